This is an optimization exercise on Yosys and OpenROAD, whose aim is small area and a short achievable clock period, not a production implementation. The RTL was checked by simulation tests, not by an equivalence proof against the original design. The runs stand in the order in which they began. Some may have run side by side, so a run need not build on the results above it, and the first need not be the original design. The series may have gaps, and a smaller design here may also do less where the tests do not look. Power figures rest on the tool's default switching activity, not on a simulated workload.

`flow/config.mk`:
```
export PLATFORM = sky130hd
export DESIGN_NAME = cpu
export DESIGN_NICKNAME = cpu
export VERILOG_FILES = /design/flow/design.v
export SDC_FILE = /design/flow/constraint.sdc
export NUM_CORES = 4
export LEC_CHECK = 0
export ABC_CLOCK_PERIOD_IN_PS = 10000
export CAP_MARGIN = 20
export CORE_MARGIN = 2
export CORE_UTILIZATION = 40
export SETUP_SLACK_MARGIN = 1.0
export SLEW_MARGIN = 20
```
`flow/constraint.sdc`:
```
create_clock -name core_clock -period 15.0 [get_ports {clk}]
set_input_delay 3.0000 -clock core_clock [delete_from_list [all_inputs] [get_ports {clk}]]
set_output_delay 3.0000 -clock core_clock [all_outputs]
set_load 0.01 [all_outputs]
```
`flow/design.v`:
```
module alu(
    input [31:0] input1,
    input [31:0] input2,
    input [3:0] alucon,
    output reg zero_,
    output reg [31:0] out
    );
    always @ (*) begin
        case (alucon)
            4'b0000 : out <= input1 + input2;  
            4'b1000 : out <= input1 - input2;  
            4'b0001 : out <= input1 << input2[4:0];  
            4'b0101 : out <= input1 >> input2[4:0];  
            4'b0010 : out <= $signed(input1) < $signed(input2);  
            4'b0011 : out <= input1 < input2;  
            4'b0100 : out <= input1 ^ input2;  
            4'b0110 : out <= input1 | input2;  
            4'b0111 : out <= input1 & input2;  
            4'b1101 : out <= $signed(input1) >>> input2[4:0];  
            default : out <= 32'b0;
        endcase
        if(out == 0) begin
            zero_ <= 1'b1;                
        end else begin
            zero_ <= 1'b0;
        end
    end 
endmodule
module alucontrol(
    input [1:0] aluop,
    input [6:0] funct7,
    input [2:0] funct3,
    input [31:0] idata,
    output reg [3:0] alucon
    );
    always @ (*) begin
        alucon <= 4'b1010;  
        if (aluop == 2'b00) begin  
            alucon <= 4'b0000;  
        end
        if (aluop == 2'b01) begin  
            case (funct3)
            3'b000: alucon<=4'b1000;  
            3'b001: alucon<=4'b1000;
            3'b100: alucon<=4'b0010;  
            3'b101: alucon<=4'b0010;
            3'b110: alucon<=4'b0011;  
            3'b111: alucon<=4'b0011;
            endcase   
        end
        if (aluop == 2'b10) begin  
            if (idata[6:0] == 7'b0010011 && (funct3 != 3'b001) && (funct3 != 3'b101) ) begin
                alucon[2:0] <= funct3[2:0];
                alucon[3] <= idata[5];
            end
            else begin
                alucon[2:0] <= funct3[2:0];
                alucon[3] <= funct7[5];
            end
        end
    end
endmodule
module control(
    input [31:0] idata,  
    output reg [1:0] aluop,  
    output reg regwrite,  
    output reg [1:0] alusrc,  
    output reg memtoreg, 
    output reg branch, 
    output reg jump 
    );
    always @ (*) begin
        memtoreg <= (idata[6:0] == 7'b0000011);  
        case(idata[6:0])
            7'b1100011: aluop <= 2'b01;  
            7'b0010011: aluop <= 2'b10;  
            7'b0110011: aluop <= 2'b10;  
            default: aluop <= 2'b00;
        endcase
        case(idata[6:0])
            7'b0010111: alusrc <= 2'b11;  
            7'b0100011: alusrc <= 2'b01;  
            7'b0000011: alusrc <= 2'b01;
            7'b0010011: alusrc <= 2'b01;
            7'b0110111: alusrc <= 2'b01;  
            default: alusrc <= 2'b00;
        endcase
        case(idata[6:0])
            7'b0110011: regwrite<= 1'b1;
            7'b0000011: regwrite<= 1'b1;
            7'b0010011: regwrite<= 1'b1;
            7'b1101111: regwrite<= 1'b1;
            7'b1100111: regwrite<= 1'b1;
            7'b0010111: regwrite<= 1'b1;
            7'b0110111: regwrite<= 1'b1;
            default: regwrite<= 1'b0;
        endcase
        case(idata[6:0])
            7'b1100011: branch<= 1'b1;
            default: branch<= 1'b0;
        endcase
        case(idata[6:0])
            7'b1100111: jump<= 1'b1;
            7'b1101111: jump<= 1'b1;
            default: jump<= 1'b0;
        endcase
    end
endmodule
module immgen(
    input [31:0] idata,
    output reg [31:0] imm
    );
    always @ (*) begin
        case (idata[6:0])
            7'b0110111,  
            7'b0010111:  
                imm <= {idata[31:12], 12'd0};
            7'b1101111:  
                imm <= {{12{idata[31]}}, idata[19:12], idata[20], idata[30:21], 1'b0};
            7'b1100011:  
                imm <= {{20{idata[31]}}, idata[7], idata[30:25], idata[11:8], 1'b0};  
            7'b0100011:  
                imm <= {{20{idata[31]}}, idata[31:25], idata[11:7]};
            7'b1100111:  
                imm <= {{20{idata[31]}},idata[31:20]};
            7'b0000011:  
                case (idata[14:12])
                    3'b000,  
                    3'b001,
                    3'b010,
                    3'b100,
                    3'b101:
                        imm <= {{20{idata[31]}},idata[31:20]};
                    default:
                        imm <= 32'b0;
                endcase
            7'b0010011: 
                case (idata[14:12])
                    3'b000,  
                    3'b010,
                    3'b011,
                    3'b100,
                    3'b110,
                    3'b111:
                        imm <= {{20{idata[31]}},idata[31:20]};
                    3'b001,  
                    3'b101:
                        imm <= {{27{1'b0}},idata[24:20]};
                    default:
                        imm <= 32'b0;
                endcase
            default:  
                imm <= 32'b0;
        endcase
    end
endmodule
module registers(
    input [4:0] rs1,
    input [4:0] rs2,
    input [4:0] rd,
    input [31:0] wdata,
    input regwrite,
    input clk,
    output [31:0] rv1,
    output [31:0] rv2
    );
    reg [31:0] register[31:0];
    always @ (posedge clk) begin
        if (regwrite == 1'b1) begin
            if (rd != 5'b0) begin  
                register[rd] <= wdata;
            end
        end
    end
    assign rv1 = (rs1 == 5'b0) ? 32'b0 : register[rs1];
    assign rv2 = (rs2 == 5'b0) ? 32'b0 : register[rs2];
endmodule
module cpu (
    input clk,  
    input reset,  
    output reg [31:0] iaddr,  
    input [31:0] idata,  
    output [31:0] daddr,  
    input [31:0] drdata,  
    output reg [31:0] dwdata,  
    output reg [3:0] dwe  
);
    wire [1:0] alusrc;
    wire [1:0] aluop;
    wire memtoreg;
    wire branch;
    wire jump;
    wire regwrite;
    wire [3:0] alucon;    
    wire [31:0] immgen;
    wire zero;
    wire [31:0] aluout;
    reg [31:0] drdataload;
    wire [31:0] rv1;
    wire [31:0] rv2;
    wire [31:0] rv1_r;
    wire [31:0] PC_branch;
    assign PC_branch = iaddr + immgen;
    wire [31:0] JALR_pc;
    assign JALR_pc = immgen+rv1_r;
    always @(posedge clk) begin
        if (reset) begin
            iaddr <= 0;  
        end else begin 
            iaddr <= iaddr + 4;  
            if(branch) begin
                if( (idata[14:12] == 3'b000 ||idata[14:12] == 3'b101 ||idata[14:12] == 3'b111) && (zero==1'b1) ) begin  
                    iaddr <= PC_branch;
                end
                if( (idata[14:12] == 3'b001 ||idata[14:12] == 3'b100 ||idata[14:12] == 3'b110) && (zero==1'b0) ) begin  
                    iaddr <= PC_branch;
                end           
            end
            if(jump) begin
                if( idata[6:0]== 7'b1100111 ) begin  
                    iaddr <= {JALR_pc[31:1], 1'b0};
                end
                if( idata[6:0]== 7'b1101111 ) begin  
                    iaddr <= PC_branch;
                end           
            end
        end
    end
    control CONTROL(
        .idata(idata),
        .alusrc(alusrc),
        .aluop(aluop),
        .memtoreg(memtoreg),
        .branch(branch),
        .jump(jump),
        .regwrite(regwrite)
    );
    alucontrol ALUCONTROL(
        .aluop(aluop),
        .funct7(idata[31:25]),
        .funct3(idata[14:12]),
        .idata(idata),
        .alucon(alucon)
    );
    immgen IMMGEN(
        .idata(idata),
        .imm(immgen)
    );
    assign rv1 = ((idata[6:0] == 7'b1101111) || (idata[6:0] == 7'b1100111)) ? iaddr+4 : (alusrc[1]) ? iaddr : rv1_r; 
    alu ALU(
        .input1(rv1), 
        .input2((alusrc[0]) ? immgen : rv2), 
        .alucon(alucon),
        .zero_(zero),
        .out(aluout)   
    ); 
    registers REGISTERS(
        .rs1( ((idata[6:0] == 7'b1101111) || (idata[6:0] == 7'b0010111) || (idata[6:0] == 7'b0110111)) ? 5'b0 : idata[19:15]),  
        .rs2( ((idata[6:0] == 7'b1101111) || (idata[6:0] == 7'b0010111) || (idata[6:0] == 7'b0110111)  || (idata[6:0] == 7'b1100111)) ? 5'b0 : idata[24:20]),  
        .rd( (idata[6:0] == 7'b1100011) ? 5'b0 : idata[11:7]),  
        .wdata((memtoreg) ? drdataload : aluout),  
        .regwrite(regwrite),
        .clk(clk),
        .rv1(rv1_r),
        .rv2(rv2)
    );
    assign daddr= aluout;
    always @(*) begin
        if (idata[6:0] == 7'b0000011) begin  
            case(idata[14:12]) 
                3'b000: begin  
                    case(daddr[1:0])
                        2'b00: 
                            drdataload <= $signed(drdata[7:0]);
                        2'b01: 
                            drdataload <= $signed(drdata[15:8]);
                        2'b10: 
                            drdataload <= $signed(drdata[23:16]);
                        2'b11: 
                            drdataload <= $signed(drdata[31:24]);
                        default: 
                            drdataload <= 32'b0;
                    endcase
                end
                3'b001: begin  
                    case(daddr[1:0])
                        2'b00: 
                            drdataload <= $signed(drdata[15:0]);
                        2'b10: 
                            drdataload <= $signed(drdata[31:16]);
                        default: 
                            drdataload <= 32'b0;
                    endcase
                end
                3'b010: 
                    drdataload <= drdata;  
                3'b100: begin  
                    case(daddr[1:0])
                        2'b00: 
                            drdataload <= drdata[7:0];
                        2'b01: 
                            drdataload <= drdata[15:8];
                        2'b10: 
                            drdataload <= drdata[23:16];
                        2'b11: 
                            drdataload <= drdata[31:24];
                        default: 
                            drdataload <= 32'b0;
                    endcase
                end
                3'b101: begin  
                    case(daddr[1:0])
                        2'b00: 
                            drdataload <= drdata[15:0];
                        2'b10: 
                            drdataload <= drdata[31:16];
                        default: 
                            drdataload <= 32'b0;
                    endcase
                end
                default: 
                    drdataload <= 32'b0;
            endcase
        end
        else drdataload <= 32'b0;
        if (idata[6:0] == 7'b0100011) begin  
            dwdata <= (rv2 << daddr[1:0] *8);
            case(idata[14:12])
                3'b000: begin  
                    case(daddr[1:0])
                        2'b00: 
                            dwe <= 4'b0001;
                        2'b01: 
                            dwe <= 4'b0010;
                        2'b10: 
                            dwe <= 4'b0100;
                        2'b11: 
                            dwe <= 4'b1000;
                        default: 
                            dwe <= 4'b0000;
                    endcase
                end
                3'b001: begin  
                    case(daddr[1:0])
                        2'b00: 
                            dwe <= 4'b0011;
                        2'b10: 
                            dwe <= 4'b1100;
                        default: 
                            dwe <= 4'b0000;
                    endcase
                end
                3'b010: begin  
                    case(daddr[1:0])
                        2'b00: 
                            dwe <= 4'b1111;
                        default: 
                            dwe <= 4'b0000;
                    endcase
                end
                default: 
                    dwe <= 4'b0000;
            endcase
        end
        else begin
            dwe <= 4'b0000;
            dwdata <= rv2;
        end
    end
endmodule
```
`flow/run.sh`:
```
#!/bin/bash
# synth_recipe.tcl (not shown) runs the flow's synth.tcl, then flattens the netlist and writes it again
# the make line also repeats each setting of config.mk as NAME=value (left out here)
make -C /OpenROAD-flow-scripts/flow DESIGN_CONFIG=/design/flow/config.mk WORK_HOME=/design/flow/orfs CLKGATE_MAP_FILE= SYNTH_SCRIPT=/design/flow/synth_recipe.tcl finish
```
==> results of run 1 <==
critical path, delay by kind of cell:
family / cells / cell delay, ns
fa+ha+maj: 1 / 0.38
simple gates: 5 / 1.64
compound gates: 13 / 3.56
buf+inv: 7 / 2.34
flip-flops by register name (all words and copies together) (netlist names):
register and count:
REGISTERS.register 1023, iaddr 32
how the worst max path moves through the flow:
| stage | start | end | slack [ns] | cells after the start |
|---|---|---|---|---|
| detailed placement | idata[5] | dwe[0] | -0.02 | 32 |
| finish | idata[18] | dwdata[21] | 0.97 | 26 |
| global placement | idata[5] | dwe[0] | 0.21 | 32 |
| floorplan | idata[20] | dwdata[16] | 2.42 | 33 |
| global route | idata[1] | dwdata[7] | 0.97 | 35 |
| CTS | idata[4] | dwe[0] | 1.0 | 34 |
logic make-up (layout without fill, tap and decap cells):
group / Yosys count / in the layout / share of synthesized area [%]
buffers and inverters: 752 / 1180 / 4.79
AOI/OAI and AO/OA: 2480 / 2480 / 24.8
and+or+nand+nor: 2489 / 2489 / 16.5
other: 1 / 64 / 0.00544
xor gates and xnor gates: 89 / 89 / 1.13
DFF: 1055 / 1055 / 45.5
muxes: 247 / 247 / 4.29
adders and majority gates: 165 / 165 / 3.04
layout by cell type (no fill, tap or decap), drive strengths merged, types with 136 or more instances in the layout:
cell type	Yosys	final
a211oi	211	211
ha	161	161
a21oi	549	549
clkbuf	336	136
o21ai	372	372
nor2	573	573
inv	155	163
nor3	217	217
buf	257	652
edfxtp	1023	1023
mux2i	173	173
nand2	1007	1007
nand3	194	194
o22ai	151	151
clkdlybuf4s50	0	155
a31oi	167	167
layer usage:
metal | global-route usage, % | up-vias | routed length [um]
met1 | 53.1 | 34700 | 138000
met4 | 38.8 | 16 | 45300
li1 | - | 28800 | -
met2 | 66.1 | 6506 | 170000
met3 | 14.3 | 1940 | 55300
met5 | 0 | - | 107
what timing repair did:
item | CTS | global route
pin swaps | 6 | 14
endpoints found under the hold margin | 0 | 0
gates resized for setup | 51 | 79
buffers inserted | 12 | 16
cloned | 1 | 5
endpoints found under the setup margin | 53 | 47
power by group:
part | internal [mW] | total, mW | switching [mW]
combinational | 1.10 | 3.76 | 2.66
clock | 1.59 | 2.85 | 1.26
sequential | 3.70 | 3.72 | 0.0232
final cells by class:
| class | count | area (sq um) |
|---|---|---|
| sequential | 1055 | 31400 |
| timing repair buffer | 816 | 7300 |
| tap | 2310 | 2890 |
| multi-input combinational | 5501 | 35600 |
| clock inverter | 76 | 738 |
| inverter | 159 | 611 |
| fill | 16100 | 89900 |
| clock buffer | 129 | 2890 |
| antenna | 33 | 82.6 |
==> results_dict.tcl, run 1 <==
set metrics [dict create \
    ys_seq_area_share_pct 45.5 \
    power_density_nw_per_um2 127 \
    grt_first_pass_wirelength_um 549000 \
    grt_max_degree 81 \
    layout.cells.non_filler 10100 \
    period_share_pct 93.5 \
    rsz0062_at_grt "no" \
    cts_made_buffers 112 \
    holdWs_ns 0.709 \
    min_path_type "flip-flop to flip-flop" \
    drv_cap 0 \
    holdPathEnd "iaddr[0]$_SDFF_PP0_" \
    ys_ff_latch 1055 \
    drt.antenna.violating_nets 0 \
    yosysTopAreaCellShare_pct 44.6 \
    r2r_start "iaddr[3]$_SDFF_PP0_" \
    holdPathStages 3 \
    htree_levels 3 \
    worst_pin_slew_ns 1.27 \
    final_layout_size_suffix_gt1_share_pct 15.2 \
    p_leak_nw 29.2 \
    drt-vias-per-instance 7.14 \
    worstPathMaxFanout 27 \
    cts_buffer_depth 3 \
    crit_slowest_cell "or3b_2" \
    crit_arrival_ns 11.03 \
    gr-usage-all-layers_pct 45.0 \
    clock_sinks 1055 \
    routed_wl_um 409000 \
    syn_area_per_cell_sq_um 9.47 \
    synth_area_leader_cell "edfxtp_1" \
    synthCells 7278 \
    tritoncts "built" \
    grt_pass1_vias 65900 \
    min_from "iaddr[0]$_SDFF_PP0_" \
    final_area_sq_um 81400 \
    rr_worst_depth 33 \
    setup_slack_ns 0.974 \
    fin_worst_skew_ns 0.0481 \
    synth.distinct_cells 125 \
    synth-edff-count 1023 \
    required_ns 12.00 \
    setup_viol 0 \
    core_sq_um 171000 \
    nets 7876 \
    synthMostInstantiatedCell "edfxtp_1" \
    synthTopCellsByCount "edfxtp_1, nand2_1, nor2_1, a21oi_1, o21ai_0" \
    drt_iter0_markers 11500 \
    dp_cells 9802 \
    grt_overflow 0 \
    async_flop_share_pct 0 \
    crit_path_frequent_cell "buf_4" \
    antenna_found_initial 31 \
    hold_violations 0 \
    port-buffer-count 165 \
    cts_hold_buf 0 \
    syn_area_sq_um 69000 \
    dp_hpwl_um 283000 \
    ir_drop_v 0.000100 \
    clk_latency_ns 0.80 \
    synth_top_flop_cell "edfxtp_1" \
    relSlewSlack_pct 15.2 \
    slew_violations 0 \
    cts_root_buf "clkbuf_16" \
    yosys-top-cells-area "edfxtp_1, nand2_1, a21oi_1" \
    syn_to_final_growth_pct 18.1 \
    place_area_sq_um 76600 \
    drt_first_pass_iters 9 \
    r2r-end "iaddr[12]$_SDFF_PP0_" \
    drc_errors 0 \
    cts.clk_slew.worst_paths_ns 0.06 \
    top_level_ports 166 \
    fin_crit_ns 14.03 \
    die_area_sq_um 176000 \
    pre_cts_ws_ns -0.0200 \
    std_cell_rows 152 \
    r2r_setup_slack_ns 5.44 \
    wl_per_cell_um 40.6 \
    status "finished clean" \
    tns_ns 0 \
    postLayoutCoreUtil_pct 47.5 \
    synth-warning-count 6 \
    fp.dieH_um 419 \
    cp_slowest_stage_delay_ns 0.73 \
    gp_congestion 1.06 \
    fp.dieW_um 419 \
    power_mw 10.3 \
    start_util_pct 40.2 \
    end_kind "primary output" \
    path_class "primary input to primary output" \
    num_vias 72000 \
    cp-start-kind "primary input" \
    fmax_ghz 0.0713 \
]
==> run 2: changes to the inputs <==
==> flow/design.v (replaced) <==
module registers(
    input clk,
    input [4:0] rs1,
    input [4:0] rs2,
    input [4:0] rd,
    input we,
    input [31:0] wdata,
    output [31:0] rv1,
    output [31:0] rv2
    );
    reg [31:0] rf [1:31];
    wire [31:0] sel1 = 32'b1 << rs1;
    wire [31:0] sel2 = 32'b1 << rs2;
    wire [31:0] selw = 32'b1 << rd;
    genvar i;
    generate
        for (i = 1; i < 32; i = i + 1) begin : g_wr
            always @(posedge clk)
                if (we & selw[i]) rf[i] <= wdata;
        end
    endgenerate
    genvar b;
    generate
        for (b = 0; b < 32; b = b + 1) begin : g_rd
            wire [30:0] col;
            for (i = 1; i < 32; i = i + 1) begin : g_col
                assign col[i - 1] = rf[i][b];
            end
            rdbit R1(.d(col), .s(sel1[31:1]), .y(rv1[b]));
            rdbit R2(.d(col), .s(sel2[31:1]), .y(rv2[b]));
        end
    endgenerate
endmodule
module rdbit(
    input [30:0] d,
    input [30:0] s,
    output y
    );
    assign y = |(d & s);
endmodule
module cpu (
    input clk,
    input reset,
    output [31:0] iaddr,
    input [31:0] idata,
    output [31:0] daddr,
    input [31:0] drdata,
    output [31:0] dwdata,
    output [3:0] dwe
);
    wire [6:0] op = idata[6:0];
    wire [2:0] f3 = idata[14:12];
    wire is_load   = ~op[6] & ~op[5] & ~op[4];
    wire is_store  = ~op[6] &  op[5] & ~op[4];
    wire is_branch =  op[6] & ~op[2];
    wire is_jal    =  op[6] &  op[3];
    wire is_jalr   =  op[6] &  op[2] & ~op[3];
    wire is_lui    = ~op[6] &  op[5] &  op[2];
    wire is_auipc  = ~op[6] & ~op[5] &  op[2];
    wire regwrite  = ~is_branch & ~is_store;
    wire s = idata[31];
    wire [31:0] imm_i  = {{20{s}}, idata[31:20]};
    wire [31:0] imm_ls = {{20{s}}, idata[31:25], is_store ? idata[11:7] : idata[24:20]};
    wire [31:0] imm_u  = {idata[31:12], 12'b0};
    wire [31:0] imm_b  = {{20{s}}, idata[7], idata[30:25], idata[11:8], 1'b0};
    wire [31:0] imm_j  = {{12{s}}, idata[19:12], idata[20], idata[30:21], 1'b0};
    wire [31:0] imm_pc = op[6] ? (op[2] ? imm_j : imm_b) : imm_u;    
    reg [31:1] pc;
    assign iaddr = {pc, 1'b0};
    wire [31:0] rv1, rv2;
    reg [31:0] wdata;
    registers REGISTERS(
        .clk(clk), .rs1(idata[19:15]), .rs2(idata[24:20]), .rd(idata[11:7]),
        .we(regwrite), .wdata(wdata), .rv1(rv1), .rv2(rv2)
    );
    wire [31:0] agu = rv1 + imm_ls;
    assign daddr = agu;
    wire [31:0] a = rv1;
    wire [31:0] b = op[5] ? rv2 : imm_i;
    wire sub = ~(op[4] & (f3 == 3'b000) & ~(op[5] & idata[30]));
    wire [32:0] sum = {1'b0, a} + {1'b0, b ^ {32{sub}}} + {32'b0, sub};
    wire eq  = (a == b);
    wire ltu = ~sum[32];
    wire lt  = (a[31] ^ b[31]) ? a[31] : sum[31];
    wire left = ~f3[2];
    wire [31:0] arev, srev, sh;
    genvar i;
    generate
        for (i = 0; i < 32; i = i + 1) begin : g_rev
            assign arev[i] = a[31 - i];
            assign srev[i] = sh[31 - i];
        end
    endgenerate
    wire [31:0] sin = left ? arev : a;
    assign sh = $signed({idata[30] & a[31], sin}) >>> b[4:0];
    wire [31:0] shres = left ? srev : sh;
    reg [31:0] aluout;
    always @(*) begin
        case (f3)
            3'b000: aluout = sum[31:0];
            3'b001: aluout = shres;
            3'b010: aluout = {31'b0, lt};
            3'b011: aluout = {31'b0, ltu};
            3'b100: aluout = a ^ b;
            3'b101: aluout = shres;
            3'b110: aluout = a | b;
            default: aluout = a & b;
        endcase
    end
    wire [31:0] pc4 = {pc[31:2] + 30'd1, pc[1], 1'b0};
    wire [31:0] pcimm = {pc, 1'b0} + imm_pc;
    wire taken = (f3[2] ? (f3[1] ? ltu : lt) : eq) ^ f3[0];
    wire [31:0] npc = is_jalr ? agu : ((is_jal | (is_branch & taken)) ? pcimm : pc4);
    always @(posedge clk) begin
        if (reset) pc <= 31'b0;
        else pc <= npc[31:1];
    end
    wire [1:0] ea = agu[1:0];
    wire [7:0] lb = ea[1] ? (ea[0] ? drdata[31:24] : drdata[23:16])
                          : (ea[0] ? drdata[15:8]  : drdata[7:0]);
    wire [15:0] lh = ea[1] ? drdata[31:16] : drdata[15:0];
    wire hmis = f3[0] & ea[0];
    wire lsign = ~f3[2] & ~hmis & (f3[0] ? lh[15] : lb[7]);
    wire [31:0] ld;
    assign ld[7:0]   = f3[1] ? drdata[7:0]   : (f3[0] ? (hmis ? 8'b0 : lh[7:0])  : lb);
    assign ld[15:8]  = f3[1] ? drdata[15:8]  : (f3[0] ? (hmis ? 8'b0 : lh[15:8]) : {8{lsign}});
    assign ld[31:16] = f3[1] ? drdata[31:16] : {16{lsign}};
    always @(*) begin
        if (is_load) wdata = ld;
        else if (is_lui) wdata = imm_u;
        else if (is_auipc) wdata = pcimm;
        else if (op[6]) wdata = pc4;           
        else wdata = aluout;
    end
    assign dwdata[7:0]   = rv2[7:0];
    assign dwdata[15:8]  = ea[0] ? rv2[7:0] : rv2[15:8];
    assign dwdata[23:16] = ea[1] ? rv2[7:0] : rv2[23:16];
    assign dwdata[31:24] = ea[1] ? (ea[0] ? rv2[7:0] : rv2[15:8]) : rv2[31:24];
    wire a0 = (ea == 2'b00);
    assign dwe[0] = is_store & a0;
    assign dwe[1] = is_store & ((f3[1] | f3[0]) ? a0 : (ea == 2'b01));
    assign dwe[2] = is_store & (f3[1] ? a0 : (ea == 2'b10));
    assign dwe[3] = is_store & (f3[1] ? a0 : (f3[0] ? (ea == 2'b10) : (ea == 2'b11)));
endmodule
--- a/flow/config.mk
+++ b/flow/config.mk
@@ -9,5 +9,6 @@
 export CAP_MARGIN = 20
 export CORE_MARGIN = 2
 export CORE_UTILIZATION = 40
-export SETUP_SLACK_MARGIN = 1.0
+export SETUP_SLACK_MARGIN = 5
 export SLEW_MARGIN = 20
+export SYNTH_HIERARCHICAL = 1
==> run 2 against run 1 <==
  * Clock power shrank 12%
  * Die area shrank 21%
  * Synthesized cell count down 39%
  * Hold slack worse by 0.071 ns
  * Final area fell by 18%
  * Final cell count decreased by 32%
  * Maximum frequency is 31% higher
  * Critical endpoint is now daddr[29]
==> results_dict.tcl, run 2 <==
set metrics [dict create \
    r2r_setup_slack_ns 8.23 \
    ys_ff_latch 1023 \
    final_layout_size_suffix_gt1_share_pct 20.0 \
    cts_made_buffers 106 \
    drt.antenna.violating_nets 0 \
    grt_overflow 0 \
    routed_wl_um 267000 \
    relSlewSlack_pct 10.4 \
    holdWs_ns 0.639 \
    synth-edff-count 992 \
    clk_latency_ns 0.75 \
    nFillCells 11900 \
    r2r_start "REGISTERS.rf[5][7]$_DFFE_PP_" \
    cts_hold_buf 0 \
    worstPathMaxFanout 8 \
    antenna_found_initial 31 \
    num_vias 48300 \
    nets 5196 \
    synth-warning-count 9 \
    fp.dieH_um 372 \
    grt_pass1_vias 44900 \
    htree_levels 3 \
    tns_ns 0 \
    yosys-top-cells-area "edfxtp_1, a22oi_1, ha_1" \
    synth_top_flop_cell "edfxtp_1" \
    register_area_sq_um 30400 \
    drv_cap 0 \
    layout_commonest_cell "edfxtp_1" \
    crit_end "daddr[29]" \
    cts_buffer_depth 3 \
    wl_per_cell_um 39.0 \
    drt-vias-per-instance 7.05 \
    synth.distinct_cells 93 \
    ys_seq_area_share_pct 56.0 \
    crit_slowest_cell "or4_4" \
    cts.clk_slew.worst_paths_ns 0.06 \
    drc_errors 0 \
    async_flop_share_pct 0 \
    path_class "primary input to primary output" \
    crit_chain "buf_16 > or3b_4 > nor2_4 > bufbuf_16 > a222oi_1 > nand3_2 > or4_4 > buf_8 > ha_4 > a21oi_4 > o21ai_1 > a211oi_1 > nor2_2 > buf_12 > and2_4 > a21o_1 > a21oi_2 > o21ai_2 > a21oi_2 > xnor2_2 > buf_6" \
    port-buffer-count 162 \
    fin_worst_skew_ns 0.0320 \
    cp_slowest_stage_delay_ns 0.67 \
    dp_hpwl_um 180000 \
    tritoncts "built" \
    grt_first_pass_wirelength_um 359000 \
    p_seq_share_pct 40.3 \
    min_path_type "flip-flop to flip-flop" \
    synth_area_leader_cell "edfxtp_1" \
    syn_area_per_cell_sq_um 12.2 \
    yosysTopAreaCellShare_pct 54.9 \
    r2r-end "REGISTERS.rf[5][24]$_DFFE_PP_" \
    drt_first_pass_iters 9 \
    p_leak_nw 22.9 \
    syn_to_final_growth_pct 22.6 \
    setup_viol 0 \
    top_level_ports 166 \
    rsz0062_at_grt "yes" \
    power_density_nw_per_um2 125 \
    gr-usage-all-layers_pct 37.5 \
    std_cell_rows 135 \
    synthTopCellsByCount "edfxtp_1, a22oi_1, nor2_1, nand2_1, a21oi_1" \
    required_ns 12.00 \
    power.internal_mw 5.50 \
    start_util_pct 40.2 \
    status "finished clean" \
    clock_sinks 1023 \
    switching_share_pct 34.0 \
    cp-start-kind "primary input" \
    top_regs "REGISTERS.rf: 992 flops, pc: 31 flops" \
    clkPwrFrac_pct 30.2 \
    fmax_ghz 0.0934 \
    fin_crit_ns 10.71 \
    crit_arrival_ns 7.71 \
    hold_violations 0 \
    synthCells 4453 \
    crit_path_frequent_cell "a21oi_2" \
    ir_drop_v 0.000115 \
    worst_pin_slew_ns 1.34 \
    fp.dieW_um 372 \
    period_share_pct 71.4 \
    drt_iter0_markers 7980 \
    final_cell_mix "edfxtp_1, a22oi_1, buf_4, nand2_1, a21oi_1" \
    power_switching_mw 2.84 \
    largest_register "REGISTERS.rf" \
    synthMostInstantiatedCell "edfxtp_1" \
    combPwrFrac_pct 29.5 \
    multiInputGateArea_sq_um 25200 \
    grt_max_degree 49 \
    gp_congestion 1.05 \
    die_area_sq_um 139000 \
    crit_start "idata[16]" \
    rr_worst_depth 18 \
    end_kind "primary output" \
    cts_root_buf "clkbuf_16" \
    syn_area_sq_um 54300 \
    holdPathStages 2 \
    slew_violations 0 \
    largest_reg_flops 992 \
    core_sq_um 135000 \
]
## run 2: changes by cell type after synthesis, sizes merged, moves of 224 or more
cell,previous run,this run
buf,257,33
a21oi,549,196
nand2,1007,213
clkbuf,336,97
a22oi,53,776
nor2,573,273
## run 2: final cells by class
type / count / share of cell area [%]
clock buffers: 132 / 4.13
flip-flops and latches: 1023 / 45.7
repair buffers: 532 / 7.47
multi-input cells: 3199 / 37.9
diodes: 15 / 0.0564
inverters: 107 / 0.617
clock inverters: 61 / 0.743
well taps: 1781 / 3.35
## run 2: how the worst min path moves through the flow
stage                       start            endpoint  slack [ns]
6_report       pc[1]$_SDFFE_PP0P_  pc[1]$_SDFFE_PP0P_        0.64
5_1_grt        pc[1]$_SDFFE_PP0P_  pc[1]$_SDFFE_PP0P_        0.64
4_1_cts        pc[1]$_SDFFE_PP0P_  pc[1]$_SDFFE_PP0P_        0.62
3_5_place_dp   pc[1]$_SDFFE_PP0P_  pc[1]$_SDFFE_PP0P_        0.61
3_3_place_gp   pc[1]$_SDFFE_PP0P_  pc[1]$_SDFFE_PP0P_        0.62
2_1_floorplan  pc[1]$_SDFFE_PP0P_  pc[1]$_SDFFE_PP0P_        0.58
## run 2: worst max-delay path: cells and delay by family
family | cells | cell delay [ns]
adder cells (fa/ha/maj) | 1 | 0.27
buffers and inverters | 5 | 0.91
XOR/XNOR | 1 | 0.16
AO/OA/AOI/OAI | 8 | 1.60
AND/OR/NAND/NOR | 6 | 1.72
## run 2: cell families (layout without fill, tap and decap cells)
group	after synthesis	in the layout	synth area share, %
muxes	156	156	3.42
and+or+nand+nor	1063	1069	9.84
xor gates and xnor gates	144	144	2.32
DFF	1023	1023	56.0
AOI/OAI and AO/OA	1668	1668	22.9
buffers and inverters	237	832	1.70
other	1	16	0.00691
adders and majority gates	161	161	3.75
## run 2: power groups by stage
stage               sequential (mW)  clock, mW  combinational, mW
floorplan                      3.42          0               1.09
global placement               3.42          0               2.14
CTS                            3.36       2.53               2.27
finish                         3.36       2.52               2.46
global route                   3.36       2.63               2.52
detailed placement             3.42          0               2.14
## run 2: per-module statistics from Yosys, one instance, submodules excluded
module / cells / flops+latches / times used
cpu: 2043 / 31 / 1
rdbit: 20 / 0 / 64
registers: 1130 / 992 / 1
## run 2: routing by layer
layer | up-vias | wire length [um] | GRT usage, %
li1 | 19700 | - | -
met1 | 23900 | 93100 | 45.9
met2 | 3791 | 112000 | 54.0
met3 | 917 | 34300 | 11.6
met4 | 24 | 26800 | 31.4
met5 | - | 157 | 0
## run 2: stage by stage
step / utilization [%] / instances / setup WS [ns] / power, mW / cell area [sq um]
floorplan: - / 4453 / 4.93 / 4.51 / 54400
global placement: 44.5 / 6480 / 1.51 / 5.56 / 60200
detailed placement: 44.6 / 6482 / 1.48 / 5.56 / 60200
CTS: 48.6 / 6789 / 4.35 / 8.16 / 65600
global route: 49.2 / 6841 / 4.24 / 8.51 / 66500
finish: 49.2 / 6850 / 4.29 / 8.34 / 66500
## run 2: timing repair
item	4_1_cts	5_1_grt
buffers inserted	106	41
endpoints found under the hold margin	0	0
pin swaps	101	91
gates resized for setup	373	94
setup endpoints to repair	929	186
gates cloned	8	1
==> run 3: changes to the inputs <==
--- a/flow/design.v
+++ b/flow/design.v
@@ -8,15 +8,15 @@
     output [31:0] rv1,
     output [31:0] rv2
     );
-    reg [31:0] rf [1:31];
+    wire [31:0] rf [1:31];
     wire [31:0] sel1 = 32'b1 << rs1;
     wire [31:0] sel2 = 32'b1 << rs2;
     wire [31:0] selw = 32'b1 << rd;
+    wire [31:0] we_n = ~({32{we}} & selw);
     genvar i;
     generate
         for (i = 1; i < 32; i = i + 1) begin : g_wr
-            always @(posedge clk)
-                if (we & selw[i]) rf[i] <= wdata;
+            regword W(.clk(clk), .we(we & selw[i]), .hold(we_n[i]), .d(wdata), .q(rf[i]));
         end
     endgenerate
     genvar b;
@@ -37,6 +37,16 @@
     output y
     );
     assign y = |(d & s);
+endmodule
+module regword(
+    input clk,
+    input we,
+    input hold,
+    input [31:0] d,
+    output reg [31:0] q
+    );
+    always @(posedge clk)
+        q <= ({32{we}} & d) | ({32{hold}} & q);
 endmodule
 module cpu (
     input clk,
==> run 3 against run 2 <==
  * First-iteration DRC count rose by 12%
  * Power rose by 31%
  * Non-clock buffer count rose by 2
  * Combinational power rose by 65%
  * Critical endpoint is now daddr[30]
  * Largest power group unchanged
==> results_dict.tcl, run 3 <==
set metrics [dict create \
    crit_path_frequent_cell "buf_6" \
    fin_worst_skew_ns 0.0436 \
    drt_iter0_markers 8972 \
    htree_levels 3 \
    drc_errors 0 \
    grt_util_met3_pct 13.7 \
    grt_first_pass_wirelength_um 418000 \
    tritoncts "built" \
    power.internal_mw 6.63 \
    synth_top_family_by_area "compound AO/OA/AOI/OAI gates" \
    synthMostInstantiatedCell "dfxtp_1" \
    num_vias 58000 \
    yosys-top-cells-area "dfxtp_1, a22o_1, a22oi_1" \
    cts.clk_slew.worst_paths_ns 0.06 \
    synth_area_leader_cell "dfxtp_1" \
    gp_congestion 1.06 \
    wl_per_cell_um 38.4 \
    start_util_pct 40.4 \
    busiest_layer "met2" \
    r2r_setup_slack_ns 8.04 \
    period_share_pct 72.5 \
    fp.dieH_um 377 \
    cp-start-kind "primary input" \
    synth-warning-count 9 \
    cts_hold_buf 0 \
    layout_commonest_cell "dfxtp_1" \
    power_density_nw_per_um2 166 \
    yosys.area_share.simple_pct 9.86 \
    final_cell_mix "dfxtp_1, a22o_1, a22oi_1, buf_4, nand2_1" \
    tns_ns 0 \
    synthTopCellsByCount "dfxtp_1, a22o_1, a22oi_1, nor2_1, nand2_1" \
    hold_violations 0 \
    clk_latency_ns 0.78 \
    syn_area_per_cell_sq_um 9.81 \
    holdPathStages 1 \
    power_switching_mw 4.34 \
    use_met2_pct 58.6 \
    cp_slowest_stage_delay_ns 0.74 \
    clkPwrFrac_pct 25.7 \
    yosys.area_share.adder_pct 3.66 \
    crit_slowest_cell "or4_1" \
    worstPathMaxFanout 5 \
    combPwrFrac_pct 37.1 \
    crit_chain "buf_8 > buf_12 > or2_4 > nor2_4 > buf_6 > a22oi_2 > nand4_1 > or4_1 > buf_6 > ha_4 > inv_2 > fa_2 > nor2b_4 > o31a_1 > o221a_4 > o211ai_1 > nand2_2 > a221oi_4 > o21a_1 > o21ai_2 > xnor2_2 > inv_1 > buf_2" \
    synth-edff-count 0 \
    fp.dieW_um 377 \
    grt_overflow 0 \
    final_layout_size_suffix_gt1_share_pct 18.2 \
    antenna_found_initial 21 \
    synthCells 5672 \
    gr-usage-met1_pct 50.4 \
    synth_xor_area_share_pct 2.28 \
    power_mw 11.0 \
    clock_sinks 1023 \
    setup_viol 0 \
    required_ns 12.00 \
    rr_worst_depth 16 \
    p_leak_nw 26.6 \
    ys_seq_area_share_pct 36.8 \
    top_regs "REGISTERS.g_wr.W.q: 992 flops, pc: 31 flops" \
    switching_share_pct 39.6 \
    nets 6221 \
    drt-vias-per-instance 7.35 \
    relSlewSlack_pct 11.4 \
    end_kind "primary output" \
    dp_hpwl_um 197000 \
    status "finished clean" \
    ir_drop_v 0.000116 \
    die_area_sq_um 142000 \
    worst_pin_slew_ns 1.33 \
    drt.antenna.violating_nets 0 \
    slew_violations 0 \
    top_level_ports 166 \
    cts_buffer_depth 3 \
    core_sq_um 138000 \
    synth-compound-area-share_pct 38.0 \
    fmax_ghz 0.0919 \
    cts_root_buf "clkbuf_16" \
    async_flop_share_pct 0 \
    ys_ff_latch 1023 \
    port-buffer-count 162 \
    gr-usage-all-layers_pct 40.7 \
    synth.distinct_cells 97 \
    drt_first_pass_iters 12 \
    rsz0062_at_grt "yes" \
    syn_to_final_growth_pct 18.8 \
    grt_max_degree 63 \
    muxShareOfSynthArea_pct 3.81 \
    drv_cap 0 \
    postLayoutCoreUtil_pct 47.9 \
    cts_made_buffers 108 \
    grt_pass1_vias 52800 \
    p_seq_share_pct 37.2 \
    synth_top_flop_cell "dfxtp_1" \
    std_cell_rows 136 \
    min_path_type "flip-flop to flip-flop" \
    yosysTopAreaCellShare_pct 36.8 \
    routed_wl_um 303000 \
    fin_crit_ns 10.88 \
    crit_arrival_ns 7.88 \
    largest_reg_flops 992 \
    syn_area_sq_um 55600 \
    path_class "primary input to primary output" \
    largest_register "REGISTERS.g_wr.W.q" \
]
## run 3: Yosys stat by module (local to each module, per instance)
module / times used / flip-flops and latches / cell area (sq um) / cells
cpu: 1 / 31 / 14100 / 2034
regword: 31 / 32 / 991 / 70
rdbit: 64 / 0 / 154 / 20
registers: 1 / 0 / 912 / 188
## run 3: path summary, 6_finish.rpt
| path | startpoint | end |
|---|---|---|
| max | idata[18] | daddr[30] |
| min | REGISTERS.g_wr[13].W.q[28]$_DFF_P_ | REGISTERS.g_wr[13].W.q[28]$_DFF_P_ |
| max reg2reg | REGISTERS.g_wr[12].W.q[0]$_DFF_P_ | REGISTERS.g_wr[22].W.q[10]$_DFF_P_ |
| min reg2reg | REGISTERS.g_wr[13].W.q[28]$_DFF_P_ | REGISTERS.g_wr[13].W.q[28]$_DFF_P_ |
## run 3: area by class of cell
cell class	count	area (sq um)
clock inverter	45	541
timing repair buffer	534	5040
sequential	1023	20500
clock buffer	156	3160
antenna	7	17.5
fill	12900	71800
timing repair inverter	1	7.51
multi-input combinational	4220	34200
inverter	106	408
tap	1794	2240
## run 3: cells by family after synthesis
logic type / count (synthesis)
muxes: 186
other: 1
buffers and inverters: 432
DFF: 1023
xor gates and xnor gates: 145
adders and majority gates: 161
and+or+nand+nor: 1079
AOI/OAI and AO/OA: 2645
## run 3: metrics by stage
step                cells  setup slack (ns)  area (sq um)  hold slack, ns
finish               7886              4.12         66100           0.496
global placement     7539              1.94         59400           0.476
detailed placement   7539              1.99         59400           0.478
floorplan            5672              5.01         55700           0.461
CTS                  7840              4.39         65300           0.497
global route         7879              4.15         66100           0.510
## run 3: timing repair
action                                  CTS  global route
pin swaps                                92            55
setup buffers                            90            36
cloned                                   10             1
gates resized for setup                 362           101
endpoints found under the setup margin  605           499
## run 3: layer usage
layer / share of wire [%] / vias up
li1: - / 23800
met1: 36 / 28400
met2: 41 / 4740
met3: 14 / 1077
met4: 9.1 / 23
met5: 0.058 / -
## run 3: power groups by stage
stage	Combinational, mW	Clock, mW	Sequential, mW
6_report	4.07	2.82	4.08
3_3_place_gp	3.55	0	4.07
3_5_place_dp	3.57	0	4.09
5_1_grt	4.19	2.93	4.16
2_1_floorplan	2.06	0	3.96
4_1_cts	3.79	2.82	4.05
## run 3: critical path: cells and delay by family
kind	cells	cell delay, ns
AND/OR/NAND/NOR	6	1.87
AO/OA/AOI/OAI	7	1.56
buffers and inverters	7	0.76
adder cells (fa/ha/maj)	2	0.39
XOR/XNOR	1	0.27
==> run 4: changes to the inputs <==
--- a/flow/design.v
+++ b/flow/design.v
@@ -1,3 +1,128 @@
+module ksadd(
+    input [31:0] a,
+    input [31:0] b,
+    output [31:0] y
+    );
+    wire [31:0] gn, pn, x, c;
+    genvar i;
+    generate
+        for (i = 0; i < 32; i = i + 1) begin : g_in
+            nand2g G(.a(a[i]), .b(b[i]), .y(gn[i]));
+            nor2g  P(.a(a[i]), .b(b[i]), .y(pn[i]));
+            xor2g  X(.a(a[i]), .b(b[i]), .y(x[i]));
+        end
+        assign y[0] = x[0];
+        for (i = 1; i < 32; i = i + 1) begin : g_s
+            xor2g S(.a(x[i]), .b(c[i - 1]), .y(y[i]));
+        end
+    endgenerate
+    ksprefix K(.gn(gn), .pn(pn), .c(c));
+endmodule
+module ksaddc(
+    input [31:0] a,
+    input [31:0] b,
+    input cin,
+    output [31:0] y,
+    output cout
+    );
+    wire [31:0] gn, pn, x, c;
+    genvar i;
+    generate
+        majn M0(.a(a[0]), .b(b[0]), .c(cin), .y(gn[0]));
+        assign pn[0] = 1'b1;
+        xor2g X0(.a(a[0]), .b(b[0]), .y(x[0]));
+        for (i = 1; i < 32; i = i + 1) begin : g_in
+            nand2g G(.a(a[i]), .b(b[i]), .y(gn[i]));
+            nor2g  P(.a(a[i]), .b(b[i]), .y(pn[i]));
+            xor2g  X(.a(a[i]), .b(b[i]), .y(x[i]));
+        end
+        xor2g S0(.a(x[0]), .b(cin), .y(y[0]));
+        for (i = 1; i < 32; i = i + 1) begin : g_s
+            xor2g S(.a(x[i]), .b(c[i - 1]), .y(y[i]));
+        end
+    endgenerate
+    ksprefix K(.gn(gn), .pn(pn), .c(c));
+    assign cout = c[31];
+endmodule
+module ksprefix(
+    input [31:0] gn,
+    input [31:0] pn,
+    output [31:0] c
+    );
+    wire [31:0] g [0:5];
+    wire [31:0] p [0:5];
+    wire [31:0] gf;      
+    wire [31:0] gfi;     
+    assign g[0] = gn;
+    assign p[0] = pn;
+    genvar i, l;
+    generate
+        for (l = 0; l < 5; l = l + 1) begin : g_lv
+            for (i = 0; i < 32; i = i + 1) begin : g_n
+                if (i >= (1 << l)) begin : g_node
+                    wire glo;
+                    if (l == 0 || (i - (1 << l)) >= (1 << (l - 1))) begin : g_dir
+                        assign glo = g[l][i - (1 << l)];
+                    end else if ((LV(i - (1 << l)) % 2) == (l % 2)) begin : g_same
+                        assign glo = gf[i - (1 << l)];
+                    end else begin : g_inv
+                        assign glo = gfi[i - (1 << l)];
+                    end
+                    if (l % 2 == 0) begin : g_e
+                        oai21g GG(.a(g[l][i]), .b(p[l][i]), .c(glo), .y(g[l+1][i]));
+                        nor2g  PP(.a(p[l][i]), .b(p[l][i - (1 << l)]), .y(p[l+1][i]));
+                    end else begin : g_o
+                        aoi21g GG(.a(g[l][i]), .b(p[l][i]), .c(glo), .y(g[l+1][i]));
+                        nand2g PP(.a(p[l][i]), .b(p[l][i - (1 << l)]), .y(p[l+1][i]));
+                    end
+                end else begin : g_none
+                    assign g[l+1][i] = 1'b0;
+                    assign p[l+1][i] = 1'b0;
+                end
+            end
+        end
+        for (i = 0; i < 32; i = i + 1) begin : g_f
+            assign gf[i] = g[LV(i)][i];
+            invg GI(.a(gf[i]), .y(gfi[i]));
+            if (LV(i) % 2 == 1) begin : g_hi
+                assign c[i] = gf[i];
+            end else begin : g_lo
+                assign c[i] = gfi[i];
+            end
+        end
+    endgenerate
+    function integer LV(input integer n);
+        begin
+            if (n == 0) LV = 0;
+            else if (n < 2) LV = 1;
+            else if (n < 4) LV = 2;
+            else if (n < 8) LV = 3;
+            else if (n < 16) LV = 4;
+            else LV = 5;
+        end
+    endfunction
+endmodule
+module invg(input a, output y);
+    assign y = ~a;
+endmodule
+module nand2g(input a, input b, output y);
+    assign y = ~(a & b);
+endmodule
+module nor2g(input a, input b, output y);
+    assign y = ~(a | b);
+endmodule
+module xor2g(input a, input b, output y);
+    assign y = a ^ b;
+endmodule
+module aoi21g(input a, input b, input c, output y);
+    assign y = ~(a | (b & c));
+endmodule
+module oai21g(input a, input b, input c, output y);
+    assign y = ~(a & (b | c));
+endmodule
+module majn(input a, input b, input c, output y);
+    assign y = ~((a & b) | (a & c) | (b & c));
+endmodule
 module registers(
     input clk,
     input [4:0] rs1,
@@ -34,6 +159,28 @@
 module rdbit(
     input [30:0] d,
     input [30:0] s,
+    output y
+    );
+    wire [3:0] u;
+    wire [1:0] vn;
+    rdgrp8 G0(.d(d[7:0]),   .s(s[7:0]),   .y(u[0]));
+    rdgrp8 G1(.d(d[15:8]),  .s(s[15:8]),  .y(u[1]));
+    rdgrp8 G2(.d(d[23:16]), .s(s[23:16]), .y(u[2]));
+    rdgrp7 G3(.d(d[30:24]), .s(s[30:24]), .y(u[3]));
+    nor2g  V0(.a(u[0]), .b(u[1]), .y(vn[0]));
+    nor2g  V1(.a(u[2]), .b(u[3]), .y(vn[1]));
+    nand2g Y(.a(vn[0]), .b(vn[1]), .y(y));
+endmodule
+module rdgrp8(
+    input [7:0] d,
+    input [7:0] s,
+    output y
+    );
+    assign y = |(d & s);
+endmodule
+module rdgrp7(
+    input [6:0] d,
+    input [6:0] s,
     output y
     );
     assign y = |(d & s);
@@ -83,12 +230,14 @@
         .clk(clk), .rs1(idata[19:15]), .rs2(idata[24:20]), .rd(idata[11:7]),
         .we(regwrite), .wdata(wdata), .rv1(rv1), .rv2(rv2)
     );
-    wire [31:0] agu = rv1 + imm_ls;
+    wire [31:0] agu;
+    ksadd AGU(.a(rv1), .b(imm_ls), .y(agu));
     assign daddr = agu;
     wire [31:0] a = rv1;
     wire [31:0] b = op[5] ? rv2 : imm_i;
     wire sub = ~(op[4] & (f3 == 3'b000) & ~(op[5] & idata[30]));
-    wire [32:0] sum = {1'b0, a} + {1'b0, b ^ {32{sub}}} + {32'b0, sub};
+    wire [32:0] sum;
+    ksaddc ADDSUB(.a(a), .b(b ^ {32{sub}}), .cin(sub), .y(sum[31:0]), .cout(sum[32]));
     wire eq  = (a == b);
     wire ltu = ~sum[32];
     wire lt  = (a[31] ^ b[31]) ? a[31] : sum[31];
==> run 4 against run 3 <==
  * Still clean on timing, DRC and antenna
  * Synthesized cell count grew 9.4%
  * Sequential power shrank 4%
  * Sequential share of layout area shrank 0.64 points
  * Non-clock buffer count shrank 29
  * Routed wire length grew 2.7%
  * Register-to-register slack gained 0.11 ns
  * Critical path type is now primary input to flip-flop
  * Critical endpoint is now pc[3]$_SDFF_PP0_
  * Largest cell class unchanged
  * Largest power group unchanged
==> results_dict.tcl, run 4 <==
set metrics [dict create \
    switching_share_pct 39.4 \
    path_class "primary input to flip-flop" \
    period_share_pct 68.3 \
    dp_hpwl_um 202000 \
    min_path_type "flip-flop to flip-flop" \
    grt_pass1_vias 55600 \
    fp.dieH_um 381 \
    cp-start-kind "primary input" \
    cts_root_buf "clkbuf_16" \
    drt_iter0_markers 9800 \
    port-buffer-count 162 \
    drt.antenna.violating_nets 0 \
    setup_viol 0 \
    register_area_sq_um 20500 \
    routed_wl_um 311000 \
    fin_crit_ns 10.25 \
    p_leak_nw 26.3 \
    largest_register "REGISTERS.g_wr.W.q" \
    drt-vias-per-instance 7.14 \
    setup_slack_ns 4.75 \
    hold_violations 0 \
    grt_max_degree 67 \
    holdWs_ns 0.497 \
    synth-warning-count 10 \
    dp_cells 8134 \
    layout.cells.non_filler 8481 \
    std_cell_rows 138 \
    grt_overflow 0 \
    holdPathStages 1 \
    htree_levels 3 \
    status "finished clean" \
    syn_to_final_growth_pct 18.7 \
    wl_per_cell_um 36.7 \
    postLayoutCoreUtil_pct 47.8 \
    rr_worst_depth 23 \
    gp_congestion 1.09 \
    clock_sinks 1023 \
    p_seq_share_pct 36.9 \
    drt_first_pass_iters 8 \
    worst_pin_slew_ns 1.22 \
    end_kind "flip-flop" \
    relSlewSlack_pct 18.4 \
    fmax_ghz 0.0976 \
    ir_drop_v 0.000102 \
    clk_latency_ns 0.78 \
    antenna_found_initial 11 \
    combPwrFrac_pct 35.0 \
    final_cell_mix "dfxtp_1, a22o_1, a22oi_1, nand2_1, nor2_1" \
    pre_cts_ws_ns 2.65 \
    nFillCells 13600 \
    crit_arrival_ns 10.90 \
    cts.clk_slew.worst_paths_ns 0.07 \
    fin_worst_skew_ns 0.0546 \
    grt_first_pass_wirelength_um 429000 \
    tritoncts "built" \
    cts_hold_buf 0 \
    top_level_ports 166 \
    num_vias 60600 \
    drc_errors 0 \
    power.internal_mw 6.45 \
    syn_area_sq_um 56800 \
    cts_made_buffers 109 \
    multiInputGateArea_sq_um 35300 \
    required_ns 15.65 \
    synthCells 6208 \
    final_layout_size_suffix_gt1_share_pct 17.6 \
    start_util_pct 40.2 \
    core_sq_um 141000 \
    drv_cap 0 \
    power_density_nw_per_um2 158 \
    rsz0062_at_grt "yes" \
    cts_buffer_depth 3 \
    top_regs "REGISTERS.g_wr.W.q: 992 flops, pc: 31 flops" \
    gr-usage-all-layers_pct 40.7 \
    syn_area_per_cell_sq_um 9.15 \
    largest_reg_flops 992 \
    tns_ns 0 \
    nets 6658 \
    die_area_sq_um 145000 \
    clkPwrFrac_pct 28.1 \
    power_switching_mw 4.19 \
    fp.dieW_um 381 \
    slew_violations 0 \
    worstPathMaxFanout 32 \
    layout_commonest_cell "dfxtp_1" \
]
[run 4: power groups by stage]
stage                     Clock [mW]  Sequential (mW)  Combinational (mW)
after detailed placement           0             3.94                3.37
after global placement             0             3.92                3.34
final                           2.99             3.93                3.72
after CTS                       2.98             3.90                3.48
after global routing            3.09             4.00                3.82
after floorplan                    0             3.83                1.97
[run 4: worst paths after layout]
check / endpoint / slack, ns / startpoint
setup / recovery: pc[3]$_SDFF_PP0_ / 4.75 / idata[22]
hold / removal: REGISTERS.g_wr[2].W.q[22]$_DFF_P_ / 0.50 / REGISTERS.g_wr[2].W.q[22]$_DFF_P_
setup reg to reg: pc[3]$_SDFF_PP0_ / 8.15 / REGISTERS.g_wr[25].W.q[19]$_DFF_P_
hold reg to reg: REGISTERS.g_wr[2].W.q[22]$_DFF_P_ / 0.50 / REGISTERS.g_wr[2].W.q[22]$_DFF_P_
[run 4: critical path: stages]
cell and delay, ns:
clkdlybuf4s15_2 0.52, nand2b_4 0.51, nor2_2 0.05, buf_4 0.30
a222oi_1 0.41, nand3_1 0.34, nor2_2 0.57, nand2_1 0.51
a21oi_1 0.61, xnor2_2 0.29, nor2_1 0.15, nor2_1 0.25
nand2_1 0.14, nor2_1 0.22, nand2_1 0.08, o21ai_1 0.28
xor2_1 0.39, mux2i_1 0.16, a211oi_1 0.39, a31oi_1 0.20
xnor2_2 0.28, o21ai_4 0.30, buf_4 0.38, mux2i_1 0.28
nor2_1 0.06, a21oi_1 0.12, nor2_1 0.05
[run 4: final cells by class]
cell class              count  area share, %
inverters                 130          0.729
diodes                      7         0.0260
clock buffers             142           4.52
flip-flops and latches   1023           30.4
repair buffers            505           7.26
well taps                1890           3.51
multi-input cells        4727           52.3
clock inverters            57           1.28
[run 4: metal layers]
layer  wire length [um]  global-route usage (%)  vias to the layer above  part of all wire, %
li1                   -                       -                    25200                    -
met1             114000                    50.6                    29400                   37
met2             123000                    56.6                     4911                   40
met3              44500                    15.3                     1095                   14
met4              28800                    30.4                       10                  9.3
met5                276                    1.16                        -                0.089
[run 4: metrics by stage]
step | total power, mW | cell area (sq um)
2_1_floorplan | 5.80 | 56900
3_3_place_gp | 7.26 | 60700
3_5_place_dp | 7.31 | 60700
4_1_cts | 10.4 | 66300
5_1_grt | 10.9 | 67400
6_report | 10.6 | 67500
[run 4: repair_timing]
action,in CTS,in global routing
gates resized for setup,243,142
cloned,13,3
setup buffers,82,31
pin swaps,57,52
setup endpoints to repair,953,134
endpoints found under the hold margin,0,0
==> run 5: changes to the inputs <==
--- a/flow/config.mk
+++ b/flow/config.mk
@@ -8,7 +8,8 @@
 export ABC_CLOCK_PERIOD_IN_PS = 10000
 export CAP_MARGIN = 20
 export CORE_MARGIN = 2
-export CORE_UTILIZATION = 40
+export CORE_UTILIZATION = 55
+export CTS_BUF_LIST = sky130_fd_sc_hd__clkbuf_8
 export SETUP_SLACK_MARGIN = 5
 export SLEW_MARGIN = 20
 export SYNTH_HIERARCHICAL = 1
==> run 5 against run 4 <==
  * Largest cell class unchanged
  * Still clean on timing, DRC and antenna
  * Critical path type is now primary input to primary output
  * Power fell by 3.9%
  * Sequential power barely moved
  * Largest power group unchanged
  * Routed wire length fell by 3.0%
  * Highest routed layer unchanged
  * Sequential cell count did not move
  * Maximum frequency fell by 1.2%
  * Clock power fell by 15%
  * Non-clock buffer count rose by 14
  * Register-to-register slack got worse by 0.02 ns
  * First-iteration DRC count rose by 33%
  * Clock skew rose by 0.0019 ns
  * Hold slack got worse by 0.0014 ns
  * Global-route usage rose by 13 points
==> results_dict.tcl, run 5 <==
set metrics [dict create \
    r2r-end "pc[31]$_SDFF_PP0_" \
    min_from "REGISTERS.g_wr[13].W.q[14]$_DFF_P_" \
    final_area_sq_um 66200 \
    grt_pass1_vias 56300 \
    synth-warning-count 10 \
    grt_first_pass_wirelength_um 417000 \
    layout_commonest_cell "dfxtp_1" \
    syn_area_per_cell_sq_um 9.15 \
    end_kind "primary output" \
    drt_iter0_markers 13000 \
    drt.antenna.violating_nets 0 \
    crit_arrival_ns 7.37 \
    setup_viol 0 \
    fp.dieW_um 325 \
    ir_drop_v 0.000104 \
    routed_wl_um 302000 \
    cp_top_family "buffers and inverters" \
    cts_root_buf "clkbuf_8" \
    cts_made_buffers 169 \
    fmax_ghz 0.0965 \
    holdPathStages 1 \
    crit_path_frequent_cell "buf_4" \
    largest_register "REGISTERS.g_wr.W.q" \
    holdWs_ns 0.495 \
    fin_worst_skew_ns 0.0565 \
    drt-vias-per-instance 7.80 \
    cts.clk_slew.worst_paths_ns 0.06 \
    relSlewSlack_pct 14.0 \
    num_vias 62900 \
    path_class "primary input to primary output" \
    synthCells 6208 \
    htree_levels 4 \
    tritoncts "built" \
    start_util_pct 55.6 \
    std_cell_rows 117 \
    place_area_sq_um 60000 \
    drt_first_pass_iters 10 \
    power_density_nw_per_um2 154 \
    cp-start-kind "primary input" \
    crit_slowest_cell "nand4_1" \
    antenna_found_initial 12 \
    largest_reg_flops 992 \
    crit_start "idata[18]" \
    dp_cells 7610 \
    worst_pin_slew_ns 1.29 \
    tns_ns 0 \
    die_area_sq_um 106000 \
    status "finished clean" \
    grt_max_degree 67 \
    drv_cap 0 \
    clk_latency_ns 0.92 \
    nets 6723 \
    fp.dieH_um 325 \
    cp_slowest_stage_delay_ns 0.59 \
    cts_buffer_depth 3 \
    holdPathEnd "REGISTERS.g_wr[13].W.q[14]$_DFF_P_" \
    p_leak_nw 26.3 \
    wl_per_cell_um 37.4 \
    grt_overflow 0 \
    power_mw 10.2 \
    syn_to_final_growth_pct 16.5 \
    r2r_setup_slack_ns 8.13 \
    port-buffer-count 162 \
    final_cell_mix "dfxtp_1, a22o_1, a22oi_1, nand2_1, nor2_1" \
    final_layout_size_suffix_gt1_share_pct 17.7 \
    top_level_ports 166 \
    required_ns 12.00 \
    layout.cells.non_filler 8061 \
    gp_congestion 1.09 \
    clock_sinks 1023 \
    slew_violations 0 \
    min_path_type "flip-flop to flip-flop" \
    syn_area_sq_um 56800 \
    fin_crit_ns 10.37 \
    dp_hpwl_um 188000 \
    crit_buf_inv 8 \
    core_sq_um 102000 \
    worstPathMaxFanout 14 \
    gr-usage-all-layers_pct 53.9 \
    top_regs "REGISTERS.g_wr.W.q: 992 flops, pc: 31 flops" \
    rsz0062_at_grt "yes" \
    crit_chain "clkbuf_4 > nand2b_4 > buf_4 > nor2_4 > buf_4 > buf_4 > a22oi_1 > nand4_1 > nor2_4 > nand2_1 > buf_4 > nand2_1 > o21ai_1 > a21oi_2 > inv_1 > a21oi_2 > o21ai_2 > xor2_2 > buf_4 > clkdlybuf4s50_1" \
    rr_worst_depth 24 \
    hold_violations 0 \
    period_share_pct 69.1 \
    drc_errors 0 \
    r2r_start "REGISTERS.g_wr[9].W.q[4]$_DFF_P_" \
]
-- run 5: worst max path at each step --
stage	to	slack (ns)	cells past startpoint
2_1_floorplan	dwdata[16]	5.03	15
3_3_place_gp	daddr[31]	2.56	16
3_5_place_dp	daddr[31]	2.59	16
4_1_cts	daddr[31]	4.88	17
5_1_grt	daddr[28]	4.73	20
6_report	daddr[28]	4.63	20
-- run 5: repair_timing --
action / in CTS / in global routing
pin swaps: 82 / 34
gates cloned: 5 / 2
gates resized for setup: 273 / 86
setup buffers: 106 / 28
hold buffers: 0 / 0
setup endpoints to repair: 762 / 212
-- run 5: area by class of cell --
class                      count  area [sq um]
timing repair buffer         519          4840
fill                        8769         36000
inverter                     130           495
clock buffer                 212          2920
antenna                        9          22.5
tap                         1368          1710
sequential                  1023         20500
clock inverter                82           482
multi-input combinational   4718         35200
-- run 5: layer usage --
layer  global-route usage (%)  routed length (um)  vias up
li1                         -                   -    25300
met1                     66.3              104000    29700
met2                     72.0              113000     6293
met3                     27.1               55200     1514
met4                     38.2               29000       10
met5                     1.77                 315        -
-- run 5: metrics by stage --
stage / setup WS (ns) / utilization [%]
6_report: 4.63 / 64.8
5_1_grt: 4.73 / 64.8
4_1_cts: 4.88 / 63.9
3_5_place_dp: 2.59 / 58.7
3_3_place_gp: 2.56 / 58.7
2_1_floorplan: 5.03 / -
-- run 5: power breakdown --
part	leakage (nW)	total (mW)	internal (mW)	switching (mW)
Clock	1.95	2.55	1.32	1.23
Combinational	15.9	3.74	1.32	2.42
Sequential	8.46	3.93	3.39	0.544
Total	26.3	10.2	6.04	4.19
==> run 6: changes to the inputs <==
--- a/flow/design.v
+++ b/flow/design.v
@@ -23,13 +23,18 @@
     input [31:0] b,
     input cin,
     output [31:0] y,
-    output cout
+    output cout,
+    output [31:0] gn,    
+    output [31:0] pn,    
+    output [31:0] x      
     );
-    wire [31:0] gn, pn, x, c;
+    wire [31:0] c;
     genvar i;
     generate
-        majn M0(.a(a[0]), .b(b[0]), .c(cin), .y(gn[0]));
-        assign pn[0] = 1'b1;
+        wire g0n, p0n;
+        majn M0(.a(a[0]), .b(b[0]), .c(cin), .y(g0n));
+        nand2g G0(.a(a[0]), .b(b[0]), .y(gn[0]));
+        nor2g  P0(.a(a[0]), .b(b[0]), .y(pn[0]));
         xor2g X0(.a(a[0]), .b(b[0]), .y(x[0]));
         for (i = 1; i < 32; i = i + 1) begin : g_in
             nand2g G(.a(a[i]), .b(b[i]), .y(gn[i]));
@@ -41,7 +46,7 @@
             xor2g S(.a(x[i]), .b(c[i - 1]), .y(y[i]));
         end
     endgenerate
-    ksprefix K(.gn(gn), .pn(pn), .c(c));
+    ksprefix K(.gn({gn[31:1], g0n}), .pn({pn[31:1], 1'b1}), .c(c));
     assign cout = c[31];
 endmodule
 module ksprefix(
@@ -123,6 +128,29 @@
 module majn(input a, input b, input c, output y);
     assign y = ~((a & b) | (a & c) | (b & c));
 endmodule
+module shifter(
+    input [31:0] a,
+    input left,
+    input [4:0] sh,
+    input f,
+    output [31:0] y
+    );
+    wire [31:0] s0, s1, s2, s3, s4;
+    genvar i;
+    generate
+        for (i = 0; i < 32; i = i + 1) begin : g_m
+            mux2ig M0(.a(a[i]),  .b(a[31 - i]), .s(left), .y(s0[i]));
+            mux2ig M1(.a(s0[i]), .b(i + 1  < 32 ? s0[(i + 1) % 32]  : ~f), .s(sh[0]), .y(s1[i]));
+            mux2ig M2(.a(s1[i]), .b(i + 2  < 32 ? s1[(i + 2) % 32]  :  f), .s(sh[1]), .y(s2[i]));
+            mux2ig M3(.a(s2[i]), .b(i + 4  < 32 ? s2[(i + 4) % 32]  : ~f), .s(sh[2]), .y(s3[i]));
+            mux2ig M4(.a(s3[i]), .b(i + 8  < 32 ? s3[(i + 8) % 32]  :  f), .s(sh[3]), .y(s4[i]));
+            mux2ig M5(.a(s4[i]), .b(i + 16 < 32 ? s4[(i + 16) % 32] : ~f), .s(sh[4]), .y(y[i]));
+        end
+    endgenerate
+endmodule
+module mux2ig(input a, input b, input s, output y);
+    assign y = ~(s ? b : a);
+endmodule
 module registers(
     input clk,
     input [4:0] rs1,
@@ -235,35 +263,33 @@
     assign daddr = agu;
     wire [31:0] a = rv1;
     wire [31:0] b = op[5] ? rv2 : imm_i;
-    wire sub = ~(op[4] & (f3 == 3'b000) & ~(op[5] & idata[30]));
+    wire sub = op[6] | (~f3[2] & f3[1]) | ((f3 == 3'b000) & op[5] & idata[30]);
     wire [32:0] sum;
-    ksaddc ADDSUB(.a(a), .b(b ^ {32{sub}}), .cin(sub), .y(sum[31:0]), .cout(sum[32]));
-    wire eq  = (a == b);
+    wire [31:0] gn, pn, x;
+    ksaddc ADDSUB(.a(a), .b(b ^ {32{sub}}), .cin(sub), .y(sum[31:0]), .cout(sum[32]),
+                  .gn(gn), .pn(pn), .x(x));
+    wire eq  = &x;               
     wire ltu = ~sum[32];
     wire lt  = (a[31] ^ b[31]) ? a[31] : sum[31];
-    wire left = ~f3[2];
-    wire [31:0] arev, srev, sh;
+    wire [31:0] sh, srev;
+    shifter SHIFT(.a(a), .left(~f3[2]), .sh(b[4:0]), .f(idata[30] & a[31]), .y(sh));
     genvar i;
     generate
         for (i = 0; i < 32; i = i + 1) begin : g_rev
-            assign arev[i] = a[31 - i];
             assign srev[i] = sh[31 - i];
         end
     endgenerate
-    wire [31:0] sin = left ? arev : a;
-    assign sh = $signed({idata[30] & a[31], sin}) >>> b[4:0];
-    wire [31:0] shres = left ? srev : sh;
     reg [31:0] aluout;
     always @(*) begin
         case (f3)
             3'b000: aluout = sum[31:0];
-            3'b001: aluout = shres;
+            3'b001: aluout = srev;
             3'b010: aluout = {31'b0, lt};
             3'b011: aluout = {31'b0, ltu};
-            3'b100: aluout = a ^ b;
-            3'b101: aluout = shres;
-            3'b110: aluout = a | b;
-            default: aluout = a & b;
+            3'b100: aluout = x;
+            3'b101: aluout = sh;
+            3'b110: aluout = ~pn;
+            default: aluout = ~gn;
         endcase
     end
     wire [31:0] pc4 = {pc[31:2] + 30'd1, pc[1], 1'b0};
--- a/flow/config.mk
+++ b/flow/config.mk
@@ -8,8 +8,7 @@
 export ABC_CLOCK_PERIOD_IN_PS = 10000
 export CAP_MARGIN = 20
 export CORE_MARGIN = 2
-export CORE_UTILIZATION = 55
-export CTS_BUF_LIST = sky130_fd_sc_hd__clkbuf_8
+export CORE_UTILIZATION = 40
 export SETUP_SLACK_MARGIN = 5
 export SLEW_MARGIN = 20
 export SYNTH_HIERARCHICAL = 1
==> run 6 against run 5 <==
  * Core utilization decreased by 17 points
  * Clock skew decreased by 0.013 ns
  * Via count decreased by 7.2%
  * Worst setup slack improved by 0.21 ns
  * Synthesized area decreased by 2.5%
  * Hold slack improved by 0.00088 ns
  * Critical path type unchanged
  * Critical endpoint is now dwdata[18]
==> results_dict.tcl, run 6 <==
set metrics [dict create \
    status "finished clean" \
    p_leak_nw 25.6 \
    nFillCells 13100 \
    grt_pass1_vias 53800 \
    rsz0062_at_grt "yes" \
    cts_hold_buf 0 \
    largest_reg_flops 992 \
    top_regs "REGISTERS.g_wr.W.q: 992 flops, pc: 31 flops" \
    cts_buffer_depth 3 \
    power_mw 10.2 \
    fp.dieW_um 376 \
    syn_area_sq_um 55400 \
    grt_overflow 0 \
    cts_root_buf "clkbuf_16" \
    top_level_ports 166 \
    fmax_ghz 0.0984 \
    nets 6336 \
    final_area_sq_um 66000 \
    hold_violations 0 \
    worstPathMaxFanout 32 \
    syn_to_final_growth_pct 19.1 \
    place_area_sq_um 59300 \
    crit_buf_inv 4 \
    clock_sinks 1023 \
    clk_latency_ns 0.78 \
    drt_iter0_markers 9355 \
    drt_first_pass_iters 10 \
    fin_crit_ns 10.16 \
    std_cell_rows 136 \
    antenna_found_initial 13 \
    cp_top_family "simple AND/OR/NAND/NOR gates" \
    synth-warning-count 10 \
    r2r_setup_slack_ns 8.45 \
    port-buffer-count 162 \
    num_vias 58400 \
    final_cell_mix "dfxtp_1, a22o_1, a22oi_1, nand2_1, nor2_1" \
    largest_register "REGISTERS.g_wr.W.q" \
    drv_cap 0 \
    crit_arrival_ns 7.16 \
    fin_worst_skew_ns 0.0430 \
    worst_pin_slew_ns 1.21 \
    synthCells 5925 \
    routed_wl_um 294000 \
    core_sq_um 137000 \
    layout_commonest_cell "dfxtp_1" \
    end_kind "primary output" \
    final_layout_size_suffix_gt1_share_pct 17.6 \
    crit_slowest_cell "nor2_1" \
    cp_slowest_stage_delay_ns 0.76 \
    crit_start "idata[24]" \
    gr-usage-all-layers_pct 39.5 \
    relSlewSlack_pct 19.4 \
    cts_made_buffers 106 \
    required_ns 12.00 \
    syn_area_per_cell_sq_um 9.35 \
    fp.dieH_um 376 \
    start_util_pct 40.3 \
    min_from "REGISTERS.g_wr[16].W.q[19]$_DFF_P_" \
    drt.antenna.violating_nets 0 \
    ir_drop_v 0.000124 \
    crit_chain "clkdlybuf4s50_1 > buf_4 > nand3b_1 > nor2_4 > buf_4 > a22oi_1 > nand4_1 > nor2_1 > nand2_1 > mux2_2 > clkdlybuf4s50_1" \
    gp_congestion 1.04 \
    power_density_nw_per_um2 155 \
    wl_per_cell_um 36.2 \
    dp_hpwl_um 184000 \
    die_area_sq_um 142000 \
    period_share_pct 67.7 \
    cp-start-kind "primary input" \
    drc_errors 0 \
    cts.clk_slew.worst_paths_ns 0.06 \
    htree_levels 3 \
    tritoncts "built" \
    min_path_type "flip-flop to flip-flop" \
    tns_ns 0 \
    setup_viol 0 \
    path_class "primary input to primary output" \
    grt_first_pass_wirelength_um 406000 \
    grt_max_degree 68 \
    drt-vias-per-instance 7.18 \
    slew_violations 0 \
    r2r_start "REGISTERS.g_wr[6].W.q[18]$_DFF_P_" \
]
## run 6: per-layer routing
layer	vias up	routed length (um)	GRT usage, %
met5	-	153	0.583
met4	8	24300	27.3
met3	1074	43000	16.7
met2	4631	117000	54.9
met1	28400	109000	48.9
li1	24200	-	-
## run 6: cell type report
class	instances	area, sq um	share of cell area [%]
multi-input cells	4539	34500	52.3
flip-flops and latches	1023	20500	31.0
repair buffers	512	4860	7.37
clock buffers	136	2890	4.37
well taps	1794	2240	3.40
clock inverters	56	806	1.22
inverters	56	210	0.319
diodes	7	17.5	0.0265
## run 6: per-stage QoR
stage          util [%]  setup slack, ns  instances  hold slack, ns
3_3_place_gp       43.0             2.92       7764           0.474
5_1_grt            48.0             5.00       8118           0.507
2_1_floorplan         -             5.01       5925           0.461
3_5_place_dp       43.1             2.87       7768           0.477
4_1_cts            47.6             4.89       8094           0.498
6_report           48.0             4.84       8123           0.496
## run 6: worst paths after layout
check                                                           to  cells after the start
worst max register to register  REGISTERS.g_wr[28].W.q[28]$_DFF_P_                     21
worst min-delay path            REGISTERS.g_wr[16].W.q[19]$_DFF_P_                      1
worst max-delay path                                    dwdata[18]                     11
worst min register to register  REGISTERS.g_wr[16].W.q[19]$_DFF_P_                      1
## run 6: timing repair
| action | in CTS | in global routing |
|---|---|---|
| gates resized for setup | 337 | 92 |
| pin swaps | 77 | 30 |
| setup buffers | 124 | 18 |
| gates cloned | 10 | 4 |
| setup endpoints to repair | 960 | 582 |
## run 6: where the power goes
group / switching [mW] / total [mW] / internal [mW]
registers: 0.542 / 3.94 / 3.40
logic: 2.15 / 3.43 / 1.28
clock network: 1.23 / 2.87 / 1.64
==> run 7: changes to the inputs <==
==> flow/flow/run.sh (new file) <==
#!/bin/bash
# Layout flow: the standard ORFS flow (standard.sh, unchanged synthesis,
# floorplan, power grid, placement, CTS and routing), run with a larger setup
# repair margin so that timing repair keeps improving the critical paths, and
# with buf_2 cells as the port buffers. The make output goes to orfs_make.log;
# each ORFS step keeps its own log under orfs/logs/.
set -euo pipefail
bash standard.sh \
    SETUP_SLACK_MARGIN=6.5 \
    "BUFFER_PORTS_ARGS=-buffer_cell sky130_fd_sc_hd__buf_2" \
    finish > orfs_make.log 2>&1
==> flow/standard.sh (new file) <==
#!/bin/bash
# synth_recipe.tcl (not shown) runs the flow's synth.tcl, then flattens the netlist and writes it again
# the make line also repeats each setting of config.mk as NAME=value (left out here)
make -C /OpenROAD-flow-scripts/flow DESIGN_CONFIG=/design/flow/config.mk WORK_HOME=/design/flow/orfs CLKGATE_MAP_FILE= SYNTH_SCRIPT=/design/flow/synth_recipe.tcl "${@:-finish}"
--- a/flow/config.mk
+++ b/flow/config.mk
@@ -9,6 +9,5 @@
 export CAP_MARGIN = 20
 export CORE_MARGIN = 2
 export CORE_UTILIZATION = 40
-export SETUP_SLACK_MARGIN = 5
 export SLEW_MARGIN = 20
 export SYNTH_HIERARCHICAL = 1
removed: flow/run.sh
==> run 7 against run 6 <==
  * Still clean on timing, DRC and antenna
  * Critical path depth grew 8
  * Maximum frequency grew 6.4%
  * Die area is the same
  * Synthesized area is the same
  * Power grew 3.3%
  * Sequential power is essentially flat
  * Critical endpoint is now daddr[28]
==> results_dict.tcl, run 7 <==
set metrics [dict create \
    status "finished clean" \
    cts_made_buffers 108 \
    core_sq_um 137000 \
    syn_area_per_cell_sq_um 9.35 \
    r2r_start "REGISTERS.g_wr[9].W.q[24]$_DFF_P_" \
    fin_crit_ns 9.55 \
    p_seq_share_pct 37.3 \
    synthCells 5925 \
    grt_max_degree 68 \
    cts_root_buf "clkbuf_16" \
    grt_pass1_vias 53800 \
    switching_share_pct 38.5 \
    min_path_type "flip-flop to flip-flop" \
    worstPathMaxFanout 7 \
    p_leak_nw 26.6 \
    clk_latency_ns 0.79 \
    cts.clk_slew.worst_paths_ns 0.05 \
    antenna_found_initial 21 \
    final_cell_mix "dfxtp_1, a22o_1, a22oi_1, nand2_1, mux2i_1" \
    crit_arrival_ns 6.55 \
    rsz0062_at_grt "yes" \
    drt_iter0_markers 9843 \
    multiInputGateArea_sq_um 36000 \
    cp-start-kind "primary input" \
    drt_first_pass_iters 9 \
    grt_util_met3_pct 14.5 \
    combPwrFrac_pct 35.6 \
    power_density_nw_per_um2 155 \
    gr-usage-all-layers_pct 39.0 \
    fmax_ghz 0.105 \
    grt_first_pass_wirelength_um 403000 \
    use_met2_pct 54.4 \
    register_area_sq_um 20500 \
    wl_per_cell_um 35.8 \
    routed_wl_um 292000 \
    top_regs "REGISTERS.g_wr.W.q: 992 flops, pc: 31 flops" \
    layout_commonest_cell "dfxtp_1" \
    top_level_ports 166 \
    final_layout_size_suffix_gt1_share_pct 23.4 \
    clkPwrFrac_pct 27.2 \
    nFillCells 12700 \
    power.internal_mw 6.51 \
    drt.antenna.violating_nets 0 \
    busiest_layer "met2" \
    tritoncts "built" \
    htree_levels 3 \
    cts_buffer_depth 3 \
    ir_drop_v 0.000113 \
    worst_pin_slew_ns 1.22 \
    tns_ns 0 \
    end_kind "primary output" \
    die_area_sq_um 142000 \
    std_cell_rows 136 \
    relSlewSlack_pct 18.7 \
    drc_errors 0 \
    port-buffer-count 162 \
    holdPathStages 1 \
    r2r_setup_slack_ns 9.24 \
    gr-usage-met1_pct 49.8 \
    start_util_pct 40.3 \
    drv_cap 0 \
    path_class "primary input to primary output" \
    fp.dieH_um 376 \
    synth-warning-count 10 \
    hold_violations 0 \
    nets 6377 \
    cts_hold_buf 0 \
    num_vias 58500 \
    gp_congestion 1.05 \
    min_from "REGISTERS.g_wr[22].W.q[17]$_DFF_P_" \
    period_share_pct 63.6 \
    setup_viol 0 \
    fp.dieW_um 376 \
    rr_worst_depth 21 \
    syn_to_final_growth_pct 23.6 \
    clock_sinks 1023 \
    drt-vias-per-instance 7.17 \
    required_ns 12.00 \
    grt_overflow 0 \
    largest_reg_flops 992 \
    r2r-end "REGISTERS.g_wr[6].W.q[29]$_DFF_P_" \
    syn_area_sq_um 55400 \
    dp_hpwl_um 177000 \
    largest_register "REGISTERS.g_wr.W.q" \
    postLayoutCoreUtil_pct 49.8 \
    power_switching_mw 4.07 \
    slew_violations 0 \
    fin_worst_skew_ns 0.0639 \
    holdPathEnd "REGISTERS.g_wr[22].W.q[17]$_DFF_P_" \
]
[run 7: area by class of cell]
| cell class | instances | share of cell area (%) |
|---|---|---|
| Multi-Input combinational cell | 4534 | 52.5 |
| Sequential cell | 1023 | 29.9 |
| Antenna cell | 8 | 0.0292 |
| Clock inverter | 40 | 1.01 |
| Inverter | 56 | 0.323 |
| Tap cell | 1794 | 3.28 |
| Timing Repair Buffer | 555 | 8.50 |
| Timing Repair inverter | 1 | 0.00731 |
| Clock buffer | 150 | 4.41 |
[run 7: power groups by stage]
stage               Clock, mW  Sequential (mW)  Combinational, mW
floorplan                   0             3.84               1.90
global placement            0             3.93               2.92
detailed placement          0             3.95               2.94
CTS                      2.87             3.91               3.41
global route             2.98             4.02               3.87
finish                   2.88             3.94               3.76
[run 7: worst max path at each step]
stage,start,to,depth (start not counted)
after floorplan,idata[15],dwdata[27],14
after global placement,idata[17],daddr[14],16
after detailed placement,idata[17],daddr[14],16
after CTS,idata[15],daddr[28],18
after global routing,idata[15],daddr[28],19
final,idata[15],daddr[28],19
[run 7: worst max-delay path, stage by stage]
cell     delay [ns]
buf_16         0.12
or3b_4         0.27
buf_12         0.12
nor2_4         0.03
buf_12         0.14
buf_12         0.15
a22oi_2        0.13
nand4_1        0.40
nor2_4         0.45
nand2_2        0.11
buf_12         0.17
nor2_4         0.21
nor2_4         0.08
a21oi_4        0.22
o21ai_4        0.09
a21oi_4        0.21
o21ai_2        0.10
xor2_2         0.28
buf_2          0.22
[run 7: stage by stage]
step                cells  total power, mW  setup slack, ns  hold WS [ns]  instance area [sq um]
finish               8161             10.6             5.45         0.496                  68500
global route         8156             10.9             5.50         0.506                  68500
CTS                  8106             10.2             5.70         0.497                  66900
detailed placement   7728             6.90             3.64         0.478                  58200
global placement     7727             6.86             3.58         0.474                  58200
floorplan            5925             5.74             6.41         0.461                  56200
[run 7: routing by layer]
metal / wire length [um] / vias up
met2: 117000 / 4514
met5: 432 / -
met1: 110000 / 28700
met4: 23300 / 20
li1: - / 24300
met3: 41800 / 962
[run 7: repair_timing]
item	4_1_cts	5_1_grt
gates resized for setup	668	214
setup endpoints to repair	1091	832
pin swaps	142	58
cloned	24	4
setup buffers	164	34
==> run 8: changes to the inputs <==
--- a/flow/design.v
+++ b/flow/design.v
@@ -162,9 +162,10 @@
     output [31:0] rv2
     );
     wire [31:0] rf [1:31];
-    wire [31:0] sel1 = 32'b1 << rs1;
-    wire [31:0] sel2 = 32'b1 << rs2;
-    wire [31:0] selw = 32'b1 << rd;
+    wire [31:0] sel1, sel2, selw;
+    dec5 D1(.a(rs1), .y(sel1));
+    dec5 D2(.a(rs2), .y(sel2));
+    dec5 DW(.a(rd), .y(selw));
     wire [31:0] we_n = ~({32{we}} & selw);
     genvar i;
     generate
@@ -223,6 +224,32 @@
     always @(posedge clk)
         q <= ({32{we}} & d) | ({32{hold}} & q);
 endmodule
+module dec5(
+    input [4:0] a,
+    output [31:0] y
+    );
+    wire [4:0] an;
+    wire [7:0] hin;      
+    wire [3:0] lon;      
+    genvar i;
+    generate
+        for (i = 0; i < 5; i = i + 1) begin : g_inv
+            invg I(.a(a[i]), .y(an[i]));
+        end
+        for (i = 0; i < 8; i = i + 1) begin : g_hi
+            nand3g H(.a(i & 4 ? a[4] : an[4]), .b(i & 2 ? a[3] : an[3]), .c(i & 1 ? a[2] : an[2]), .y(hin[i]));
+        end
+        for (i = 0; i < 4; i = i + 1) begin : g_lo
+            nand2g L(.a(i & 2 ? a[1] : an[1]), .b(i & 1 ? a[0] : an[0]), .y(lon[i]));
+        end
+        for (i = 0; i < 32; i = i + 1) begin : g_y
+            nor2g Y(.a(hin[i / 4]), .b(lon[i % 4]), .y(y[i]));
+        end
+    endgenerate
+endmodule
+module nand3g(input a, input b, input c, output y);
+    assign y = ~(a & b & c);
+endmodule
 module cpu (
     input clk,
     input reset,
==> flow/run.sh (new file) <==
#!/bin/bash
# synth_recipe.tcl (not shown) runs the flow's synth.tcl, then flattens the netlist and writes it again
# the make line also repeats each setting of config.mk as NAME=value (left out here)
make -C /OpenROAD-flow-scripts/flow DESIGN_CONFIG=/design/flow/config.mk WORK_HOME=/design/flow/orfs CLKGATE_MAP_FILE= SYNTH_SCRIPT=/design/flow/synth_recipe.tcl finish
--- a/flow/config.mk
+++ b/flow/config.mk
@@ -9,5 +9,7 @@
 export CAP_MARGIN = 20
 export CORE_MARGIN = 2
 export CORE_UTILIZATION = 40
+export CTS_BUF_LIST = sky130_fd_sc_hd__clkbuf_8
+export SETUP_SLACK_MARGIN = 5
 export SLEW_MARGIN = 20
 export SYNTH_HIERARCHICAL = 1
removed: flow/flow/run.sh
removed: flow/standard.sh
==> run 8 against run 7 <==
  * Highest routed layer unchanged
  * Sequential share of layout area is 1.9 points higher
  * Hold slack worse by 0.00081 ns
  * Largest power group unchanged
  * Final area is 5.9% lower
  * Still clean on timing, DRC and antenna
  * Final cell count hardly changed
==> results_dict.tcl, run 8 <==
set metrics [dict create \
    top_regs "REGISTERS.g_wr.W.q: 992 flops, pc: 31 flops" \
    std_cell_rows 136 \
    postLayoutCoreUtil_pct 46.8 \
    grt_pass1_vias 52800 \
    setup_slack_ns 4.92 \
    clkPwrFrac_pct 26.7 \
    gp_congestion 1.03 \
    drt_first_pass_iters 9 \
    period_share_pct 67.2 \
    final_layout_size_suffix_gt1_share_pct 16.5 \
    fp.dieH_um 376 \
    required_ns 12.00 \
    dp_hpwl_um 175000 \
    largest_register "REGISTERS.g_wr.W.q" \
    gr-usage-all-layers_pct 36.8 \
    largest_reg_flops 992 \
    drt.antenna.violating_nets 0 \
    wl_per_cell_um 33.5 \
    grt_first_pass_wirelength_um 383000 \
    switching_share_pct 39.2 \
    grt_overflow 0 \
    syn_area_sq_um 55400 \
    relSlewSlack_pct 22.6 \
    crit_start "idata[15]" \
    clock_sinks 1023 \
    fp.dieW_um 376 \
    combPwrFrac_pct 33.3 \
    nets 6336 \
    cts_root_buf "clkbuf_8" \
    slew_violations 0 \
    min_from "REGISTERS.g_wr[13].W.q[10]$_DFF_P_" \
    core_sq_um 137000 \
    clk_latency_ns 0.97 \
    r2r_setup_slack_ns 8.20 \
    cts_buffer_depth 3 \
    layout_commonest_cell "dfxtp_1" \
    rr_worst_depth 21 \
    layout.cells.non_filler 8164 \
    start_util_pct 40.3 \
    path_class "primary input to primary output" \
    antenna_found_initial 11 \
    worstPathMaxFanout 32 \
    num_vias 57200 \
    end_kind "primary output" \
    htree_levels 4 \
    port-buffer-count 162 \
    cts.clk_slew.worst_paths_ns 0.06 \
    fin_worst_skew_ns 0.0594 \
    hold_violations 0 \
    rsz0062_at_grt "yes" \
    grt_max_degree 68 \
    crit_arrival_ns 7.08 \
    drt_iter0_markers 9399 \
    routed_wl_um 274000 \
    drv_cap 0 \
    tritoncts "built" \
    r2r_start "REGISTERS.g_wr[12].W.q[4]$_DFF_P_" \
    power_density_nw_per_um2 153 \
    worst_pin_slew_ns 1.16 \
    cp-start-kind "primary input" \
    cts_made_buffers 172 \
    drc_errors 0 \
    die_area_sq_um 142000 \
    pre_cts_ws_ns 2.85 \
    tns_ns 0 \
    synthCells 5950 \
    fin_crit_ns 10.08 \
    synth-warning-count 10 \
    final_cell_mix "dfxtp_1, a22o_1, a22oi_1, nand2_1, nor2_1" \
    setup_viol 0 \
    p_leak_nw 25.2 \
    power_switching_mw 3.85 \
    p_seq_share_pct 40.1 \
    fmax_ghz 0.0992 \
    status "finished clean" \
    r2r-end "pc[20]$_SDFF_PP0_" \
    dp_cells 7795 \
    syn_area_per_cell_sq_um 9.32 \
    drt-vias-per-instance 7.01 \
    top_level_ports 166 \
    crit_end "daddr[30]" \
    syn_to_final_growth_pct 16.2 \
    power.internal_mw 5.98 \
    min_path_type "flip-flop to flip-flop" \
    ir_drop_v 0.0000756 \
]
-- run 8: changes by cell type in the layout (fill, tap and decap cells not counted), moves of 46 or more --
cell	change
clkbuf_8	+202
clkdlybuf4s50_1	+140
clkbuf_16	-110
buf_2	-107
nor2_1	+100
nor2_4	-96
buf_6	-81
inv_1	+64
buf_12	-59
o21ai_1	+46
-- run 8: repair_timing --
action / CTS / global route
pin swaps: 38 / 59
cloned: 2 / 1
hold buffers: 0 / 0
resized for setup: 266 / 108
endpoints found under the hold margin: 0 / 0
endpoints found under the setup margin: 670 / 433
buffers inserted: 45 / 14
-- run 8: critical path, cell delays in order --
cell,delay [ns]
buf_8,0.17
clkinvlp_4,0.23
nand2_8,0.21
nor2_4,0.06
buf_8,0.22
a22oi_1,0.23
nand4_1,0.35
nor2_4,0.39
nand2_2,0.26
nor2_1,0.29
o21ai_1,0.16
a21oi_2,0.18
o21ai_1,0.15
a21oi_2,0.13
o21ai_1,0.12
xor2_2,0.27
clkdlybuf4s50_1,0.60
-- run 8: cell type report --
type | count | area [sq um]
clock inverter | 86 | 551
antenna | 4 | 10.0
tap | 1794 | 2240
clock buffer | 216 | 2970
inverter | 71 | 274
sequential | 1023 | 20500
multi-input combinational | 4551 | 34100
fill | 13300 | 73100
timing repair buffer | 419 | 3780
-- run 8: through the flow --
step                      total power, mW  hold slack, ns  cell area [sq um]
after floorplan                      5.70           0.461              55500
after global placement               6.89           0.475              59000
after detailed placement             6.94           0.478              59000
after CTS                            9.63           0.496              63800
after global routing                 10.2           0.504              64400
final                                9.82           0.495              64400
-- run 8: worst min-delay path by stage --
stage / endpoint / cells after the start
final: REGISTERS.g_wr[13].W.q[10]$_DFF_P_ / 1
after floorplan: REGISTERS.g_wr[25].W.q[10]$_DFF_P_ / 1
after detailed placement: REGISTERS.g_wr[5].W.q[8]$_DFF_P_ / 1
after global routing: REGISTERS.g_wr[13].W.q[28]$_DFF_P_ / 1
after CTS: REGISTERS.g_wr[31].W.q[3]$_DFF_P_ / 1
after global placement: REGISTERS.g_wr[25].W.q[23]$_DFF_P_ / 1
-- run 8: power by group through the flow --
| stage | Sequential, mW | Clock, mW | Combinational [mW] |
|---|---|---|---|
| after floorplan | 3.84 | 0 | 1.86 |
| after global placement | 3.93 | 0 | 2.96 |
| after detailed placement | 3.95 | 0 | 2.99 |
| after CTS | 3.91 | 2.62 | 3.09 |
| after global routing | 4.01 | 2.75 | 3.39 |
| final | 3.94 | 2.62 | 3.27 |
-- run 8: metal layers --
metal / share of wire, % / routed length [um] / up-vias / track usage [%]
li1: - / - / 24200 / -
met1: 38 / 104000 / 27700 / 47.1
met2: 41 / 111000 / 4324 / 52.0
met3: 14 / 37200 / 907 / 12.4
met4: 7.7 / 21100 / 14 / 24.5
met5: 0.094 / 258 / - / 0.240
==> run 9: changes to the inputs <==
==> flow/flow/run.sh (new file) <==
#!/bin/bash
# Layout flow: the standard ORFS flow (standard.sh, unchanged synthesis,
# floorplan, power grid, placement, CTS and routing), run with a larger setup
# repair margin so that timing repair keeps improving the critical paths, and
# with buf_2 cells as the port buffers. The make output goes to orfs_make.log;
# each ORFS step keeps its own log under orfs/logs/.
set -euo pipefail
bash standard.sh \
    SETUP_SLACK_MARGIN=6.5 \
    "BUFFER_PORTS_ARGS=-buffer_cell sky130_fd_sc_hd__buf_2" \
    finish > orfs_make.log 2>&1
==> flow/standard.sh (new file) <==
#!/bin/bash
# synth_recipe.tcl (not shown) runs the flow's synth.tcl, then flattens the netlist and writes it again
# the make line also repeats each setting of config.mk as NAME=value (left out here)
make -C /OpenROAD-flow-scripts/flow DESIGN_CONFIG=/design/flow/config.mk WORK_HOME=/design/flow/orfs CLKGATE_MAP_FILE= SYNTH_SCRIPT=/design/flow/synth_recipe.tcl "${@:-finish}"
--- a/flow/config.mk
+++ b/flow/config.mk
@@ -10,6 +10,5 @@
 export CORE_MARGIN = 2
 export CORE_UTILIZATION = 40
 export CTS_BUF_LIST = sky130_fd_sc_hd__clkbuf_8
-export SETUP_SLACK_MARGIN = 5
 export SLEW_MARGIN = 20
 export SYNTH_HIERARCHICAL = 1
removed: flow/run.sh
==> run 9 against run 8 <==
  * The layout now fails its checks (capacitance limit, slew limit)
  * Final cell count rose by 1.7%
  * Clock-buffer cell count rose by 12
  * Sequential cell count did not move
  * Final area rose by 5.2%
  * Clock skew rose by 0.012 ns
  * Power rose by 4.6%
  * Clock power barely moved
  * Maximum frequency rose by 6.3%
  * Synthesized area did not move
  * Largest cell class unchanged
  * Via count rose by 1.6%
  * Register-to-register slack improved by 1.1 ns
  * Critical path depth did not move
==> results_dict.tcl, run 9 <==
set metrics [dict create \
    status "finished with violations" \
    checkFailReasons "capacitance limit, slew limit" \
    tns_ns 0 \
    drt_iter0_markers 9686 \
    hold_violations 0 \
    drt.antenna.violating_nets 0 \
    final_area_sq_um 67700 \
    synthCells 5950 \
    register_area_sq_um 20500 \
    power_density_nw_per_um2 152 \
    worst_pin_slew_ns 2.01 \
    top_level_ports 166 \
    final_layout_size_suffix_gt1_share_pct 23.8 \
    pre_cts_ws_ns 3.90 \
    fin_worst_skew_ns 0.0715 \
    nets 6468 \
    slew_violations 10 \
    syn_area_per_cell_sq_um 9.32 \
    num_vias 58100 \
    fin_crit_ns 9.48 \
    ir_drop_v 0.0000842 \
    worstPathMaxFanout 8 \
    clock_sinks 1023 \
    setup_viol 0 \
    grt_overflow 0 \
    required_ns 12.00 \
    grt_max_degree 68 \
    nFillCells 12900 \
    final_cell_mix "dfxtp_1, a22o_1, a22oi_1, nand2_1, nor2_1" \
    largest_reg_flops 992 \
    core_sq_um 137000 \
    layout_commonest_cell "dfxtp_1" \
    postLayoutCoreUtil_pct 49.3 \
    largest_register "REGISTERS.g_wr.W.q" \
    crit_arrival_ns 6.48 \
    p_leak_nw 26.7 \
    port-buffer-count 162 \
    crit_slowest_cell "nor2_4" \
    cp_slowest_stage_delay_ns 0.49 \
    dp_hpwl_um 173000 \
    htree_levels 4 \
    start_util_pct 40.3 \
    crit_chain "buf_16 > clkinvlp_4 > nand2_8 > nor2_4 > bufbuf_16 > a22oi_1 > nand4_1 > nor2_4 > nand2_8 > nand2_1 > o21ai_1 > a21oi_2 > o21ai_1 > a21oi_2 > o21ai_2 > xor2_2 > buf_2" \
    syn_area_sq_um 55400 \
    multiInputGateArea_sq_um 36000 \
    fp.dieW_um 376 \
    top_regs "REGISTERS.g_wr.W.q: 992 flops, pc: 31 flops" \
    die_area_sq_um 142000 \
    std_cell_rows 136 \
    syn_to_final_growth_pct 22.2 \
    end_kind "primary output" \
    clk_latency_ns 0.94 \
    crit_buf_inv 4 \
    drt_first_pass_iters 10 \
    grt_first_pass_wirelength_um 397000 \
    gr-usage-all-layers_pct 38.3 \
    cp-start-kind "primary input" \
    path_class "primary input to primary output" \
    cts_made_buffers 174 \
    routed_wl_um 286000 \
    place_area_sq_um 58300 \
    cts_root_buf "clkbuf_8" \
    tritoncts "built" \
    rsz0062_at_grt "yes" \
    drc_errors 0 \
    cts.clk_slew.worst_paths_ns 0.05 \
    fmax_ghz 0.106 \
    min_path_type "flip-flop to flip-flop" \
    wl_per_cell_um 34.4 \
    drt-vias-per-instance 7.00 \
    setup_slack_ns 5.52 \
    grt_pass1_vias 53700 \
    drv_cap 1 \
    gp_congestion 1.04 \
    relSlewSlack_pct -34.4 \
    cts_buffer_depth 3 \
    fp.dieH_um 376 \
    synth-warning-count 10 \
    cp_top_family "simple AND/OR/NAND/NOR gates" \
    antenna_found_initial 15 \
    period_share_pct 63.2 \
]
run 9: path summary, 6_finish.rpt:
| check | startpoint | to | slack [ns] | depth (start not counted) |
|---|---|---|---|---|
| setup / recovery | idata[16] | daddr[27] | 5.52 | 17 |
| hold / removal | REGISTERS.g_wr[10].W.q[22]$_DFF_P_ | REGISTERS.g_wr[10].W.q[22]$_DFF_P_ | 0.49 | 1 |
| setup reg to reg | REGISTERS.g_wr[3].W.q[4]$_DFF_P_ | REGISTERS.g_wr[10].W.q[18]$_DFF_P_ | 9.32 | 20 |
| hold reg to reg | REGISTERS.g_wr[10].W.q[22]$_DFF_P_ | REGISTERS.g_wr[10].W.q[22]$_DFF_P_ | 0.49 | 1 |
run 9: final cells by class:
class | instances | share of cell area (%)
Antenna cell | 7 | 0.0259
Clock buffer | 228 | 4.63
Clock inverter | 83 | 0.715
Inverter | 71 | 0.447
Multi-Input combinational cell | 4559 | 53.1
Sequential cell | 1023 | 30.2
Tap cell | 1794 | 3.31
Timing Repair Buffer | 540 | 7.55
Timing Repair inverter | 1 | 0.00739
run 9: metrics by stage:
step	hold slack (ns)	instances	total power [mW]
2_1_floorplan	0.461	5950	5.73
3_3_place_gp	0.476	7790	6.84
3_5_place_dp	0.478	7790	6.88
4_1_cts	0.497	8256	9.88
5_1_grt	0.507	8302	10.6
6_report	0.495	8306	10.3
run 9: timing repair:
item | CTS | global route
endpoints found under the setup margin | 1091 | 897
setup buffers | 137 | 36
resized for setup | 583 | 244
pin swaps | 143 | 129
cloned | 18 | 7
hold buffers | 0 | 0
run 9: routing by layer:
metal	GRT usage, %	vias up	part of all wire [%]
li1	-	24500	-
met1	47.1	28100	37
met2	52.7	4435	40
met3	16.3	1028	15
met4	28.3	14	8.9
met5	0	-	0.084
run 9: where the power goes:
part	internal [mW]	switching, mW
clock	1.40	1.25
combinational	1.41	2.28
sequential	3.40	0.541
total	6.21	4.07
==> run 10: changes to the inputs <==
--- a/flow/flow/run.sh
+++ b/flow/flow/run.sh
@@ -6,6 +6,6 @@
 # each ORFS step keeps its own log under orfs/logs/.
 set -euo pipefail
 bash standard.sh \
-    SETUP_SLACK_MARGIN=6.5 \
+    SETUP_SLACK_MARGIN=5.8 \
     "BUFFER_PORTS_ARGS=-buffer_cell sky130_fd_sc_hd__buf_2" \
     finish > orfs_make.log 2>&1
--- a/flow/config.mk
+++ b/flow/config.mk
@@ -10,5 +10,6 @@
 export CORE_MARGIN = 2
 export CORE_UTILIZATION = 40
 export CTS_BUF_LIST = sky130_fd_sc_hd__clkbuf_8
+export CTS_CLUSTER_SIZE = 20
 export SLEW_MARGIN = 20
 export SYNTH_HIERARCHICAL = 1
==> run 10 against run 9 <==
  * Now clean on timing, DRC and antenna
  * Sequential cell count stayed put
  * Non-clock buffer count down 34
  * Final area shrank 2.2%
  * Synthesized area is the same
  * Largest power group unchanged
  * Final cell count decreased by 0.49%
  * First-iteration DRC count grew 1.1%
  * Worst setup slack better by 0.10 ns
  * Hold slack got worse by 0.0014 ns
  * Routed wire length fell by 1.9%
  * Combinational power decreased by 7.0%
==> results_dict.tcl, run 10 <==
set metrics [dict create \
    end_kind "primary output" \
    cts.clk_slew.worst_paths_ns 0.06 \
    die_area_sq_um 142000 \
    fmax_ghz 0.107 \
    port-buffer-count 162 \
    syn_to_final_growth_pct 19.5 \
    cts_hold_buf 0 \
    required_ns 12.00 \
    min_path_type "flip-flop to flip-flop" \
    fin_crit_ns 9.38 \
    power_density_nw_per_um2 151 \
    synth-warning-count 10 \
    cts_root_buf "clkbuf_8" \
    relSlewSlack_pct 13.8 \
    grt_first_pass_wirelength_um 385000 \
    worstPathMaxFanout 32 \
    hold_violations 0 \
    grt_max_degree 68 \
    place_area_sq_um 58100 \
    synthCells 5950 \
    worst_pin_slew_ns 1.29 \
    cts_buffer_depth 3 \
    tns_ns 0 \
    ir_drop_v 0.0000814 \
    drv_cap 0 \
    syn_area_per_cell_sq_um 9.32 \
    setup_viol 0 \
    clk_latency_ns 0.95 \
    holdPathStages 1 \
    fp.dieW_um 376 \
    rsz0062_at_grt "yes" \
    final_layout_size_suffix_gt1_share_pct 22.1 \
    dp_hpwl_um 172000 \
    layout_commonest_cell "dfxtp_1" \
    nets 6427 \
    start_util_pct 40.3 \
    antenna_found_initial 14 \
    crit_arrival_ns 6.38 \
    largest_reg_flops 992 \
    drt.antenna.violating_nets 0 \
    drt_iter0_markers 9793 \
    p_leak_nw 26.2 \
    tritoncts "built" \
    pre_cts_ws_ns 3.85 \
    grt_overflow 0 \
    rr_worst_depth 22 \
    fin_worst_skew_ns 0.0558 \
    path_class "primary input to primary output" \
    slew_violations 0 \
    setup_slack_ns 5.62 \
    status "finished clean" \
    grt_pass1_vias 52800 \
    num_vias 58300 \
    core_sq_um 137000 \
    gp_congestion 1.08 \
    cts_made_buffers 173 \
    htree_levels 4 \
    multiInputGateArea_sq_um 35300 \
    nFillCells 13000 \
    postLayoutCoreUtil_pct 48.2 \
    final_area_sq_um 66200 \
    drc_errors 0 \
    fp.dieH_um 376 \
    wl_per_cell_um 33.9 \
    period_share_pct 62.5 \
    drt-vias-per-instance 7.05 \
    largest_register "REGISTERS.g_wr.W.q" \
    top_level_ports 166 \
    clock_sinks 1023 \
    routed_wl_um 280000 \
    register_area_sq_um 20500 \
    final_cell_mix "dfxtp_1, a22o_1, a22oi_1, nand2_1, nor2_1" \
    top_regs "REGISTERS.g_wr.W.q: 992 flops, pc: 31 flops" \
    std_cell_rows 136 \
    syn_area_sq_um 55400 \
    gr-usage-all-layers_pct 37.1 \
    cp-start-kind "primary input" \
    drt_first_pass_iters 14 \
]
## run 10: cell type report
cell class / count / share of cell area [%]
inverters: 71 / 0.431
repair buffers: 506 / 6.57
flip-flops and latches: 1023 / 30.9
diodes: 2 / 0.00755
clock inverters: 99 / 0.876
clock buffers: 216 / 4.49
well taps: 1794 / 3.39
multi-input cells: 4554 / 53.3
## run 10: what timing repair did
| item | 4_1_cts | 5_1_grt |
|---|---|---|
| pin swaps | 117 | 153 |
| endpoints found under the setup margin | 568 | 646 |
| gates resized for setup | 447 | 222 |
| buffers inserted | 92 | 53 |
| gates cloned | 7 | 10 |
## run 10: power breakdown
group          total (mW)  switching, mW  internal, mW
logic                3.43           2.16          1.26
clock network        2.61           1.25          1.36
registers            3.95          0.548          3.40
total                9.99           3.97          6.02
## run 10: final timing paths
check,slack [ns],start,to
worst max-delay path,5.62,idata[24],dwdata[19]
worst min-delay path,0.49,REGISTERS.g_wr[8].W.q[20]$_DFF_P_,REGISTERS.g_wr[8].W.q[20]$_DFF_P_
worst max register to register,8.61,REGISTERS.g_wr[4].W.q[4]$_DFF_P_,pc[15]$_SDFF_PP0_
worst min register to register,0.49,REGISTERS.g_wr[8].W.q[20]$_DFF_P_,REGISTERS.g_wr[8].W.q[20]$_DFF_P_
## run 10: metrics by stage
stage | hold WS (ns) | power [mW] | std cells
after floorplan | 0.461 | 5.71 | 5950
after global placement | 0.476 | 6.80 | 7786
after detailed placement | 0.478 | 6.86 | 7786
after CTS | 0.497 | 9.68 | 8200
after global routing | 0.505 | 10.3 | 8264
final | 0.493 | 9.99 | 8265
## run 10: metal layers
layer  up-vias  share of wire [%]  global-route usage, %  routed length, um
li1      24400                  -                      -                  -
met1     28300                 38                   47.7             105000
met2      4531                 40                   51.8             113000
met3       982                 14                   12.3              39400
met4        20                8.0                   25.9              22300
met5         -              0.057                      0                161
## run 10: critical path, stage by stage
cell and delay (ns):
buf_2 0.32, inv_1 0.19, nand3_1 0.29, nor2_4 0.04, buf_4 0.31, a22oi_1 0.29
nand4_1 0.30, nor2_1 0.54, nand2_1 0.49, mux2_2 0.41, buf_2 0.14
==> run 11: changes to the inputs <==
--- a/flow/flow/run.sh
+++ b/flow/flow/run.sh
@@ -6,6 +6,6 @@
 # each ORFS step keeps its own log under orfs/logs/.
 set -euo pipefail
 bash standard.sh \
-    SETUP_SLACK_MARGIN=5.8 \
+    SETUP_SLACK_MARGIN=5.5 \
     "BUFFER_PORTS_ARGS=-buffer_cell sky130_fd_sc_hd__buf_2" \
     finish > orfs_make.log 2>&1
--- a/flow/config.mk
+++ b/flow/config.mk
@@ -6,10 +6,10 @@
 export NUM_CORES = 4
 export LEC_CHECK = 0
 export ABC_CLOCK_PERIOD_IN_PS = 10000
-export CAP_MARGIN = 20
+export CAP_MARGIN = 10
 export CORE_MARGIN = 2
 export CORE_UTILIZATION = 40
 export CTS_BUF_LIST = sky130_fd_sc_hd__clkbuf_8
 export CTS_CLUSTER_SIZE = 20
-export SLEW_MARGIN = 20
+export SLEW_MARGIN = 10
 export SYNTH_HIERARCHICAL = 1
==> run 11 against run 10 <==
  * Largest power group unchanged
  * Global-route usage is 0.90 points higher
  * Core utilization shrank 1.5 points
  * Sequential share of layout area increased by 0.99 points
  * Clock-buffer cell count grew 7
  * Worst setup slack got worse by 0.28 ns
  * Still clean on timing, DRC and antenna
  * Hold slack improved by 0.0027 ns
  * Sequential power about the same
  * Register-to-register slack got worse by 0.31 ns
  * Synthesized cell count did not move
  * Via count fell by 0.83%
==> results_dict.tcl, run 11 <==
set metrics [dict create \
    syn_to_final_growth_pct 15.8 \
    drt_first_pass_iters 7 \
    clk_latency_ns 0.96 \
    relSlewSlack_pct 20.4 \
    worstPathMaxFanout 32 \
    grt_overflow 0 \
    std_cell_rows 136 \
    synthCells 5950 \
    num_vias 57800 \
    status "finished clean" \
    wl_per_cell_um 34.5 \
    period_share_pct 64.4 \
    nets 6351 \
    slew_violations 0 \
    grt_pass1_vias 52800 \
    cts_root_buf "clkbuf_8" \
    cts_buffer_depth 3 \
    rsz0062_at_grt "yes" \
    cts.clk_slew.worst_paths_ns 0.05 \
    cts_made_buffers 172 \
    final_cell_mix "dfxtp_1, a22o_1, a22oi_1, nand2_1, nor2_1" \
    fmax_ghz 0.104 \
    routed_wl_um 282000 \
    setup_viol 0 \
    die_area_sq_um 142000 \
    fin_crit_ns 9.66 \
    largest_reg_flops 992 \
    clock_sinks 1023 \
    hold_violations 0 \
    tritoncts "built" \
    grt_max_degree 68 \
    layout.cells.non_filler 8183 \
    gr-usage-all-layers_pct 38.0 \
    syn_area_per_cell_sq_um 9.32 \
    fin_worst_skew_ns 0.0777 \
    antenna_found_initial 15 \
    dp_hpwl_um 177000 \
    syn_area_sq_um 55400 \
    ir_drop_v 0.0000687 \
    power_mw 9.86 \
    top_level_ports 166 \
    fp.dieW_um 376 \
    top_regs "REGISTERS.g_wr.W.q: 992 flops, pc: 31 flops" \
    end_kind "primary output" \
    largest_register "REGISTERS.g_wr.W.q" \
    min_path_type "flip-flop to flip-flop" \
    drt_iter0_markers 9971 \
    start_util_pct 40.3 \
    drt.antenna.violating_nets 0 \
    fp.dieH_um 376 \
    final_layout_size_suffix_gt1_share_pct 19.2 \
    synth-warning-count 10 \
    gp_congestion 1.09 \
    worst_pin_slew_ns 1.19 \
    core_sq_um 137000 \
    required_ns 12.00 \
    cts_hold_buf 0 \
    htree_levels 4 \
    p_leak_nw 25.4 \
    power_density_nw_per_um2 154 \
    postLayoutCoreUtil_pct 46.7 \
    path_class "primary input to primary output" \
    layout_commonest_cell "dfxtp_1" \
    cp-start-kind "primary input" \
    port-buffer-count 162 \
    dp_cells 7800 \
    drt-vias-per-instance 7.06 \
    drv_cap 0 \
    holdWs_ns 0.496 \
    grt_first_pass_wirelength_um 392000 \
    crit_arrival_ns 6.66 \
    drc_errors 0 \
    tns_ns 0 \
]
run 11: metal layers:
layer  wire [um]  part of all wire [%]  vias up  GRT usage [%]
met5         280                 0.099        -              0
met4       22000                   7.8       16           25.6
met2      112000                    40     4406           52.2
li1            -                     -    24300              -
met1      109000                    39    28100           49.1
met3       39000                    14      933           13.8
run 11: report_power, final:
group	switching, mW	internal, mW	leakage, nW
Sequential	0.542	3.40	8.48
Combinational	2.09	1.16	14.9
Clock	1.25	1.42	2.06
Total	3.89	5.98	25.4
run 11: area by class of cell:
type	instances	area [sq um]
diodes	6	15.0
multi-input cells	4552	34400
flip-flops and latches	1023	20500
repair buffers	433	3130
clock inverters	81	553
inverters	71	285
well taps	1794	2240
clock buffers	223	3070
fillers	13300	73300
run 11: stage by stage:
stage	setup slack [ns]	instance area (sq um)
5_1_grt	5.47	64200
4_1_cts	5.49	63400
2_1_floorplan	5.64	55700
3_3_place_gp	3.77	58200
3_5_place_dp	3.79	58200
6_report	5.34	64200
run 11: final timing paths:
| path | slack, ns | from | cells past startpoint | to |
|---|---|---|---|---|
| setup / recovery | 5.34 | idata[24] | 12 | dwdata[24] |
| hold / removal | 0.50 | REGISTERS.g_wr[8].W.q[13]$_DFF_P_ | 1 | REGISTERS.g_wr[8].W.q[13]$_DFF_P_ |
| setup reg to reg | 8.30 | REGISTERS.g_wr[4].W.q[31]$_DFF_P_ | 16 | REGISTERS.g_wr[8].W.q[18]$_DFF_P_ |
| hold reg to reg | 0.50 | REGISTERS.g_wr[8].W.q[13]$_DFF_P_ | 1 | REGISTERS.g_wr[8].W.q[13]$_DFF_P_ |
run 11: worst max-delay path, stage by stage:
cell,delay [ns]
buf_2,0.31
inv_1,0.15
nand3_1,0.40
nor2_4,0.04
buf_4,0.30
a22oi_1,0.26
nand4_1,0.29
nor2_1,0.69
nand2_1,0.39
mux2_2,0.38
mux2_2,0.27
buf_2,0.14
run 11: what timing repair did:
action / in CTS / in global routing
cloned: 3 / 1
setup buffers: 42 / 27
gates resized for setup: 258 / 133
pin swaps: 47 / 58
endpoints found under the setup margin: 218 / 584
==> run 12: changes to the inputs <==
--- a/flow/design.v
+++ b/flow/design.v
@@ -345,9 +345,9 @@
         else wdata = aluout;
     end
     assign dwdata[7:0]   = rv2[7:0];
-    assign dwdata[15:8]  = ea[0] ? rv2[7:0] : rv2[15:8];
-    assign dwdata[23:16] = ea[1] ? rv2[7:0] : rv2[23:16];
-    assign dwdata[31:24] = ea[1] ? (ea[0] ? rv2[7:0] : rv2[15:8]) : rv2[31:24];
+    assign dwdata[15:8]  = (f3[1:0] == 2'b00) ? rv2[7:0] : rv2[15:8];
+    assign dwdata[23:16] = f3[1] ? rv2[23:16] : rv2[7:0];
+    assign dwdata[31:24] = f3[1] ? rv2[31:24] : (f3[0] ? rv2[15:8] : rv2[7:0]);
     wire a0 = (ea == 2'b00);
     assign dwe[0] = is_store & a0;
     assign dwe[1] = is_store & ((f3[1] | f3[0]) ? a0 : (ea == 2'b01));
--- a/flow/flow/run.sh
+++ b/flow/flow/run.sh
@@ -6,6 +6,6 @@
 # each ORFS step keeps its own log under orfs/logs/.
 set -euo pipefail
 bash standard.sh \
-    SETUP_SLACK_MARGIN=5.5 \
+    SETUP_SLACK_MARGIN=5.8 \
     "BUFFER_PORTS_ARGS=-buffer_cell sky130_fd_sc_hd__buf_2" \
     finish > orfs_make.log 2>&1
--- a/flow/config.mk
+++ b/flow/config.mk
@@ -6,10 +6,10 @@
 export NUM_CORES = 4
 export LEC_CHECK = 0
 export ABC_CLOCK_PERIOD_IN_PS = 10000
-export CAP_MARGIN = 10
+export CAP_MARGIN = 20
 export CORE_MARGIN = 2
 export CORE_UTILIZATION = 40
 export CTS_BUF_LIST = sky130_fd_sc_hd__clkbuf_8
 export CTS_CLUSTER_SIZE = 20
-export SLEW_MARGIN = 10
+export SLEW_MARGIN = 20
 export SYNTH_HIERARCHICAL = 1
==> run 12 against run 11 <==
  * Critical endpoint is now daddr[30]
  * Register-to-register slack better by 0.48 ns
  * Largest cell class unchanged
  * Highest routed layer unchanged
  * Still clean on timing, DRC and antenna
  * Non-clock buffer count is 100 higher
  * Maximum frequency is 2.2% higher
  * Largest power group unchanged
==> results_dict.tcl, run 12 <==
set metrics [dict create \
    core_sq_um 137000 \
    min_path_type "flip-flop to flip-flop" \
    drc_errors 0 \
    multiInputGateArea_sq_um 34900 \
    final_cell_mix "dfxtp_1, a22o_1, a22oi_1, nor2_1, nand2_1" \
    ir_drop_v 0.0000957 \
    drt.antenna.violating_nets 0 \
    gr-usage-all-layers_pct 38.6 \
    r2r_start "REGISTERS.g_wr[4].W.q[31]$_DFF_P_" \
    antenna_found_initial 20 \
    fp.dieW_um 376 \
    rr_worst_depth 21 \
    clock_sinks 1023 \
    cts_root_buf "clkbuf_8" \
    hold_violations 0 \
    fp.dieH_um 376 \
    tritoncts "built" \
    grt_pass1_vias 53200 \
    routed_wl_um 287000 \
    end_kind "primary output" \
    synthCells 5938 \
    worst_pin_slew_ns 1.29 \
    p_leak_nw 26.2 \
    power_switching_mw 3.93 \
    cp-start-kind "primary input" \
    grt_first_pass_wirelength_um 399000 \
    grt_util_met3_pct 14.6 \
    combPwrFrac_pct 34.1 \
    start_util_pct 40.3 \
    grt_overflow 0 \
    final_area_sq_um 66100 \
    fin_worst_skew_ns 0.0767 \
    wl_per_cell_um 34.6 \
    use_met2_pct 53.2 \
    p_seq_share_pct 39.4 \
    power.internal_mw 6.01 \
    clkPwrFrac_pct 26.5 \
    drv_cap 0 \
    holdPathStages 1 \
    tns_ns 0 \
    cts_made_buffers 173 \
    largest_register "REGISTERS.g_wr.W.q" \
    grt_max_degree 68 \
    status "finished clean" \
    syn_area_per_cell_sq_um 9.33 \
    dp_hpwl_um 179000 \
    busiest_layer "met2" \
    postLayoutCoreUtil_pct 48.1 \
    min_from "REGISTERS.g_wr[10].W.q[7]$_DFF_P_" \
    drt_iter0_markers 9433 \
    layout_commonest_cell "dfxtp_1" \
    setup_viol 0 \
    required_ns 12.00 \
    power_density_nw_per_um2 150 \
    die_area_sq_um 142000 \
    num_vias 58300 \
    htree_levels 4 \
    cts.clk_slew.worst_paths_ns 0.05 \
    r2r-end "REGISTERS.g_wr[4].W.q[28]$_DFF_P_" \
    dp_cells 7782 \
    final_layout_size_suffix_gt1_share_pct 22.4 \
    holdPathEnd "REGISTERS.g_wr[10].W.q[7]$_DFF_P_" \
    setup_slack_ns 5.55 \
    std_cell_rows 136 \
    clk_latency_ns 0.95 \
    layout.cells.non_filler 8279 \
    nets 6447 \
    drt_first_pass_iters 11 \
    crit_arrival_ns 6.45 \
    power_mw 9.94 \
    relSlewSlack_pct 13.7 \
    pre_cts_ws_ns 3.65 \
    slew_violations 0 \
    place_area_sq_um 58200 \
    largest_reg_flops 992 \
    drt-vias-per-instance 7.04 \
    syn_to_final_growth_pct 19.3 \
    r2r_setup_slack_ns 8.78 \
    switching_share_pct 39.5 \
    fmax_ghz 0.106 \
    fin_crit_ns 9.45 \
    top_level_ports 166 \
    syn_area_sq_um 55400 \
    register_area_sq_um 20500 \
    top_regs "REGISTERS.g_wr.W.q: 992 flops, pc: 31 flops" \
    holdWs_ns 0.495 \
    gp_congestion 1.07 \
    nFillCells 13100 \
    rsz0062_at_grt "yes" \
    cts_buffer_depth 3 \
    period_share_pct 63.0 \
    path_class "primary input to primary output" \
    port-buffer-count 162 \
    worstPathMaxFanout 8 \
    synth-warning-count 10 \
    gr-usage-met1_pct 49.7 \
]
==> run 12: worst max-delay path, stage by stage <==
cell	delay, ns
buf_16	0.11
clkinvlp_4	0.21
nand3_4	0.25
nor2_4	0.11
bufbuf_16	0.30
a22oi_2	0.16
nand4_1	0.33
nor2_4	0.50
nand2_8	0.12
nor2_4	0.17
nor2_2	0.09
a21oi_2	0.21
o21ai_2	0.10
a21oi_2	0.16
o21ai_2	0.12
xor2_2	0.15
buf_4	0.18
buf_2	0.14
==> run 12: cell type report <==
class                           count  share of cell area [%]
Timing Repair Buffer              533                    6.85
Clock inverter                     78                   0.751
Antenna cell                       10                  0.0379
Sequential cell                  1023                    31.0
Clock buffer                      223                    4.64
Multi-Input combinational cell   4535                    52.8
Inverter                           83                   0.521
Tap cell                         1794                    3.40
==> run 12: routing by layer <==
metal	wire (um)	part of all wire (%)	vias up
li1	-	-	24500
met1	108000	38	28300
met2	114000	40	4388
met3	41200	14	1055
met4	23200	8.1	22
met5	353	0.12	-
==> run 12: power groups by stage <==
| stage | registers [mW] | clock network, mW | logic (mW) |
|---|---|---|---|
| after floorplan | 3.82 | 0 | 1.82 |
| after global placement | 3.91 | 0 | 2.84 |
| after detailed placement | 3.93 | 0 | 2.87 |
| after CTS | 3.89 | 2.63 | 3.13 |
| after global routing | 3.99 | 2.76 | 3.50 |
| final | 3.92 | 2.64 | 3.39 |
==> run 12: timing repair <==
item / CTS / global route
endpoints found under the setup margin: 1038 / 893
cloned: 14 / 0
pin swaps: 116 / 95
resized for setup: 425 / 194
setup buffers: 125 / 46
hold buffers: 0 / 0
==> run 12: worst max-delay path by stage <==
stage                          from                                  to  slack (ns)  cells after the start
final                     idata[18]                           daddr[30]        5.55                     18
after global routing      idata[18]                           daddr[21]        5.59                     17
after CTS                 idata[18]                           daddr[22]        5.75                     19
after detailed placement  idata[16]                           daddr[30]        3.65                     16
after global placement    idata[16]                           daddr[22]        3.67                     16
after floorplan           idata[24]  REGISTERS.g_wr[10].W.q[16]$_DFF_P_        5.81                     24
==> run 13: changes to the inputs <==
--- a/flow/design.v
+++ b/flow/design.v
@@ -345,9 +345,9 @@
         else wdata = aluout;
     end
     assign dwdata[7:0]   = rv2[7:0];
-    assign dwdata[15:8]  = (f3[1:0] == 2'b00) ? rv2[7:0] : rv2[15:8];
-    assign dwdata[23:16] = f3[1] ? rv2[23:16] : rv2[7:0];
-    assign dwdata[31:24] = f3[1] ? rv2[31:24] : (f3[0] ? rv2[15:8] : rv2[7:0]);
+    assign dwdata[15:8]  = ea[0] ? rv2[7:0] : rv2[15:8];
+    assign dwdata[23:16] = ea[1] ? rv2[7:0] : rv2[23:16];
+    assign dwdata[31:24] = ea[1] ? (ea[0] ? rv2[7:0] : rv2[15:8]) : rv2[31:24];
     wire a0 = (ea == 2'b00);
     assign dwe[0] = is_store & a0;
     assign dwe[1] = is_store & ((f3[1] | f3[0]) ? a0 : (ea == 2'b01));
--- a/flow/config.mk
+++ b/flow/config.mk
@@ -8,7 +8,7 @@
 export ABC_CLOCK_PERIOD_IN_PS = 10000
 export CAP_MARGIN = 20
 export CORE_MARGIN = 2
-export CORE_UTILIZATION = 40
+export CORE_UTILIZATION = 50
 export CTS_BUF_LIST = sky130_fd_sc_hd__clkbuf_8
 export CTS_CLUSTER_SIZE = 20
 export SLEW_MARGIN = 20
==> run 13 against run 12 <==
  * Synthesized cell count is 0.20% higher
  * Clock power hardly changed
  * Largest power group unchanged
  * Clock-buffer cell count is 1 higher
  * Maximum frequency is 0.36% lower
  * Final cell count is 3.0% lower
  * Sequential power hardly changed
  * Highest routed layer unchanged
  * Die area is 20% lower
  * Final area is 2.0% higher
  * Critical path depth is 2 higher
  * Core utilization is 13 points higher
  * Still clean on timing, DRC and antenna
==> results_dict.tcl, run 13 <==
set metrics [dict create \
    end_kind "primary output" \
    fp.dieW_um 337 \
    cp-start-kind "primary input" \
    nFillCells 9610 \
    gp_congestion 1.06 \
    grt_overflow 0 \
    drt_iter0_markers 9737 \
    combPwrFrac_pct 36.2 \
    drt-vias-per-instance 7.34 \
    p_leak_nw 26.9 \
    power_mw 10.4 \
    largest_reg_flops 992 \
    min_from "REGISTERS.g_wr[2].W.q[27]$_DFF_P_" \
    path_class "primary input to primary output" \
    gr-usage-all-layers_pct 49.2 \
    num_vias 58900 \
    crit_arrival_ns 6.48 \
    required_ns 12.00 \
    setup_slack_ns 5.52 \
    die_area_sq_um 114000 \
    power.internal_mw 6.24 \
    final_area_sq_um 67500 \
    postLayoutCoreUtil_pct 61.1 \
    grt_first_pass_wirelength_um 402000 \
    multiInputGateArea_sq_um 35900 \
    r2r_start "REGISTERS.g_wr[11].W.q[3]$_DFF_P_" \
    drt.antenna.violating_nets 0 \
    wl_per_cell_um 36.6 \
    r2r-end "REGISTERS.g_wr[8].W.q[24]$_DFF_P_" \
    pre_cts_ws_ns 3.80 \
    holdPathEnd "REGISTERS.g_wr[2].W.q[27]$_DFF_P_" \
    clk_latency_ns 0.93 \
    syn_to_final_growth_pct 21.7 \
    routed_wl_um 293000 \
    drc_errors 0 \
    tns_ns 0 \
    fp.dieH_um 337 \
    fin_worst_skew_ns 0.0360 \
    antenna_found_initial 14 \
    final_cell_mix "dfxtp_1, a22o_1, a22oi_1, nand2_1, buf_4" \
    drt_first_pass_iters 9 \
    start_util_pct 50.2 \
    status "finished clean" \
    fin_crit_ns 9.48 \
    crit_chain "buf_12 > clkinvlp_4 > nand2_8 > buf_12 > buf_12 > nor2_4 > buf_12 > a22oi_2 > nand4_1 > nor2_2 > nand2_2 > buf_12 > nor2_4 > nor2_2 > a21oi_2 > o21ai_1 > a21oi_2 > o21ai_2 > xor2_2 > buf_2" \
    rsz0062_at_grt "yes" \
    worstPathMaxFanout 7 \
    crit_path_frequent_cell "buf_12" \
    period_share_pct 63.2 \
    crit_slowest_cell "nand4_1" \
    syn_area_per_cell_sq_um 9.32 \
    place_area_sq_um 57800 \
    top_level_ports 166 \
    cts_buffer_depth 3 \
    tritoncts "built" \
    cp_slowest_stage_delay_ns 0.50 \
    port-buffer-count 162 \
    cts_hold_buf 0 \
    synthCells 5950 \
    syn_area_sq_um 55400 \
    setup_viol 0 \
    switching_share_pct 39.8 \
    grt_pass1_vias 53400 \
    relSlewSlack_pct 13.5 \
    htree_levels 4 \
    hold_violations 0 \
    dp_hpwl_um 179000 \
    cts_made_buffers 171 \
    holdPathStages 1 \
    std_cell_rows 122 \
    drv_cap 0 \
    cts_root_buf "clkbuf_8" \
    grt_max_degree 63 \
    cts.clk_slew.worst_paths_ns 0.06 \
    core_sq_um 110000 \
    rr_worst_depth 23 \
    ir_drop_v 0.000101 \
    power_switching_mw 4.12 \
    register_area_sq_um 20500 \
    min_path_type "flip-flop to flip-flop" \
    clkPwrFrac_pct 25.7 \
    worst_pin_slew_ns 1.30 \
    layout_commonest_cell "dfxtp_1" \
    clock_sinks 1023 \
    p_seq_share_pct 38.2 \
    nets 6499 \
    synth-warning-count 10 \
    slew_violations 0 \
    power_density_nw_per_um2 154 \
    top_regs "REGISTERS.g_wr.W.q: 992 flops, pc: 31 flops" \
    largest_register "REGISTERS.g_wr.W.q" \
    r2r_setup_slack_ns 8.62 \
    fmax_ghz 0.105 \
    final_layout_size_suffix_gt1_share_pct 24.1 \
]
[run 13: metrics by stage]
step / hold WS (ns) / instances
CTS: 0.497 / 7968
global placement: 0.474 / 7482
floorplan: 0.461 / 5950
detailed placement: 0.478 / 7482
global route: 0.509 / 8024
finish: 0.495 / 8028
[run 13: worst max path at each step]
stage          cells past startpoint                                 to       from
3_5_place_dp                      16                          daddr[24]  idata[19]
5_1_grt                           21                          daddr[24]  idata[19]
2_1_floorplan                     22  REGISTERS.g_wr[10].W.q[0]$_DFF_P_  idata[21]
3_3_place_gp                      16                          daddr[24]  idata[19]
6_report                          20                          daddr[31]  idata[16]
4_1_cts                           21                          daddr[24]  idata[15]
[run 13: critical path, delay by kind of cell]
kind,cells,cell delay [ns]
AND/OR/NAND/NOR,7,1.51
buffers and inverters,7,1.03
XOR/XNOR,1,0.27
AO/OA/AOI/OAI,5,0.63
[run 13: final cells by class]
cell class / count / area share, %
diodes: 6 / 0.0223
clock buffers: 224 / 4.57
clock inverters: 82 / 0.792
inverters: 71 / 0.443
multi-input cells: 4556 / 53.2
flip-flops and latches: 1023 / 30.4
well taps: 1488 / 2.76
repair buffers: 578 / 7.86
[run 13: timing repair]
item | 4_1_cts | 5_1_grt
gates cloned | 13 | 9
resized for setup | 644 | 172
endpoints found under the setup margin | 1000 | 717
endpoints found under the hold margin | 0 | 0
pin swaps | 198 | 107
buffers inserted | 167 | 45
[run 13: power by group through the flow]
stage                     clock [mW]  combinational (mW)  sequential, mW
final                           2.66                3.75            3.95
after detailed placement           0                2.98            3.96
after global placement             0                2.95            3.94
after floorplan                    0                1.87            3.84
after CTS                       2.65                3.38            3.92
after global routing            2.78                3.85            4.03
[run 13: layer usage]
metal	wire length (um)	share of wire [%]	vias up	global-route usage [%]
met5	23	0.0078	-	0
met4	23400	8.0	4	33.0
met3	45200	15	955	19.4
met2	116000	39	4690	67.1
met1	109000	37	28600	63.6
li1	-	-	24600	-
==> run 14: changes to the inputs <==
--- a/flow/design.v
+++ b/flow/design.v
@@ -151,6 +151,24 @@
 module mux2ig(input a, input b, input s, output y);
     assign y = ~(s ? b : a);
 endmodule
+module wbsel10(
+    input [9:0] s,
+    input [7:0] d,
+    input pn,
+    input gn,
+    output y
+    );
+    assign y = |(s[9:2] & d) | (s[1] & ~pn) | (s[0] & ~gn);
+endmodule
+module wbsel12(
+    input [11:0] s,
+    input [9:0] d,
+    input pn,
+    input gn,
+    output y
+    );
+    assign y = |(s[11:2] & d) | (s[1] & ~pn) | (s[0] & ~gn);
+endmodule
 module registers(
     input clk,
     input [4:0] rs1,
@@ -280,7 +298,7 @@
     reg [31:1] pc;
     assign iaddr = {pc, 1'b0};
     wire [31:0] rv1, rv2;
-    reg [31:0] wdata;
+    wire [31:0] wdata;
     registers REGISTERS(
         .clk(clk), .rs1(idata[19:15]), .rs2(idata[24:20]), .rd(idata[11:7]),
         .we(regwrite), .wdata(wdata), .rv1(rv1), .rv2(rv2)
@@ -306,19 +324,6 @@
             assign srev[i] = sh[31 - i];
         end
     endgenerate
-    reg [31:0] aluout;
-    always @(*) begin
-        case (f3)
-            3'b000: aluout = sum[31:0];
-            3'b001: aluout = srev;
-            3'b010: aluout = {31'b0, lt};
-            3'b011: aluout = {31'b0, ltu};
-            3'b100: aluout = x;
-            3'b101: aluout = sh;
-            3'b110: aluout = ~pn;
-            default: aluout = ~gn;
-        endcase
-    end
     wire [31:0] pc4 = {pc[31:2] + 30'd1, pc[1], 1'b0};
     wire [31:0] pcimm = {pc, 1'b0} + imm_pc;
     wire taken = (f3[2] ? (f3[1] ? ltu : lt) : eq) ^ f3[0];
@@ -337,17 +342,27 @@
     assign ld[7:0]   = f3[1] ? drdata[7:0]   : (f3[0] ? (hmis ? 8'b0 : lh[7:0])  : lb);
     assign ld[15:8]  = f3[1] ? drdata[15:8]  : (f3[0] ? (hmis ? 8'b0 : lh[15:8]) : {8{lsign}});
     assign ld[31:16] = f3[1] ? drdata[31:16] : {16{lsign}};
-    always @(*) begin
-        if (is_load) wdata = ld;
-        else if (is_lui) wdata = imm_u;
-        else if (is_auipc) wdata = pcimm;
-        else if (op[6]) wdata = pc4;           
-        else wdata = aluout;
-    end
+    wire is_op = ~op[6] & op[4] & ~op[2];    
+    wire [7:0] opsel = {8{is_op}} & (8'b1 << f3);
+    wire [11:0] wsel = {opsel[3], opsel[2],                        
+                        is_load, is_lui, is_auipc, op[6],          
+                        opsel[0], opsel[1], opsel[5], opsel[4], opsel[6], opsel[7]};
+    genvar k;
+    generate
+        for (k = 0; k < 32; k = k + 1) begin : g_wb
+            if (k == 0) begin : g_b0
+                wbsel12 W(.s(wsel), .d({ltu, lt, ld[k], imm_u[k], pcimm[k], pc4[k],
+                          sum[k], srev[k], sh[k], x[k]}), .pn(pn[k]), .gn(gn[k]), .y(wdata[k]));
+            end else begin : g_bn
+                wbsel10 W(.s(wsel[9:0]), .d({ld[k], imm_u[k], pcimm[k], pc4[k],
+                          sum[k], srev[k], sh[k], x[k]}), .pn(pn[k]), .gn(gn[k]), .y(wdata[k]));
+            end
+        end
+    endgenerate
     assign dwdata[7:0]   = rv2[7:0];
-    assign dwdata[15:8]  = ea[0] ? rv2[7:0] : rv2[15:8];
-    assign dwdata[23:16] = ea[1] ? rv2[7:0] : rv2[23:16];
-    assign dwdata[31:24] = ea[1] ? (ea[0] ? rv2[7:0] : rv2[15:8]) : rv2[31:24];
+    assign dwdata[15:8]  = (f3[1:0] == 2'b00) ? rv2[7:0] : rv2[15:8];
+    assign dwdata[23:16] = f3[1] ? rv2[23:16] : rv2[7:0];
+    assign dwdata[31:24] = f3[1] ? rv2[31:24] : (f3[0] ? rv2[15:8] : rv2[7:0]);
     wire a0 = (ea == 2'b00);
     assign dwe[0] = is_store & a0;
     assign dwe[1] = is_store & ((f3[1] | f3[0]) ? a0 : (ea == 2'b01));
--- a/flow/flow/run.sh
+++ b/flow/flow/run.sh
@@ -6,6 +6,6 @@
 # each ORFS step keeps its own log under orfs/logs/.
 set -euo pipefail
 bash standard.sh \
-    SETUP_SLACK_MARGIN=5.8 \
+    SETUP_SLACK_MARGIN=5.5 \
     "BUFFER_PORTS_ARGS=-buffer_cell sky130_fd_sc_hd__buf_2" \
     finish > orfs_make.log 2>&1
--- a/flow/config.mk
+++ b/flow/config.mk
@@ -6,10 +6,10 @@
 export NUM_CORES = 4
 export LEC_CHECK = 0
 export ABC_CLOCK_PERIOD_IN_PS = 10000
-export CAP_MARGIN = 20
+export CAP_MARGIN = 10
 export CORE_MARGIN = 2
-export CORE_UTILIZATION = 50
+export CORE_UTILIZATION = 40
 export CTS_BUF_LIST = sky130_fd_sc_hd__clkbuf_8
 export CTS_CLUSTER_SIZE = 20
-export SLEW_MARGIN = 20
+export SLEW_MARGIN = 10
 export SYNTH_HIERARCHICAL = 1
==> run 14 against run 13 <==
  * Non-clock buffer count shrank 83
  * Global-route usage shrank 8.9 points
  * Hold slack gained 0.00078 ns
  * Largest cell class unchanged
  * Still clean
  * Critical path type unchanged
  * Via count shrank 2.7%
  * Synthesized area shrank 1.0%
==> results_dict.tcl, run 14 <==
set metrics [dict create \
    drt.antenna.violating_nets 0 \
    wl_per_cell_um 36.9 \
    drt-vias-per-instance 7.04 \
    syn_area_sq_um 54900 \
    combPwrFrac_pct 32.4 \
    end_kind "primary output" \
    worst_pin_slew_ns 1.17 \
    clock_sinks 1023 \
    layout_commonest_cell "dfxtp_1" \
    pre_cts_ws_ns 3.61 \
    tns_ns 0 \
    largest_reg_flops 992 \
    syn_to_final_growth_pct 17.4 \
    routed_wl_um 301000 \
    switching_share_pct 39.7 \
    fp.dieW_um 374 \
    grt_max_degree 63 \
    num_vias 57300 \
    power.internal_mw 5.74 \
    cts_root_buf "clkbuf_8" \
    fmax_ghz 0.103 \
    worstPathMaxFanout 32 \
    gp_congestion 1.04 \
    die_area_sq_um 140000 \
    required_ns 12.00 \
    relSlewSlack_pct 21.7 \
    drt_iter0_markers 8768 \
    rsz0062_at_grt "yes" \
    htree_levels 4 \
    antenna_found_initial 10 \
    ir_drop_v 0.000102 \
    slew_violations 0 \
    cts_made_buffers 172 \
    hold_violations 0 \
    top_level_ports 166 \
    rr_worst_depth 24 \
    core_sq_um 136000 \
    grt_overflow 0 \
    grt_first_pass_wirelength_um 407000 \
    largest_register "REGISTERS.g_wr.W.q" \
    multiInputGateArea_sq_um 33400 \
    synth-warning-count 10 \
    power_switching_mw 3.78 \
    start_util_pct 40.4 \
    fin_worst_skew_ns 0.0498 \
    min_path_type "flip-flop to flip-flop" \
    drv_cap 0 \
    path_class "primary input to primary output" \
    power_density_nw_per_um2 148 \
    r2r_start "REGISTERS.g_wr[9].W.q[0]$_DFF_P_" \
    holdPathStages 1 \
    port-buffer-count 162 \
    top_regs "REGISTERS.g_wr.W.q: 992 flops, pc: 31 flops" \
    period_share_pct 64.9 \
    final_layout_size_suffix_gt1_share_pct 20.8 \
    std_cell_rows 135 \
    cts_buffer_depth 3 \
    tritoncts "built" \
    status "finished clean" \
    nets 6311 \
    clk_latency_ns 0.97 \
    cp-start-kind "primary input" \
    p_seq_share_pct 39.7 \
    p_leak_nw 25.8 \
    fin_crit_ns 9.74 \
    drc_errors 0 \
    cts.clk_slew.worst_paths_ns 0.06 \
    setup_slack_ns 5.26 \
    grt_pass1_vias 51300 \
    clkPwrFrac_pct 27.9 \
    drt_first_pass_iters 12 \
    register_area_sq_um 20500 \
    nFillCells 13300 \
    final_cell_mix "dfxtp_1, a22oi_1, a22o_1, nand2_1, nor2_1" \
    setup_viol 0 \
    crit_arrival_ns 6.74 \
    dp_hpwl_um 193000 \
    syn_area_per_cell_sq_um 9.49 \
    fp.dieH_um 374 \
    min_from "REGISTERS.g_wr[18].W.q[10]$_DFF_P_" \
    synthCells 5781 \
    crit_start "idata[21]" \
    gr-usage-all-layers_pct 40.4 \
]
## run 14: final timing paths
kind                                              to  slack, ns
hold reg to reg   REGISTERS.g_wr[18].W.q[10]$_DFF_P_       0.50
hold / removal    REGISTERS.g_wr[18].W.q[10]$_DFF_P_       0.50
setup / recovery                          dwdata[30]       5.26
setup reg to reg                   pc[21]$_SDFF_PP0_       8.46
## run 14: power groups by stage
| stage | clock (mW) | sequential (mW) | combinational, mW |
|---|---|---|---|
| after floorplan | 0 | 3.70 | 1.62 |
| after global placement | 0 | 3.78 | 2.70 |
| after detailed placement | 0 | 3.80 | 2.71 |
| after CTS | 2.65 | 3.76 | 2.82 |
| after global routing | 2.78 | 3.85 | 3.16 |
| final | 2.65 | 3.78 | 3.08 |
## run 14: layout make-up
class / instances / share of cell area [%]
sequential: 1023 / 31.8
inverter: 147 / 0.896
multi-input combinational: 4374 / 51.9
tap: 1781 / 3.46
antenna: 8 / 0.0311
clock buffer: 207 / 4.43
timing repair buffer: 495 / 6.37
clock inverter: 106 / 1.15
## run 14: layer usage
layer | vias up | routed length, um | GRT usage [%]
li1 | 24000 | - | -
met5 | - | 155 | 0
met3 | 899 | 39500 | 12.6
met2 | 4458 | 122000 | 57.7
met1 | 27900 | 116000 | 52.5
met4 | 4 | 22500 | 25.3
## run 14: worst max-delay path, stage by stage
cell and delay, ns:
buf_2 0.36, nand2_2 0.46, nor2_4 0.21, buf_4 0.47, a22oi_1 0.18, nand4_1 0.48
nor2_2 0.19, nand2_1 0.11, buf_4 0.26, mux2i_1 0.11, o21ai_1 0.54, buf_2 0.25
## run 14: timing repair
| item | 4_1_cts | 5_1_grt |
|---|---|---|
| resized for setup | 283 | 178 |
| endpoints found under the setup margin | 183 | 139 |
| gates cloned | 6 | 10 |
| hold buffers | 0 | 0 |
| pin swaps | 68 | 95 |
| buffers inserted | 39 | 73 |
## run 14: through the flow
step                instance area, sq um  hold slack, ns  std cells  power, mW  util (%)
global placement                   57600           0.475       7689       6.48      42.4
detailed placement                 57600           0.478       7692       6.51      42.4
global route                       64400           0.507       8134       9.79      47.4
floorplan                          55000           0.461       5795       5.32         -
finish                             64400           0.495       8141       9.52      47.4
CTS                                62800           0.497       8050       9.24      46.2
==> run 15: changes to the inputs <==
--- a/flow/flow/run.sh
+++ b/flow/flow/run.sh
@@ -6,6 +6,6 @@
 # each ORFS step keeps its own log under orfs/logs/.
 set -euo pipefail
 bash standard.sh \
-    SETUP_SLACK_MARGIN=5.5 \
+    SETUP_SLACK_MARGIN=5.8 \
     "BUFFER_PORTS_ARGS=-buffer_cell sky130_fd_sc_hd__buf_2" \
     finish > orfs_make.log 2>&1
==> run 15 against run 14 <==
  * Register-to-register slack better by 0.25 ns
  * Critical path depth up 1
  * Routed wire length about the same
  * Combinational power is 6.8% higher
  * Synthesized cell count stayed put
  * Hold slack better by 0.0027 ns
  * Worst setup slack improved by 0.15 ns
  * Clock-buffer cell count increased by 6
  * Sequential cell count stayed put
  * Power grew 2.3%
==> results_dict.tcl, run 15 <==
set metrics [dict create \
    std_cell_rows 135 \
    fin_crit_ns 9.58 \
    cp_top_family "simple AND/OR/NAND/NOR gates" \
    switching_share_pct 39.9 \
    final_layout_size_suffix_gt1_share_pct 23.9 \
    drt_iter0_markers 9712 \
    crit_slowest_cell "nand4_1" \
    start_util_pct 40.4 \
    p_leak_nw 26.7 \
    setup_viol 0 \
    layout.cells.non_filler 8260 \
    worst_pin_slew_ns 1.25 \
    fin_worst_skew_ns 0.0751 \
    cp-start-kind "primary input" \
    cts_buffer_depth 3 \
    crit_cells 13 \
    routed_wl_um 301000 \
    min_path_type "flip-flop to flip-flop" \
    setup_slack_ns 5.42 \
    largest_register "REGISTERS.g_wr.W.q" \
    holdPathStages 1 \
    gr-usage-all-layers_pct 40.8 \
    fp.dieW_um 374 \
    combPwrFrac_pct 33.8 \
    drc_errors 0 \
    clock_sinks 1023 \
    fmax_ghz 0.104 \
    largest_reg_flops 992 \
    cts_made_buffers 170 \
    crit_buf_inv 5 \
    fp.dieH_um 374 \
    power.internal_mw 5.85 \
    grt_max_degree 63 \
    required_ns 12.00 \
    top_regs "REGISTERS.g_wr.W.q: 992 flops, pc: 31 flops" \
    power_density_nw_per_um2 146 \
    wl_per_cell_um 36.4 \
    synth-warning-count 10 \
    cp_slowest_stage_delay_ns 0.55 \
    hold_violations 0 \
    top_level_ports 166 \
    drv_cap 0 \
    synthCells 5781 \
    syn_area_sq_um 54900 \
    antenna_found_initial 15 \
    final_cell_mix "dfxtp_1, a22oi_1, a22o_1, buf_4, nand2_1" \
    dp_hpwl_um 190000 \
    cts.clk_slew.worst_paths_ns 0.06 \
    layout_commonest_cell "dfxtp_1" \
    period_share_pct 63.9 \
    power_mw 9.74 \
    gp_congestion 1.09 \
    syn_area_per_cell_sq_um 9.49 \
    pre_cts_ws_ns 3.65 \
    drt-vias-per-instance 7.09 \
    grt_pass1_vias 53200 \
    grt_overflow 0 \
    drt_first_pass_iters 12 \
    clkPwrFrac_pct 27.3 \
    path_class "primary input to primary output" \
    tritoncts "built" \
    num_vias 58600 \
    dp_cells 7688 \
    end_kind "primary output" \
    p_seq_share_pct 38.9 \
    drt.antenna.violating_nets 0 \
    tns_ns 0 \
    relSlewSlack_pct 16.6 \
    grt_first_pass_wirelength_um 413000 \
    cts_root_buf "clkbuf_8" \
    ir_drop_v 0.0000905 \
    syn_to_final_growth_pct 21.6 \
    port-buffer-count 162 \
    worstPathMaxFanout 32 \
    rr_worst_depth 21 \
    nets 6434 \
    slew_violations 0 \
    crit_path_frequent_cell "nand2_1" \
    die_area_sq_um 140000 \
    crit_chain "buf_2 > inv_1 > nand2_1 > buf_4 > nor2_4 > buf_4 > a22oi_1 > nand4_1 > nor2_1 > nand2_1 > nand2_1 > o21ai_1 > buf_2" \
    clk_latency_ns 0.97 \
    power_switching_mw 3.89 \
    rsz0062_at_grt "yes" \
    crit_arrival_ns 6.58 \
    status "finished clean" \
    htree_levels 4 \
    core_sq_um 136000 \
]
## run 15: area by class of cell
type	instances	area (sq um)
clock buffers	213	2930
diodes	10	25.0
fillers	12900	69100
repair buffers	621	5520
multi-input cells	4373	34300
well taps	1781	2230
clock inverters	92	646
flip-flops and latches	1023	20500
inverters	147	577
## run 15: power by group through the flow
stage | sequential [mW] | clock (mW) | combinational [mW]
global placement | 3.78 | 0 | 2.67
finish | 3.79 | 2.66 | 3.29
floorplan | 3.70 | 0 | 1.62
global route | 3.85 | 2.77 | 3.36
detailed placement | 3.80 | 0 | 2.68
CTS | 3.76 | 2.65 | 3.00
## run 15: worst paths after layout
check,start,endpoint,slack (ns)
setup / recovery,idata[20],dwdata[24],5.42
hold / removal,REGISTERS.g_wr[18].W.q[11]$_DFF_P_,REGISTERS.g_wr[18].W.q[11]$_DFF_P_,0.50
setup reg to reg,REGISTERS.g_wr[12].W.q[0]$_DFF_P_,REGISTERS.g_wr[4].W.q[30]$_DFF_P_,8.71
hold reg to reg,REGISTERS.g_wr[18].W.q[11]$_DFF_P_,REGISTERS.g_wr[18].W.q[11]$_DFF_P_,0.50
## run 15: worst register-to-register path: cells and delay by family (launching register included)
family / cells / cell delay (ns)
compound gates: 11 / 2.89
simple gates: 5 / 1.65
buf+inv: 3 / 0.80
xor+xnor: 2 / 0.50
flops: 1 / 0.33
## run 15: stage by stage
step / area, sq um / hold slack [ns] / util, %
6_report: 66700 / 0.498 / 49.1
5_1_grt: 66700 / 0.507 / 49.1
4_1_cts: 65600 / 0.497 / 48.3
3_5_place_dp: 57600 / 0.478 / 42.4
3_3_place_gp: 57600 / 0.476 / 42.4
2_1_floorplan: 55200 / 0.461 / -
## run 15: repair_timing
action                     CTS  global route
gates cloned                14             3
setup buffers              186            54
setup endpoints to repair  345           273
pin swaps                  199            99
hold buffers                 0             0
resized for setup          587           114
## run 15: metal layers
| layer | vias to the layer above | wire (um) | global-route usage [%] |
|---|---|---|---|
| li1 | 24200 | - | - |
| met1 | 28600 | 111000 | 50.5 |
| met2 | 4649 | 120000 | 57.3 |
| met3 | 1114 | 42900 | 16.1 |
| met4 | 10 | 27000 | 28.9 |
| met5 | - | 69 | 0 |
==> run 16: changes to the inputs <==
--- a/flow/design.v
+++ b/flow/design.v
@@ -208,29 +208,32 @@
     input [30:0] s,
     output y
     );
-    wire [3:0] u;
-    wire [1:0] vn;
-    rdgrp8 G0(.d(d[7:0]),   .s(s[7:0]),   .y(u[0]));
-    rdgrp8 G1(.d(d[15:8]),  .s(s[15:8]),  .y(u[1]));
-    rdgrp8 G2(.d(d[23:16]), .s(s[23:16]), .y(u[2]));
-    rdgrp7 G3(.d(d[30:24]), .s(s[30:24]), .y(u[3]));
-    nor2g  V0(.a(u[0]), .b(u[1]), .y(vn[0]));
-    nor2g  V1(.a(u[2]), .b(u[3]), .y(vn[1]));
-    nand2g Y(.a(vn[0]), .b(vn[1]), .y(y));
+    wire [10:0] t;       
+    wire [2:0] u;
+    genvar i;
+    generate
+        for (i = 0; i < 10; i = i + 1) begin : g_t
+            aoi222g A(.d(d[3*i+2:3*i]), .s(s[3*i+2:3*i]), .y(t[i]));
+        end
+    endgenerate
+    nand2g T10(.a(d[30]), .b(s[30]), .y(t[10]));
+    nand4g N0(.a(t[0]), .b(t[1]), .c(t[2]), .d(t[3]), .y(u[0]));
+    nand4g N1(.a(t[4]), .b(t[5]), .c(t[6]), .d(t[7]), .y(u[1]));
+    nand3g N2(.a(t[8]), .b(t[9]), .c(t[10]), .y(u[2]));
+    or3g O(.a(u[0]), .b(u[1]), .c(u[2]), .y(y));
 endmodule
-module rdgrp8(
-    input [7:0] d,
-    input [7:0] s,
+module aoi222g(
+    input [2:0] d,
+    input [2:0] s,
     output y
     );
-    assign y = |(d & s);
+    assign y = ~|(d & s);
 endmodule
-module rdgrp7(
-    input [6:0] d,
-    input [6:0] s,
-    output y
-    );
-    assign y = |(d & s);
+module nand4g(input a, input b, input c, input d, output y);
+    assign y = ~(a & b & c & d);
+endmodule
+module or3g(input a, input b, input c, output y);
+    assign y = a | b | c;
 endmodule
 module regword(
     input clk,
--- a/flow/flow/run.sh
+++ b/flow/flow/run.sh
@@ -6,6 +6,6 @@
 # each ORFS step keeps its own log under orfs/logs/.
 set -euo pipefail
 bash standard.sh \
-    SETUP_SLACK_MARGIN=5.8 \
+    SETUP_SLACK_MARGIN=5.5 \
     "BUFFER_PORTS_ARGS=-buffer_cell sky130_fd_sc_hd__buf_2" \
     finish > orfs_make.log 2>&1
==> run 16 against run 15 <==
  * Clock-buffer cell count shrank 8
  * Sequential power increased by 1%
  * Still clean on timing, DRC and antenna
  * Synthesized cell count shrank 6.7%
  * Core utilization down 1.9 points
  * Maximum frequency is 3.0% lower
  * Clock skew shrank 0.0064 ns
  * Die area fell by 2.1%
  * Highest routed layer unchanged
  * Hold slack worse by 0.0019 ns
  * Routed wire length down 5.9%
  * Global-route usage decreased by 1.8 points
==> results_dict.tcl, run 16 <==
set metrics [dict create \
    status "finished clean" \
    wl_per_cell_um 36.8 \
    worst_pin_slew_ns 1.40 \
    syn_to_final_growth_pct 17.1 \
    ir_drop_v 0.0000807 \
    syn_area_per_cell_sq_um 9.96 \
    cts.clk_slew.worst_paths_ns 0.06 \
    drc_errors 0 \
    required_ns 12.00 \
    fmax_ghz 0.101 \
    grt_pass1_vias 51200 \
    relSlewSlack_pct 6.50 \
    drt_iter0_markers 12100 \
    synthCells 5392 \
    gp_congestion 1.05 \
    crit_start "idata[19]" \
    syn_area_sq_um 53700 \
    routed_wl_um 283000 \
    path_class "primary input to primary output" \
    final_layout_size_suffix_gt1_share_pct 21.1 \
    combPwrFrac_pct 33.5 \
    cts_root_buf "clkbuf_8" \
    drt_first_pass_iters 13 \
    port-buffer-count 162 \
    power.internal_mw 5.83 \
    grt_overflow 0 \
    tns_ns 0 \
    fp.dieW_um 370 \
    synth-warning-count 10 \
    crit_arrival_ns 6.88 \
    p_seq_share_pct 39.9 \
    start_util_pct 40.3 \
    grt_max_degree 67 \
    clk_latency_ns 0.92 \
    drt-vias-per-instance 7.28 \
    std_cell_rows 134 \
    slew_violations 0 \
    die_area_sq_um 137000 \
    switching_share_pct 39.3 \
    top_level_ports 166 \
    core_sq_um 133000 \
    min_from "REGISTERS.g_wr[31].W.q[15]$_DFF_P_" \
    gr-usage-all-layers_pct 39.0 \
    p_leak_nw 25.4 \
    worstPathMaxFanout 10 \
    min_path_type "flip-flop to flip-flop" \
    clock_sinks 1023 \
    fp.dieH_um 370 \
    top_regs "REGISTERS.g_wr.W.q: 992 flops, pc: 31 flops" \
    drt.antenna.violating_nets 0 \
    layout_commonest_cell "dfxtp_1" \
    nFillCells 12600 \
    cp-start-kind "primary input" \
    final_cell_mix "dfxtp_1, a22o_1, a222oi_1, nand2_1, buf_4" \
    end_kind "primary output" \
    tritoncts "built" \
    fin_crit_ns 9.88 \
    rsz0062_at_grt "yes" \
    power_mw 9.61 \
    power_density_nw_per_um2 153 \
    hold_violations 0 \
    power_switching_mw 3.78 \
    grt_first_pass_wirelength_um 388000 \
    nets 5896 \
    htree_levels 4 \
    r2r_start "REGISTERS.g_wr[7].W.q[6]$_DFF_P_" \
    cts_buffer_depth 3 \
    largest_reg_flops 992 \
    setup_viol 0 \
    fin_worst_skew_ns 0.0687 \
    largest_register "REGISTERS.g_wr.W.q" \
    period_share_pct 65.8 \
    dp_hpwl_um 179000 \
    cts_made_buffers 167 \
    drv_cap 0 \
    num_vias 56100 \
    antenna_found_initial 15 \
    clkPwrFrac_pct 26.6 \
]
## run 16: timing repair
| action | in CTS | in global routing |
|---|---|---|
| buffers inserted | 80 | 45 |
| endpoints found under the setup margin | 202 | 101 |
| cloned | 10 | 7 |
| hold buffers | 0 | 0 |
| resized for setup | 301 | 79 |
| pin swaps | 129 | 47 |
## run 16: cell type report
cell class / instances / area (sq um) / share of cell area (%)
Inverter: 138 / 548 / 0.871
Antenna cell: 9 / 22.5 / 0.0358
Clock inverter: 89 / 598 / 0.951
Tap cell: 1768 / 2210 / 3.52
Multi-Input combinational cell: 3982 / 32000 / 50.8
Timing Repair Buffer: 486 / 4240 / 6.74
Clock buffer: 205 / 2820 / 4.49
Sequential cell: 1023 / 20500 / 32.6
## run 16: power groups by stage
| stage | Clock, mW | Combinational, mW | Sequential (mW) |
|---|---|---|---|
| 2_1_floorplan | 0 | 1.70 | 3.74 |
| 3_3_place_gp | 0 | 2.73 | 3.83 |
| 3_5_place_dp | 0 | 2.76 | 3.85 |
| 4_1_cts | 2.54 | 2.99 | 3.81 |
| 5_1_grt | 2.67 | 3.31 | 3.90 |
| 6_report | 2.55 | 3.22 | 3.84 |
## run 16: critical path, cell delays in order
cell and delay [ns]:
buf_16 0.12, clkinvlp_4 0.16, buf_12 0.16, nand3_4 0.15
nor2_4 0.11, buf_12 0.17, a222oi_1 0.31, nand4_1 0.68
or3_4 0.70, nor2_4 0.14, nor2_1 0.10, a21oi_2 0.20
o21ai_2 0.14, a21oi_2 0.22, inv_2 0.09, xor2_4 0.25
buf_6 0.15
## run 16: per-layer routing
metal,up-vias,GRT usage [%],part of all wire [%]
met5,-,0.490,0.049
met4,10,28.3,9.0
met3,1097,11.8,14
met2,4675,56.9,41
met1,27000,48.4,36
li1,23300,-,-
## run 16: worst paths after layout
path	end	slack, ns	cells after the start
min	REGISTERS.g_wr[31].W.q[15]$_DFF_P_	0.50	1
max	daddr[16]	5.12	17
max reg2reg	REGISTERS.g_wr[24].W.q[0]$_DFF_P_	8.30	16
min reg2reg	REGISTERS.g_wr[31].W.q[15]$_DFF_P_	0.50	1
## run 16: per-stage QoR
stage                     cells  cell area [sq um]  util, %  hold slack, ns  setup slack [ns]
final                      7700              62900     47.2           0.496              5.12
after floorplan            5406              53800        -           0.461              5.62
after global routing       7694              62900     47.2           0.510              5.19
after detailed placement   7255              56200     42.2           0.477              3.37
after global placement     7255              56200     42.2           0.474              3.31
after CTS                  7639              61900     46.5           0.496              5.42
==> run 17: changes to the inputs <==
--- a/flow/design.v
+++ b/flow/design.v
@@ -151,24 +151,6 @@
 module mux2ig(input a, input b, input s, output y);
     assign y = ~(s ? b : a);
 endmodule
-module wbsel10(
-    input [9:0] s,
-    input [7:0] d,
-    input pn,
-    input gn,
-    output y
-    );
-    assign y = |(s[9:2] & d) | (s[1] & ~pn) | (s[0] & ~gn);
-endmodule
-module wbsel12(
-    input [11:0] s,
-    input [9:0] d,
-    input pn,
-    input gn,
-    output y
-    );
-    assign y = |(s[11:2] & d) | (s[1] & ~pn) | (s[0] & ~gn);
-endmodule
 module registers(
     input clk,
     input [4:0] rs1,
@@ -301,7 +283,7 @@
     reg [31:1] pc;
     assign iaddr = {pc, 1'b0};
     wire [31:0] rv1, rv2;
-    wire [31:0] wdata;
+    reg [31:0] wdata;
     registers REGISTERS(
         .clk(clk), .rs1(idata[19:15]), .rs2(idata[24:20]), .rd(idata[11:7]),
         .we(regwrite), .wdata(wdata), .rv1(rv1), .rv2(rv2)
@@ -327,6 +309,19 @@
             assign srev[i] = sh[31 - i];
         end
     endgenerate
+    reg [31:0] aluout;
+    always @(*) begin
+        case (f3)
+            3'b000: aluout = sum[31:0];
+            3'b001: aluout = srev;
+            3'b010: aluout = {31'b0, lt};
+            3'b011: aluout = {31'b0, ltu};
+            3'b100: aluout = x;
+            3'b101: aluout = sh;
+            3'b110: aluout = ~pn;
+            default: aluout = ~gn;
+        endcase
+    end
     wire [31:0] pc4 = {pc[31:2] + 30'd1, pc[1], 1'b0};
     wire [31:0] pcimm = {pc, 1'b0} + imm_pc;
     wire taken = (f3[2] ? (f3[1] ? ltu : lt) : eq) ^ f3[0];
@@ -345,27 +340,17 @@
     assign ld[7:0]   = f3[1] ? drdata[7:0]   : (f3[0] ? (hmis ? 8'b0 : lh[7:0])  : lb);
     assign ld[15:8]  = f3[1] ? drdata[15:8]  : (f3[0] ? (hmis ? 8'b0 : lh[15:8]) : {8{lsign}});
     assign ld[31:16] = f3[1] ? drdata[31:16] : {16{lsign}};
-    wire is_op = ~op[6] & op[4] & ~op[2];    
-    wire [7:0] opsel = {8{is_op}} & (8'b1 << f3);
-    wire [11:0] wsel = {opsel[3], opsel[2],                        
-                        is_load, is_lui, is_auipc, op[6],          
-                        opsel[0], opsel[1], opsel[5], opsel[4], opsel[6], opsel[7]};
-    genvar k;
-    generate
-        for (k = 0; k < 32; k = k + 1) begin : g_wb
-            if (k == 0) begin : g_b0
-                wbsel12 W(.s(wsel), .d({ltu, lt, ld[k], imm_u[k], pcimm[k], pc4[k],
-                          sum[k], srev[k], sh[k], x[k]}), .pn(pn[k]), .gn(gn[k]), .y(wdata[k]));
-            end else begin : g_bn
-                wbsel10 W(.s(wsel[9:0]), .d({ld[k], imm_u[k], pcimm[k], pc4[k],
-                          sum[k], srev[k], sh[k], x[k]}), .pn(pn[k]), .gn(gn[k]), .y(wdata[k]));
-            end
-        end
-    endgenerate
+    always @(*) begin
+        if (is_load) wdata = ld;
+        else if (is_lui) wdata = imm_u;
+        else if (is_auipc) wdata = pcimm;
+        else if (op[6]) wdata = pc4;           
+        else wdata = aluout;
+    end
     assign dwdata[7:0]   = rv2[7:0];
-    assign dwdata[15:8]  = (f3[1:0] == 2'b00) ? rv2[7:0] : rv2[15:8];
-    assign dwdata[23:16] = f3[1] ? rv2[23:16] : rv2[7:0];
-    assign dwdata[31:24] = f3[1] ? rv2[31:24] : (f3[0] ? rv2[15:8] : rv2[7:0]);
+    assign dwdata[15:8]  = ea[0] ? rv2[7:0] : rv2[15:8];
+    assign dwdata[23:16] = ea[1] ? rv2[7:0] : rv2[23:16];
+    assign dwdata[31:24] = ea[1] ? (ea[0] ? rv2[7:0] : rv2[15:8]) : rv2[31:24];
     wire a0 = (ea == 2'b00);
     assign dwe[0] = is_store & a0;
     assign dwe[1] = is_store & ((f3[1] | f3[0]) ? a0 : (ea == 2'b01));
==> run 17 against run 16 <==
  * Now fails the layout checks on capacitance limit, slew limit
  * Sequential power is 3% higher
  * Die area rose by 0.57%
  * Sequential cell count stayed put
  * Core utilization grew 0.46 points
  * Worst setup slack got worse by 0.48 ns
  * Power increased by 5.8%
  * Combinational power up 13%
  * Via count rose by 2.9%
  * Largest power group unchanged
==> results_dict.tcl, run 17 <==
set metrics [dict create \
    status "finished with violations" \
    checkFailReasons "capacitance limit, slew limit" \
    grt_pass1_vias 52900 \
    cp_slowest_stage_delay_ns 0.96 \
    min_path_type "flip-flop to flip-flop" \
    nets 5967 \
    grt_max_degree 63 \
    slew_violations 6 \
    largest_reg_flops 992 \
    drt_iter0_markers 12000 \
    worst_pin_slew_ns 1.69 \
    final_layout_size_suffix_gt1_share_pct 21.7 \
    fp.dieW_um 371 \
    synth-warning-count 10 \
    std_cell_rows 134 \
    grt_overflow 0 \
    port-buffer-count 162 \
    tritoncts "built" \
    setup_viol 0 \
    multiInputGateArea_sq_um 33000 \
    cts.clk_slew.worst_paths_ns 0.05 \
    die_area_sq_um 138000 \
    gp_congestion 1.08 \
    grt_first_pass_wirelength_um 398000 \
    cts_buffer_depth 3 \
    ir_drop_v 0.000110 \
    drv_cap 2 \
    worstPathMaxFanout 8 \
    cp-start-kind "primary input" \
    start_util_pct 40.4 \
    end_kind "primary output" \
    register_area_sq_um 20500 \
    syn_area_per_cell_sq_um 9.81 \
    clock_sinks 1023 \
    required_ns 12.00 \
    hold_violations 0 \
    largest_register "REGISTERS.g_wr.W.q" \
    num_vias 57700 \
    p_leak_nw 25.5 \
    layout.cells.non_filler 7784 \
    crit_slowest_cell "nand4_1" \
    drt.antenna.violating_nets 0 \
    tns_ns 0 \
    synthCells 5502 \
    syn_area_sq_um 54000 \
    fin_crit_ns 10.36 \
    syn_to_final_growth_pct 18.0 \
    dp_cells 7286 \
    nFillCells 12500 \
    period_share_pct 69.1 \
    drt-vias-per-instance 7.41 \
    dp_hpwl_um 174000 \
    drt_first_pass_iters 13 \
    top_level_ports 166 \
    antenna_found_initial 22 \
    rsz0062_at_grt "yes" \
    crit_arrival_ns 7.36 \
    relSlewSlack_pct -12.6 \
    fin_worst_skew_ns 0.0659 \
    drc_errors 0 \
    clk_latency_ns 0.99 \
    path_class "primary input to primary output" \
    top_regs "REGISTERS.g_wr.W.q: 992 flops, pc: 31 flops" \
    core_sq_um 134000 \
    cts_root_buf "clkbuf_8" \
    fp.dieH_um 371 \
    r2r_setup_slack_ns 8.19 \
    wl_per_cell_um 37.6 \
    routed_wl_um 293000 \
    power_density_nw_per_um2 160 \
    crit_chain "buf_16 > clkinvlp_4 > buf_12 > nand2_8 > nor2_4 > buf_12 > a222oi_1 > nand4_1 > or3_4 > nor2_4 > o21ai_4 > a21oi_4 > o21ai_2 > a21oi_2 > o21ai_2 > xor2_2 > buf_2" \
    gr-usage-all-layers_pct 40.0 \
    htree_levels 4 \
    cts_made_buffers 168 \
    final_cell_mix "dfxtp_1, a22o_1, a222oi_1, nand2_1, nor2_1" \
    fmax_ghz 0.0965 \
    layout_commonest_cell "dfxtp_1" \
]
## run 17: changes by cell type in the layout (fill, tap and decap cells not counted), sizes merged, moves of 33 or more
cell	change
a21oi	+88
o21ai	+54
a22o	-33
a22oi	-100
nor2	+37
inv	-85
## run 17: path summary, 6_finish.rpt
| check | from | to | depth (start not counted) |
|---|---|---|---|
| max | idata[15] | daddr[17] | 17 |
| min | REGISTERS.g_wr[6].W.q[13]$_DFF_P_ | REGISTERS.g_wr[6].W.q[13]$_DFF_P_ | 1 |
| max reg2reg | REGISTERS.g_wr[10].W.q[16]$_DFF_P_ | REGISTERS.g_wr[31].W.q[2]$_DFF_P_ | 17 |
| min reg2reg | REGISTERS.g_wr[6].W.q[13]$_DFF_P_ | REGISTERS.g_wr[6].W.q[13]$_DFF_P_ | 1 |
## run 17: critical path: cells and delay by family
family	cells	cell delay [ns]
xor gates and xnor gates	1	0.23
and+or+nand+nor	5	2.28
AOI/OAI and AO/OA	6	1.03
buffers and inverters	5	0.74
## run 17: what timing repair did
| item | in CTS | in global routing |
|---|---|---|
| pin swaps | 121 | 57 |
| gates resized for setup | 270 | 144 |
| hold buffers | 0 | 0 |
| buffers inserted | 119 | 42 |
| cloned | 11 | 8 |
| setup endpoints to repair | 528 | 790 |
## run 17: metal layers
layer  vias to the layer above  wire length (um)  track usage, %
met3                      1363             42700            15.4
li1                      23600                 -               -
met4                        12             29600            31.8
met5                         -               280            1.12
met2                      4947            120000            58.7
met1                     27800            101000            46.3
## run 17: final cells by class
type	instances	share of cell area, %
multi-input combinational	4108	51.7
sequential	1023	32.1
timing repair buffer	497	6.73
clock buffer	213	4.60
tap	1768	3.47
clock inverter	89	0.838
inverter	71	0.448
antenna	15	0.0589
## run 17: metrics by stage
stage | total power, mW | setup slack (ns) | hold slack [ns] | instance area [sq um] | util (%)
2_1_floorplan | 5.70 | 5.56 | 0.461 | 54300 | -
3_3_place_gp | 6.85 | 3.65 | 0.474 | 56500 | 42.2
3_5_place_dp | 6.90 | 3.63 | 0.476 | 56500 | 42.2
4_1_cts | 9.67 | 5.41 | 0.495 | 62500 | 46.7
5_1_grt | 10.4 | 4.55 | 0.507 | 63700 | 47.6
6_report | 10.2 | 4.64 | 0.497 | 63700 | 47.6
## run 17: where the power goes
| group | switching, mW | internal [mW] |
|---|---|---|
| clock network | 1.24 | 1.34 |
| registers | 0.549 | 3.40 |
| logic | 2.29 | 1.37 |
| total | 4.07 | 6.10 |
==> run 18: changes to the inputs <==
==> flow/design.v: back to that of run 16 <==
--- a/flow/flow/run.sh
+++ b/flow/flow/run.sh
@@ -6,6 +6,6 @@
 # each ORFS step keeps its own log under orfs/logs/.
 set -euo pipefail
 bash standard.sh \
-    SETUP_SLACK_MARGIN=5.5 \
+    SETUP_SLACK_MARGIN=5.2 \
     "BUFFER_PORTS_ARGS=-buffer_cell sky130_fd_sc_hd__buf_2" \
     finish > orfs_make.log 2>&1
==> run 18 against run 17 <==
  * The run now finishes clean
  * Power fell by 5.1%
  * Worst setup slack better by 0.38 ns
  * Maximum frequency increased by 3.8%
  * Combinational power is 13% lower
  * Routed wire length is 0.67% lower
  * First-iteration DRC count up 3.3%
  * Largest cell class unchanged
  * Largest power group unchanged
==> results_dict.tcl, run 18 <==
set metrics [dict create \
    status "finished clean" \
    register_area_sq_um 20500 \
    dp_hpwl_um 186000 \
    syn_area_per_cell_sq_um 9.96 \
    drt-vias-per-instance 7.30 \
    fp.dieW_um 370 \
    die_area_sq_um 137000 \
    antenna_found_initial 17 \
    top_regs "REGISTERS.g_wr.W.q: 992 flops, pc: 31 flops" \
    top_level_ports 166 \
    core_sq_um 133000 \
    worstPathMaxFanout 16 \
    grt_overflow 0 \
    clk_latency_ns 0.95 \
    cts.clk_slew.worst_paths_ns 0.06 \
    final_layout_size_suffix_gt1_share_pct 20.6 \
    clock_sinks 1023 \
    gr-usage-all-layers_pct 40.5 \
    gp_congestion 1.07 \
    pre_cts_ws_ns 2.90 \
    min_path_type "flip-flop to flip-flop" \
    nFillCells 12800 \
    cp_slowest_stage_delay_ns 0.72 \
    ir_drop_v 0.000108 \
    fin_worst_skew_ns 0.0661 \
    dp_cells 7250 \
    power_mw 9.66 \
    drt_first_pass_iters 14 \
    crit_start "idata[19]" \
    grt_pass1_vias 52400 \
    relSlewSlack_pct 8.13 \
    htree_levels 4 \
    rsz0062_at_grt "yes" \
    cts_hold_buf 0 \
    r2r_setup_slack_ns 8.21 \
    crit_slowest_cell "or3_4" \
    cts_made_buffers 173 \
    syn_area_sq_um 53700 \
    fp.dieH_um 370 \
    p_leak_nw 25.3 \
    std_cell_rows 134 \
    worst_pin_slew_ns 1.34 \
    crit_end "daddr[31]" \
    largest_reg_flops 992 \
    fmax_ghz 0.100 \
    drt.antenna.violating_nets 0 \
    start_util_pct 40.3 \
    routed_wl_um 291000 \
    holdPathStages 1 \
    cts_buffer_depth 3 \
    wl_per_cell_um 37.7 \
    synthCells 5392 \
    final_cell_mix "dfxtp_1, a22o_1, a222oi_1, nand2_1, buf_4" \
    rr_worst_depth 23 \
    cts_root_buf "clkbuf_8" \
    layout_commonest_cell "dfxtp_1" \
    crit_arrival_ns 6.98 \
    fin_crit_ns 9.98 \
    multiInputGateArea_sq_um 31700 \
    synth-warning-count 10 \
    cp-start-kind "primary input" \
    layout.cells.non_filler 7728 \
    hold_violations 0 \
    num_vias 56400 \
    drv_cap 0 \
    setup_slack_ns 5.02 \
    crit_chain "buf_16 > clkinvlp_4 > buf_6 > nand3_4 > nor2_4 > buf_4 > a222oi_1 > nand4_1 > or3_4 > nor2_4 > o21ai_2 > a21oi_2 > o21ai_2 > a21oi_2 > o21ai_2 > xor2_2 > buf_2" \
    r2r_start "REGISTERS.g_wr[19].W.q[4]$_DFF_P_" \
    required_ns 12.00 \
    drt_iter0_markers 12400 \
    period_share_pct 66.5 \
    drc_errors 0 \
    slew_violations 0 \
    syn_to_final_growth_pct 16.3 \
    grt_first_pass_wirelength_um 400000 \
    holdWs_ns 0.494 \
    largest_register "REGISTERS.g_wr.W.q" \
    end_kind "primary output" \
    port-buffer-count 162 \
    tns_ns 0 \
    grt_max_degree 67 \
    power_density_nw_per_um2 155 \
    r2r-end "pc[19]$_SDFF_PP0_" \
    crit_path_frequent_cell "o21ai_2" \
    setup_viol 0 \
    nets 5913 \
    tritoncts "built" \
    path_class "primary input to primary output" \
]
run 18: cell count changes in the layout (fill, tap and decap cells not counted), moves of 25 or more:
cell	delta
a21oi_1	-76
inv_1	+89
a22o_1	+33
a22oi_1	+101
o21ai_0	-49
buf_2	+28
mux2i_1	-25
a221oi_2	+31
nor2_1	-32
buf_6	-30
nand4_1	+32
run 18: repair_timing:
item / 4_1_cts / 5_1_grt
gates resized for setup: 152 / 111
gates cloned: 6 / 1
setup buffers: 84 / 67
endpoints found under the hold margin: 0 / 0
pin swaps: 73 / 71
endpoints found under the setup margin: 67 / 62
run 18: critical path, delay by kind of cell:
family / cells / cell delay [ns]
AO/OA/AOI/OAI: 6 / 1.00
XOR/XNOR: 1 / 0.29
buffers and inverters: 5 / 0.89
AND/OR/NAND/NOR: 5 / 1.71
run 18: layout make-up:
cell class / count / share of cell area (%)
Antenna cell: 13 / 0.0521
Clock buffer: 212 / 4.67
Clock inverter: 95 / 1.08
Inverter: 138 / 0.866
Multi-Input combinational cell: 3987 / 50.8
Sequential cell: 1023 / 32.8
Tap cell: 1768 / 3.54
Timing Repair Buffer: 492 / 6.15
run 18: worst min-delay path by stage:
stage	startpoint	to	slack, ns
after floorplan	REGISTERS.g_wr[10].W.q[10]$_DFF_P_	REGISTERS.g_wr[10].W.q[10]$_DFF_P_	0.46
after global placement	REGISTERS.g_wr[28].W.q[20]$_DFF_P_	REGISTERS.g_wr[28].W.q[20]$_DFF_P_	0.47
after detailed placement	REGISTERS.g_wr[1].W.q[25]$_DFF_P_	REGISTERS.g_wr[1].W.q[25]$_DFF_P_	0.48
after CTS	REGISTERS.g_wr[31].W.q[3]$_DFF_P_	REGISTERS.g_wr[31].W.q[3]$_DFF_P_	0.50
after global routing	REGISTERS.g_wr[31].W.q[3]$_DFF_P_	REGISTERS.g_wr[31].W.q[3]$_DFF_P_	0.51
final	REGISTERS.g_wr[31].W.q[3]$_DFF_P_	REGISTERS.g_wr[31].W.q[3]$_DFF_P_	0.49
run 18: layer usage:
metal	GRT usage, %	vias to the layer above	routed length [um]
met2	60.6	4676	122000
met5	1.36	-	386
li1	-	23300	-
met4	30.9	16	27200
met1	48.2	27300	102000
met3	12.5	1160	38700
run 18: where the power goes:
group | switching [mW] | internal [mW]
clock network | 1.27 | 1.36
logic | 2.08 | 1.10
registers | 0.502 | 3.34
run 18: stage by stage:
| step | utilization, % | area [sq um] |
|---|---|---|
| detailed placement | 42.1 | 56200 |
| CTS | 46.0 | 61300 |
| global route | 46.8 | 62400 |
| floorplan | - | 53700 |
| finish | 46.8 | 62400 |
| global placement | 42.1 | 56200 |
==> run 19: changes to the inputs <==
==> flow/design.v: back to that of run 12 <==
--- a/flow/flow/run.sh
+++ b/flow/flow/run.sh
@@ -6,6 +6,6 @@
 # each ORFS step keeps its own log under orfs/logs/.
 set -euo pipefail
 bash standard.sh \
-    SETUP_SLACK_MARGIN=5.2 \
+    SETUP_SLACK_MARGIN=5.5 \
     "BUFFER_PORTS_ARGS=-buffer_cell sky130_fd_sc_hd__buf_2" \
     finish > orfs_make.log 2>&1
==> run 19 against run 18 <==
  * Still clean on timing, DRC and antenna
  * Core utilization grew 0.091 points
  * Largest power group unchanged
  * Critical path depth rose by 2
  * Clock power about the same
  * Critical endpoint is now daddr[16]
  * Worst setup slack better by 0.35 ns
==> results_dict.tcl, run 19 <==
set metrics [dict create \
    nets 6368 \
    largest_reg_flops 992 \
    grt_max_degree 63 \
    top_regs "REGISTERS.g_wr.W.q: 992 flops, pc: 31 flops" \
    dp_hpwl_um 178000 \
    crit_arrival_ns 6.63 \
    hold_violations 0 \
    multiInputGateArea_sq_um 34300 \
    required_ns 12.00 \
    syn_area_per_cell_sq_um 9.33 \
    grt_pass1_vias 52900 \
    die_area_sq_um 142000 \
    period_share_pct 64.2 \
    relSlewSlack_pct 14.8 \
    gp_congestion 1.06 \
    crit_buf_inv 7 \
    clk_latency_ns 0.98 \
    top_level_ports 166 \
    fp.dieH_um 376 \
    end_kind "primary output" \
    drt_iter0_markers 9463 \
    grt_first_pass_wirelength_um 395000 \
    fin_worst_skew_ns 0.0698 \
    worst_pin_slew_ns 1.27 \
    min_path_type "flip-flop to flip-flop" \
    grt_overflow 0 \
    power_density_nw_per_um2 152 \
    path_class "primary input to primary output" \
    cts_root_buf "clkbuf_8" \
    clock_sinks 1023 \
    power_mw 9.81 \
    cts_hold_buf 0 \
    drt-vias-per-instance 7.04 \
    status "finished clean" \
    drc_errors 0 \
    crit_slowest_cell "nor2_4" \
    tritoncts "built" \
    cp_slowest_stage_delay_ns 0.38 \
    drt_first_pass_iters 8 \
    fin_crit_ns 9.63 \
    setup_viol 0 \
    final_layout_size_suffix_gt1_share_pct 19.9 \
    p_leak_nw 25.6 \
    fmax_ghz 0.104 \
    layout_commonest_cell "dfxtp_1" \
    final_cell_mix "dfxtp_1, a22o_1, a22oi_1, nor2_1, nand2_1" \
    cts_made_buffers 173 \
    core_sq_um 137000 \
    gr-usage-all-layers_pct 38.3 \
    start_util_pct 40.3 \
    syn_area_sq_um 55400 \
    fp.dieW_um 376 \
    routed_wl_um 285000 \
    tns_ns 0 \
    port-buffer-count 162 \
    htree_levels 4 \
    antenna_found_initial 14 \
    wl_per_cell_um 34.8 \
    cts.clk_slew.worst_paths_ns 0.06 \
    cp_top_family "simple AND/OR/NAND/NOR gates" \
    cp-start-kind "primary input" \
    synthCells 5938 \
    drt.antenna.violating_nets 0 \
    largest_register "REGISTERS.g_wr.W.q" \
    num_vias 57800 \
    rsz0062_at_grt "yes" \
    cts_buffer_depth 3 \
    drv_cap 0 \
    nFillCells 13300 \
    synth-warning-count 10 \
    slew_violations 0 \
    register_area_sq_um 20500 \
    std_cell_rows 136 \
    syn_to_final_growth_pct 16.4 \
    ir_drop_v 0.000131 \
    crit_chain "buf_12 > clkinvlp_4 > nand3_4 > buf_6 > nor2_4 > buf_12 > a22oi_1 > nand4_1 > nor2_4 > nand2_8 > nand2_2 > o21ai_4 > a21oi_2 > buf_4 > o21ai_2 > a21oi_2 > inv_1 > xor2_2 > buf_2" \
    worstPathMaxFanout 32 \
]
## run 19: final timing paths
path | start | end | slack [ns] | depth (start not counted)
setup / recovery | idata[18] | daddr[16] | 5.37 | 19
setup reg to reg | REGISTERS.g_wr[1].W.q[0]$_DFF_P_ | REGISTERS.g_wr[1].W.q[27]$_DFF_P_ | 8.43 | 26
hold reg to reg | REGISTERS.g_wr[23].W.q[30]$_DFF_P_ | REGISTERS.g_wr[23].W.q[30]$_DFF_P_ | 0.50 | 1
hold / removal | REGISTERS.g_wr[23].W.q[30]$_DFF_P_ | REGISTERS.g_wr[23].W.q[30]$_DFF_P_ | 0.50 | 1
## run 19: final cells by class
class / count / share of cell area (%)
multi-input combinational: 4534 / 53.2
inverter: 83 / 0.518
sequential: 1023 / 31.7
antenna: 8 / 0.0310
timing repair buffer: 455 / 5.46
clock inverter: 97 / 0.985
tap: 1794 / 3.48
clock buffer: 215 / 4.59
## run 19: metrics by stage
step           hold WS [ns]  util (%)  setup slack (ns)  std cells  cell area, sq um
6_report              0.495      46.9              5.37       8209             64500
5_1_grt               0.511      46.9              5.41       8204             64500
4_1_cts               0.497      46.2              5.44       8158             63500
3_5_place_dp          0.478      42.2              3.62       7772             58000
3_3_place_gp          0.476      42.2              3.58       7772             58000
2_1_floorplan         0.461         -              5.50       5938             55500
## run 19: repair_timing
item	CTS	global route
endpoints found under the setup margin	683	851
gates cloned	7	2
buffers inserted	67	41
resized for setup	266	157
pin swaps	71	82
## run 19: power by group
part | internal, mW | switching [mW] | leakage [nW]
Sequential | 3.38 | 0.529 | 8.48
Combinational | 1.15 | 2.10 | 15.1
Clock | 1.36 | 1.28 | 2.07
Total | 5.90 | 3.91 | 25.6
## run 19: routing by layer
layer	GRT usage (%)	wire length, um
met1	50.1	109000
met5	0	34
met3	11.9	38600
met4	26.0	23800
met2	53.6	114000

[static timing again, ports no longer ideal]
Ports are ideal in the flow. The routed layouts listed here were re-timed in OpenROAD.
Step 1, drivers: a clkbuf_16 drives clk and a buf_2 each remaining input, both assumed.
Step 2 times the ports against the registers' clock, not the clock port: input delays grow and output delays shrink by t, the midpoint of the rising clock arrivals with the driver on.
a / b / c = no drivers / after step 1 / after step 2; a / b = the first two.
| run | t (ns) | setup slack, ns | worst data-port slew with drivers (ns) |
|---|---|---|---|
| run 1 | 0.858 | 0.974 / 0.867 / 0.867 | 0.21 |
| run 2 | 0.804 | 4.289 / 4.138 / 4.138 | 0.24 |
| run 3 | 0.829 | 4.120 / 3.967 / 3.967 | 0.27 |
| run 4 | 0.831 | 4.755 / 4.805 / 3.974 | 0.04 |
| run 5 | 0.974 | 4.632 / 4.608 / 3.884 | 0.05 |
| run 6 | 0.835 | 4.842 / 4.808 / 4.209 | 0.09 |
| run 7 | 0.832 | 5.455 / 5.315 / 5.315 | 0.19 |
| run 8 | 1.016 | 4.920 / 4.854 / 4.161 | 0.06 |
| run 9 | 0.977 | 5.521 / 5.416 / 5.416 | 0.18 |
| run 10 | 0.991 | 5.624 / 5.534 / 4.693 | 0.14 |
| run 11 | 0.995 | 5.339 / 5.303 / 4.459 | 0.17 |
| run 12 | 0.989 | 5.549 / 5.460 / 4.940 | 0.16 |
| run 13 | 0.992 | 5.515 / 5.427 / 4.663 | 0.15 |
| run 14 | 1.019 | 5.261 / 5.236 / 4.389 | 0.10 |
| run 15 | 1.015 | 5.416 / 5.359 / 4.768 | 0.13 |
| run 16 | 0.963 | 5.123 / 5.039 / 4.327 | 0.08 |
| run 17 | 1.026 | 4.642 / 4.559 / 4.441 | 0.18 |
| run 18 | 0.987 | 5.024 / 4.935 / 4.220 | 0.09 |
| run 19 | 1.023 | 5.371 / 5.302 / 4.400 | 0.16 |
The setup slack of run 19, which loses most, moves by -0.069 ns with the drivers and by -0.971 ns with both steps.
